This is an optimization exercise on Yosys and OpenROAD, whose aim is small area, a short achievable clock period and few clock cycles per item, not a production implementation. At most, simulation tests tie the RTL to the original design; equivalence was not proved. Order is by start time. A run may have started before the one above it ended, and the first run may already hold edits. Some runs may be left out. An edit can pass the tests and still lose a function that they never use. Function not checked in runs 2, 3, 5, 7 to 10, 12, 14 and 23: the RTL went through the layout flow alone. No activity file was given, so power comes from the tool's default toggle rates.

### flow/config.mk
export PLATFORM = sky130hd
export DESIGN_NAME = ysyx_23060203_MDU
export DESIGN_NICKNAME = ysyx_23060203_MDU
export VERILOG_FILES = /design/flow/design.v
export SDC_FILE = /design/flow/constraint.sdc
export NUM_CORES = 4
export LEC_CHECK = 0
export CAP_MARGIN = 20
export CORE_MARGIN = 2
export CORE_UTILIZATION = 40
export SLEW_MARGIN = 20
### flow/constraint.sdc
create_clock -name core_clock -period 7.0 [get_ports {clock}]
set_input_delay 1.4000 -clock core_clock [delete_from_list [all_inputs] [get_ports {clock}]]
set_output_delay 1.4000 -clock core_clock [all_outputs]
set_load 0.01 [all_outputs]
### flow/design.v
module ysyx_23060203_MUL_radix_4 (
  input clock, reset,
  input flush,
  output in_ready,
  input in_valid,
  input [1:0] in_sign,
  input [31:0] in_a, in_b,
  input out_ready,
  output out_valid,
  output [63:0] out_prod
);
  reg [5:0] state, state_next;
  wire st_idle = state == 0;
  wire st_hold = state == 6'd34;
  reg [33:0] a, a_next;
  reg [33:0] b, b_next;
  wire [67:0] s = {a, 34'b0};
  wire [67:0] ds = {s[66:0], 1'b0};
  wire [67:0] ms = {~a + 1, 34'b0};
  wire [67:0] mds = {ms[66:0], 1'b0};
  reg [67:0] prod, prod_next;
  reg [67:0] prod_next_add;
  always_comb begin
    case ({b[state+1], b[state], b[state-1]})
      3'b001, 3'b010 : prod_next_add = s;
      3'b011         : prod_next_add = ds;
      3'b100         : prod_next_add = mds;
      3'b101, 3'b110 : prod_next_add = ms;
      default        : prod_next_add = 0;
    endcase
  end
  wire [67:0] prod_next_uns = prod + prod_next_add;
  always @(posedge clock) begin
    if (reset) begin
      state <= 0;
    end else begin
      state <= state_next;
      prod <= prod_next;
      a <= a_next;
      b <= b_next;
    end
  end
  wire [33:0] in_sa = {{2{in_sign[1] & in_a[31]}}, in_a};
  wire [67:0] in_s = {in_sa, 34'b0};
  wire [67:0] in_ms = {~in_sa + 1, 34'b0};
  always_comb begin
    state_next = state;
    prod_next = prod;
    a_next = a;
    b_next = b;
    if (in_ready & in_valid) begin
      state_next = 6'd2;
      case (in_b[1:0])
        2'b01: prod_next = {{2{in_s[67]}}, in_s[67:2]};
        2'b10: prod_next = {in_ms[67], in_ms[67:1]};
        2'b11: prod_next = {{2{in_ms[67]}}, in_ms[67:2]};
        default: prod_next = 0;
      endcase
      a_next = in_sa;
      b_next = {{2{in_sign[0] & in_b[31]}}, in_b};
    end
    if (st_idle) begin
      if (in_valid) ;
    end else if (st_hold) begin
      if (flush | out_ready) begin
        if (in_valid) begin
          ;  
        end else begin
          state_next = 0;
        end
      end
    end else begin
      if (flush) begin
        if (in_valid) begin
          ;  
        end else begin
          state_next = 0;
        end
      end else begin
        state_next = state + 6'd2;
        prod_next = {{2{prod_next_uns[67]}}, prod_next_uns[67:2]};
      end
    end
  end
  assign in_ready = st_idle | flush | (out_ready & st_hold);
  assign out_valid = st_hold & ~flush;
  assign out_prod = prod[63:0];
endmodule
module ysyx_23060203_DIV (
  input clock, reset,
  input flush,
  output in_ready,
  input in_valid,
  input in_sign,
  input [31:0] in_a, in_b,
  input out_ready,
  output out_valid,
  output [31:0] out_quot,
  output [31:0] out_rem
);
  parameter ST_HOLD = 6'b111111;
  parameter ST_IDLE = 6'd32;
  reg [5:0] state, state_next;
  wire st_hold = state == ST_HOLD;
  wire st_idle = state == ST_IDLE;
  reg [63:0] a, a_next;
  reg [31:0] b, b_next;
  reg qs, qs_next;
  reg rs, rs_next;
  reg [31:0] q, q_next;
  wire [32:0] rem = a[63:31] - {1'b0, b};
  always @(posedge clock) begin
    if (reset) begin
      state <= ST_IDLE;
    end else begin
      state <= state_next;
      a <= a_next;
      b <= b_next;
      qs <= qs_next;
      rs <= rs_next;
      q <= q_next;
    end
  end
  wire in_as = in_a[31] & in_sign;
  wire in_bs = in_b[31] & in_sign;
  always_comb begin
    state_next = state;
    a_next = a;
    b_next = b;
    qs_next = qs;
    rs_next = rs;
    q_next = q;
    if (in_ready & in_valid) begin
      state_next = 6'd31;
      a_next = {32'b0, ({32{in_as}} ^ in_a) + {31'b0, in_as}};
      b_next = ({32{in_bs}} ^ in_b) + {31'b0, in_bs};
      qs_next = (in_a[31] ^ in_b[31]) & in_sign & (|in_b);
      rs_next = in_a[31] & in_sign;
    end
    if (st_idle) begin
      if (in_valid) ;
    end else if (st_hold) begin
      if (flush | out_ready) begin
        if (in_valid) begin
          ;
        end else begin
          state_next = ST_IDLE;
        end
      end
    end else begin
      if (flush) begin
        if (in_valid) begin
          ;
        end else begin
          state_next = ST_IDLE;
        end
      end else begin
        state_next = state - 1;
        a_next = rem[32] ? {a[62:0], 1'b0} : {rem[31:0], a[30:0], 1'b0};
        q_next = {q[30:0], ~rem[32]};
      end
    end
  end
  assign in_ready = st_idle | flush | (out_ready & st_hold);
  assign out_valid = st_hold & ~flush;
  assign out_quot = ({32{qs}} ^ q) + {31'b0, qs};
  assign out_rem  = ({32{rs}} ^ a[63:32]) + {31'b0, rs};
endmodule
module ysyx_23060203_MDU (
  input clock, reset,
  input flush,
  output in_ready,
  input in_valid,
  input [2:0] in_op,  
  input [31:0] in_a, in_b,
  input out_ready,
  output out_valid,
  output [31:0] out_data
);
  wire in_div = in_op[2];
  wire fire = in_valid & in_ready;
  reg [2:0] op;
  always @(posedge clock) begin
    if (fire) op <= in_op;
  end
  wire [1:0] mul_sign = {^in_op[1:0], ~in_op[1] & in_op[0]};
  wire mul_in_ready, mul_out_valid;
  wire [63:0] mul_prod;
  wire [31:0] mul_val = (|op[1:0]) ? mul_prod[63:32] : mul_prod[31:0];
  ysyx_23060203_MUL_radix_4 MUL (
    .clock(clock), .reset(reset), .flush(flush),
    .in_ready(mul_in_ready), .in_valid(fire & ~in_div),
    .in_sign(mul_sign), .in_a(in_a), .in_b(in_b),
    .out_ready(out_ready), .out_valid(mul_out_valid),
    .out_prod(mul_prod)
  );
  wire div_sign = ~in_op[0];
  wire div_in_ready, div_out_valid;
  wire [31:0] div_quot, div_rem;
  wire [31:0] div_val = op[1] ? div_rem : div_quot;
  ysyx_23060203_DIV DIV (
    .clock(clock), .reset(reset), .flush(flush),
    .in_ready(div_in_ready), .in_valid(fire & in_div),
    .in_sign(div_sign), .in_a(in_a), .in_b(in_b),
    .out_ready(out_ready), .out_valid(div_out_valid),
    .out_quot(div_quot), .out_rem(div_rem)
  );
  assign in_ready = mul_in_ready & div_in_ready;
  assign out_valid = mul_out_valid | div_out_valid;
  assign out_data = op[2] ? div_val : mul_val;
endmodule
### flow/run.sh
#!/bin/bash
# synth_recipe.tcl (not shown) runs the flow's synth.tcl, then flattens the netlist and writes it again
# the make line also repeats each setting of config.mk as NAME=value (left out here)
make -C /OpenROAD-flow-scripts/flow DESIGN_CONFIG=/design/flow/config.mk WORK_HOME=/design/flow/orfs CLKGATE_MAP_FILE= SYNTH_SCRIPT=/design/flow/synth_recipe.tcl finish
==> results.json, run 1 <==
{
  "outcome": "complete, no violations",
  "avgRoutedWirePerCell_um": 21.0,
  "dieArea_mm2": 0.0628,
  "cts_made_buffers": 35,
  "netlist_instances": 2847,
  "worst_hold_path_type": "flip-flop to flip-flop",
  "p_comb_share_pct": 43.1,
  "ys_seq_area_share_pct": 34.0,
  "syn_avg_cell_area_um2": 8.54,
  "cts_root_buf": "clkbuf_16",
  "placed_cells": 3574,
  "cts.sinks": 279,
  "relSlewSlack_pct": 7.49,
  "yosysUniqueCellTypes": 99,
  "final_util_pct": 45.0,
  "crit_type": "flip-flop to primary output",
  "dp_slack_ps": 375,
  "core_area_mm2": 0.0602,
  "synth_common_cells": "nand2_1 (292), edfxtp_1 (267), nor2_1 (225)",
  "finClkSkew_ps": 23.4,
  "power_switching_mw": 3.17,
  "totalWireLength_um": 76300,
  "cts_tree": "built",
  "vdd_drop_max_v": 0.000224,
  "internal_power_mw": 4.81,
  "timing.rr.end": "MUL.prod[65]",
  "path_clk_slew_ps": 60,
  "fin_setup_tns_ps": 0,
  "portBuffers": 105,
  "dr.first_iter.drc_count": 2093,
  "p_seq_share_pct": 32.8,
  "cp-startpoint": "DIV.qs",
  "areaGrowthSynthToFinish_pct": 11.5,
  "synthArstFlopShare_pct": 0,
  "setup_viol_count_final": 0,
  "synth-edff-count": 267,
  "htree_num_levels": 2,
  "ys.warnings.count": 3,
  "drive_above_1_share_pct": 5.99,
  "vias": 22000,
  "worstPathArrival_ps": 5100,
  "crit_end": "out_data[29]",
  "start_util_pct": 40.4,
  "yosys-top-cells-area": "edfxtp_1 (33%), xnor2_1 (6.9%), nand2_1 (4.5%)",
  "start_kind": "flip-flop",
  "r2r_setup_slack_ps": 540,
  "dp_hpwl_um": 56600,
  "row_count": 90,
  "syn-num-nets": 3005,
  "r2r_start": "MUL.state[1]",
  "overflow": 0,
  "synth_top_area_share_pct": 33.0,
  "power_density_mw_per_mm2": 294,
  "ant_nets": 0,
  "post-route-period-util_pct": 92.8,
  "hold_violations": 0,
  "cts_max_path_buffers": 3,
  "ff2ff_path_depth": 24,
  "ios": 106,
  "antenna_found_initial": 2,
  "fin_area_mm2": 0.0271,
  "finalNetCount": 2987,
  "tightest_slew_ps": 1370,
  "leakagePower_nw": 9.71,
  "max_freq_mhz": 154,
  "synthFlopType": "edfxtp_1",
  "clkPwrFrac_pct": 24.1,
  "postPlaceCellArea_mm2": 0.0259,
  "stdcell_count": 3636,
  "grt_max_degree": 81,
  "crit_path_end_kind": "primary output",
  "min_from": "DIV.q[0]",
  "post-route-min-period_ps": 6500,
  "postCtsSetupBuffers": 0,
  "grt.total_usage_pct": 23.7,
  "synth_area_leader_cell": "edfxtp_1",
  "die_y_um": 251,
  "grt_pass1_vias": 20000,
  "drc": 0,
  "rsz0062_at_grt": "no",
  "die_x_um": 251,
  "fin_ws_ps": 503,
  "synthesis.area_mm2": 0.0243,
  "via_per_inst": 6.06,
  "routabilityCongestion": 0.954,
  "ys_ff_latch": 279,
  "grt_pass1_wl_um": 119000,
  "synth_most_common_cell": "nand2_1",
  "cap_viol_max_count": 0,
  "dr.pass1.iters": 6,
  "clock_latency_ps": 560,
  "p_sw_share_pct": 39.8,
  "finalMaxSlewViolations": 0,
  "crit_fanout": 24,
  "required_ps": 5600
}
==> per-layer routing <==
metal	vias up	part of all wire, %	GRT usage [%]
li1	10500	-	-
met1	10600	48	36.3
met2	824	43	35.3
met3	89	7.0	2.82
met4	0	2.0	5.90
met5	-	0	0
==> area by class of cell <==
class	instances	area [µm²]
diodes	1	2.50
multi-input cells	2258	14900
repair buffers	143	1330
flip-flops and latches	279	8260
fillers	5713	33100
well taps	782	978
clock buffers	42	945
clock inverters	19	241
inverters	112	423
==> power by group through the flow <==
stage	combinational (mW)	clock, mW	sequential (mW)
6_report	3.44	1.92	2.62
5_1_grt	3.79	2.01	2.67
4_1_cts	3.39	1.96	2.61
3_5_place_dp	3.38	0	2.64
3_3_place_gp	3.31	0	2.63
2_1_floorplan	2.55	0	2.44
==> cell usage in the layout, fill, tap and decap left out, types with 11 or more instances in the layout <==
master           synthesis  routed
a211oi_1                29      29
a21o_1                  42      42
a21oi_1                192     191
a22oi_1                 13      13
a31oi_1                 29      29
a32oi_1                 17      17
and3_1                  32      31
buf_4                    3      38
clkbuf_16                0      37
clkdlybuf4s50_1          0     103
dfxtp_1                 12      11
edfxtp_1               267     267
ha_1                    84      84
inv_1                  109     108
mux2i_1                 52      51
mux4_2                  24      24
nand2_1                292     290
nand2b_1                43      43
nand3_1                 96      95
nand3b_1                17      17
nand4_1                 36      36
nor2_1                 225     217
nor2b_1                 30      30
nor3_1                  79      77
nor3b_1                 15      15
nor4_1                  15      15
o211ai_1                63      63
o21a_1                  19      19
o21ai_0                203     203
o21ai_1                 24      24
o221ai_1                26      26
o22ai_1                 30      30
o311ai_1                13      13
o31ai_1                 20      20
or3_1                   28      28
xnor2_1                193     193
xor2_1                  94      93
==> sequential cells by signal, summed over array words and instances (netlist names) <==
name,cells
MUL.b,33
MUL.state,6
DIV.state,6
MUL.prod,68
DIV.a,64
MUL.a,33
DIV.b,32
DIV.q,32
op,3
DIV.rs,1
DIV.qs,1
==> cell families after synthesis <==
| group | after synthesis | share of synthesized area (%) |
|---|---|---|
| adders and majority gates | 86 | 4.49 |
| and+or+nand+nor | 985 | 20.1 |
| muxes | 79 | 4.50 |
| DFF | 279 | 34.0 |
| AOI/OAI and AO/OA | 821 | 21.7 |
| xor gates and xnor gates | 287 | 10.3 |
| buffers and inverters | 310 | 4.95 |
==> how the worst min path moves through the flow <==
stage / to / slack [ps] / cells after the start
final: DIV.q[1] / 470 / 0
after global routing: DIV.q[1] / 480 / 0
after CTS: DIV.q[1] / 470 / 0
after detailed placement: DIV.q[1] / 460 / 0
after global placement: DIV.q[1] / 450 / 0
after floorplan: DIV.q[24] / 420 / 0
==> through the flow <==
| step | hold WS [ps] | total power, mW |
|---|---|---|
| CTS | 468 | 7.96 |
| finish | 467 | 7.98 |
| floorplan | 421 | 4.99 |
| detailed placement | 458 | 6.02 |
| global route | 484 | 8.46 |
| global placement | 448 | 5.94 |
==> critical path, stage by stage, from the launching register on <==
cell and delay (ps):
edfxtp_1 930, or3b_2 520, a21oi_1 360, o2111a_1 360, and3_1 310, and3b_1 400, nand2_1 140, o21ai_0 200
a21oi_1 100, xnor2_1 130, a221oi_1 440, clkdlybuf4s50_1 630
==> repair_timing <==
action / CTS / global route
resized for setup: 0 / 5
hold buffers: 0 / 0
setup endpoints to repair: 0 / 4
Testbench counts, summed over its fixed seeds: cycles 80,184, ops 3,200.
==> inputs of run 2 (changes only) <==
==> flow/design.v (replaced) <==
module ysyx_23060203_LZC (
  input [31:0] x,
  output [5:0] z
);
  wire [15:0] v0;
  wire [15:0] z0;
  wire [7:0] v1;
  wire [15:0] z1;
  wire [3:0] v2;
  wire [11:0] z2;
  wire [1:0] v3;
  wire [7:0] z3;
  genvar i;
  generate
    for (i = 0; i < 16; i = i + 1) begin : g0
      assign v0[i] = x[2*i+1] | x[2*i];
      assign z0[i] = ~x[2*i+1];
    end
    for (i = 0; i < 8; i = i + 1) begin : g1
      assign v1[i] = v0[2*i+1] | v0[2*i];
      assign z1[2*i+1:2*i] = v0[2*i+1] ? {1'b0, z0[2*i+1]} : {1'b1, z0[2*i]};
    end
    for (i = 0; i < 4; i = i + 1) begin : g2
      assign v2[i] = v1[2*i+1] | v1[2*i];
      assign z2[3*i+2:3*i] = v1[2*i+1] ? {1'b0, z1[4*i+3:4*i+2]} : {1'b1, z1[4*i+1:4*i]};
    end
    for (i = 0; i < 2; i = i + 1) begin : g3
      assign v3[i] = v2[2*i+1] | v2[2*i];
      assign z3[4*i+3:4*i] = v2[2*i+1] ? {1'b0, z2[6*i+5:6*i+3]} : {1'b1, z2[6*i+2:6*i]};
    end
  endgenerate
  assign z = v3[1] ? {2'b00, z3[7:4]} : (v3[0] ? {2'b01, z3[3:0]} : 6'd32);
endmodule
module ysyx_23060203_MDU (
  input clock, reset,
  input flush,
  output in_ready,
  input in_valid,
  input [2:0] in_op,  
  input [31:0] in_a, in_b,
  input out_ready,
  output out_valid,
  output [31:0] out_data
);
  localparam S_IDLE = 2'd0, S_PREP = 2'd1, S_RUN = 2'd2, S_DONE = 2'd3;
  reg [1:0] st;
  reg [2:0] op;
  reg [4:0] cnt;
  reg neg;
  reg [31:0] H, L, B;
  reg [32:0] A;
  wire fire = in_valid & in_ready;
  assign in_ready = (st == S_IDLE) | ((st == S_DONE) & out_ready);
  assign out_valid = st == S_DONE;
  wire is_div = op[2];
  wire in_div = in_op[2];
  wire a_signed = in_div ? ~in_op[0] : (in_op[1:0] != 2'd3);
  wire b_signed = in_div ? ~in_op[0] : ~in_op[1];
  wire sa = a_signed & in_a[31];
  wire sb = b_signed & in_b[31];
  wire [31:0] ua = sa ? -in_a : in_a;
  wire [31:0] ub = sb ? -in_b : in_b;
  wire [5:0] za_in, zb_in;
  ysyx_23060203_LZC lza (.x(ua), .z(za_in));
  ysyx_23060203_LZC lzb (.x(ub), .z(zb_in));
  wire bz_in = zb_in[5];
  wire neg_in = in_div ? (in_op[1] ? sa : (sa ^ sb) & ~bz_in) : (sa ^ sb);
  wire [5:0] za = H[5:0];
  wire [5:0] zb = H[11:6];
  wire swap = za > zb;  
  wire [31:0] mcand = swap ? A[31:0] : L;
  wire [31:0] mplier = swap ? L : A[31:0];
  wire [5:0] zm = swap ? za : zb;
  wire bz = zb[5];
  wire [6:0] k = {1'b0, zb} - {1'b0, za};
  wire kneg = k[6];
  wire [4:0] sh_amt = is_div ? {k[4:1], 1'b1} : {zm[4:1], 1'b0};
  wire [31:0] sh_in = is_div ? A[31:0] : mplier;
  wire [32:0] sh_out = {1'b0, sh_in} << sh_amt;
  wire [4:0] steps = is_div ? ((bz | kneg) ? 5'd0 : {1'b0, k[4:1]} + 5'd1)
                            : (zm[5] ? 5'd0 : 5'd16 - {1'b0, zm[4:1]});
  wire [32:0] x1 = is_div ? {1'b0, L} : {1'b0, L[30:0], 1'b0};
  wire [32:0] y1 = is_div ? ~A : {1'b0, B[31] ? A[31:0] : 32'd0};
  wire [33:0] s1 = {1'b0, x1} + {1'b0, y1} + {33'd0, is_div};
  wire c1 = is_div ? s1[33] : s1[32];
  wire [31:0] r1 = (is_div & ~c1) ? L : s1[31:0];
  wire [32:0] x2 = is_div ? {1'b0, r1} : {1'b0, r1[30:0], 1'b0};
  wire [32:0] y2 = is_div ? {1'b1, ~A[32:1]} : {1'b0, B[30] ? A[31:0] : 32'd0};
  wire [33:0] s2 = {1'b0, x2} + {1'b0, y2} + {33'd0, is_div};
  wire c2 = is_div ? s2[33] : s2[32];
  wire [31:0] r2 = (is_div & ~c2) ? r1 : s2[31:0];
  wire [31:0] hsh = {H[29:0], L[31], r1[31]};
  always @(posedge clock) begin
    if (reset) begin
      st <= S_IDLE;
    end else if (fire) begin
      st <= S_PREP;
    end else if (flush) begin
      st <= S_IDLE;
    end else begin
      case (st)
        S_PREP: st <= (steps == 5'd0) ? S_DONE : S_RUN;
        S_RUN: if (cnt == 5'd1) st <= S_DONE;
        S_DONE: if (out_ready) st <= S_IDLE;
        default: ;
      endcase
    end
  end
  always @(posedge clock) begin
    if (fire) begin
      op <= in_op;
      neg <= neg_in;
      L <= ua;
      A <= {1'b0, ub};
      H[11:0] <= {zb_in, za_in};
    end else if (st == S_PREP) begin
      cnt <= steps;
      H <= 32'd0;
      if (is_div) begin
        A <= sh_out;
        B <= {32{bz}};
      end else begin
        L <= 32'd0;
        A <= {1'b0, mcand};
        B <= sh_out[31:0];
      end
    end else if (st == S_RUN) begin
      cnt <= cnt - 5'd1;
      L <= r2;
      if (is_div) begin
        A <= {2'b0, A[32:2]};
        B <= {B[29:0], c1, c2};
      end else begin
        H <= hsh + {30'd0, c1, c2};
        B <= {B[29:0], 2'b0};
      end
    end
  end
  wire hi = ~is_div & (op[1:0] != 2'd0);
  wire [31:0] x = hi ? H : ((is_div & ~op[1]) ? B : L);
  wire cin = hi ? (L == 32'd0) : 1'b1;
  assign out_data = neg ? (~x + {31'd0, cin}) : x;
endmodule
==> results.json, run 2 <==
{
  "crit_family": "compound AO/OA/AOI/OAI gates",
  "outcome": "failed layout checks",
  "die_x_um": 225,
  "finClkSkew_ps": 14.4,
  "crit_fanout": 7,
  "worst_hold_path_type": "flip-flop to flip-flop",
  "grt_pass1_wl_um": 137000,
  "worstPathArrival_ps": 7870,
  "final_common_cell": "buf_4",
  "largest_reg_flops": 33,
  "setup_viol_count_final": 28,
  "row_count": 80,
  "finalMaxSlewViolations": 0,
  "relSlewSlack_pct": 13.4,
  "synth_common_cells": "nand2_1 (320), nor2_1 (255), o21ai_0 (230)",
  "grt_pass1_vias": 21900,
  "cap_viol_max_count": 0,
  "grt.total_usage_pct": 36.6,
  "yosys-top-cells-area": "edfxtp_1 (21%), mux2i_1 (6.2%), nand2_1 (6.2%)",
  "portBuffers": 105,
  "path_clk_slew_ps": 70,
  "synth_area_leader_cell": "edfxtp_1",
  "antenna_found_initial": 6,
  "violations": "negative setup slack",
  "ys_ff_latch": 140,
  "avgRoutedWirePerCell_um": 25.6,
  "cts.sinks": 140,
  "ys_seq_area_share_pct": 21.4,
  "hold_violations": 0,
  "drive_above_1_share_pct": 26.5,
  "htree_num_levels": 4,
  "max_freq_mhz": 131,
  "final_cell_mix": "buf_4 (488), nand2_1 (298), nor2_1 (243)",
  "cts_tree": "built",
  "cts_root_buf": "clkbuf_16",
  "areaGrowthSynthToFinish_pct": 36.7,
  "synth-edff-count": 137,
  "synth_top_area_share_pct": 21.1,
  "rsz0062_at_grt": "yes",
  "post-route-min-period_ps": 7660,
  "ys.warnings.count": 1,
  "dr.first_iter.drc_count": 2672,
  "crit_type": "flip-flop to flip-flop",
  "post-route-period-util_pct": 109,
  "ios": 106,
  "totalWireLength_um": 94600,
  "ff2ff_path_depth": 40,
  "syn_avg_cell_area_um2": 7.55,
  "die_y_um": 225,
  "dp_hpwl_um": 74300,
  "yosysUniqueCellTypes": 87,
  "crit_path_end_kind": "flip-flop",
  "ant_nets": 0,
  "via_per_inst": 6.24,
  "slowest_delay_ps": 440,
  "syn-num-nets": 2748,
  "grt_max_degree": 79,
  "routabilityCongestion": 1.04,
  "required_ps": 7200,
  "vias": 23000,
  "tightest_slew_ps": 1290,
  "cts_made_buffers": 17,
  "synthArstFlopShare_pct": 0,
  "fin_hold_ws_ps": 570,
  "netlist_instances": 2585,
  "crit_path_top_delay_cell": "edfxtp_1",
  "r2r_setup_slack_ps": -660,
  "clock_latency_ps": 480,
  "cts_max_path_buffers": 2,
  "synth_most_common_cell": "nand2_1",
  "start_util_pct": 40.7,
  "start_kind": "flip-flop",
  "critPathBufInv": 6,
  "ctsHoldBuffers": 0,
  "crit_cells": 40,
  "core_area_mm2": 0.0479,
  "finalNetCount": 3227,
  "dr.pass1.iters": 5,
  "dieArea_mm2": 0.0506,
  "drc": 0,
  "fin_ws_ps": -662,
  "whs_path_depth": 1,
  "overflow": 0,
  "synthFlopType": "edfxtp_1",
  "synthesis.area_mm2": 0.0195,
  "largest_register": "A"
}
## run 2: changes by cell type in the layout (fill, tap and decap cells not counted), sizes merged, moves of 27 or more
cell,before,now
edfxtp,267,137
a21oi,192,154
nand2,293,320
nand3,96,60
mux2,3,52
nor2,228,256
mux2i,52,120
xnor2,193,100
buf,40,525
inv,112,82
a21o,42,75
## run 2: timing repair
item / in CTS / in global routing
resized for setup: 138 / 78
pin swaps: 76 / 56
setup buffers: 51 / 23
setup endpoints to repair: 31 / 60
cloned: 5 / 0
## run 2: final cells by class
cell class	count	area, µm²
Fill cell	4528	21300
Multi-Input combinational cell	2194	15500
Timing Repair Buffer	632	5330
Sequential cell	140	4170
Tap cell	615	769
Clock buffer	19	443
Inverter	79	302
Clock inverter	13	131
Antenna cell	1	2.50
## run 2: worst paths after layout
| path | from | end |
|---|---|---|
| worst min register to register | B[1] | B[3] |
| worst max register to register | op[2] | H[29] |
| worst min-delay path | B[1] | B[3] |
| worst max-delay path | op[2] | H[29] |
## run 2: metal layers
metal / vias to the layer above / GRT usage (%) / share of wire [%] / wire [µm]
li1: 10600 / - / - / -
met1: 11000 / 47.8 / 42 / 39300
met2: 1170 / 56.0 / 43 / 40800
met3: 247 / 9.29 / 9.9 / 9360
met4: 6 / 17.9 / 5.4 / 5140
met5: - / 0 / 0.068 / 64
## run 2: logic make-up (layout without fill, tap and decap cells)
family	after synthesis	in the layout	share of synthesized area [%]
xor gates and xnor gates	182	182	8.17
muxes	174	174	9.39
AOI/OAI and AO/OA	838	838	28.2
adders and majority gates	91	91	6.07
DFF	140	140	21.4
buffers and inverters	251	743	4.92
other	0	1	0
and+or+nand+nor	909	909	21.9
## run 2: through the flow
step	instances	cell area, µm²	setup TNS (ps)	setup WS, ps	utilization, %
after floorplan	2585	19900	-18490	-1040	-
after global placement	3589	24400	-13750	-817	50.9
after detailed placement	3590	24400	-20510	-1050	51.0
after CTS	3674	26100	-11800	-702	54.5
after global routing	3692	26700	-18840	-968	55.6
final	3693	26700	-10710	-662	55.6
## run 2: worst reg2reg max path, delay by kind of cell (launching register included)
family	cells	cell delay, ps
simple gates	14	2060
xor+xnor	1	140
mux	2	550
fa+ha+maj	4	1250
buf+inv	6	890
flops	1	440
compound gates	13	2050
Power of run 2 is not shown: the default activity estimate is doubtful for this run.
==> inputs of run 3 (changes only) <==
--- a/flow/config.mk
+++ b/flow/config.mk
@@ -8,4 +8,5 @@
 export CAP_MARGIN = 20
 export CORE_MARGIN = 2
 export CORE_UTILIZATION = 40
+export SETUP_SLACK_MARGIN = 3.0
 export SLEW_MARGIN = 20
==> results.json, run 3 <==
{
  "outcome": "failed layout checks",
  "violations": "negative setup slack",
  "antenna_cells": 0,
  "routabilityCongestion": 1.03,
  "ff2ff_path_depth": 40,
  "drive_above_1_share_pct": 33.8,
  "ctsHoldBuffers": 0,
  "dr.first_iter.drc_count": 2757,
  "crit_path_frequent_cell": "buf_12",
  "seq_area_mm2": 0.00417,
  "finClkSkew_ps": 14.5,
  "grt_pass1_vias": 22200,
  "max_freq_mhz": 131,
  "yosys-top-cells-area": "edfxtp_1 (21%), mux2i_1 (6.2%), nand2_1 (6.2%)",
  "synth_top_family_by_area": "compound AO/OA/AOI/OAI gates",
  "slowest_delay_ps": 420,
  "fin_hold_ws_ps": 578,
  "cts_made_buffers": 17,
  "path_clk_slew_ps": 70,
  "setup_viol_count_final": 32,
  "vias": 23900,
  "rsz0062_at_grt": "yes",
  "placed_cells": 3590,
  "crit_path_end_kind": "flip-flop",
  "final_common_cell": "buf_4",
  "min_from": "B[12]",
  "cts_tree": "built",
  "synthFlopType": "edfxtp_1",
  "synth_common_cells": "nand2_1 (320), nor2_1 (255), o21ai_0 (230)",
  "tightest_slew_ps": 1130,
  "ys_ff_latch": 140,
  "finalMaxSlewViolations": 0,
  "largest_register": "A",
  "muxShareOfSynthArea_pct": 9.39,
  "stdcell_count": 3764,
  "dp_slack_ps": -994,
  "ys_seq_area_share_pct": 21.4,
  "fin_area_mm2": 0.0286,
  "areaGrowthSynthToFinish_pct": 46.6,
  "timing.rr.end": "H[28]",
  "cts.sinks": 140,
  "r2r_setup_slack_ps": -620,
  "start_kind": "flip-flop",
  "netlist_instances": 2585,
  "post-route-min-period_ps": 7620,
  "largest_reg_flops": 33,
  "syn-num-nets": 2748,
  "postPlaceCellArea_mm2": 0.0247,
  "cts_root_buf": "clkbuf_16",
  "synth_area_leader_cell": "edfxtp_1",
  "synthesis.area_mm2": 0.0195,
  "ant_nets": 0,
  "synth_most_common_cell": "nand2_1",
  "post-route-period-util_pct": 109,
  "cts_max_path_buffers": 2,
  "antenna_found_initial": 1,
  "synth_compound_area_share_pct": 28.2,
  "multi_input_area_mm2": 0.0166,
  "dieArea_mm2": 0.0506,
  "synth-edff-count": 137,
  "synthArstFlopShare_pct": 0,
  "yosysUniqueCellTypes": 87,
  "die_y_um": 225,
  "ys.warnings.count": 1,
  "crit_fanout": 7,
  "clock_latency_ps": 480,
  "htree_num_levels": 4,
  "overflow": 0,
  "row_count": 80,
  "worstPathArrival_ps": 7820,
  "crit_path_top_delay_cell": "edfxtp_1",
  "drc": 0,
  "worst_hold_path_type": "flip-flop to flip-flop",
  "synthAdderAreaFrac_pct": 6.07,
  "syn_avg_cell_area_um2": 7.55,
  "relSlewSlack_pct": 24.2,
  "core_area_mm2": 0.0479,
  "grt_pass1_wl_um": 141000,
  "portBuffers": 105,
  "dp_hpwl_um": 74000,
  "whs_endpoint": "B[14]",
  "avgRoutedWirePerCell_um": 26.2,
  "start_util_pct": 40.7,
  "yosys.area_share.simple_pct": 21.9,
  "finalNetCount": 3299,
  "cap_viol_max_count": 0,
  "whs_path_depth": 1,
  "hold_violations": 0,
  "ios": 106,
  "grt_max_degree": 83,
  "r2r_start": "op[2]",
  "synth_xor_area_share_pct": 8.17,
  "totalWireLength_um": 98600,
  "required_ps": 7200,
  "final_cell_mix": "buf_4 (509), nand2_1 (288), nor2_1 (234)",
  "dr.pass1.iters": 6,
  "synth_top_area_share_pct": 21.1,
  "crit_type": "flip-flop to flip-flop",
  "fill_cells": 4249,
  "fin_ws_ps": -620,
  "via_per_inst": 6.36,
  "grt.total_usage_pct": 37.3,
  "die_x_um": 225
}
[run 3: repair_timing]
action,CTS,global route
setup buffers,45,84
pin swaps,81,115
resized for setup,278,261
hold endpoints to repair,0,0
endpoints found under the setup margin,161,163
gates cloned,6,5
[run 3: final cells by class]
type	instances	area share, %
clock inverters	15	0.647
inverters	79	1.08
repair buffers	703	21.5
multi-input cells	2195	58.0
well taps	615	2.69
flip-flops and latches	140	14.6
clock buffers	17	1.49
[run 3: worst max path at each step]
| stage | startpoint | endpoint | slack, ps | depth (start not counted) |
|---|---|---|---|---|
| 3_3_place_gp | op[2] | H[31] | -900 | 38 |
| 3_5_place_dp | op[2] | H[31] | -990 | 38 |
| 2_1_floorplan | op[2] | H[26] | -1040 | 40 |
| 6_report | op[2] | H[28] | -620 | 40 |
| 4_1_cts | B[31] | H[28] | -420 | 38 |
| 5_1_grt | op[2] | H[29] | -890 | 41 |
[run 3: cell families (layout without fill, tap and decap cells)]
group | Yosys count | after routing
compound gates | 838 | 838
simple gates | 909 | 910
buf+inv | 251 | 814
fa+ha+maj | 91 | 91
flops | 140 | 140
xor+xnor | 182 | 182
mux | 174 | 174
[run 3: metal layers]
metal	GRT usage (%)	vias to the layer above	wire, µm
li1	-	10800	-
met1	47.9	11600	39600
met2	59.0	1285	44100
met3	8.41	287	9570
met4	18.5	0	5220
met5	0	-	0
[run 3: stage by stage]
step | utilization [%] | setup TNS [ps]
after global routing | 59.7 | -18940
after global placement | 51.6 | -15280
after detailed placement | 51.6 | -20480
after floorplan | - | -18490
final | 59.7 | -10120
after CTS | 56.2 | -4930
[run 3: critical path, delay by kind of cell (launching register included)]
family | cells | cell delay (ps)
compound gates | 12 | 2140
xor+xnor | 1 | 160
fa+ha+maj | 4 | 1150
buf+inv | 6 | 740
flops | 1 | 420
mux | 2 | 340
simple gates | 15 | 2380
Power of run 3 is not shown: the default activity estimate is doubtful for this run.
==> inputs of run 4 (changes only) <==
--- a/flow/design.v
+++ b/flow/design.v
@@ -45,10 +45,9 @@
   localparam S_IDLE = 2'd0, S_PREP = 2'd1, S_RUN = 2'd2, S_DONE = 2'd3;
   reg [1:0] st;
   reg [2:0] op;
-  reg [4:0] cnt;
+  reg [5:0] cnt;
   reg neg;
-  reg [31:0] H, L, B;
-  reg [32:0] A;
+  reg [31:0] H, L, A, B;
   wire fire = in_valid & in_ready;
   assign in_ready = (st == S_IDLE) | ((st == S_DONE) & out_ready);
   assign out_valid = st == S_DONE;
@@ -68,28 +67,23 @@
   wire [5:0] za = H[5:0];
   wire [5:0] zb = H[11:6];
   wire swap = za > zb;  
-  wire [31:0] mcand = swap ? A[31:0] : L;
-  wire [31:0] mplier = swap ? L : A[31:0];
+  wire [31:0] mcand = swap ? A : L;
+  wire [31:0] mplier = swap ? L : A;
   wire [5:0] zm = swap ? za : zb;
   wire bz = zb[5];
   wire [6:0] k = {1'b0, zb} - {1'b0, za};
   wire kneg = k[6];
-  wire [4:0] sh_amt = is_div ? {k[4:1], 1'b1} : {zm[4:1], 1'b0};
-  wire [31:0] sh_in = is_div ? A[31:0] : mplier;
-  wire [32:0] sh_out = {1'b0, sh_in} << sh_amt;
-  wire [4:0] steps = is_div ? ((bz | kneg) ? 5'd0 : {1'b0, k[4:1]} + 5'd1)
-                            : (zm[5] ? 5'd0 : 5'd16 - {1'b0, zm[4:1]});
-  wire [32:0] x1 = is_div ? {1'b0, L} : {1'b0, L[30:0], 1'b0};
-  wire [32:0] y1 = is_div ? ~A : {1'b0, B[31] ? A[31:0] : 32'd0};
-  wire [33:0] s1 = {1'b0, x1} + {1'b0, y1} + {33'd0, is_div};
-  wire c1 = is_div ? s1[33] : s1[32];
-  wire [31:0] r1 = (is_div & ~c1) ? L : s1[31:0];
-  wire [32:0] x2 = is_div ? {1'b0, r1} : {1'b0, r1[30:0], 1'b0};
-  wire [32:0] y2 = is_div ? {1'b1, ~A[32:1]} : {1'b0, B[30] ? A[31:0] : 32'd0};
-  wire [33:0] s2 = {1'b0, x2} + {1'b0, y2} + {33'd0, is_div};
-  wire c2 = is_div ? s2[33] : s2[32];
-  wire [31:0] r2 = (is_div & ~c2) ? r1 : s2[31:0];
-  wire [31:0] hsh = {H[29:0], L[31], r1[31]};
+  wire [4:0] sh_amt = is_div ? k[4:0] : zm[4:0];
+  wire [31:0] sh_in = is_div ? A : mplier;
+  wire [31:0] sh_out = sh_in << sh_amt;
+  wire [5:0] steps = is_div ? ((bz | kneg) ? 6'd0 : {1'b0, k[4:0]} + 6'd1)
+                            : 6'd32 - zm;
+  wire [31:0] opx = is_div ? L : {L[30:0], 1'b0};
+  wire [31:0] opy = is_div ? ~A : (B[31] ? A : 32'd0);
+  wire [32:0] sum = {1'b0, opx} + {1'b0, opy} + {32'd0, is_div};
+  wire cout = sum[32];
+  wire [31:0] hsh = {H[30:0], L[31]};
+  wire [31:0] hinc = hsh + 32'd1;
   always @(posedge clock) begin
     if (reset) begin
       st <= S_IDLE;
@@ -99,8 +93,8 @@
       st <= S_IDLE;
     end else begin
       case (st)
-        S_PREP: st <= (steps == 5'd0) ? S_DONE : S_RUN;
-        S_RUN: if (cnt == 5'd1) st <= S_DONE;
+        S_PREP: st <= (steps == 6'd0) ? S_DONE : S_RUN;
+        S_RUN: if (cnt == 6'd1) st <= S_DONE;
         S_DONE: if (out_ready) st <= S_IDLE;
         default: ;
       endcase
@@ -111,7 +105,7 @@
       op <= in_op;
       neg <= neg_in;
       L <= ua;
-      A <= {1'b0, ub};
+      A <= ub;
       H[11:0] <= {zb_in, za_in};
     end else if (st == S_PREP) begin
       cnt <= steps;
@@ -121,18 +115,19 @@
         B <= {32{bz}};
       end else begin
         L <= 32'd0;
-        A <= {1'b0, mcand};
-        B <= sh_out[31:0];
+        A <= mcand;
+        B <= sh_out;
       end
     end else if (st == S_RUN) begin
-      cnt <= cnt - 5'd1;
-      L <= r2;
+      cnt <= cnt - 6'd1;
       if (is_div) begin
-        A <= {2'b0, A[32:2]};
-        B <= {B[29:0], c1, c2};
+        if (cout) L <= sum[31:0];
+        A <= {1'b0, A[31:1]};
+        B <= {B[30:0], cout};
       end else begin
-        H <= hsh + {30'd0, c1, c2};
-        B <= {B[29:0], 2'b0};
+        L <= sum[31:0];
+        H <= cout ? hinc : hsh;
+        B <= {B[30:0], 1'b0};
       end
     end
   end
--- a/flow/config.mk
+++ b/flow/config.mk
@@ -8,5 +8,5 @@
 export CAP_MARGIN = 20
 export CORE_MARGIN = 2
 export CORE_UTILIZATION = 40
-export SETUP_SLACK_MARGIN = 3.0
+export SETUP_SLACK_MARGIN = 4.0
 export SLEW_MARGIN = 20
==> results.json, run 4 <==
{
  "synthesis.area_mm2": 0.0166,
  "outcome": "complete, no violations",
  "yosys-top-cells-area": "edfxtp_1 (25%), mux2i_1 (6.0%), o21ai_0 (5.6%)",
  "grt_pass1_wl_um": 118000,
  "synth_common_cells": "nand2_1 (235), o21ai_0 (185), nor2_1 (178)",
  "cts_tree": "built",
  "power_density_mw_per_mm2": 427,
  "ys.warnings.count": 1,
  "max_freq_mhz": 184,
  "cts_root_buf": "clkbuf_16",
  "die_x_um": 208,
  "drive_above_1_share_pct": 41.6,
  "grt_max_degree": 69,
  "post-route-min-period_ps": 5430,
  "min_from": "st[1]",
  "hold_violations": 0,
  "routabilityCongestion": 1.01,
  "clock_latency_ps": 470,
  "start_kind": "flip-flop",
  "syn-num-nets": 2255,
  "row_count": 74,
  "synth_top_area_share_pct": 25.0,
  "cts_max_path_buffers": 2,
  "overflow": 0,
  "fin_ws_ps": 1570,
  "worstPathArrival_ps": 4030,
  "synth_area_leader_cell": "edfxtp_1",
  "placed_cells": 2677,
  "avgRoutedWirePerCell_um": 27.2,
  "r2r_start": "op[2]",
  "antenna_found_initial": 1,
  "final_cell_mix": "buf_4 (242), nand2_1 (189), nor2_1 (143)",
  "portBuffers": 105,
  "dieArea_mm2": 0.0431,
  "crit_type": "flip-flop to primary output",
  "cp-startpoint": "L[10]",
  "die_y_um": 208,
  "cts.sinks": 140,
  "finClkSkew_ps": 13.4,
  "crit_fanout": 5,
  "final_common_cell": "buf_4",
  "dr.first_iter.drc_count": 2476,
  "cts_made_buffers": 17,
  "synth-edff-count": 138,
  "dr.pass1.iters": 5,
  "vias": 20100,
  "areaGrowthSynthToFinish_pct": 57.0,
  "dp_slack_ps": 1150,
  "crit_path_end_kind": "primary output",
  "tightest_slew_ps": 1200,
  "ios": 106,
  "synth_most_common_cell": "nand2_1",
  "vdd_drop_max_v": 0.000211,
  "dp_hpwl_um": 54300,
  "leakagePower_nw": 10.0,
  "post-route-period-util_pct": 77.6,
  "rsz0062_at_grt": "yes",
  "worst_hold_path_type": "flip-flop to flip-flop",
  "netlist_instances": 2127,
  "fin_setup_tns_ps": 0,
  "ys_ff_latch": 140,
  "fill_cells": 3338,
  "grt.total_usage_pct": 36.1,
  "required_ps": 5600,
  "totalWireLength_um": 83400,
  "cap_viol_max_count": 0,
  "drc": 0,
  "path_clk_slew_ps": 70,
  "ant_nets": 0,
  "via_per_inst": 6.58,
  "grt_pass1_vias": 18500,
  "finalMaxSlewViolations": 0,
  "htree_num_levels": 4,
  "synthArstFlopShare_pct": 0,
  "setup_viol_count_final": 0,
  "relSlewSlack_pct": 19.6,
  "ys_seq_area_share_pct": 25.2,
  "finalNetCount": 2643,
  "core_area_mm2": 0.0409,
  "start_util_pct": 40.5,
  "syn_avg_cell_area_um2": 7.80,
  "yosysUniqueCellTypes": 87,
  "stdcell_count": 3061,
  "synthFlopType": "edfxtp_1"
}
-- run 4: cells by family after synthesis --
logic type                 count (synthesis)  share of synthesized area (%)
xor gates and xnor gates                 159                           8.39
and+or+nand+nor                          771                           22.5
DFF                                      140                           25.2
adders and majority gates                 56                           4.36
AOI/OAI and AO/OA                        671                           26.4
muxes                                    138                           8.63
buffers and inverters                    192                           4.49
-- run 4: repair_timing --
action	4_1_cts	5_1_grt
buffers inserted	219	115
setup endpoints to repair	270	229
cloned	15	2
resized for setup	727	320
hold endpoints to repair	0	0
hold buffers	0	0
pin swaps	235	201
-- run 4: worst paths after layout --
| path | cells after the start | end | slack, ps |
|---|---|---|---|
| worst max register to register | 21 | H[4] | 2440 |
| worst max-delay path | 15 | out_data[31] | 1570 |
| worst min-delay path | 2 | st[1] | 550 |
| worst min register to register | 2 | st[1] | 550 |
-- run 4: metal layers --
layer  vias up  GRT usage [%]  share of wire [%]
met5         -              0                  0
met4         0           19.9                7.2
met3       310           8.96                 11
met2      1333           55.7                 44
met1      9663           46.3                 38
li1       8824              -                  -
-- run 4: power breakdown --
group / leakage [nW] / internal [mW] / total, mW / switching, mW
Clock: 0.294 / 0.589 / 0.983 / 0.393
Combinational: 8.37 / 3.83 / 8.65 / 4.82
Sequential: 1.34 / 1.20 / 1.50 / 0.298
-- run 4: cell type report --
| cell class | instances | area (µm²) | share of cell area, % |
|---|---|---|---|
| clock buffer | 18 | 429 | 1.65 |
| sequential | 140 | 4190 | 16.1 |
| timing repair inverter | 1 | 8.76 | 0.0336 |
| antenna | 1 | 2.50 | 0.00961 |
| timing repair buffer | 504 | 4940 | 18.9 |
| multi-input combinational | 1799 | 15400 | 59.2 |
| clock inverter | 14 | 176 | 0.677 |
| tap | 532 | 666 | 2.56 |
| inverter | 52 | 225 | 0.865 |
-- run 4: critical path, cell delays in order (launching register included) --
cell      delay, ps
edfxtp_1        550
nor4_4          340
nand4_1         250
o21ai_2         250
ha_4            200
buf_6           110
inv_4            30
or4_4           420
nand4b_1        240
nor2_2          200
nand2_2          90
or2_4           310
buf_6           130
o31ai_4         170
xnor2_1         130
buf_2           140
-- run 4: through the flow --
| step | utilization [%] | total power, mW | cell area [µm²] | hold WS, ps |
|---|---|---|---|---|
| 2_1_floorplan | - | 4.62 | 17400 | 531 |
| 3_3_place_gp | 45.9 | 6.38 | 18800 | 559 |
| 3_5_place_dp | 45.9 | 6.39 | 18800 | 561 |
| 4_1_cts | 58.1 | 9.57 | 23800 | 552 |
| 5_1_grt | 63.6 | 11.4 | 26000 | 572 |
| 6_report | 63.7 | 11.1 | 26100 | 552 |
Testbench counts for the RTL of run 4, summed over its fixed seeds: cycles 36,279, ops 3,200.
==> inputs of run 5 (changes only) <==
--- a/flow/design.v
+++ b/flow/design.v
@@ -42,12 +42,14 @@
   output out_valid,
   output [31:0] out_data
 );
-  localparam S_IDLE = 2'd0, S_PREP = 2'd1, S_RUN = 2'd2, S_DONE = 2'd3;
-  reg [1:0] st;
+  localparam S_IDLE = 3'd0, S_PREP = 3'd1, S_RUN = 3'd2, S_FIX = 3'd3,
+             S_DONE = 3'd4;
+  reg [2:0] st;
   reg [2:0] op;
   reg [5:0] cnt;
   reg neg;
-  reg [31:0] H, L, A, B;
+  reg [32:0] H;
+  reg [31:0] L, A, B;
   wire fire = in_valid & in_ready;
   assign in_ready = (st == S_IDLE) | ((st == S_DONE) & out_ready);
   assign out_valid = st == S_DONE;
@@ -62,7 +64,7 @@
   wire [5:0] za_in, zb_in;
   ysyx_23060203_LZC lza (.x(ua), .z(za_in));
   ysyx_23060203_LZC lzb (.x(ub), .z(zb_in));
-  wire bz_in = zb_in[5];
+  wire bz_in = in_b == 32'd0;
   wire neg_in = in_div ? (in_op[1] ? sa : (sa ^ sb) & ~bz_in) : (sa ^ sb);
   wire [5:0] za = H[5:0];
   wire [5:0] zb = H[11:6];
@@ -76,14 +78,18 @@
   wire [4:0] sh_amt = is_div ? k[4:0] : zm[4:0];
   wire [31:0] sh_in = is_div ? A : mplier;
   wire [31:0] sh_out = sh_in << sh_amt;
+  wire top = sh_out[31];  
   wire [5:0] steps = is_div ? ((bz | kneg) ? 6'd0 : {1'b0, k[4:0]} + 6'd1)
-                            : 6'd32 - zm;
-  wire [31:0] opx = is_div ? L : {L[30:0], 1'b0};
-  wire [31:0] opy = is_div ? ~A : (B[31] ? A : 32'd0);
-  wire [32:0] sum = {1'b0, opx} + {1'b0, opy} + {32'd0, is_div};
-  wire cout = sum[32];
-  wire [31:0] hsh = {H[30:0], L[31]};
-  wire [31:0] hinc = hsh + 32'd1;
+                            : (zm[5] ? 6'd0 : 6'd31 - zm);
+  wire en = is_div | B[31];
+  wire [32:0] sum = {1'b0, L} + {1'b0, A & {32{en}}} + {32'd0, is_div};
+  wire c = sum[32];
+  wire [32:0] hinc = H + 33'd1;
+  wire hi = ~is_div & (op[1:0] != 2'd0);
+  wire [31:0] plo = {H[0], L[31:1]};
+  wire [31:0] x = hi ? H[32:1] : (is_div ? (op[1] ? L : B) : plo);
+  wire xc = hi ? (plo == 32'd0) : 1'b1;
+  wire [31:0] nx = ~x + {31'd0, xc};
   always @(posedge clock) begin
     if (reset) begin
       st <= S_IDLE;
@@ -93,10 +99,11 @@
       st <= S_IDLE;
     end else begin
       case (st)
-        S_PREP: st <= (steps == 6'd0) ? S_DONE : S_RUN;
-        S_RUN: if (cnt == 6'd1) st <= S_DONE;
+        S_PREP: st <= (steps != 6'd0) ? S_RUN : (neg ? S_FIX : S_DONE);
+        S_RUN: if (cnt == 6'd1) st <= neg ? S_FIX : S_DONE;
+        S_FIX: st <= S_DONE;
         S_DONE: if (out_ready) st <= S_IDLE;
-        default: ;
+        default: st <= S_IDLE;
       endcase
     end
   end
@@ -109,30 +116,30 @@
       H[11:0] <= {zb_in, za_in};
     end else if (st == S_PREP) begin
       cnt <= steps;
-      H <= 32'd0;
       if (is_div) begin
-        A <= sh_out;
+        A <= ~sh_out;
         B <= {32{bz}};
       end else begin
-        L <= 32'd0;
+        H <= {32'd0, top & mcand[31]};
+        L <= {mcand[30:0] & {31{top}}, 1'b0};
         A <= mcand;
-        B <= sh_out;
+        B <= {sh_out[30:0], 1'b0};
       end
     end else if (st == S_RUN) begin
       cnt <= cnt - 6'd1;
       if (is_div) begin
-        if (cout) L <= sum[31:0];
-        A <= {1'b0, A[31:1]};
-        B <= {B[30:0], cout};
+        if (c) L <= sum[31:0];
+        A <= {1'b1, A[31:1]};
+        B <= {B[30:0], c};
       end else begin
-        L <= sum[31:0];
-        H <= cout ? hinc : hsh;
+        L <= {sum[30:0], 1'b0};
+        H <= {c ? hinc[31:0] : H[31:0], sum[31]};
         B <= {B[30:0], 1'b0};
       end
+    end else if (st == S_FIX) begin
+      L <= nx;
     end
   end
-  wire hi = ~is_div & (op[1:0] != 2'd0);
-  wire [31:0] x = hi ? H : ((is_div & ~op[1]) ? B : L);
-  wire cin = hi ? (L == 32'd0) : 1'b1;
-  assign out_data = neg ? (~x + {31'd0, cin}) : x;
+  wire sel_l = neg | (is_div & op[1]);
+  assign out_data = sel_l ? L : x;
 endmodule
--- a/flow/config.mk
+++ b/flow/config.mk
@@ -8,5 +8,4 @@
 export CAP_MARGIN = 20
 export CORE_MARGIN = 2
 export CORE_UTILIZATION = 40
-export SETUP_SLACK_MARGIN = 4.0
 export SLEW_MARGIN = 20
==> results.json, run 5 <==
{
  "synth_most_common_cell": "nand2_1",
  "grt.total_usage_pct": 41.9,
  "r2r_setup_slack_ps": 1610,
  "ios": 106,
  "htree_num_levels": 4,
  "ant_nets": 0,
  "dr.pass1.iters": 8,
  "largest_register": "H",
  "yosysUniqueCellTypes": 108,
  "hold_violations": 0,
  "dp_slack_ps": 1400,
  "postCtsSetupBuffers": 0,
  "areaGrowthSynthToFinish_pct": 12.9,
  "ctsHoldBuffers": 0,
  "final_util_pct": 45.8,
  "setup_viol_count_final": 0,
  "crit_path_end_kind": "flip-flop",
  "max_freq_mhz": 186,
  "r2r_start": "H[2]",
  "whs_endpoint": "B[6]",
  "fin_setup_tns_ps": 0,
  "ys_seq_area_share_pct": 23.0,
  "syn-num-nets": 2563,
  "post-route-period-util_pct": 77.0,
  "totalWireLength_um": 102000,
  "drive_above_1_share_pct": 8.07,
  "path_clk_slew_ps": 70,
  "synth_common_cells": "nand2_1 (293), o21ai_0 (202), nor2_1 (193)",
  "synth-edff-count": 139,
  "synthArstFlopShare_pct": 0,
  "dr.first_iter.drc_count": 3293,
  "via_per_inst": 7.13,
  "finalNetCount": 2587,
  "crit_type": "flip-flop to flip-flop",
  "tightest_slew_ps": 1200,
  "outcome": "complete, no violations",
  "required_ps": 7200,
  "die_y_um": 218,
  "start_util_pct": 40.5,
  "whs_path_depth": 2,
  "largest_reg_flops": 33,
  "postPlaceCellArea_mm2": 0.0202,
  "dieArea_mm2": 0.0477,
  "finClkSkew_ps": 12.6,
  "syn_avg_cell_area_um2": 7.54,
  "post_cts_resized": 0,
  "yosys-top-cells-area": "edfxtp_1 (23%), nand2_1 (6.0%), o21ai_0 (5.5%)",
  "start_kind": "flip-flop",
  "rsz0062_at_grt": "no",
  "crit_fanout": 17,
  "row_count": 78,
  "clock_latency_ps": 490,
  "worst_hold_path_type": "flip-flop to flip-flop",
  "grt_pass1_vias": 19700,
  "synthFlopType": "edfxtp_1",
  "avgRoutedWirePerCell_um": 33.2,
  "overflow": 0,
  "cts_made_buffers": 17,
  "synth_top_area_share_pct": 22.7,
  "antenna_found_initial": 6,
  "fin_ws_ps": 1610,
  "portBuffers": 105,
  "drc": 0,
  "core_area_mm2": 0.0454,
  "cts.sinks": 142,
  "dp_hpwl_um": 77500,
  "ys.warnings.count": 1,
  "grt_pass1_wl_um": 143000,
  "cts_root_buf": "clkbuf_16",
  "netlist_instances": 2440,
  "synth_area_leader_cell": "edfxtp_1",
  "fin_area_mm2": 0.0208,
  "cts_max_path_buffers": 2,
  "post-route-min-period_ps": 5390,
  "min_from": "B[5]",
  "cap_viol_max_count": 0,
  "worstPathArrival_ps": 5590,
  "final_cell_mix": "nand2_1 (293), o21ai_0 (202), nor2_1 (192)",
  "finalMaxSlewViolations": 0,
  "vias": 22000,
  "synthesis.area_mm2": 0.0184,
  "ff2ff_path_depth": 14,
  "relSlewSlack_pct": 19.1,
  "cts_tree": "built",
  "die_x_um": 218,
  "final_common_cell": "nand2_1",
  "ys_ff_latch": 142,
  "routabilityCongestion": 1.08,
  "timing.rr.end": "A[18]",
  "grt_max_degree": 137
}
-- run 5: worst max path at each step --
| stage | start | end | slack, ps | cells past startpoint |
|---|---|---|---|---|
| finish | H[2] | A[18] | 1610 | 14 |
| global route | H[2] | L[22] | 1530 | 15 |
| CTS | op[1] | out_data[22] | 1680 | 6 |
| detailed placement | in_a[1] | H[0] | 1400 | 13 |
| global placement | in_a[1] | H[0] | 1590 | 13 |
| floorplan | op[2] | L[0] | 490 | 23 |
-- run 5: worst max-delay path: stages, from the launching register on --
cell	delay (ps)
edfxtp_1	320
buf_4	260
clkinv_1	180
buf_4	200
ha_1	360
o21a_1	220
o31a_1	200
o2111ai_2	840
o211ai_2	480
o211ai_1	350
a32oi_1	270
nand2_1	130
a31oi_1	110
o21ai_0	980
nand2_1	160
-- run 5: cells by family after synthesis --
| family | share of synthesized area (%) |
|---|---|
| and+or+nand+nor | 24.3 |
| AOI/OAI and AO/OA | 30.4 |
| buffers and inverters | 5.44 |
| xor gates and xnor gates | 7.52 |
| DFF | 23.0 |
| muxes | 5.84 |
| adders and majority gates | 3.55 |
-- run 5: area by class of cell --
type,instances,area [µm²]
Multi-Input combinational cell,2049,13300
Clock inverter,15,160
Sequential cell,142,4230
Fill cell,4650,24600
Tap cell,600,751
Clock buffer,17,425
Timing Repair Buffer,190,1700
Antenna cell,1,2.50
Inverter,64,240
-- run 5: per-stage QoR --
| step | cells | hold WS, ps |
|---|---|---|
| after floorplan | 2440 | 536 |
| after global placement | 3045 | 549 |
| after detailed placement | 3045 | 562 |
| after CTS | 3077 | 577 |
| after global routing | 3077 | 603 |
| final | 3078 | 577 |
-- run 5: metal layers --
metal / track usage, % / part of all wire (%)
met1: 54.2 / 39
met2: 59.8 / 40
met5: 0 / 0.037
met3: 14.6 / 14
met4: 24.9 / 7.0
Power of run 5 is not shown: the default activity estimate is doubtful for this run.
==> inputs of run 6 (changes only) <==
==> flow/design.v: back to that of run 4 <==
==> results.json, run 6 <==
{
  "outcome": "complete, no violations",
  "stdcell_count": 2715,
  "power_density_mw_per_mm2": 394,
  "setup_viol_count_final": 0,
  "post-route-period-util_pct": 91.8,
  "portBuffers": 105,
  "ys.warnings.count": 1,
  "synth-edff-count": 138,
  "avgRoutedWirePerCell_um": 25.7,
  "synth_xor_area_share_pct": 8.39,
  "vias": 17700,
  "synth_compound_area_share_pct": 26.4,
  "postCtsSetupBuffers": 0,
  "critPathBufInv": 2,
  "drive_above_1_share_pct": 8.11,
  "synth_top_family_by_area": "compound AO/OA/AOI/OAI gates",
  "dp_hpwl_um": 54700,
  "cts.sinks": 140,
  "vdd_drop_max_v": 0.000244,
  "start_util_pct": 40.5,
  "grt_pass1_wl_um": 104000,
  "dp_slack_ps": 1100,
  "finClkSkew_ps": 17.7,
  "rsz0062_at_grt": "no",
  "post_cts_resized": 0,
  "totalWireLength_um": 69800,
  "yosys.area_share.simple_pct": 22.5,
  "cts_made_buffers": 17,
  "final_cell_mix": "nand2_1 (234), o21ai_0 (182), nor2_1 (177)",
  "ant_nets": 0,
  "leakagePower_nw": 6.94,
  "grt_max_degree": 76,
  "ys_ff_latch": 140,
  "fin_setup_tns_ps": 0,
  "placed_cells": 2683,
  "ios": 106,
  "dr.pass1.iters": 7,
  "crit_path_top_delay_cell": "or4_1",
  "routabilityCongestion": 1.07,
  "row_count": 74,
  "die_y_um": 208,
  "ys_seq_area_share_pct": 25.2,
  "synth_top_area_share_pct": 25.0,
  "synth_most_common_cell": "nand2_1",
  "start_kind": "flip-flop",
  "clock_latency_ps": 480,
  "hold_violations": 0,
  "synth_area_leader_cell": "edfxtp_1",
  "slowest_delay_ps": 600,
  "yosys-top-cells-area": "edfxtp_1 (25%), mux2i_1 (6.0%), o21ai_0 (5.6%)",
  "synthAdderAreaFrac_pct": 4.36,
  "areaGrowthSynthToFinish_pct": 13.7,
  "muxShareOfSynthArea_pct": 8.63,
  "via_per_inst": 6.53,
  "worst_hold_path_type": "flip-flop to flip-flop",
  "cts_root_buf": "clkbuf_16",
  "yosysUniqueCellTypes": 87,
  "required_ps": 5600,
  "tightest_slew_ps": 994,
  "synthFlopType": "edfxtp_1",
  "antenna_cells": 0,
  "synthesis.area_mm2": 0.0166,
  "max_freq_mhz": 156,
  "drc": 0,
  "ctsHoldBuffers": 0,
  "antenna_found_initial": 1,
  "final_common_cell": "nand2_1",
  "post-route-min-period_ps": 6430,
  "die_x_um": 208,
  "syn-num-nets": 2255,
  "cts_tree": "built",
  "synth_common_cells": "nand2_1 (235), o21ai_0 (185), nor2_1 (178)",
  "netlist_instances": 2127,
  "fill_cells": 4143,
  "finalMaxSlewViolations": 0,
  "worstPathCellList": "o21ba_2, nor2_1, a21oi_1, ha_1, inv_1, or4_1, nand4b_1, nor2_1, nand2_1, or2_2, o41ai_1, xor2_1, clkdlybuf4s50_1",
  "crit_type": "flip-flop to primary output",
  "cts_max_path_buffers": 2,
  "relSlewSlack_pct": 33.7,
  "crit_path_end_kind": "primary output",
  "crit_fanout": 19,
  "overflow": 0,
  "grt_pass1_vias": 16100,
  "core_area_mm2": 0.0409,
  "worstPathArrival_ps": 5030,
  "cap_viol_max_count": 0,
  "crit_family": "simple AND/OR/NAND/NOR gates",
  "path_clk_slew_ps": 60,
  "grt.total_usage_pct": 31.5,
  "syn_avg_cell_area_um2": 7.80,
  "crit_path_frequent_cell": "nor2_1",
  "dr.first_iter.drc_count": 2335,
  "dieArea_mm2": 0.0431,
  "htree_num_levels": 4,
  "synthArstFlopShare_pct": 0,
  "fin_ws_ps": 573,
  "finalNetCount": 2298
}
[run 6: cell count changes after synthesis, sizes merged, moves of 17 or more]
cell / before / now
nor3: 75 / 45
nand4: 53 / 32
nand2: 295 / 235
o221ai: 23 / 6
nor2b: 50 / 29
clkbuf: 128 / 107
a21o: 22 / 43
a21oi: 166 / 117
buf: 57 / 33
nor2: 195 / 178
a221o: 25 / 5
mux2i: 77 / 100
o21ai: 208 / 190
[run 6: layout make-up]
| type | instances | area, µm² | share of cell area, % |
|---|---|---|---|
| Clock buffer | 18 | 429 | 2.27 |
| Clock inverter | 14 | 184 | 0.975 |
| Inverter | 52 | 195 | 1.03 |
| Multi-Input combinational cell | 1795 | 11700 | 62.1 |
| Sequential cell | 140 | 4180 | 22.2 |
| Tap cell | 532 | 666 | 3.53 |
| Timing Repair Buffer | 164 | 1490 | 7.92 |
[run 6: worst paths after layout]
| kind | startpoint | cells past startpoint | slack [ps] | to |
|---|---|---|---|---|
| max | op[2] | 13 | 570 | out_data[27] |
| min | B[12] | 1 | 570 | B[13] |
| max reg2reg | H[1] | 13 | 1450 | A[28] |
| min reg2reg | B[12] | 1 | 570 | B[13] |
[run 6: per-layer routing]
metal,global-route usage (%),vias to the layer above,part of all wire [%]
li1,-,8111,-
met2,47.8,987,43
met4,14.6,0,4.7
met1,43.2,8462,42
met3,5.90,158,9.6
met5,0,-,0
[run 6: metrics by stage]
stage	hold WS, ps	power, mW	instance area (µm²)	util, %
final	574	7.42	18900	46.1
after CTS	573	7.22	18900	46.1
after global placement	562	6.22	18200	44.6
after floorplan	531	4.46	16600	-
after detailed placement	562	6.23	18200	44.6
after global routing	594	7.74	18900	46.1
[run 6: cells by family after synthesis]
group | after synthesis
XOR/XNOR | 159
AND/OR/NAND/NOR | 771
AO/OA/AOI/OAI | 671
flip-flops | 140
adder cells (fa/ha/maj) | 56
multiplexers | 138
buffers and inverters | 192
[run 6: power by group]
| part | switching, mW | internal [mW] | leakage [nW] |
|---|---|---|---|
| clock | 0.418 | 0.568 | 0.293 |
| sequential | 0.321 | 1.21 | 1.34 |
| combinational | 3.17 | 1.74 | 5.30 |
Testbench counts for the RTL of run 6, summed over its fixed seeds: cycles 36,279, ops 3,200.
==> inputs of run 7 (changes only) <==
==> flow/design.v: back to that of run 5 <==
--- a/flow/config.mk
+++ b/flow/config.mk
@@ -8,4 +8,5 @@
 export CAP_MARGIN = 20
 export CORE_MARGIN = 2
 export CORE_UTILIZATION = 40
+export SETUP_SLACK_MARGIN = 3.0
 export SLEW_MARGIN = 20
==> results.json, run 7 <==
{
  "rsz0062_at_grt": "yes",
  "ys_seq_area_share_pct": 23.0,
  "ant_nets": 0,
  "worstPathArrival_ps": 4400,
  "via_per_inst": 7.13,
  "worst_hold_path_type": "flip-flop to flip-flop",
  "start_util_pct": 40.5,
  "largest_register": "H",
  "cts_tree": "built",
  "tightest_slew_ps": 1150,
  "netlist_instances": 2440,
  "ys.warnings.count": 1,
  "row_count": 78,
  "finalNetCount": 2812,
  "timing.rr.end": "H[9]",
  "areaGrowthSynthToFinish_pct": 38.1,
  "grt_pass1_vias": 21500,
  "avgRoutedWirePerCell_um": 32.9,
  "syn_avg_cell_area_um2": 7.54,
  "relSlewSlack_pct": 23.2,
  "cts.sinks": 142,
  "clock_latency_ps": 500,
  "cts_max_path_buffers": 2,
  "portBuffers": 105,
  "outcome": "complete, no violations",
  "cts_root_buf": "clkbuf_16",
  "finalMaxSlewViolations": 0,
  "crit_fanout": 15,
  "synth_top_area_share_pct": 22.7,
  "max_freq_mhz": 240,
  "ios": 106,
  "synth_common_cells": "nand2_1 (293), o21ai_0 (202), nor2_1 (193)",
  "cap_viol_max_count": 0,
  "setup_viol_count_final": 0,
  "ff2ff_path_depth": 14,
  "ctsHoldBuffers": 0,
  "r2r_setup_slack_ps": 2840,
  "fin_setup_tns_ps": 0,
  "routabilityCongestion": 1.06,
  "synth-edff-count": 139,
  "cp-startpoint": "B[31]",
  "multi_input_area_mm2": 0.0156,
  "synthFlopType": "edfxtp_1",
  "die_x_um": 218,
  "crit_type": "flip-flop to flip-flop",
  "grt_max_degree": 52,
  "required_ps": 7240,
  "dieArea_mm2": 0.0477,
  "dp_hpwl_um": 74400,
  "htree_num_levels": 4,
  "post-route-period-util_pct": 59.4,
  "antenna_found_initial": 8,
  "drive_above_1_share_pct": 27.4,
  "vias": 23600,
  "grt.total_usage_pct": 43.1,
  "fill_cells": 4310,
  "synth_area_leader_cell": "edfxtp_1",
  "grt_pass1_wl_um": 149000,
  "finClkSkew_ps": 11.7,
  "crit_end": "H[9]",
  "yosysUniqueCellTypes": 108,
  "path_clk_slew_ps": 70,
  "drc": 0,
  "final_cell_mix": "nand2_1 (285), buf_4 (224), nor2_1 (174)",
  "r2r_start": "B[31]",
  "cts_made_buffers": 17,
  "die_y_um": 218,
  "seq_area_mm2": 0.00423,
  "synth_most_common_cell": "nand2_1",
  "yosys-top-cells-area": "edfxtp_1 (23%), nand2_1 (6.0%), o21ai_0 (5.5%)",
  "hold_violations": 0,
  "dr.pass1.iters": 8,
  "crit_path_end_kind": "flip-flop",
  "largest_reg_flops": 33,
  "post-route-min-period_ps": 4160,
  "syn-num-nets": 2563,
  "overflow": 0,
  "start_kind": "flip-flop",
  "synthArstFlopShare_pct": 0,
  "final_common_cell": "nand2_1",
  "totalWireLength_um": 109000,
  "core_area_mm2": 0.0454,
  "ys_ff_latch": 142,
  "synthesis.area_mm2": 0.0184,
  "dr.first_iter.drc_count": 4045
}
## run 7: through the flow
stage          instance area [µm²]  instances  hold WS, ps  utilization (%)  setup slack, ps
2_1_floorplan                18600       2440          536                -             1990
3_3_place_gp                 20100       3024          556             44.3             1740
3_5_place_dp                 20100       3024          561             44.4             1690
4_1_cts                      23300       3196          577             51.3             2790
5_1_grt                      25400       3301          617             56.0             2800
6_report                     25400       3304          581             56.0             2840
## run 7: area by class of cell
class | count | area share (%)
multi-input cells | 2059 | 61.2
flip-flops and latches | 142 | 16.7
repair buffers | 405 | 15.8
well taps | 600 | 2.96
clock buffers | 19 | 1.70
inverters | 64 | 1.04
clock inverters | 12 | 0.571
diodes | 3 | 0.0296
## run 7: worst min path at each step
stage,startpoint,to,slack [ps],cells past startpoint
4_1_cts,B[8],B[9],580,2
3_3_place_gp,B[8],B[9],560,2
6_report,B[8],B[9],580,2
5_1_grt,B[11],B[12],620,1
2_1_floorplan,B[15],B[16],540,2
3_5_place_dp,B[8],B[9],560,2
## run 7: worst max-delay path, stage by stage (launching register included)
cell       delay [ps]
edfxtp_1          570
nor2_4            220
buf_8             170
clkbuf_16         210
nor2b_1           110
ha_2              420
nand4_1           130
or3_4             410
o211a_4           280
buf_6             120
buf_6             110
o31a_4            440
or3_4             420
xor2_1            180
o22ai_1            90
## run 7: per-layer routing
layer / track usage (%) / up-vias / wire length (µm)
met5: 0 / - / 48
met2: 63.4 / 1980 / 45200
met1: 52.0 / 11200 / 39200
met4: 31.7 / 8 / 9170
met3: 14.8 / 542 / 15200
li1: - / 9812 / -
## run 7: cell families (layout without fill, tap and decap cells)
kind of cell | count (synthesis) | in the layout | synth area share, %
buffers and inverters | 249 | 500 | 5.44
DFF | 142 | 142 | 23.0
and+or+nand+nor | 914 | 918 | 24.3
other | 0 | 3 | 0
AOI/OAI and AO/OA | 823 | 828 | 30.4
adders and majority gates | 51 | 51 | 3.55
xor gates and xnor gates | 158 | 158 | 7.52
muxes | 103 | 104 | 5.84
## run 7: repair_timing
item,in CTS,in global routing
buffers inserted,123,95
pin swaps,70,114
gates resized for setup,392,270
cloned,18,9
endpoints found under the setup margin,189,150
Power of run 7 is not shown: the default activity estimate is doubtful for this run.
==> inputs of run 8 (changes only) <==
--- a/flow/config.mk
+++ b/flow/config.mk
@@ -8,5 +8,5 @@
 export CAP_MARGIN = 20
 export CORE_MARGIN = 2
 export CORE_UTILIZATION = 40
-export SETUP_SLACK_MARGIN = 3.0
+export SETUP_SLACK_MARGIN = 1.5
 export SLEW_MARGIN = 20
==> results.json, run 8 <==
{
  "vias": 21700,
  "final_common_cell": "nand2_1",
  "max_freq_mhz": 186,
  "finClkSkew_ps": 17.9,
  "crit_type": "flip-flop to primary output",
  "syn_avg_cell_area_um2": 7.54,
  "synthFlopType": "edfxtp_1",
  "fin_hold_ws_ps": 618,
  "grt_pass1_vias": 20100,
  "via_per_inst": 7.04,
  "fin_setup_tns_ps": 0,
  "synthArstFlopShare_pct": 0,
  "synth-edff-count": 139,
  "overflow": 0,
  "timing.rr.end": "L[9]",
  "htree_num_levels": 4,
  "die_y_um": 218,
  "final_cell_mix": "nand2_1 (293), o21ai_0 (202), nor2_1 (191)",
  "cts_root_buf": "clkbuf_16",
  "antenna_found_initial": 3,
  "r2r_start": "H[1]",
  "clock_latency_ps": 490,
  "grt_pass1_wl_um": 143000,
  "cts_max_path_buffers": 2,
  "cts_made_buffers": 17,
  "ff2ff_path_depth": 17,
  "ys_ff_latch": 142,
  "required_ps": 5600,
  "dr.first_iter.drc_count": 3412,
  "cap_viol_max_count": 0,
  "start_kind": "flip-flop",
  "ios": 106,
  "dp_hpwl_um": 77100,
  "ant_nets": 0,
  "largest_register": "H",
  "rsz0062_at_grt": "no",
  "start_util_pct": 40.5,
  "finalNetCount": 2592,
  "totalWireLength_um": 100000,
  "outcome": "complete, no violations",
  "drc": 0,
  "path_clk_slew_ps": 70,
  "cts.sinks": 142,
  "r2r_setup_slack_ps": 1700,
  "grt.total_usage_pct": 41.2,
  "setup_viol_count_final": 0,
  "yosys-top-cells-area": "edfxtp_1 (23%), nand2_1 (6.0%), o21ai_0 (5.5%)",
  "dr.pass1.iters": 6,
  "postCtsSetupBuffers": 0,
  "post-route-min-period_ps": 5380,
  "yosysUniqueCellTypes": 108,
  "syn-num-nets": 2563,
  "routabilityCongestion": 1.04,
  "crit_path_end_kind": "primary output",
  "drive_above_1_share_pct": 8.46,
  "whs_path_depth": 2,
  "ys.warnings.count": 1,
  "synth_most_common_cell": "nand2_1",
  "core_area_mm2": 0.0454,
  "hold_violations": 0,
  "relSlewSlack_pct": 21.4,
  "grt_max_degree": 138,
  "whs_endpoint": "B[6]",
  "ctsHoldBuffers": 0,
  "die_x_um": 218,
  "min_from": "B[5]",
  "finalMaxSlewViolations": 0,
  "synth_common_cells": "nand2_1 (293), o21ai_0 (202), nor2_1 (193)",
  "portBuffers": 105,
  "dieArea_mm2": 0.0477,
  "tightest_slew_ps": 1170,
  "worst_hold_path_type": "flip-flop to flip-flop",
  "cts_tree": "built",
  "post_cts_resized": 0,
  "ys_seq_area_share_pct": 23.0,
  "synthesis.area_mm2": 0.0184,
  "row_count": 78,
  "netlist_instances": 2440,
  "fill_cells": 4702,
  "post-route-period-util_pct": 76.9,
  "worstPathArrival_ps": 3980,
  "avgRoutedWirePerCell_um": 32.4,
  "areaGrowthSynthToFinish_pct": 13.4,
  "crit_fanout": 21,
  "synth_area_leader_cell": "edfxtp_1",
  "synth_top_area_share_pct": 22.7,
  "largest_reg_flops": 33
}
[run 8: final cells by class]
cell class | count | area [µm²] | area share [%]
diodes | 4 | 10.0 | 0.0480
clock buffers | 22 | 474 | 2.27
clock inverters | 10 | 125 | 0.599
inverters | 64 | 240 | 1.15
multi-input cells | 2049 | 13300 | 63.6
flip-flops and latches | 142 | 4230 | 20.3
well taps | 600 | 751 | 3.60
repair buffers | 195 | 1760 | 8.43
[run 8: through the flow]
step | setup WS [ps] | instance area (µm²) | utilization [%] | std cells
6_report | 1620 | 20900 | 46.0 | 3086
2_1_floorplan | 1500 | 18400 | - | 2440
3_5_place_dp | 1420 | 20200 | 44.6 | 3049
4_1_cts | 1550 | 20800 | 45.9 | 3081
3_3_place_gp | 1590 | 20200 | 44.6 | 3049
5_1_grt | 1530 | 20900 | 46.0 | 3082
[run 8: how the worst max path moves through the flow]
stage / from / end / cells past startpoint
2_1_floorplan: op[2] / L[0] / 23
3_3_place_gp: in_a[1] / H[0] / 13
3_5_place_dp: in_a[0] / H[0] / 13
4_1_cts: op[1] / out_data[2] / 6
5_1_grt: in_a[16] / H[0] / 11
6_report: op[1] / out_data[23] / 6
[run 8: per-layer routing]
layer | vias to the layer above | track usage, % | part of all wire (%)
met4 | 2 | 25.3 | 7.0
met1 | 10400 | 54.0 | 39
li1 | 9358 | - | -
met3 | 353 | 10.6 | 13
met2 | 1636 | 60.1 | 41
met5 | - | 0.938 | 0.065
[run 8: kinds of logic (layout without fill, tap and decap cells)]
kind of cell / after synthesis / count (layout) / share of synthesized area [%]
flops: 142 / 142 / 23.0
compound gates: 823 / 823 / 30.4
other cells: 0 / 4 / 0
simple gates: 914 / 914 / 24.3
mux: 103 / 103 / 5.84
buf+inv: 249 / 291 / 5.44
xor+xnor: 158 / 158 / 7.52
fa+ha+maj: 51 / 51 / 3.55
[run 8: critical path, cell delays in order (launching register included)]
cell and delay (ps):
edfxtp_1 760, or2_1 820, buf_4 350, nand2_1 150, o21ai_0 670, o21ai_0 200
clkdlybuf4s50_1 520
Power of run 8 is not shown: the default activity estimate is doubtful for this run.
==> inputs of run 9 (changes only) <==
--- a/flow/design.v
+++ b/flow/design.v
@@ -42,13 +42,13 @@
   output out_valid,
   output [31:0] out_data
 );
-  localparam S_IDLE = 3'd0, S_PREP = 3'd1, S_RUN = 3'd2, S_FIX = 3'd3,
-             S_DONE = 3'd4;
+  localparam S_IDLE = 3'd0, S_PREP = 3'd1, S_TRIP = 3'd2, S_RUN = 3'd3,
+             S_FIX = 3'd4, S_DONE = 3'd5;
   reg [2:0] st;
   reg [2:0] op;
   reg [5:0] cnt;
   reg neg;
-  reg [32:0] H;
+  reg [33:0] H, T;
   reg [31:0] L, A, B;
   wire fire = in_valid & in_ready;
   assign in_ready = (st == S_IDLE) | ((st == S_DONE) & out_ready);
@@ -68,26 +68,46 @@
   wire neg_in = in_div ? (in_op[1] ? sa : (sa ^ sb) & ~bz_in) : (sa ^ sb);
   wire [5:0] za = H[5:0];
   wire [5:0] zb = H[11:6];
-  wire swap = za > zb;  
+  wire [6:0] k = {1'b0, zb} - {1'b0, za};
+  wire kneg = k[6];
+  wire swap = kneg;  
   wire [31:0] mcand = swap ? A : L;
   wire [31:0] mplier = swap ? L : A;
   wire [5:0] zm = swap ? za : zb;
   wire bz = zb[5];
-  wire [6:0] k = {1'b0, zb} - {1'b0, za};
-  wire kneg = k[6];
-  wire [4:0] sh_amt = is_div ? k[4:0] : zm[4:0];
+  wire [4:0] sh_amt = is_div ? k[4:0] : {zm[4:1], 1'b0};
   wire [31:0] sh_in = is_div ? A : mplier;
   wire [31:0] sh_out = sh_in << sh_amt;
-  wire top = sh_out[31];  
   wire [5:0] steps = is_div ? ((bz | kneg) ? 6'd0 : {1'b0, k[4:0]} + 6'd1)
-                            : (zm[5] ? 6'd0 : 6'd31 - zm);
-  wire en = is_div | B[31];
-  wire [32:0] sum = {1'b0, L} + {1'b0, A & {32{en}}} + {32'd0, is_div};
-  wire c = sum[32];
-  wire [32:0] hinc = H + 33'd1;
+                            : (zm[5] ? 6'd0 : 6'd15 - {2'b0, zm[4:1]});
+  wire [1:0] d = (is_div | (st == S_TRIP)) ? 2'b01 : B[31:30];
+  reg [33:0] m;
+  always @* begin
+    case (d)
+      2'd0: m = 34'd0;
+      2'd1: m = {2'b00, A};
+      2'd2: m = {1'b0, A, 1'b0};
+      default: m = T;
+    endcase
+  end
+  wire [34:0] sum = {3'b000, L} + {1'b0, m} + {34'd0, is_div};
+  wire [2:0] cy = sum[34:32];
+  wire ge = sum[32];
+  wire [33:0] tri_a = {sum[33:32] + {1'b0, A[31]}, sum[31:0]};
+  reg [33:0] x0;
+  always @* begin
+    case (B[31:30])
+      2'd0: x0 = 34'd0;
+      2'd1: x0 = {2'b00, A};
+      2'd2: x0 = {1'b0, A, 1'b0};
+      default: x0 = tri_a;
+    endcase
+  end
+  wire [2:0] hlo = {1'b0, H[1:0]} + cy;
+  wire [29:0] hhi = hlo[2] ? H[31:2] + 30'd1 : H[31:2];
   wire hi = ~is_div & (op[1:0] != 2'd0);
-  wire [31:0] plo = {H[0], L[31:1]};
-  wire [31:0] x = hi ? H[32:1] : (is_div ? (op[1] ? L : B) : plo);
+  wire [31:0] plo = {H[1:0], L[31:2]};
+  wire [31:0] x = hi ? H[33:2] : (is_div ? (op[1] ? L : B) : plo);
   wire xc = hi ? (plo == 32'd0) : 1'b1;
   wire [31:0] nx = ~x + {31'd0, xc};
   always @(posedge clock) begin
@@ -99,7 +119,9 @@
       st <= S_IDLE;
     end else begin
       case (st)
-        S_PREP: st <= (steps != 6'd0) ? S_RUN : (neg ? S_FIX : S_DONE);
+        S_PREP: st <= is_div ? ((steps != 6'd0) ? S_RUN : (neg ? S_FIX : S_DONE))
+                             : S_TRIP;
+        S_TRIP: st <= (cnt != 6'd0) ? S_RUN : (neg ? S_FIX : S_DONE);
         S_RUN: if (cnt == 6'd1) st <= neg ? S_FIX : S_DONE;
         S_FIX: st <= S_DONE;
         S_DONE: if (out_ready) st <= S_IDLE;
@@ -120,21 +142,25 @@
         A <= ~sh_out;
         B <= {32{bz}};
       end else begin
-        H <= {32'd0, top & mcand[31]};
-        L <= {mcand[30:0] & {31{top}}, 1'b0};
+        L <= {mcand[30:0], 1'b0};
         A <= mcand;
-        B <= {sh_out[30:0], 1'b0};
+        B <= sh_out;
       end
+    end else if (st == S_TRIP) begin
+      T <= tri_a;
+      H <= {30'd0, x0[33:30]};
+      L <= {x0[29:0], 2'b00};
+      B <= {B[29:0], 2'b00};
     end else if (st == S_RUN) begin
       cnt <= cnt - 6'd1;
       if (is_div) begin
-        if (c) L <= sum[31:0];
+        if (ge) L <= sum[31:0];
         A <= {1'b1, A[31:1]};
-        B <= {B[30:0], c};
+        B <= {B[30:0], ge};
       end else begin
-        L <= {sum[30:0], 1'b0};
-        H <= {c ? hinc[31:0] : H[31:0], sum[31]};
-        B <= {B[30:0], 1'b0};
+        L <= {sum[29:0], 2'b00};
+        H <= {hhi, hlo[1:0], sum[31:30]};
+        B <= {B[29:0], 2'b00};
       end
     end else if (st == S_FIX) begin
       L <= nx;
--- a/flow/config.mk
+++ b/flow/config.mk
@@ -8,5 +8,5 @@
 export CAP_MARGIN = 20
 export CORE_MARGIN = 2
 export CORE_UTILIZATION = 40
-export SETUP_SLACK_MARGIN = 1.5
+export SETUP_SLACK_MARGIN = 3.0
 export SLEW_MARGIN = 20
==> results.json, run 9 <==
{
  "power_density_mw_per_mm2": 313,
  "final_common_cell": "nand2_1",
  "crit_path_top_delay_cell": "or3b_4",
  "ctsHoldBuffers": 0,
  "portBuffers": 105,
  "totalWireLength_um": 110000,
  "drive_above_1_share_pct": 27.9,
  "crit_type": "flip-flop to flip-flop",
  "grt_pass1_vias": 23000,
  "fin_setup_tns_ps": 0,
  "cts_tree": "built",
  "areaGrowthSynthToFinish_pct": 31.8,
  "synth_area_leader_cell": "edfxtp_1",
  "vdd_drop_max_v": 0.000257,
  "finalNetCount": 2972,
  "ios": 106,
  "cts_made_buffers": 17,
  "synth-edff-count": 174,
  "required_ps": 7250,
  "internal_power_mw": 4.18,
  "slowest_delay_ps": 450,
  "syn_avg_cell_area_um2": 7.90,
  "grt_max_degree": 71,
  "final_util_pct": 53.5,
  "dr.pass1.iters": 8,
  "leakagePower_nw": 10.2,
  "overflow": 0,
  "rsz0062_at_grt": "yes",
  "antenna_found_initial": 8,
  "dp_hpwl_um": 76000,
  "clock_latency_ps": 530,
  "via_per_inst": 7.06,
  "synth_top_area_share_pct": 25.0,
  "start_util_pct": 40.6,
  "post-route-period-util_pct": 84.3,
  "worstPathArrival_ps": 6150,
  "post-route-min-period_ps": 5900,
  "cts_root_buf": "clkbuf_16",
  "setup_viol_count_final": 0,
  "p_seq_share_pct": 20.3,
  "grt_pass1_wl_um": 155000,
  "hold_violations": 0,
  "finalMaxSlewViolations": 0,
  "drc": 0,
  "finClkSkew_ps": 19.1,
  "syn-num-nets": 2776,
  "crit_path_end_kind": "flip-flop",
  "start_kind": "flip-flop",
  "wl_met2_um": 45700,
  "outcome": "complete, no violations",
  "route.top_layer_used": "met5",
  "ys_ff_latch": 177,
  "vias": 25000,
  "synth_most_common_cell": "nand2_1",
  "worst_hold_path_type": "flip-flop to flip-flop",
  "path_clk_slew_ps": 80,
  "tightest_slew_ps": 1210,
  "dr.first_iter.drc_count": 3890,
  "dieArea_mm2": 0.0542,
  "netlist_instances": 2649,
  "grt.total_usage_pct": 39.1,
  "relSlewSlack_pct": 18.8,
  "avgRoutedWirePerCell_um": 31.1,
  "die_y_um": 233,
  "ys.warnings.count": 1,
  "wl_met3_um": 15100,
  "yosysUniqueCellTypes": 96,
  "cts.sinks": 177,
  "final_cell_mix": "nand2_1 (337), buf_4 (210), edfxtp_1 (174)",
  "max_freq_mhz": 170,
  "synthesis.area_mm2": 0.0209,
  "row_count": 83,
  "p_sw_share_pct": 51.5,
  "synthArstFlopShare_pct": 0,
  "power_switching_mw": 4.44,
  "cap_viol_max_count": 0,
  "reg.largest.list": "H (34), T (34)",
  "crit_path_frequent_cell": "fa_2",
  "core_area_mm2": 0.0515,
  "ys_seq_area_share_pct": 25.3,
  "synth_common_cells": "nand2_1 (354), o21ai_0 (188), nor2_1 (178)",
  "synthFlopType": "edfxtp_1",
  "crit_fanout": 6,
  "yosys-top-cells-area": "edfxtp_1 (25%), mux2i_1 (7.2%), nand2_1 (6.4%)",
  "routabilityCongestion": 1.09,
  "die_x_um": 233,
  "cts_max_path_buffers": 2,
  "worstPathCellList": "nand2b_4, or2_4, inv_2, or3_4, a32o_2, fa_2, fa_2, a21o_1, a221oi_4, or3_4, a211oi_4, o211ai_1, a21oi_1, xor2_1, ha_2, fa_2, or3b_4, buf_12, mux2_4, a211oi_2, xnor2_1, nor2_1",
  "htree_num_levels": 4,
  "fin_hold_ws_ps": 654,
  "clkPwrFrac_pct": 11.8,
  "route.layer.met1.wl_um": 40100,
  "p_comb_share_pct": 67.9,
  "ant_nets": 0
}
==> run 9: cell count changes after synthesis, moves of 23 or more <==
cell	previous run	this run
a22oi_1	17	42
buf_2	34	10
clkbuf_1	124	175
edfxtp_1	139	174
mux2_2	25	64
mux2i_1	77	151
nand2_1	293	354
nand4_1	53	30
nor2b_1	50	19
xor2_1	75	43
==> run 9: cell type report <==
type | instances | area, µm²
fillers | 4754 | 23900
well taps | 680 | 851
repair buffers | 370 | 3450
clock inverters | 13 | 136
diodes | 2 | 5.00
clock buffers | 18 | 429
flip-flops and latches | 177 | 5290
inverters | 59 | 225
multi-input cells | 2220 | 17200
==> run 9: final timing paths <==
kind                              from      to  slack (ps)  depth (start not counted)
worst max-delay path             st[2]   H[13]        1100                         22
worst max register to register   st[2]   H[13]        1100                         22
worst min register to register  cnt[0]  cnt[0]         650                          1
worst min-delay path            cnt[0]  cnt[0]         650                          1
==> run 9: routing by layer <==
| metal | up-vias | global-route usage, % |
|---|---|---|
| met5 | - | 0 |
| met4 | 10 | 25.1 |
| met3 | 574 | 13.5 |
| met2 | 2074 | 57.8 |
| met1 | 11800 | 48.3 |
| li1 | 10500 | - |
==> run 9: kinds of logic (layout without fill, tap and decap cells) <==
kind of cell               count (synthesis)  in the layout  share of synthesized area (%)
xor gates and xnor gates                 147            147                           6.29
other                                      0              2                              0
AOI/OAI and AO/OA                        888            895                           28.7
and+or+nand+nor                          898            900                           20.3
muxes                                    220            223                           11.2
DFF                                      177            177                           25.3
adders and majority gates                 55             55                           3.43
buffers and inverters                    264            460                           4.90
==> run 9: per-stage QoR <==
stage	area, µm²	setup slack [ps]	total power, mW	std cells
finish	27600	1100	8.62	3539
global route	27600	990	8.80	3537
CTS	25800	1230	7.66	3435
detailed placement	22800	34.1	5.96	3297
global placement	22800	356	5.94	3297
floorplan	21200	719	4.31	2649
==> run 9: worst max-delay path, delay by kind of cell, from the launching register on <==
family                   cells  cell delay, ps
buffers and inverters        2             210
multiplexers                 1             370
adder cells (fa/ha/maj)      4            1400
AND/OR/NAND/NOR              6            1420
flip-flops                   1             350
AO/OA/AOI/OAI                7            1530
XOR/XNOR                     2             350
==> run 9: power groups by stage <==
stage	Clock, mW	Combinational, mW	Sequential, mW
finish	1.02	5.85	1.75
global route	1.05	6.01	1.74
CTS	1.02	4.92	1.72
detailed placement	0	4.21	1.75
global placement	0	4.19	1.75
floorplan	0	2.79	1.53
==> run 9: repair_timing <==
item	in CTS	in global routing
endpoints found under the setup margin	223	182
gates resized for setup	433	250
pin swaps	120	98
gates cloned	15	6
setup buffers	92	96
==> inputs of run 10 (changes only) <==
--- a/flow/design.v
+++ b/flow/design.v
@@ -43,13 +43,13 @@
   output [31:0] out_data
 );
   localparam S_IDLE = 3'd0, S_PREP = 3'd1, S_TRIP = 3'd2, S_RUN = 3'd3,
-             S_FIX = 3'd4, S_DONE = 3'd5;
+             S_DONE = 3'd4;
   reg [2:0] st;
   reg [2:0] op;
   reg [5:0] cnt;
   reg neg;
   reg [33:0] H, T;
-  reg [31:0] L, A, B;
+  reg [31:0] L, A;
   wire fire = in_valid & in_ready;
   assign in_ready = (st == S_IDLE) | ((st == S_DONE) & out_ready);
   assign out_valid = st == S_DONE;
@@ -80,7 +80,7 @@
   wire [31:0] sh_out = sh_in << sh_amt;
   wire [5:0] steps = is_div ? ((bz | kneg) ? 6'd0 : {1'b0, k[4:0]} + 6'd1)
                             : (zm[5] ? 6'd0 : 6'd15 - {2'b0, zm[4:1]});
-  wire [1:0] d = (is_div | (st == S_TRIP)) ? 2'b01 : B[31:30];
+  wire [1:0] d = (is_div | (st == S_TRIP)) ? 2'b01 : H[33:32];
   reg [33:0] m;
   always @* begin
     case (d)
@@ -96,7 +96,7 @@
   wire [33:0] tri_a = {sum[33:32] + {1'b0, A[31]}, sum[31:0]};
   reg [33:0] x0;
   always @* begin
-    case (B[31:30])
+    case (H[33:32])
       2'd0: x0 = 34'd0;
       2'd1: x0 = {2'b00, A};
       2'd2: x0 = {1'b0, A, 1'b0};
@@ -107,7 +107,7 @@
   wire [29:0] hhi = hlo[2] ? H[31:2] + 30'd1 : H[31:2];
   wire hi = ~is_div & (op[1:0] != 2'd0);
   wire [31:0] plo = {H[1:0], L[31:2]};
-  wire [31:0] x = hi ? H[33:2] : (is_div ? (op[1] ? L : B) : plo);
+  wire [31:0] x = hi ? H[33:2] : (is_div ? (op[1] ? L : H[31:0]) : plo);
   wire xc = hi ? (plo == 32'd0) : 1'b1;
   wire [31:0] nx = ~x + {31'd0, xc};
   always @(posedge clock) begin
@@ -119,11 +119,10 @@
       st <= S_IDLE;
     end else begin
       case (st)
-        S_PREP: st <= is_div ? ((steps != 6'd0) ? S_RUN : (neg ? S_FIX : S_DONE))
+        S_PREP: st <= is_div ? ((steps != 6'd0) ? S_RUN : S_DONE)
                              : S_TRIP;
-        S_TRIP: st <= (cnt != 6'd0) ? S_RUN : (neg ? S_FIX : S_DONE);
-        S_RUN: if (cnt == 6'd1) st <= neg ? S_FIX : S_DONE;
-        S_FIX: st <= S_DONE;
+        S_TRIP: st <= (cnt != 6'd0) ? S_RUN : S_DONE;
+        S_RUN: if (cnt == 6'd1) st <= S_DONE;
         S_DONE: if (out_ready) st <= S_IDLE;
         default: st <= S_IDLE;
       endcase
@@ -140,32 +139,27 @@
       cnt <= steps;
       if (is_div) begin
         A <= ~sh_out;
-        B <= {32{bz}};
+        H <= {34{bz}};
       end else begin
         L <= {mcand[30:0], 1'b0};
         A <= mcand;
-        B <= sh_out;
+        H <= {sh_out, 2'b00};
       end
     end else if (st == S_TRIP) begin
       T <= tri_a;
-      H <= {30'd0, x0[33:30]};
+      H <= {H[31:2], x0[33:30]};
       L <= {x0[29:0], 2'b00};
-      B <= {B[29:0], 2'b00};
     end else if (st == S_RUN) begin
       cnt <= cnt - 6'd1;
       if (is_div) begin
         if (ge) L <= sum[31:0];
         A <= {1'b1, A[31:1]};
-        B <= {B[30:0], ge};
+        H <= {H[32:0], ge};
       end else begin
         L <= {sum[29:0], 2'b00};
         H <= {hhi, hlo[1:0], sum[31:30]};
-        B <= {B[29:0], 2'b00};
       end
-    end else if (st == S_FIX) begin
-      L <= nx;
     end
   end
-  wire sel_l = neg | (is_div & op[1]);
-  assign out_data = sel_l ? L : x;
+  assign out_data = neg ? nx : x;
 endmodule
==> results.json, run 10 <==
{
  "clock_latency_ps": 480,
  "cts_made_buffers": 17,
  "hold_violations": 0,
  "max_freq_mhz": 173,
  "use_met3_pct": 13.4,
  "fin_setup_tns_ps": 0,
  "worstPathArrival_ps": 6000,
  "use_met2_pct": 59.5,
  "areaGrowthSynthToFinish_pct": 40.5,
  "ios": 106,
  "synthFlopType": "edfxtp_1",
  "die_y_um": 225,
  "avgRoutedWirePerCell_um": 30.2,
  "synth_top_area_share_pct": 21.8,
  "synth_most_common_cell": "nand2_1",
  "worst_hold_path_type": "flip-flop to flip-flop",
  "htree_num_levels": 4,
  "p_sw_share_pct": 52.9,
  "p_seq_share_pct": 13.7,
  "drc": 0,
  "ys_seq_area_share_pct": 22.1,
  "antenna_found_initial": 8,
  "p_comb_share_pct": 78.5,
  "finalNetCount": 2984,
  "outcome": "complete, no violations",
  "row_count": 80,
  "required_ps": 7200,
  "synth_area_leader_cell": "edfxtp_1",
  "grt_pass1_vias": 22400,
  "busiest_layer": "met2",
  "dr.pass1.iters": 8,
  "yosys-top-cells-area": "edfxtp_1 (22%), mux2i_1 (9.1%), a21oi_1 (5.8%)",
  "start_util_pct": 40.7,
  "post-route-period-util_pct": 82.8,
  "cap_viol_max_count": 0,
  "finalMaxSlewViolations": 0,
  "post-route-min-period_ps": 5790,
  "die_x_um": 225,
  "synthesis.area_mm2": 0.0195,
  "ys.warnings.count": 1,
  "reg.largest.list": "H (34), T (34)",
  "grt_max_degree": 66,
  "final_cell_mix": "buf_4 (304), nand2_1 (238), a21oi_1 (200)",
  "cts_tree": "built",
  "drive_above_1_share_pct": 32.4,
  "synth_common_cells": "nand2_1 (258), a21oi_1 (225), o21ai_0 (220)",
  "crit_type": "flip-flop to flip-flop",
  "syn-num-nets": 2650,
  "final_common_cell": "buf_4",
  "fin_hold_ws_ps": 674,
  "via_per_inst": 6.97,
  "grt.total_usage_pct": 39.5,
  "cts_root_buf": "clkbuf_16",
  "netlist_instances": 2523,
  "tightest_slew_ps": 1270,
  "clkPwrFrac_pct": 7.8,
  "syn_avg_cell_area_um2": 7.74,
  "leakagePower_nw": 10.5,
  "cts.sinks": 145,
  "yosysUniqueCellTypes": 102,
  "fill_cells": 4233,
  "crit_fanout": 5,
  "vdd_drop_max_v": 0.000266,
  "internal_power_mw": 6.43,
  "grtUsageMet1_pct": 48.0,
  "synth-edff-count": 142,
  "ys_ff_latch": 145,
  "path_clk_slew_ps": 80,
  "routabilityCongestion": 1.03,
  "power_switching_mw": 7.22,
  "overflow": 0,
  "grt_pass1_wl_um": 148000,
  "dp_hpwl_um": 69700,
  "cts_max_path_buffers": 2,
  "core_area_mm2": 0.0479,
  "totalWireLength_um": 105000,
  "rsz0062_at_grt": "yes",
  "ant_nets": 0,
  "finClkSkew_ps": 19.5,
  "synthArstFlopShare_pct": 0,
  "ctsHoldBuffers": 0,
  "vias": 24300,
  "portBuffers": 105,
  "dieArea_mm2": 0.0506,
  "dr.first_iter.drc_count": 3406,
  "relSlewSlack_pct": 14.1,
  "crit_path_end_kind": "flip-flop",
  "start_kind": "flip-flop",
  "setup_viol_count_final": 0,
  "power_density_mw_per_mm2": 497
}
run 10: changes by cell type in the layout (fill, tap and decap cells not counted), moves of 33 or more:
cell	change
nand2_1	-99
buf_4	+94
buf_6	+58
a21oi_1	+53
nand3_1	-37
mux2_2	-33
run 10: critical path, cell delays in order (launching register included):
cell and delay, ps:
dfxtp_2 320, nand2b_4 120, or2_4 150, inv_4 50, or3_4 440, nand2_4 100
o21ai_4 80, fa_2 370, fa_2 430, a211oi_4 280, o21ai_2 110, a22oi_2 180
buf_6 140, o22ai_4 90, nor3_4 160, o31ai_2 80, buf_4 190, xor2_4 190
ha_4 200, fa_2 390, nor4_4 230, buf_4 190, o31ai_4 110, a31oi_4 280
buf_6 200, and3_4 210, xnor2_2 110, o221ai_2 100
run 10: path summary, 6_finish.rpt:
path	cells after the start	from	slack [ps]	to
max	27	st[2]	1210	H[14]
max reg2reg	27	st[2]	1210	H[14]
min	2	H[18]	670	H[20]
min reg2reg	2	H[18]	670	H[20]
run 10: metrics by stage:
step           util, %  setup slack (ps)  cells  total power [mW]  instance area, µm²
2_1_floorplan        -               993   2523              6.39               19900
3_3_place_gp      44.6               484   3103              8.98               21400
3_5_place_dp      44.6               434   3103              9.03               21400
4_1_cts           53.0              1370   3366              11.6               25400
5_1_grt           57.2              1150   3485              13.9               27400
6_report          57.2              1210   3489              13.6               27400
run 10: power by group through the flow:
stage | Clock [mW] | Combinational [mW] | Sequential (mW)
after floorplan | 0 | 4.83 | 1.55
after global placement | 0 | 6.99 | 1.99
after detailed placement | 0 | 7.04 | 1.99
after CTS | 1.06 | 8.76 | 1.83
after global routing | 1.08 | 11.0 | 1.86
final | 1.06 | 10.7 | 1.87
run 10: cell type report:
class / instances / area [µm²] / area share [%]
timing repair buffer: 526 / 4850 / 17.7
clock buffer: 18 / 429 / 1.56
multi-input combinational: 2110 / 16600 / 60.6
antenna: 4 / 10.0 / 0.0365
sequential: 145 / 4330 / 15.8
clock inverter: 14 / 201 / 0.734
inverter: 57 / 238 / 0.866
tap: 615 / 769 / 2.80
run 10: what timing repair did:
action | 4_1_cts | 5_1_grt
pin swaps | 152 | 132
gates resized for setup | 572 | 230
setup endpoints to repair | 169 | 162
gates cloned | 9 | 5
buffers inserted | 222 | 114
run 10: layer usage:
metal / part of all wire (%) / wire length, µm
met1: 36 / 38100
met2: 42 / 44600
met3: 13 / 14000
met4: 7.9 / 8320
met5: 0.18 / 189
run 10: kinds of logic after synthesis:
family / share of synthesized area, %
fa+ha+maj: 3.68
mux: 11.8
buf+inv: 5.54
simple gates: 19.6
xor+xnor: 6.66
flops: 22.1
compound gates: 30.6
==> inputs of run 11 (changes only) <==
--- a/flow/design.v
+++ b/flow/design.v
@@ -48,6 +48,7 @@
   reg [2:0] op;
   reg [5:0] cnt;
   reg neg;
+  reg [3:1] dig;  
   reg [33:0] H, T;
   reg [31:0] L, A;
   wire fire = in_valid & in_ready;
@@ -80,16 +81,8 @@
   wire [31:0] sh_out = sh_in << sh_amt;
   wire [5:0] steps = is_div ? ((bz | kneg) ? 6'd0 : {1'b0, k[4:0]} + 6'd1)
                             : (zm[5] ? 6'd0 : 6'd15 - {2'b0, zm[4:1]});
-  wire [1:0] d = (is_div | (st == S_TRIP)) ? 2'b01 : H[33:32];
-  reg [33:0] m;
-  always @* begin
-    case (d)
-      2'd0: m = 34'd0;
-      2'd1: m = {2'b00, A};
-      2'd2: m = {1'b0, A, 1'b0};
-      default: m = T;
-    endcase
-  end
+  wire [33:0] m = ({34{dig[1]}} & {2'b00, A}) | ({34{dig[2]}} & {1'b0, A, 1'b0})
+                 | ({34{dig[3]}} & T);
   wire [34:0] sum = {3'b000, L} + {1'b0, m} + {34'd0, is_div};
   wire [2:0] cy = sum[34:32];
   wire ge = sum[32];
@@ -103,8 +96,18 @@
       default: x0 = tri_a;
     endcase
   end
-  wire [2:0] hlo = {1'b0, H[1:0]} + cy;
-  wire [29:0] hhi = hlo[2] ? H[31:2] + 30'd1 : H[31:2];
+  wire [29:0] hinc = H[31:2] + 30'd1;
+  reg hc;
+  always @* begin
+    case (cy[1:0])
+      2'd0: hc = 1'b0;
+      2'd1: hc = H[1] & H[0];
+      2'd2: hc = H[1];
+      default: hc = H[1] | H[0];
+    endcase
+  end
+  wire [1:0] hlo = H[1:0] + cy[1:0];
+  wire [29:0] hhi = hc ? hinc : H[31:2];
   wire hi = ~is_div & (op[1:0] != 2'd0);
   wire [31:0] plo = {H[1:0], L[31:2]};
   wire [31:0] x = hi ? H[33:2] : (is_div ? (op[1] ? L : H[31:0]) : plo);
@@ -157,9 +160,13 @@
         H <= {H[32:0], ge};
       end else begin
         L <= {sum[29:0], 2'b00};
-        H <= {hhi, hlo[1:0], sum[31:30]};
+        H <= {hhi, hlo, sum[31:30]};
       end
     end
   end
+  wire [1:0] dn = (is_div | (st == S_PREP)) ? 2'b01 : H[31:30];
+  always @(posedge clock) begin
+    dig <= {dn == 2'd3, dn == 2'd2, dn == 2'd1};
+  end
   assign out_data = neg ? nx : x;
 endmodule
--- a/flow/config.mk
+++ b/flow/config.mk
@@ -8,5 +8,5 @@
 export CAP_MARGIN = 20
 export CORE_MARGIN = 2
 export CORE_UTILIZATION = 40
-export SETUP_SLACK_MARGIN = 3.0
+export SETUP_SLACK_MARGIN = 3.5
 export SLEW_MARGIN = 20
==> results.json, run 11 <==
{
  "portBuffers": 105,
  "finalMaxSlewViolations": 0,
  "synth_common_cells": "nand2_1 (269), o21ai_0 (173), nor2_1 (166)",
  "clock_latency_ps": 510,
  "power_density_mw_per_mm2": 487,
  "drive_above_1_share_pct": 38.8,
  "final_common_cell": "buf_4",
  "ant_nets": 0,
  "synthesis.area_mm2": 0.0187,
  "netlist_instances": 2381,
  "die_x_um": 220,
  "synth_area_leader_cell": "edfxtp_1",
  "final_cell_mix": "buf_4 (293), nand2_1 (236), edfxtp_1 (142)",
  "dieArea_mm2": 0.0484,
  "worstPathCellList": "buf_6, or4_1, o31a_1, o22ai_2, nand4_1, nor2b_2, buf_4, nand2b_4, nor2_4, nand3_4, o21ai_4, xor2_2, buf_2",
  "synthFlopType": "edfxtp_1",
  "dr.pass1.iters": 9,
  "worstPathArrival_ps": 3550,
  "areaGrowthSynthToFinish_pct": 50.2,
  "cts_max_path_buffers": 2,
  "cts_root_buf": "clkbuf_16",
  "core_area_mm2": 0.0463,
  "rsz0062_at_grt": "yes",
  "cts_made_buffers": 17,
  "ys_ff_latch": 148,
  "fin_setup_tns_ps": 0,
  "dp_hpwl_um": 66800,
  "drc": 0,
  "crit_fanout": 4,
  "ys.warnings.count": 1,
  "r2r_setup_slack_ps": 2280,
  "grt_max_degree": 54,
  "ff2ff_path_depth": 15,
  "postPlaceCellArea_mm2": 0.0207,
  "synth-edff-count": 142,
  "row_count": 79,
  "finalNetCount": 2893,
  "grt_pass1_wl_um": 143000,
  "worst_hold_path_type": "flip-flop to flip-flop",
  "via_per_inst": 6.95,
  "syn_avg_cell_area_um2": 7.84,
  "start_util_pct": 40.3,
  "tightest_slew_ps": 1180,
  "htree_num_levels": 4,
  "syn-num-nets": 2507,
  "yosys-top-cells-area": "edfxtp_1 (23%), mux2i_1 (6.1%), nand2_1 (5.4%)",
  "die_y_um": 220,
  "timing.rr.end": "H[5]",
  "totalWireLength_um": 103000,
  "cts.sinks": 148,
  "relSlewSlack_pct": 20.6,
  "start_kind": "flip-flop",
  "yosysUniqueCellTypes": 87,
  "post-route-min-period_ps": 4950,
  "synth_most_common_cell": "nand2_1",
  "crit_end": "out_data[26]",
  "synth_top_area_share_pct": 22.9,
  "setup_viol_count_final": 0,
  "hold_violations": 0,
  "required_ps": 5600,
  "routabilityCongestion": 1.02,
  "ctsHoldBuffers": 0,
  "slowest_delay_ps": 570,
  "crit_path_end_kind": "primary output",
  "grt.total_usage_pct": 40.5,
  "r2r_start": "A[19]",
  "grt_pass1_vias": 21600,
  "overflow": 0,
  "vias": 23600,
  "leakagePower_nw": 10.7,
  "finClkSkew_ps": 19.0,
  "ys_seq_area_share_pct": 23.5,
  "fin_area_mm2": 0.0280,
  "cp-startpoint": "L[13]",
  "outcome": "complete, no violations",
  "post-route-period-util_pct": 70.8,
  "crit_type": "flip-flop to primary output",
  "synthArstFlopShare_pct": 0,
  "ios": 106,
  "total_power_mw": 13.6,
  "cts_tree": "built",
  "cap_viol_max_count": 0,
  "avgRoutedWirePerCell_um": 30.5,
  "dr.first_iter.drc_count": 3665,
  "crit_path_top_delay_cell": "edfxtp_1",
  "reg.largest.list": "H (34), T (34)",
  "max_freq_mhz": 202,
  "vdd_drop_max_v": 0.000351,
  "antenna_found_initial": 2,
  "path_clk_slew_ps": 60
}
==> run 11: what timing repair did <==
action                     in CTS  in global routing
gates cloned                   18                  7
resized for setup             623                354
setup endpoints to repair     198                182
buffers inserted              218                142
pin swaps                     139                206
==> run 11: cell families after synthesis <==
logic type / share of synthesized area (%)
adders and majority gates: 3.74
muxes: 11.4
xor gates and xnor gates: 6.61
DFF: 23.5
and+or+nand+nor: 19.6
buffers and inverters: 5.63
AOI/OAI and AO/OA: 29.5
==> run 11: worst min path at each step <==
stage | endpoint | cells past startpoint | startpoint
after floorplan | dig[3] | 1 | H[30]
after global placement | cnt[4] | 2 | cnt[4]
after detailed placement | cnt[4] | 2 | cnt[4]
after CTS | cnt[4] | 2 | cnt[4]
after global routing | dig[3] | 1 | H[30]
final | cnt[4] | 2 | cnt[4]
==> run 11: routing by layer <==
| metal | track usage (%) | vias up | wire [µm] |
|---|---|---|---|
| met1 | 49.3 | 11300 | 37300 |
| met4 | 26.4 | 2 | 8680 |
| met2 | 60.5 | 1793 | 43100 |
| met5 | 0 | - | 15 |
| met3 | 14.3 | 519 | 14100 |
| li1 | - | 9953 | - |
==> run 11: critical path, delay by kind of cell, from the launching register on <==
kind                   cells  cell delay, ps
AND/OR/NAND/NOR            6            1290
XOR/XNOR                   1             140
flip-flops                 1             570
AO/OA/AOI/OAI              3             560
buffers and inverters      3             490
==> run 11: stage by stage <==
step	worst slack, ps	hold WS [ps]	utilization, %	instances
3_5_place_dp	1420	661	44.7	2970
2_1_floorplan	2510	544	-	2381
5_1_grt	1970	710	60.6	3386
3_3_place_gp	1490	651	44.7	2970
6_report	2050	673	60.6	3389
4_1_cts	2080	680	54.4	3237
==> run 11: layout make-up <==
type | count | area, µm²
clock buffers | 18 | 429
fillers | 3968 | 18200
multi-input cells | 1968 | 16600
clock inverters | 13 | 159
inverters | 87 | 347
well taps | 607 | 759
flip-flops and latches | 148 | 4390
repair buffers | 545 | 5290
diodes | 3 | 7.51
==> run 11: power by group <==
part / internal (mW) / leakage, nW / total (mW) / switching, mW
Clock: 0.557 / 0.286 / 1.00 / 0.448
Combinational: 4.67 / 8.99 / 10.8 / 6.14
Sequential: 1.36 / 1.40 / 1.82 / 0.455
Testbench counts for the RTL of run 11, summed over its fixed seeds: cycles 26,601, ops 3,200.
==> inputs of run 12 (changes only) <==
--- a/flow/design.v
+++ b/flow/design.v
@@ -112,7 +112,7 @@
   wire [31:0] plo = {H[1:0], L[31:2]};
   wire [31:0] x = hi ? H[33:2] : (is_div ? (op[1] ? L : H[31:0]) : plo);
   wire xc = hi ? (plo == 32'd0) : 1'b1;
-  wire [31:0] nx = ~x + {31'd0, xc};
+  wire [31:0] nx = xc ? -x : ~x;  
   always @(posedge clock) begin
     if (reset) begin
       st <= S_IDLE;
--- a/flow/config.mk
+++ b/flow/config.mk
@@ -8,5 +8,5 @@
 export CAP_MARGIN = 20
 export CORE_MARGIN = 2
 export CORE_UTILIZATION = 40
-export SETUP_SLACK_MARGIN = 3.5
+export SETUP_SLACK_MARGIN = 3.0
 export SLEW_MARGIN = 20
==> results.json, run 12 <==
{
  "post-route-period-util_pct": 71.7,
  "placed_cells": 3041,
  "synthArstFlopShare_pct": 0,
  "vias": 23700,
  "totalWireLength_um": 101000,
  "r2r_setup_slack_ps": 2510,
  "portBuffers": 105,
  "p_sw_share_pct": 52.3,
  "synthesis.area_mm2": 0.0191,
  "core_area_mm2": 0.0474,
  "tightest_slew_ps": 913,
  "htree_num_levels": 4,
  "ctsHoldBuffers": 0,
  "power_density_mw_per_mm2": 503,
  "finalNetCount": 2941,
  "final_cell_mix": "buf_4 (329), nand2_1 (253), edfxtp_1 (142), a21oi_1 (142), o21ai_0 (140)",
  "cp-startpoint": "op[1]",
  "rsz0062_at_grt": "yes",
  "hold_violations": 0,
  "final_common_cell": "buf_4",
  "r2r_start": "H[1]",
  "row_count": 80,
  "synth_common_cells": "nand2_1 (274), o21ai_0 (212), clkbuf_1 (177)",
  "ios": 106,
  "fin_hold_ws_ps": 585,
  "p_seq_share_pct": 13.2,
  "post-route-min-period_ps": 5020,
  "required_ps": 5600,
  "start_kind": "flip-flop",
  "via_per_inst": 6.89,
  "routabilityCongestion": 1.01,
  "internal_power_mw": 6.58,
  "syn_avg_cell_area_um2": 7.76,
  "ys_ff_latch": 148,
  "path_clk_slew_ps": 70,
  "setup_viol_count_final": 0,
  "synth_most_common_cell": "nand2_1",
  "overflow": 0,
  "yosysUniqueCellTypes": 97,
  "dr.first_iter.drc_count": 3260,
  "netlist_instances": 2460,
  "dp_hpwl_um": 65900,
  "worstPathArrival_ps": 3620,
  "ff2ff_path_depth": 20,
  "ys.warnings.count": 1,
  "drive_above_1_share_pct": 34.7,
  "vdd_drop_max_v": 0.000292,
  "die_x_um": 223,
  "crit_fanout": 5,
  "cts_root_buf": "clkbuf_16",
  "cap_viol_max_count": 0,
  "cts_made_buffers": 17,
  "max_freq_mhz": 199,
  "dr.pass1.iters": 9,
  "p_comb_share_pct": 79.3,
  "timing.rr.end": "A[29]",
  "finClkSkew_ps": 15.5,
  "synth_area_leader_cell": "edfxtp_1",
  "reg.largest.list": "H (34), T (34)",
  "crit_path_end_kind": "primary output",
  "worst_hold_path_type": "flip-flop to flip-flop",
  "drc": 0,
  "synth-edff-count": 142,
  "avgRoutedWirePerCell_um": 29.3,
  "crit_end": "out_data[29]",
  "fin_setup_tns_ps": 0,
  "syn-num-nets": 2585,
  "ys_seq_area_share_pct": 23.0,
  "grt_pass1_vias": 21800,
  "synthFlopType": "edfxtp_1",
  "finalMaxSlewViolations": 0,
  "grt.total_usage_pct": 38.0,
  "dieArea_mm2": 0.0495,
  "clkPwrFrac_pct": 7.4,
  "cts_tree": "built",
  "fill_cells": 4273,
  "leakagePower_nw": 10.3,
  "clock_latency_ps": 480,
  "antenna_found_initial": 5,
  "synth_top_area_share_pct": 22.3,
  "relSlewSlack_pct": 37.6,
  "grt_pass1_wl_um": 142000,
  "crit_type": "flip-flop to primary output",
  "cts_max_path_buffers": 2,
  "start_util_pct": 40.3,
  "stdcell_count": 3447,
  "die_y_um": 223,
  "yosys-top-cells-area": "edfxtp_1 (22%), mux2i_1 (7.3%), o21ai_0 (5.6%)",
  "power_switching_mw": 7.20,
  "cts.sinks": 148,
  "outcome": "complete, no violations",
  "grt_max_degree": 91,
  "ant_nets": 0,
  "areaGrowthSynthToFinish_pct": 43.5
}
==> run 12: cell types whose count changed after synthesis, sizes merged, moves of 12 or more <==
cell    delta
mux2      -40
o21ai     +31
mux2i     +26
clkbuf    +22
a21o      +20
nand3     +20
inv       -19
nor2      -19
buf       +15
or3       -14
nand2b    +12
o211ai    +12
==> run 12: metal layers <==
layer / track usage [%] / up-vias / wire (µm) / part of all wire (%)
met5: 0.880 / - / 85 / 0.084
met4: 24.5 / 6 / 7070 / 7.0
met3: 10.9 / 375 / 11900 / 12
met2: 58.0 / 1678 / 44200 / 44
met1: 46.9 / 11500 / 37800 / 37
li1: - / 10200 / - / -
==> run 12: final cells by class <==
cell class	instances	area, µm²	share of cell area (%)
Clock buffer	19	443	1.62
Timing Repair Buffer	550	4950	18.1
Multi-Input combinational cell	2028	16400	59.7
Tap cell	615	769	2.81
Sequential cell	148	4390	16.0
Clock inverter	13	170	0.621
Antenna cell	3	7.51	0.0274
Inverter	71	310	1.13
==> run 12: repair_timing <==
item                                    in CTS  in global routing
gates resized for setup                    575                282
setup buffers                              223                131
gates cloned                                10                  7
pin swaps                                  163                144
endpoints found under the setup margin     188                 99
==> run 12: power groups by stage <==
stage / Sequential, mW / Clock, mW / Combinational, mW
floorplan: 1.56 / 0 / 4.67
detailed placement: 2.03 / 0 / 6.93
global route: 1.83 / 1.04 / 11.3
CTS: 1.90 / 1.01 / 8.50
global placement: 2.03 / 0 / 6.90
finish: 1.82 / 1.03 / 10.9
==> run 12: worst min-delay path by stage <==
stage | startpoint | to | slack (ps) | depth (start not counted)
CTS | H[30] | dig[2] | 580 | 1
global route | H[30] | dig[2] | 600 | 1
detailed placement | H[30] | dig[2] | 570 | 1
floorplan | H[30] | dig[2] | 510 | 1
global placement | H[30] | dig[2] | 560 | 1
finish | H[30] | dig[2] | 590 | 1
==> run 12: per-stage QoR <==
step | setup WS (ps) | utilization [%] | instance area (µm²) | power, mW
after floorplan | 2540 | - | 19500 | 6.24
after global placement | 1260 | 44.4 | 21100 | 8.93
after detailed placement | 1180 | 44.4 | 21100 | 8.96
after CTS | 2040 | 52.8 | 25100 | 11.4
after global routing | 1820 | 57.7 | 27400 | 14.1
final | 1980 | 57.8 | 27400 | 13.8
==> run 12: kinds of logic (layout without fill, tap and decap cells) <==
family | Yosys count | after routing | share of synthesized area, %
AOI/OAI and AO/OA | 888 | 889 | 31.8
and+or+nand+nor | 754 | 760 | 19.2
buffers and inverters | 291 | 653 | 5.99
muxes | 186 | 186 | 10.1
DFF | 148 | 148 | 23.0
xor gates and xnor gates | 140 | 140 | 6.42
adders and majority gates | 53 | 53 | 3.59
other | 0 | 3 | 0
==> run 12: critical path, stage by stage, from the launching register on <==
cell	delay (ps)
edfxtp_1	380
buf_6	160
buf_12	120
o21a_1	160
a211o_1	290
a222oi_1	430
nand4_1	230
buf_4	190
buf_6	110
nor2_4	70
nand2_2	80
inv_2	80
nand4_1	170
buf_4	200
o31ai_4	170
xnor2_1	140
buf_2	150
==> inputs of run 13 (changes only) <==
--- a/flow/design.v
+++ b/flow/design.v
@@ -112,7 +112,7 @@
   wire [31:0] plo = {H[1:0], L[31:2]};
   wire [31:0] x = hi ? H[33:2] : (is_div ? (op[1] ? L : H[31:0]) : plo);
   wire xc = hi ? (plo == 32'd0) : 1'b1;
-  wire [31:0] nx = xc ? -x : ~x;  
+  wire [31:0] nx = ~x + {31'd0, xc};
   always @(posedge clock) begin
     if (reset) begin
       st <= S_IDLE;
==> results.json, run 13 <==
{
  "outcome": "complete, no violations",
  "final_common_cell": "buf_4",
  "p_seq_share_pct": 15.2,
  "worstPathArrival_ps": 3430,
  "vias": 23200,
  "die_y_um": 220,
  "ys_ff_latch": 148,
  "routabilityCongestion": 1.02,
  "p_comb_share_pct": 76.7,
  "areaGrowthSynthToFinish_pct": 39.8,
  "synthArstFlopShare_pct": 0,
  "ant_nets": 0,
  "internal_power_mw": 5.57,
  "muxShareOfSynthArea_pct": 11.4,
  "portBuffers": 105,
  "required_ps": 5600,
  "dr.first_iter.drc_count": 3494,
  "power_density_mw_per_mm2": 455,
  "post-route-min-period_ps": 4830,
  "r2r_setup_slack_ps": 2350,
  "rsz0062_at_grt": "yes",
  "synth_top_family_by_area": "compound AO/OA/AOI/OAI gates",
  "synthFlopType": "edfxtp_1",
  "max_freq_mhz": 207,
  "finalMaxSlewViolations": 0,
  "final_util_pct": 56.4,
  "yosys.area_share.simple_pct": 19.6,
  "finClkSkew_ps": 13.4,
  "core_area_mm2": 0.0463,
  "dp_hpwl_um": 66400,
  "synthAdderAreaFrac_pct": 3.74,
  "finalNetCount": 2830,
  "p_sw_share_pct": 53.0,
  "whs_path_depth": 2,
  "yosysUniqueCellTypes": 87,
  "ys_seq_area_share_pct": 23.5,
  "grt_pass1_vias": 20900,
  "grt_max_degree": 61,
  "netlist_instances": 2381,
  "worst_hold_path_type": "flip-flop to flip-flop",
  "post-route-period-util_pct": 69.0,
  "vdd_drop_max_v": 0.000326,
  "yosys-top-cells-area": "edfxtp_1 (23%), mux2i_1 (6.1%), nand2_1 (5.4%)",
  "dieArea_mm2": 0.0484,
  "syn_avg_cell_area_um2": 7.84,
  "syn-num-nets": 2507,
  "cts_made_buffers": 17,
  "crit_path_end_kind": "primary output",
  "drc": 0,
  "power_switching_mw": 6.28,
  "grt_pass1_wl_um": 141000,
  "start_util_pct": 40.3,
  "ys.warnings.count": 1,
  "crit_fanout": 4,
  "crit_type": "flip-flop to primary output",
  "cts_max_path_buffers": 2,
  "totalWireLength_um": 102000,
  "cap_viol_max_count": 0,
  "synth-edff-count": 142,
  "cts_root_buf": "clkbuf_16",
  "grt.total_usage_pct": 39.9,
  "synth_area_leader_cell": "edfxtp_1",
  "cts.sinks": 148,
  "fill_cells": 4179,
  "row_count": 79,
  "path_clk_slew_ps": 70,
  "cts_tree": "built",
  "clock_latency_ps": 480,
  "avgRoutedWirePerCell_um": 30.5,
  "start_kind": "flip-flop",
  "synth_common_cells": "nand2_1 (269), o21ai_0 (173), nor2_1 (166)",
  "via_per_inst": 6.96,
  "reg.largest.list": "H (34), T (34)",
  "ios": 106,
  "synth_compound_area_share_pct": 29.5,
  "fin_setup_tns_ps": 0,
  "drive_above_1_share_pct": 32.8,
  "synthesis.area_mm2": 0.0187,
  "stdcell_count": 3331,
  "dr.pass1.iters": 7,
  "ff2ff_path_depth": 19,
  "final_cell_mix": "buf_4 (300), nand2_1 (250), nor2_1 (151)",
  "relSlewSlack_pct": 22.3,
  "clkPwrFrac_pct": 8.1,
  "synth_top_area_share_pct": 22.9,
  "tightest_slew_ps": 1150,
  "die_x_um": 220,
  "hold_violations": 0,
  "htree_num_levels": 4,
  "overflow": 0,
  "synth_most_common_cell": "nand2_1",
  "placed_cells": 2976,
  "leakagePower_nw": 9.96,
  "antenna_found_initial": 9,
  "setup_viol_count_final": 0,
  "synth_xor_area_share_pct": 6.61
}
==> run 13: path summary, 6_finish.rpt <==
| check | startpoint | to |
|---|---|---|
| setup / recovery | L[17] | out_data[28] |
| setup reg to reg | dig[1] | H[26] |
| hold / removal | cnt[4] | cnt[4] |
| hold reg to reg | cnt[4] | cnt[4] |
==> run 13: through the flow <==
| step | cell area (µm²) | setup WS [ps] | power (mW) | hold slack, ps |
|---|---|---|---|---|
| CTS | 23900 | 2290 | 10.2 | 670 |
| global route | 26100 | 2100 | 12.1 | 720 |
| floorplan | 19000 | 2500 | 5.64 | 544 |
| global placement | 20600 | 1450 | 7.96 | 651 |
| detailed placement | 20600 | 1420 | 7.97 | 652 |
| finish | 26100 | 2170 | 11.9 | 664 |
==> run 13: power groups by stage <==
stage / combinational [mW] / clock [mW] / sequential, mW
finish: 9.09 / 0.959 / 1.80
floorplan: 4.07 / 0 / 1.57
CTS: 7.46 / 0.942 / 1.78
global route: 9.35 / 0.981 / 1.79
global placement: 5.98 / 0 / 1.98
detailed placement: 5.99 / 0 / 1.98
==> run 13: metal layers <==
layer | global-route usage (%) | part of all wire (%) | up-vias
li1 | - | - | 9787
met1 | 50.6 | 37 | 11100
met2 | 58.6 | 42 | 1787
met3 | 12.9 | 14 | 508
met4 | 23.9 | 7.5 | 6
met5 | 2.40 | 0.18 | -
==> run 13: final cells by class <==
| class | count | area (µm²) | area share (%) |
|---|---|---|---|
| Multi-Input combinational cell | 1964 | 15600 | 59.8 |
| Timing Repair Buffer | 486 | 4420 | 16.9 |
| Sequential cell | 148 | 4400 | 16.9 |
| Tap cell | 607 | 759 | 2.91 |
| Clock buffer | 19 | 433 | 1.66 |
| Inverter | 87 | 337 | 1.29 |
| Clock inverter | 13 | 134 | 0.513 |
| Antenna cell | 7 | 17.5 | 0.0672 |
==> run 13: cells by family after synthesis <==
kind of cell | count (synthesis)
adder cells (fa/ha/maj) | 54
flip-flops | 148
buffers and inverters | 270
AO/OA/AOI/OAI | 804
AND/OR/NAND/NOR | 764
multiplexers | 201
XOR/XNOR | 140
==> run 13: worst max-delay path, stage by stage, from the launching register on <==
cell	delay, ps
edfxtp_1	560
nor4_2	320
nand4_1	150
o21ai_1	180
ha_2	230
ha_4	150
nand4_1	160
or2_4	310
nand2b_4	160
nor2_4	120
nand3_4	140
o21ai_4	200
xor2_2	140
buf_2	140
==> run 13: repair_timing <==
action,CTS,global route
endpoints found under the hold margin,0,0
setup endpoints to repair,146,140
gates resized for setup,482,235
hold buffers,0,0
cloned,6,6
pin swaps,122,131
setup buffers,184,120
Testbench counts for the RTL of run 13, summed over its fixed seeds: cycles 26,601, ops 3,200.
==> inputs of run 14 (changes only) <==
--- a/flow/design.v
+++ b/flow/design.v
@@ -48,7 +48,8 @@
   reg [2:0] op;
   reg [5:0] cnt;
   reg neg;
-  reg [3:1] dig;  
+  reg [33:0] M;  
+  reg sub;       
   reg [33:0] H, T;
   reg [31:0] L, A;
   wire fire = in_valid & in_ready;
@@ -81,9 +82,7 @@
   wire [31:0] sh_out = sh_in << sh_amt;
   wire [5:0] steps = is_div ? ((bz | kneg) ? 6'd0 : {1'b0, k[4:0]} + 6'd1)
                             : (zm[5] ? 6'd0 : 6'd15 - {2'b0, zm[4:1]});
-  wire [33:0] m = ({34{dig[1]}} & {2'b00, A}) | ({34{dig[2]}} & {1'b0, A, 1'b0})
-                 | ({34{dig[3]}} & T);
-  wire [34:0] sum = {3'b000, L} + {1'b0, m} + {34'd0, is_div};
+  wire [34:0] sum = {3'b000, L} + {1'b0, M} + {34'd0, sub};
   wire [2:0] cy = sum[34:32];
   wire ge = sum[32];
   wire [33:0] tri_a = {sum[33:32] + {1'b0, A[31]}, sum[31:0]};
@@ -112,7 +111,7 @@
   wire [31:0] plo = {H[1:0], L[31:2]};
   wire [31:0] x = hi ? H[33:2] : (is_div ? (op[1] ? L : H[31:0]) : plo);
   wire xc = hi ? (plo == 32'd0) : 1'b1;
-  wire [31:0] nx = ~x + {31'd0, xc};
+  wire [31:0] nx = xc ? -x : ~x;  
   always @(posedge clock) begin
     if (reset) begin
       st <= S_IDLE;
@@ -140,8 +139,8 @@
       H[11:0] <= {zb_in, za_in};
     end else if (st == S_PREP) begin
       cnt <= steps;
+      sub <= is_div;
       if (is_div) begin
-        A <= ~sh_out;
         H <= {34{bz}};
       end else begin
         L <= {mcand[30:0], 1'b0};
@@ -156,7 +155,6 @@
       cnt <= cnt - 6'd1;
       if (is_div) begin
         if (ge) L <= sum[31:0];
-        A <= {1'b1, A[31:1]};
         H <= {H[32:0], ge};
       end else begin
         L <= {sum[29:0], 2'b00};
@@ -164,9 +162,20 @@
       end
     end
   end
-  wire [1:0] dn = (is_div | (st == S_PREP)) ? 2'b01 : H[31:30];
+  wire [33:0] t3 = (st == S_TRIP) ? tri_a : T;
+  reg [33:0] mn;
+  always @* begin
+    case (H[31:30])
+      2'd0: mn = 34'd0;
+      2'd1: mn = {2'b00, A};
+      2'd2: mn = {1'b0, A, 1'b0};
+      default: mn = t3;
+    endcase
+    if (st == S_PREP) mn = is_div ? {2'b00, ~sh_out} : {2'b00, mcand};
+    else if (is_div) mn = {3'b001, M[31:1]};
+  end
   always @(posedge clock) begin
-    dig <= {dn == 2'd3, dn == 2'd2, dn == 2'd1};
+    M <= mn;
   end
   assign out_data = neg ? nx : x;
 endmodule
==> results.json, run 14 <==
{
  "cts.sinks": 180,
  "start_util_pct": 40.4,
  "ant_nets": 0,
  "start_kind": "flip-flop",
  "drc": 0,
  "synth_most_common_cell": "nand2_1",
  "dp_hpwl_um": 80700,
  "cts_tree": "built",
  "yosys.area_share.simple_pct": 22.3,
  "synth_top_family_by_area": "compound AO/OA/AOI/OAI gates",
  "grt.total_usage_pct": 42.1,
  "ios": 106,
  "postPlaceCellArea_mm2": 0.0232,
  "syn_avg_cell_area_um2": 7.59,
  "dieArea_mm2": 0.0550,
  "post-route-period-util_pct": 71.5,
  "portBuffers": 105,
  "clock_latency_ps": 530,
  "finalMaxSlewViolations": 0,
  "synth_area_leader_cell": "edfxtp_1",
  "r2r_setup_slack_ps": 2390,
  "synthFlopType": "edfxtp_1",
  "multi_input_area_mm2": 0.0179,
  "path_clk_slew_ps": 80,
  "outcome": "complete, no violations",
  "yosys-top-cells-area": "edfxtp_1 (20%), nand2_1 (6.3%), o21ai_0 (5.9%)",
  "grt_max_degree": 54,
  "antenna_found_initial": 3,
  "seq_area_mm2": 0.00503,
  "cap_viol_max_count": 0,
  "relSlewSlack_pct": 22.0,
  "finalNetCount": 3177,
  "rsz0062_at_grt": "yes",
  "synth-edff-count": 143,
  "crit_path_end_kind": "primary output",
  "cts_max_path_buffers": 2,
  "grt_pass1_vias": 24200,
  "htree_num_levels": 4,
  "finClkSkew_ps": 15.4,
  "final_cell_mix": "nand2_1 (342), buf_4 (272), nor2_1 (202)",
  "ys_ff_latch": 180,
  "worstPathArrival_ps": 3610,
  "totalWireLength_um": 119000,
  "tightest_slew_ps": 1160,
  "post-route-min-period_ps": 5010,
  "final_common_cell": "nand2_1",
  "required_ps": 5600,
  "via_per_inst": 7.07,
  "synth_compound_area_share_pct": 29.8,
  "synth_top_area_share_pct": 20.2,
  "fin_area_mm2": 0.0289,
  "dr.first_iter.drc_count": 3507,
  "overflow": 0,
  "syn-num-nets": 2920,
  "routabilityCongestion": 1.05,
  "synth_common_cells": "nand2_1 (359), o21ai_0 (250), nor2_1 (230)",
  "die_y_um": 234,
  "dr.pass1.iters": 9,
  "avgRoutedWirePerCell_um": 31.7,
  "core_area_mm2": 0.0526,
  "row_count": 84,
  "synthArstFlopShare_pct": 0,
  "setup_viol_count_final": 0,
  "ys_seq_area_share_pct": 23.7,
  "synthesis.area_mm2": 0.0212,
  "cts_root_buf": "clkbuf_16",
  "fin_setup_tns_ps": 0,
  "max_freq_mhz": 200,
  "synth_xor_area_share_pct": 5.48,
  "areaGrowthSynthToFinish_pct": 36.0,
  "die_x_um": 234,
  "vias": 26500,
  "hold_violations": 0,
  "fill_cells": 4992,
  "crit_type": "flip-flop to primary output",
  "synthAdderAreaFrac_pct": 3.11,
  "cts_made_buffers": 17,
  "stdcell_count": 3756,
  "drive_above_1_share_pct": 29.6,
  "muxShareOfSynthArea_pct": 10.1,
  "yosysUniqueCellTypes": 91,
  "reg.largest.list": "H (34), M (34), T (34)",
  "grt_pass1_wl_um": 168000,
  "crit_fanout": 4,
  "worst_hold_path_type": "flip-flop to flip-flop",
  "ys.warnings.count": 1,
  "netlist_instances": 2797,
  "placed_cells": 3444
}
run 14: per-layer routing:
layer	wire length, µm	vias up	GRT usage (%)
li1	-	11200	-
met1	43700	12700	52.6
met2	49200	2056	60.6
met3	15800	526	14.4
met4	10400	4	29.5
met5	26	-	0
run 14: worst paths after layout:
path	end	cells past startpoint	startpoint
worst max-delay path	out_data[15]	9	L[29]
worst min-delay path	M[22]	2	M[23]
worst max register to register	H[10]	21	L[0]
worst min register to register	M[22]	2	M[23]
run 14: what timing repair did:
item | 4_1_cts | 5_1_grt
hold buffers | 0 | 0
pin swaps | 127 | 114
gates cloned | 12 | 3
endpoints found under the setup margin | 191 | 167
buffers inserted | 203 | 61
gates resized for setup | 568 | 253
run 14: logic make-up after synthesis:
| logic type | Yosys count |
|---|---|
| xor+xnor | 133 |
| fa+ha+maj | 51 |
| buf+inv | 301 |
| mux | 185 |
| compound gates | 943 |
| simple gates | 1004 |
| flops | 180 |
run 14: critical path, cell delays in order (launching register included):
cell	delay, ps
edfxtp_1	540
nor4_4	390
nand4_1	250
o21ai_4	240
and2_4	190
nand2_4	60
or3_4	370
o21ai_0	230
xor2_1	220
clkdlybuf4s50_1	590
run 14: per-stage QoR:
stage          setup WS, ps  hold slack, ps  utilization (%)
2_1_floorplan          2150             453                -
3_3_place_gp            923             487             44.2
3_5_place_dp            973             471             44.2
4_1_cts                2080             497             51.7
5_1_grt                1940             527             55.0
6_report               1990             491             55.0
run 14: final cells by class:
cell class	instances	area share, %
clock buffers	18	1.49
diodes	1	0.00866
inverters	74	1.01
flip-flops and latches	180	17.4
clock inverters	14	0.468
repair buffers	458	14.7
multi-input cells	2323	62.0
well taps	688	2.98
Power of run 14 is not shown: the default activity estimate is doubtful for this run.
==> inputs of run 15 (changes only) <==
--- a/flow/design.v
+++ b/flow/design.v
@@ -48,8 +48,8 @@
   reg [2:0] op;
   reg [5:0] cnt;
   reg neg;
-  reg [33:0] M;  
-  reg sub;       
+  reg o_hi, o_lo, o_q, o_r;  
+  reg [3:1] dig;  
   reg [33:0] H, T;
   reg [31:0] L, A;
   wire fire = in_valid & in_ready;
@@ -67,10 +67,11 @@
   ysyx_23060203_LZC lza (.x(ua), .z(za_in));
   ysyx_23060203_LZC lzb (.x(ub), .z(zb_in));
   wire bz_in = in_b == 32'd0;
+  wire [6:0] k_in = {1'b0, zb_in} - {1'b0, za_in};
   wire neg_in = in_div ? (in_op[1] ? sa : (sa ^ sb) & ~bz_in) : (sa ^ sb);
   wire [5:0] za = H[5:0];
   wire [5:0] zb = H[11:6];
-  wire [6:0] k = {1'b0, zb} - {1'b0, za};
+  wire [6:0] k = H[18:12];  
   wire kneg = k[6];
   wire swap = kneg;  
   wire [31:0] mcand = swap ? A : L;
@@ -82,7 +83,9 @@
   wire [31:0] sh_out = sh_in << sh_amt;
   wire [5:0] steps = is_div ? ((bz | kneg) ? 6'd0 : {1'b0, k[4:0]} + 6'd1)
                             : (zm[5] ? 6'd0 : 6'd15 - {2'b0, zm[4:1]});
-  wire [34:0] sum = {3'b000, L} + {1'b0, M} + {34'd0, sub};
+  wire [33:0] m = ({34{dig[1]}} & {2'b00, A}) | ({34{dig[2]}} & {1'b0, A, 1'b0})
+                 | ({34{dig[3]}} & T);
+  wire [34:0] sum = {3'b000, L} + {1'b0, m} + {34'd0, is_div};
   wire [2:0] cy = sum[34:32];
   wire ge = sum[32];
   wire [33:0] tri_a = {sum[33:32] + {1'b0, A[31]}, sum[31:0]};
@@ -107,10 +110,10 @@
   end
   wire [1:0] hlo = H[1:0] + cy[1:0];
   wire [29:0] hhi = hc ? hinc : H[31:2];
-  wire hi = ~is_div & (op[1:0] != 2'd0);
   wire [31:0] plo = {H[1:0], L[31:2]};
-  wire [31:0] x = hi ? H[33:2] : (is_div ? (op[1] ? L : H[31:0]) : plo);
-  wire xc = hi ? (plo == 32'd0) : 1'b1;
+  wire [31:0] x = ({32{o_hi}} & H[33:2]) | ({32{o_lo}} & plo)
+                | ({32{o_q}} & H[31:0]) | ({32{o_r}} & L);
+  wire xc = ~o_hi | (plo == 32'd0);
   wire [31:0] nx = xc ? -x : ~x;  
   always @(posedge clock) begin
     if (reset) begin
@@ -136,11 +139,15 @@
       neg <= neg_in;
       L <= ua;
       A <= ub;
-      H[11:0] <= {zb_in, za_in};
+      H[18:0] <= {k_in, zb_in, za_in};
+      o_hi <= ~in_op[2] & (in_op[1:0] != 2'd0);
+      o_lo <= ~in_op[2] & (in_op[1:0] == 2'd0);
+      o_q <= in_op[2] & ~in_op[1];
+      o_r <= in_op[2] & in_op[1];
     end else if (st == S_PREP) begin
       cnt <= steps;
-      sub <= is_div;
       if (is_div) begin
+        A <= ~sh_out;
         H <= {34{bz}};
       end else begin
         L <= {mcand[30:0], 1'b0};
@@ -155,6 +162,7 @@
       cnt <= cnt - 6'd1;
       if (is_div) begin
         if (ge) L <= sum[31:0];
+        A <= {1'b1, A[31:1]};
         H <= {H[32:0], ge};
       end else begin
         L <= {sum[29:0], 2'b00};
@@ -162,20 +170,9 @@
       end
     end
   end
-  wire [33:0] t3 = (st == S_TRIP) ? tri_a : T;
-  reg [33:0] mn;
-  always @* begin
-    case (H[31:30])
-      2'd0: mn = 34'd0;
-      2'd1: mn = {2'b00, A};
-      2'd2: mn = {1'b0, A, 1'b0};
-      default: mn = t3;
-    endcase
-    if (st == S_PREP) mn = is_div ? {2'b00, ~sh_out} : {2'b00, mcand};
-    else if (is_div) mn = {3'b001, M[31:1]};
-  end
+  wire [1:0] dn = (is_div | (st == S_PREP)) ? 2'b01 : H[31:30];
   always @(posedge clock) begin
-    M <= mn;
+    dig <= {dn == 2'd3, dn == 2'd2, dn == 2'd1};
   end
   assign out_data = neg ? nx : x;
 endmodule
==> results.json, run 15 <==
{
  "synth_top_family_by_area": "compound AO/OA/AOI/OAI gates",
  "synthesis.area_mm2": 0.0186,
  "row_count": 79,
  "ant_nets": 0,
  "ios": 106,
  "yosys.area_share.simple_pct": 21.0,
  "worst_hold_path_type": "flip-flop to flip-flop",
  "synth_most_common_cell": "nand2_1",
  "antenna_found_initial": 2,
  "crit_type": "primary input to flip-flop",
  "synth_top_area_share_pct": 23.2,
  "crit_fanout": 4,
  "cap_viol_max_count": 0,
  "post-route-period-util_pct": 77.1,
  "syn_avg_cell_area_um2": 7.75,
  "finalNetCount": 2720,
  "synth_xor_area_share_pct": 6.91,
  "cts_tree": "built",
  "vdd_drop_max_v": 0.000216,
  "cts_max_path_buffers": 2,
  "areaGrowthSynthToFinish_pct": 32.9,
  "p_seq_share_pct": 22.1,
  "drive_above_1_share_pct": 28.4,
  "htree_num_levels": 4,
  "stdcell_count": 3216,
  "cts_root_buf": "clkbuf_16",
  "dr.pass1.iters": 9,
  "routabilityCongestion": 1.04,
  "p_sw_share_pct": 50.7,
  "worstPathArrival_ps": 5640,
  "outcome": "complete, no violations",
  "grt_pass1_vias": 20300,
  "die_y_um": 220,
  "synthAdderAreaFrac_pct": 3.79,
  "yosys-top-cells-area": "edfxtp_1 (23%), a21oi_1 (4.4%), nand2_1 (4.3%)",
  "finalMaxSlewViolations": 0,
  "placed_cells": 2960,
  "core_area_mm2": 0.0463,
  "grt_max_degree": 65,
  "muxShareOfSynthArea_pct": 5.65,
  "dieArea_mm2": 0.0483,
  "ys_seq_area_share_pct": 23.8,
  "drc": 0,
  "ys.warnings.count": 1,
  "synth_area_leader_cell": "edfxtp_1",
  "path_clk_slew_ps": 70,
  "power_switching_mw": 4.13,
  "yosysUniqueCellTypes": 98,
  "dr.first_iter.drc_count": 3211,
  "synth-edff-count": 144,
  "vias": 22100,
  "ff2ff_path_depth": 17,
  "hold_violations": 0,
  "internal_power_mw": 4.02,
  "overflow": 0,
  "cts_made_buffers": 17,
  "fin_setup_tns_ps": 0,
  "postPlaceCellArea_mm2": 0.0205,
  "portBuffers": 105,
  "power_density_mw_per_mm2": 329,
  "setup_viol_count_final": 0,
  "p_comb_share_pct": 65.7,
  "syn-num-nets": 2531,
  "synth_common_cells": "nand2_1 (216), nor2_1 (205), clkbuf_1 (185)",
  "final_common_cell": "buf_4",
  "netlist_instances": 2406,
  "clock_latency_ps": 480,
  "leakagePower_nw": 9.28,
  "required_ps": 7240,
  "relSlewSlack_pct": 20.4,
  "whs_path_depth": 1,
  "max_freq_mhz": 185,
  "synthArstFlopShare_pct": 0,
  "reg.largest.list": "H (34), T (34)",
  "fin_area_mm2": 0.0248,
  "start_kind": "primary input",
  "final_cell_mix": "buf_4 (212), nand2_1 (200), nor2_1 (193)",
  "totalWireLength_um": 93100,
  "ctsHoldBuffers": 0,
  "cts.sinks": 150,
  "fill_cells": 4323,
  "grt_pass1_wl_um": 133000,
  "synth_compound_area_share_pct": 32.6,
  "via_per_inst": 6.88,
  "avgRoutedWirePerCell_um": 28.9,
  "finClkSkew_ps": 10.3,
  "start_util_pct": 40.3,
  "die_x_um": 220,
  "ys_ff_latch": 150,
  "crit_path_end_kind": "flip-flop",
  "post-route-min-period_ps": 5400,
  "rsz0062_at_grt": "yes",
  "synthFlopType": "edfxtp_1",
  "clkPwrFrac_pct": 12.3,
  "tightest_slew_ps": 1190,
  "grt.total_usage_pct": 37.3,
  "dp_hpwl_um": 64700
}
-- run 15: cell types whose count changed in the layout (fill, tap and decap cells not counted), moves of 23 or more --
cell      delta
a222oi_1    +23
a22oi_1     +52
buf_4       -60
dfxtp_1     -32
mux2i_1     -33
nand2_1    -142
nand3_1     -23
o21ai_0     -84
-- run 15: timing repair --
action / in CTS / in global routing
hold endpoints to repair: 0 / 0
setup buffers: 136 / 82
setup endpoints to repair: 129 / 122
resized for setup: 464 / 227
pin swaps: 107 / 124
cloned: 5 / 0
-- run 15: area by class of cell --
class	count	area [µm²]	share of cell area, %
clock buffers	17	425	1.72
diodes	1	2.50	0.0101
inverters	81	329	1.33
clock inverters	15	166	0.672
repair buffers	392	3400	13.7
flip-flops and latches	150	4450	18.0
well taps	607	759	3.07
multi-input cells	1953	15200	61.5
-- run 15: logic make-up (layout without fill, tap and decap cells) --
kind of cell | after synthesis | count (layout)
flip-flops | 150 | 150
multiplexers | 102 | 102
AND/OR/NAND/NOR | 791 | 791
buffers and inverters | 304 | 505
other | 0 | 1
XOR/XNOR | 147 | 147
adder cells (fa/ha/maj) | 55 | 56
AO/OA/AOI/OAI | 857 | 857
-- run 15: critical path, stage by stage --
cell and delay (ps):
clkdlybuf4s50_1 420, or3_4 400, or3_4 400, o41ai_2 280, mux2i_1 170, a21oi_2 180
nand3b_1 150, buf_4 180, nor3_4 210, inv_2 70, o31a_1 350, fa_2 420
nor2b_1 130, o21ai_1 80, nand2b_1 100, a21o_1 120, a21oi_1 60, nor2_1 170
o32ai_2 120, a31o_2 230
-- run 15: power groups by stage --
stage | clock (mW) | combinational [mW] | sequential, mW
floorplan | 0 | 2.81 | 1.46
global placement | 0 | 3.91 | 1.84
detailed placement | 0 | 3.94 | 1.84
CTS | 0.987 | 4.60 | 1.78
global route | 1.02 | 5.60 | 1.78
finish | 0.998 | 5.35 | 1.80
-- run 15: layer usage --
metal,part of all wire [%],up-vias,GRT usage (%)
li1,-,9642,-
met1,37,10600,45.1
met2,44,1522,57.7
met3,12,366,11.5
met4,7.5,2,22.8
met5,0.012,-,0
-- run 15: worst paths after layout --
| kind | start | end | slack, ps |
|---|---|---|---|
| setup / recovery | in_b[23] | H[18] | 1600 |
| hold / removal | H[30] | dig[2] | 610 |
| setup reg to reg | A[0] | H[3] | 2200 |
| hold reg to reg | H[30] | dig[2] | 610 |
-- run 15: metrics by stage --
step	power [mW]	util (%)	hold WS [ps]	setup slack [ps]
global placement	5.75	44.3	609	342
CTS	7.37	50.2	614	1630
detailed placement	5.78	44.3	610	287
finish	8.15	53.6	611	1600
floorplan	4.28	-	558	1470
global route	8.40	53.5	640	1480
Testbench counts for the RTL of run 15, summed over its fixed seeds: cycles 26,601, ops 3,200.
==> inputs of run 16 (changes only) <==
--- a/flow/config.mk
+++ b/flow/config.mk
@@ -8,5 +8,5 @@
 export CAP_MARGIN = 20
 export CORE_MARGIN = 2
 export CORE_UTILIZATION = 40
-export SETUP_SLACK_MARGIN = 3.0
+export SETUP_SLACK_MARGIN = 2.0
 export SLEW_MARGIN = 20
==> results.json, run 16 <==
{
  "antenna_cells": 0,
  "ys_seq_area_share_pct": 23.8,
  "synth_xor_area_share_pct": 6.91,
  "dieArea_mm2": 0.0483,
  "vias": 21800,
  "synth_most_common_cell": "nand2_1",
  "grt_pass1_vias": 19900,
  "final_cell_mix": "nand2_1 (209), buf_4 (206), nor2_1 (195)",
  "vdd_drop_max_v": 0.000205,
  "grt.total_usage_pct": 34.7,
  "ant_nets": 0,
  "crit_type": "primary input to flip-flop",
  "muxShareOfSynthArea_pct": 5.65,
  "yosysUniqueCellTypes": 98,
  "drc": 0,
  "r2r_start": "dig[1]",
  "post-route-min-period_ps": 5400,
  "finClkSkew_ps": 15.5,
  "finalNetCount": 2663,
  "leakagePower_nw": 8.65,
  "crit_end": "H[18]",
  "rsz0062_at_grt": "yes",
  "via_per_inst": 6.90,
  "stdcell_count": 3158,
  "required_ps": 7270,
  "areaGrowthSynthToFinish_pct": 23.7,
  "crit_path_end_kind": "flip-flop",
  "dr.first_iter.drc_count": 2931,
  "synthesis.area_mm2": 0.0186,
  "synth-edff-count": 144,
  "netlist_instances": 2406,
  "cts_root_buf": "clkbuf_16",
  "grt_pass1_wl_um": 126000,
  "worstPathArrival_ps": 5660,
  "finalMaxSlewViolations": 0,
  "yosys.area_share.simple_pct": 21.0,
  "routabilityCongestion": 1.04,
  "final_util_pct": 49.8,
  "tightest_slew_ps": 1270,
  "cp-startpoint": "in_a[0]",
  "synth_top_family_by_area": "compound AO/OA/AOI/OAI gates",
  "synthFlopType": "edfxtp_1",
  "syn-num-nets": 2531,
  "crit_fanout": 4,
  "synthArstFlopShare_pct": 0,
  "htree_num_levels": 4,
  "max_freq_mhz": 185,
  "overflow": 0,
  "core_area_mm2": 0.0463,
  "syn_avg_cell_area_um2": 7.75,
  "cts_made_buffers": 17,
  "path_clk_slew_ps": 70,
  "die_x_um": 220,
  "total_power_mw": 7.16,
  "hold_violations": 0,
  "post-route-period-util_pct": 77.1,
  "cts_tree": "built",
  "totalWireLength_um": 87100,
  "cts_max_path_buffers": 2,
  "final_common_cell": "nand2_1",
  "ff2ff_path_depth": 15,
  "antenna_found_initial": 3,
  "yosys-top-cells-area": "edfxtp_1 (23%), a21oi_1 (4.4%), nand2_1 (4.3%)",
  "dp_hpwl_um": 62000,
  "synth_area_leader_cell": "edfxtp_1",
  "r2r_setup_slack_ps": 2040,
  "portBuffers": 105,
  "placed_cells": 2971,
  "row_count": 79,
  "avgRoutedWirePerCell_um": 27.6,
  "cap_viol_max_count": 0,
  "start_util_pct": 40.3,
  "relSlewSlack_pct": 14.1,
  "power_density_mw_per_mm2": 311,
  "grt_max_degree": 74,
  "synthAdderAreaFrac_pct": 3.79,
  "ys_ff_latch": 150,
  "fin_setup_tns_ps": 0,
  "setup_viol_count_final": 0,
  "dr.pass1.iters": 9,
  "timing.rr.end": "H[10]",
  "outcome": "complete, no violations",
  "clock_latency_ps": 500,
  "synth_top_area_share_pct": 23.2,
  "cts.sinks": 150,
  "drive_above_1_share_pct": 20.6,
  "synth_compound_area_share_pct": 32.6,
  "die_y_um": 220,
  "ios": 106,
  "ys.warnings.count": 1,
  "ctsHoldBuffers": 0,
  "synth_common_cells": "nand2_1 (216), nor2_1 (205), clkbuf_1 (185)",
  "worst_hold_path_type": "flip-flop to flip-flop",
  "start_kind": "primary input",
  "reg.largest.list": "H (34), T (34)"
}
[run 16: power breakdown]
group          internal (mW)  switching (mW)  leakage [nW]
logic                   1.70            2.72          6.94
clock network          0.540           0.425         0.277
registers               1.31           0.463          1.43
[run 16: worst min-delay path by stage]
stage	start	endpoint	slack (ps)	depth (start not counted)
floorplan	st[1]	st[2]	560	2
global placement	st[1]	st[2]	620	2
detailed placement	H[30]	dig[2]	620	1
CTS	H[30]	dig[2]	640	1
global route	H[30]	dig[2]	680	1
finish	st[1]	st[2]	650	2
[run 16: critical path, cell delays in order]
cell and delay [ps]:
buf_12 110, inv_12 50, ha_4 140, or3b_4 400, or3_4 400, buf_6 130, or4_4 520, nor4_4 140
a211o_1 180, nand3_2 120, nor3_4 200, o221a_2 200, a211oi_2 40, buf_4 170, ha_4 160, fa_2 340
nor2b_1 130, o21ai_1 70, nand2b_1 110, a21o_1 140, a21oi_2 50, nor2_1 130, o32ai_2 110, a31o_2 230
[run 16: logic make-up (layout without fill, tap and decap cells)]
family,after synthesis,count (layout)
compound gates,857,857
simple gates,791,791
buf+inv,304,447
flops,150,150
xor+xnor,147,147
mux,102,102
fa+ha+maj,55,57
[run 16: metal layers]
metal	vias up	global-route usage, %	part of all wire [%]
met5	-	0	0.013
met4	2	21.8	7.0
met3	324	9.12	11
met2	1411	52.2	43
met1	10500	44.1	39
li1	9533	-	-
[run 16: layout make-up]
class                   count  area (µm²)
inverters                  81         324
well taps                 607         759
flip-flops and latches    150        4450
clock inverters             9         104
clock buffers              23         468
multi-input cells        1954       14100
fillers                  4551       23200
repair buffers            334        2850
[run 16: repair_timing]
action | 4_1_cts | 5_1_grt
endpoints found under the setup margin | 95 | 52
pin swaps | 48 | 69
resized for setup | 241 | 181
buffers inserted | 86 | 60
cloned | 4 | 3
[run 16: metrics by stage]
stage	setup slack, ps	instance area [µm²]	hold WS (ps)
CTS	1600	22100	638
floorplan	1470	18700	558
global placement	344	20300	623
finish	1600	23100	653
detailed placement	328	20300	625
global route	1500	23100	681
==> inputs of run 17 (changes only) <==
--- a/flow/design.v
+++ b/flow/design.v
@@ -67,11 +67,10 @@
   ysyx_23060203_LZC lza (.x(ua), .z(za_in));
   ysyx_23060203_LZC lzb (.x(ub), .z(zb_in));
   wire bz_in = in_b == 32'd0;
-  wire [6:0] k_in = {1'b0, zb_in} - {1'b0, za_in};
   wire neg_in = in_div ? (in_op[1] ? sa : (sa ^ sb) & ~bz_in) : (sa ^ sb);
   wire [5:0] za = H[5:0];
   wire [5:0] zb = H[11:6];
-  wire [6:0] k = H[18:12];  
+  wire [6:0] k = {1'b0, zb} - {1'b0, za};
   wire kneg = k[6];
   wire swap = kneg;  
   wire [31:0] mcand = swap ? A : L;
@@ -139,7 +138,7 @@
       neg <= neg_in;
       L <= ua;
       A <= ub;
-      H[18:0] <= {k_in, zb_in, za_in};
+      H[11:0] <= {zb_in, za_in};
       o_hi <= ~in_op[2] & (in_op[1:0] != 2'd0);
       o_lo <= ~in_op[2] & (in_op[1:0] == 2'd0);
       o_q <= in_op[2] & ~in_op[1];
==> results.json, run 17 <==
{
  "cts_tree": "built",
  "dr.first_iter.drc_count": 3406,
  "finClkSkew_ps": 27.1,
  "relSlewSlack_pct": 18.4,
  "rsz0062_at_grt": "yes",
  "fin_hold_ws_ps": 588,
  "leakagePower_nw": 8.00,
  "synthArstFlopShare_pct": 0,
  "final_common_cell": "nand2_1",
  "synth_compound_area_share_pct": 31.5,
  "drc": 0,
  "synthesis.area_mm2": 0.0188,
  "grt_max_degree": 48,
  "fill_cells": 4623,
  "cts_root_buf": "clkbuf_16",
  "netlist_instances": 2382,
  "avgRoutedWirePerCell_um": 30.8,
  "dr.pass1.iters": 9,
  "grt_pass1_vias": 19800,
  "grt.total_usage_pct": 37.8,
  "synth_area_leader_cell": "edfxtp_1",
  "die_x_um": 221,
  "postPlaceCellArea_mm2": 0.0203,
  "ant_nets": 0,
  "power_switching_mw": 5.39,
  "vias": 21700,
  "post-route-period-util_pct": 74.8,
  "synthAdderAreaFrac_pct": 3.65,
  "synth-edff-count": 144,
  "syn_avg_cell_area_um2": 7.88,
  "internal_power_mw": 4.25,
  "die_y_um": 221,
  "totalWireLength_um": 94300,
  "cts_made_buffers": 17,
  "synth_common_cells": "nand2_1 (233), a21oi_1 (185), clkbuf_1 (173)",
  "power_density_mw_per_mm2": 442,
  "required_ps": 7270,
  "ys_ff_latch": 150,
  "p_seq_share_pct": 18.1,
  "row_count": 79,
  "synth_most_common_cell": "nand2_1",
  "finalMaxSlewViolations": 0,
  "clock_latency_ps": 490,
  "worst_hold_path_type": "flip-flop to flip-flop",
  "fin_setup_tns_ps": 0,
  "fin_area_mm2": 0.0218,
  "overflow": 0,
  "worstPathArrival_ps": 5500,
  "routabilityCongestion": 1.07,
  "synth_top_area_share_pct": 23.0,
  "clkPwrFrac_pct": 9.7,
  "grt_pass1_wl_um": 135000,
  "vdd_drop_max_v": 0.000208,
  "crit_type": "flip-flop to flip-flop",
  "p_sw_share_pct": 55.9,
  "areaGrowthSynthToFinish_pct": 16.2,
  "start_kind": "flip-flop",
  "yosys.area_share.simple_pct": 18.5,
  "p_comb_share_pct": 72.3,
  "outcome": "complete, no violations",
  "final_cell_mix": "nand2_1 (230), a21oi_1 (182), o21ai_0 (158)",
  "crit_path_end_kind": "flip-flop",
  "ios": 106,
  "path_clk_slew_ps": 70,
  "cap_viol_max_count": 0,
  "muxShareOfSynthArea_pct": 9.75,
  "post-route-min-period_ps": 5230,
  "via_per_inst": 7.10,
  "synthFlopType": "edfxtp_1",
  "total_power_mw": 9.64,
  "ys.warnings.count": 1,
  "hold_violations": 0,
  "synth_top_family_by_area": "compound AO/OA/AOI/OAI gates",
  "crit_fanout": 38,
  "core_area_mm2": 0.0465,
  "yosysUniqueCellTypes": 101,
  "antenna_found_initial": 3,
  "syn-num-nets": 2507,
  "max_freq_mhz": 191,
  "synth_xor_area_share_pct": 6.52,
  "drive_above_1_share_pct": 13.3,
  "dieArea_mm2": 0.0487,
  "htree_num_levels": 4,
  "cts_max_path_buffers": 2,
  "setup_viol_count_final": 0,
  "finalNetCount": 2562,
  "ys_seq_area_share_pct": 23.7,
  "portBuffers": 105,
  "ctsHoldBuffers": 0,
  "reg.largest.list": "H (34), T (34)",
  "tightest_slew_ps": 1210,
  "cts.sinks": 150,
  "dp_hpwl_um": 67800,
  "final_util_pct": 46.9,
  "start_util_pct": 40.4,
  "yosys-top-cells-area": "edfxtp_1 (23%), mux2i_1 (7.5%), a21oi_1 (4.9%)"
}
run 17: final timing paths:
kind	to	slack, ps	depth (start not counted)	startpoint
setup / recovery	H[5]	1770	13	H[2]
hold / removal	dig[2]	590	1	H[30]
setup reg to reg	H[5]	1770	13	H[2]
hold reg to reg	dig[2]	590	1	H[30]
run 17: worst max-delay path, stage by stage (launching register included):
cell and delay, ps:
edfxtp_1 390, buf_4 310, inv_1 230, ha_1 410
a211o_1 230, a21o_1 180, a21o_1 120, buf_4 510
mux2_2 480, o21ai_1 740, nand2_1 470, o221ai_1 600
a31oi_1 180, o41ai_1 130
run 17: stage by stage:
step | instances | setup WS, ps
2_1_floorplan | 2382 | 2740
3_3_place_gp | 2946 | 1420
3_5_place_dp | 2946 | 1300
4_1_cts | 3039 | 1850
5_1_grt | 3057 | 1860
6_report | 3063 | 1770
run 17: repair_timing:
item | 4_1_cts | 5_1_grt
buffers inserted | 61 | 18
pin swaps | 4 | 12
resized for setup | 48 | 46
endpoints found under the setup margin | 51 | 58
run 17: layer usage:
metal | wire length (µm) | vias up | part of all wire, % | track usage (%)
met5 | 117 | - | 0.12 | 0.606
met4 | 5680 | 2 | 6.0 | 20.0
met3 | 12700 | 368 | 13 | 13.0
met2 | 39900 | 1682 | 42 | 56.4
met1 | 36000 | 10400 | 38 | 48.0
li1 | - | 9274 | - | -
run 17: area by class of cell:
type	instances	area (µm²)	area share (%)
antenna	6	15.0	0.0688
clock buffer	18	429	1.97
clock inverter	14	113	0.516
inverter	95	357	1.63
multi-input combinational	1922	13500	62.0
sequential	150	4450	20.4
tap	607	759	3.48
timing repair buffer	251	2170	9.94
run 17: power groups by stage:
stage / combinational (mW) / sequential, mW / clock [mW]
global route: 7.20 / 1.73 / 0.947
floorplan: 4.02 / 1.48 / 0
finish: 6.97 / 1.74 / 0.932
global placement: 6.03 / 1.88 / 0
detailed placement: 6.02 / 1.89 / 0
CTS: 6.46 / 1.71 / 0.918
run 17: logic make-up (layout without fill, tap and decap cells):
| family | count (synthesis) | count (layout) |
|---|---|---|
| buf+inv | 310 | 378 |
| compound gates | 848 | 848 |
| flops | 150 | 150 |
| fa+ha+maj | 53 | 53 |
| other cells | 0 | 6 |
| mux | 178 | 178 |
| simple gates | 705 | 705 |
| xor+xnor | 138 | 138 |
Testbench counts for the RTL of run 17, summed over its fixed seeds: cycles 26,601, ops 3,200.
==> inputs of run 18 (changes only) <==
--- a/flow/design.v
+++ b/flow/design.v
@@ -67,10 +67,11 @@
   ysyx_23060203_LZC lza (.x(ua), .z(za_in));
   ysyx_23060203_LZC lzb (.x(ub), .z(zb_in));
   wire bz_in = in_b == 32'd0;
+  wire [6:0] k_in = {1'b0, zb_in} - {1'b0, za_in};
   wire neg_in = in_div ? (in_op[1] ? sa : (sa ^ sb) & ~bz_in) : (sa ^ sb);
   wire [5:0] za = H[5:0];
   wire [5:0] zb = H[11:6];
-  wire [6:0] k = {1'b0, zb} - {1'b0, za};
+  wire [6:0] k = H[18:12];  
   wire kneg = k[6];
   wire swap = kneg;  
   wire [31:0] mcand = swap ? A : L;
@@ -138,7 +139,7 @@
       neg <= neg_in;
       L <= ua;
       A <= ub;
-      H[11:0] <= {zb_in, za_in};
+      H[18:0] <= {k_in, zb_in, za_in};
       o_hi <= ~in_op[2] & (in_op[1:0] != 2'd0);
       o_lo <= ~in_op[2] & (in_op[1:0] == 2'd0);
       o_q <= in_op[2] & ~in_op[1];
--- a/flow/config.mk
+++ b/flow/config.mk
@@ -5,6 +5,7 @@
 export SDC_FILE = /design/flow/constraint.sdc
 export NUM_CORES = 4
 export LEC_CHECK = 0
+export ABC_AREA = 1
 export CAP_MARGIN = 20
 export CORE_MARGIN = 2
 export CORE_UTILIZATION = 40
==> results.json, run 18 <==
{
  "relSlewSlack_pct": 27.7,
  "synth_area_leader_cell": "edfxtp_1",
  "post-route-period-util_pct": 70.5,
  "ctsHoldBuffers": 0,
  "netlist_instances": 3149,
  "slowest_delay_ps": 550,
  "htree_num_levels": 4,
  "worstPathArrival_ps": 3540,
  "rsz0062_at_grt": "yes",
  "synth_common_cells": "nand2_1 (905), inv_1 (357), nor2_1 (284)",
  "crit_path_end_kind": "primary output",
  "setup_viol_count_final": 0,
  "dp_slack_ps": 1220,
  "start_kind": "flip-flop",
  "path_clk_slew_ps": 70,
  "dr.first_iter.drc_count": 3307,
  "dieArea_mm2": 0.0505,
  "tightest_slew_ps": 1080,
  "finalMaxSlewViolations": 0,
  "antenna_found_initial": 2,
  "leakagePower_nw": 9.59,
  "worstPathCellList": "inv_1, nand4_1, nor2_1, nand4_1, nand2_4, nand3_1, nor2_2, nand4_1, nand2_1, o21a_2, xor2_1, clkdlybuf4s50_1",
  "dp_hpwl_um": 72800,
  "yosysUniqueCellTypes": 70,
  "ant_nets": 0,
  "worst_hold_path_type": "flip-flop to flip-flop",
  "overflow": 0,
  "crit_path_frequent_cell": "nand4_1",
  "outcome": "complete, no violations",
  "total_power_mw": 7.21,
  "cts_root_buf": "clkbuf_16",
  "grt_pass1_wl_um": 136000,
  "cts_max_path_buffers": 2,
  "synthesis.area_mm2": 0.0195,
  "cts_tree": "built",
  "syn-num-nets": 3274,
  "critPathBufInv": 2,
  "synth_most_common_cell": "nand2_1",
  "core_area_mm2": 0.0479,
  "portBuffers": 105,
  "ys.warnings.count": 1,
  "routabilityCongestion": 1.05,
  "power_density_mw_per_mm2": 328,
  "hold_violations": 0,
  "crit_path_top_delay_cell": "clkdlybuf4s50_1",
  "reg.largest.list": "H (34), T (34)",
  "yosys-top-cells-area": "edfxtp_1 (22%), nand2_1 (17%), inv_1 (6.9%)",
  "fin_setup_tns_ps": 0,
  "synthFlopType": "edfxtp_1",
  "die_x_um": 225,
  "fin_hold_ws_ps": 501,
  "clock_latency_ps": 510,
  "areaGrowthSynthToFinish_pct": 12.6,
  "required_ps": 5600,
  "vias": 23200,
  "drc": 0,
  "avgRoutedWirePerCell_um": 24.5,
  "drive_above_1_share_pct": 7.93,
  "final_cell_mix": "nand2_1 (900), inv_1 (337), nor2_1 (274)",
  "crit_family": "simple AND/OR/NAND/NOR gates",
  "finClkSkew_ps": 12.8,
  "die_y_um": 225,
  "finalNetCount": 3316,
  "synth-edff-count": 144,
  "ios": 106,
  "grt_max_degree": 68,
  "grt.total_usage_pct": 36.4,
  "grt_pass1_vias": 21400,
  "synth_top_area_share_pct": 22.2,
  "crit_fanout": 9,
  "syn_avg_cell_area_um2": 6.19,
  "dr.pass1.iters": 7,
  "synthArstFlopShare_pct": 0,
  "fin_ws_ps": 2060,
  "final_common_cell": "nand2_1",
  "post-route-min-period_ps": 4940,
  "max_freq_mhz": 203,
  "ys_seq_area_share_pct": 22.8,
  "cts.sinks": 150,
  "cap_viol_max_count": 0,
  "row_count": 80,
  "start_util_pct": 40.7,
  "crit_type": "flip-flop to primary output",
  "vdd_drop_max_v": 0.000225,
  "totalWireLength_um": 93400,
  "ys_ff_latch": 150,
  "cts_made_buffers": 17,
  "via_per_inst": 6.07
}
==> run 18: changes by cell type in the layout (fill, tap and decap cells not counted), moves of 38 or more <==
cell / before / now
nor3_1: 72 / 30
mux2_2: 38 / 0
inv_1: 92 / 337
nand2_1: 230 / 900
a22oi_1: 76 / 9
o22ai_1: 21 / 83
o211ai_1: 22 / 78
mux2i_1: 136 / 2
o21ai_0: 158 / 209
nor2_1: 146 / 274
buf_4: 139 / 54
nand3_1: 53 / 202
xnor2_1: 80 / 37
==> run 18: power breakdown <==
group	switching [mW]	leakage [nW]	total, mW	internal, mW
logic	3.21	7.88	4.61	1.40
registers	0.268	1.42	1.57	1.30
clock network	0.461	0.286	1.02	0.563
==> run 18: cell families (layout without fill, tap and decap cells) <==
logic type,count (synthesis),after routing,synth area share (%)
xor+xnor,136,136,6.22
buf+inv,527,582,11.0
fa+ha+maj,53,53,3.52
other cells,0,1,0
flops,150,150,22.8
compound gates,686,686,21.2
mux,3,3,0.218
simple gates,1594,1594,35.1
==> run 18: routing by layer <==
layer  track usage (%)  share of wire, %  vias to the layer above
li1                  -                 -                    10700
met1              47.1                39                    10700
met2              54.0                42                     1496
met3              9.48                12                      291
met4              22.8               7.2                        2
met5                 0             0.019                        -
==> run 18: worst paths after layout <==
path / depth (start not counted) / endpoint / slack (ps) / startpoint
worst max-delay path: 12 / out_data[18] / 2060 / H[0]
worst min-delay path: 1 / dig[2] / 500 / H[30]
worst max register to register: 22 / H[2] / 2150 / dig[1]
worst min register to register: 1 / dig[2] / 500 / H[30]
==> run 18: timing repair <==
item                       in CTS  in global routing
pin swaps                       3                  8
gates resized for setup        32                 49
setup endpoints to repair      29                 22
setup buffers                  10                 14
cloned                          0                  2
==> run 18: layout make-up <==
cell class              instances  area (µm²)
multi-input cells            2472       13100
diodes                          1        2.50
inverters                     387        1490
fillers                      5041       26000
repair buffers                162        1540
well taps                     615         769
clock buffers                  18         429
repair inverters                1        5.00
flip-flops and latches        150        4440
clock inverters                14         176
==> run 18: through the flow <==
stage                     instances  instance area, µm²  util, %
after detailed placement       3761               20900     43.6
after global placement         3761               20900     43.6
after global routing           3819               22000     45.8
final                          3820               22000     45.8
after CTS                      3803               21700     45.2
after floorplan                3149               19500        -
==> run 18: worst register-to-register path, delay by kind of cell (launching register included) <==
family                     cells  cell delay (ps)
and+or+nand+nor               14             1560
adders and majority gates      3             1230
buffers and inverters          2              810
AOI/OAI and AO/OA              3              710
DFF                            1              300
Testbench counts for the RTL of run 18, summed over its fixed seeds: cycles 26,601, ops 3,200.
==> inputs of run 19 (changes only) <==
--- a/flow/design.v
+++ b/flow/design.v
@@ -67,11 +67,10 @@
   ysyx_23060203_LZC lza (.x(ua), .z(za_in));
   ysyx_23060203_LZC lzb (.x(ub), .z(zb_in));
   wire bz_in = in_b == 32'd0;
-  wire [6:0] k_in = {1'b0, zb_in} - {1'b0, za_in};
   wire neg_in = in_div ? (in_op[1] ? sa : (sa ^ sb) & ~bz_in) : (sa ^ sb);
   wire [5:0] za = H[5:0];
   wire [5:0] zb = H[11:6];
-  wire [6:0] k = H[18:12];  
+  wire [6:0] k = {1'b0, zb} - {1'b0, za};
   wire kneg = k[6];
   wire swap = kneg;  
   wire [31:0] mcand = swap ? A : L;
@@ -139,7 +138,7 @@
       neg <= neg_in;
       L <= ua;
       A <= ub;
-      H[18:0] <= {k_in, zb_in, za_in};
+      H[11:0] <= {zb_in, za_in};
       o_hi <= ~in_op[2] & (in_op[1:0] != 2'd0);
       o_lo <= ~in_op[2] & (in_op[1:0] == 2'd0);
       o_q <= in_op[2] & ~in_op[1];
==> results.json, run 19 <==
{
  "via_per_inst": 6.14,
  "crit_type": "flip-flop to primary output",
  "antenna_found_initial": 2,
  "grt.total_usage_pct": 36.9,
  "core_area_mm2": 0.0490,
  "cts_root_buf": "clkbuf_16",
  "yosysUniqueCellTypes": 71,
  "ys.warnings.count": 1,
  "internal_power_mw": 4.30,
  "synthArstFlopShare_pct": 0,
  "post-route-min-period_ps": 4920,
  "ctsHoldBuffers": 0,
  "clock_latency_ps": 480,
  "row_count": 81,
  "required_ps": 5600,
  "path_clk_slew_ps": 70,
  "whs_endpoint": "cnt[0]",
  "syn-num-nets": 3297,
  "p_sw_share_pct": 59.7,
  "syn_avg_cell_area_um2": 6.25,
  "ios": 106,
  "ff2ff_path_depth": 15,
  "areaGrowthSynthToFinish_pct": 11.5,
  "dp_slack_ps": 2190,
  "synth_most_common_cell": "nand2_1",
  "fin_ws_ps": 2080,
  "power_switching_mw": 6.36,
  "slowest_delay_ps": 580,
  "r2r_setup_slack_ps": 2210,
  "worstPathCellList": "inv_1, o22ai_1, nor2_2, nand2_1, nor2_2, nand2_1, nor4_1, nand2_1, xor2_1, nand2_1, o21ai_1, nand2_1, o21ai_1, clkdlybuf4s50_1",
  "clkPwrFrac_pct": 10.1,
  "seq_area_mm2": 0.00444,
  "synthFlopType": "edfxtp_1",
  "post-route-period-util_pct": 70.3,
  "synthesis.area_mm2": 0.0198,
  "hold_violations": 0,
  "dp_hpwl_um": 75100,
  "ant_nets": 0,
  "crit_fanout": 6,
  "crit_cells": 14,
  "reg.largest.list": "H (34), T (34)",
  "dr.pass1.iters": 8,
  "die_y_um": 227,
  "outcome": "complete, no violations",
  "fin_setup_tns_ps": 0,
  "crit_path_top_delay_cell": "clkdlybuf4s50_1",
  "grt_max_degree": 73,
  "worstPathArrival_ps": 3520,
  "drive_above_1_share_pct": 9.11,
  "synth-edff-count": 144,
  "grt_pass1_wl_um": 139000,
  "synth_area_leader_cell": "edfxtp_1",
  "yosys-top-cells-area": "edfxtp_1 (22%), nand2_1 (17%), nand3_1 (7.0%)",
  "max_freq_mhz": 203,
  "dieArea_mm2": 0.0513,
  "tightest_slew_ps": 1030,
  "timing.rr.end": "A[4]",
  "p_seq_share_pct": 17.3,
  "synth_top_area_share_pct": 21.8,
  "vias": 23800,
  "portBuffers": 105,
  "relSlewSlack_pct": 31.2,
  "start_util_pct": 40.5,
  "crit_path_frequent_cell": "nand2_1",
  "rsz0062_at_grt": "yes",
  "crit_family": "simple AND/OR/NAND/NOR gates",
  "power_density_mw_per_mm2": 482,
  "cts_tree": "built",
  "final_common_cell": "nand2_1",
  "finalNetCount": 3328,
  "finClkSkew_ps": 17.9,
  "dr.first_iter.drc_count": 3393,
  "cts_made_buffers": 17,
  "overflow": 0,
  "netlist_instances": 3172,
  "vdd_drop_max_v": 0.000269,
  "r2r_start": "H[3]",
  "die_x_um": 227,
  "cap_viol_max_count": 0,
  "whs_path_depth": 1,
  "drc": 0,
  "totalWireLength_um": 96500,
  "worst_hold_path_type": "flip-flop to flip-flop",
  "grt_pass1_vias": 21800,
  "leakagePower_nw": 9.47,
  "min_from": "cnt[0]",
  "critPathBufInv": 2,
  "htree_num_levels": 4,
  "setup_viol_count_final": 0,
  "ys_ff_latch": 150,
  "synth_common_cells": "nand2_1 (882), inv_1 (361), nand3_1 (278)",
  "fill_cells": 5280,
  "ys_seq_area_share_pct": 22.4,
  "avgRoutedWirePerCell_um": 24.9,
  "cts.sinks": 150,
  "final_cell_mix": "nand2_1 (880), inv_1 (332), nand3_1 (278)",
  "finalMaxSlewViolations": 0,
  "crit_path_end_kind": "primary output",
  "multi_input_area_mm2": 0.0132,
  "antenna_cells": 0,
  "routabilityCongestion": 1.06,
  "start_kind": "flip-flop",
  "cts_max_path_buffers": 2,
  "p_comb_share_pct": 72.6
}
==> run 19: power groups by stage <==
stage,Clock (mW),Combinational [mW],Sequential (mW)
after global placement,0,7.24,1.84
after floorplan,0,5.06,1.61
after CTS,1.06,7.36,1.82
final,1.08,7.73,1.84
after detailed placement,0,7.28,1.84
after global routing,1.10,8.28,1.84
==> run 19: kinds of logic after synthesis <==
| group | Yosys count | synth area share [%] |
|---|---|---|
| flops | 150 | 22.4 |
| buf+inv | 538 | 11.4 |
| fa+ha+maj | 53 | 3.46 |
| xor+xnor | 122 | 5.43 |
| compound gates | 659 | 20.3 |
| simple gates | 1650 | 37.0 |
==> run 19: layout make-up <==
cell class              count  area share, %
well taps                 664           3.76
repair inverters            2         0.0453
inverters                 398           7.07
multi-input cells        2484           59.8
repair buffers            150           6.35
clock buffers              18           1.94
flip-flops and latches    150           20.1
clock inverters            13          0.934
==> run 19: stage by stage <==
stage / area, µm² / power (mW) / utilization, % / hold slack [ps] / std cells
2_1_floorplan: 19800 / 6.67 / - / 475 / 3172
3_3_place_gp: 21200 / 9.08 / 43.3 / 622 / 3829
3_5_place_dp: 21200 / 9.12 / 43.3 / 627 / 3829
4_1_cts: 21900 / 10.2 / 44.7 / 641 / 3864
5_1_grt: 22100 / 11.2 / 45.1 / 675 / 3879
6_report: 22100 / 10.7 / 45.1 / 637 / 3879
==> run 19: metal layers <==
metal | vias up | global-route usage, % | part of all wire [%]
li1 | 10800 | - | -
met1 | 11000 | 46.3 | 38
met2 | 1626 | 58.1 | 44
met3 | 375 | 7.87 | 11
met4 | 2 | 22.5 | 7.0
met5 | - | 0 | 0.013
==> run 19: how the worst max path moves through the flow <==
stage	from	to
after detailed placement	L[20]	out_data[21]
after CTS	L[4]	out_data[21]
after global routing	L[29]	out_data[15]
after global placement	L[20]	out_data[29]
final	H[11]	out_data[24]
after floorplan	out_ready	L[0]
==> run 19: repair_timing <==
action / 4_1_cts / 5_1_grt
setup endpoints to repair: 22 / 21
hold endpoints to repair: 0 / 0
cloned: 0 / 2
gates resized for setup: 27 / 31
pin swaps: 0 / 5
setup buffers: 4 / 12
Testbench counts for the RTL of run 19, summed over its fixed seeds: cycles 26,601, ops 3,200.
==> inputs of run 20 (changes only) <==
--- a/flow/design.v
+++ b/flow/design.v
@@ -67,10 +67,11 @@
   ysyx_23060203_LZC lza (.x(ua), .z(za_in));
   ysyx_23060203_LZC lzb (.x(ub), .z(zb_in));
   wire bz_in = in_b == 32'd0;
+  wire [6:0] k_in = {1'b0, zb_in} - {1'b0, za_in};
   wire neg_in = in_div ? (in_op[1] ? sa : (sa ^ sb) & ~bz_in) : (sa ^ sb);
   wire [5:0] za = H[5:0];
   wire [5:0] zb = H[11:6];
-  wire [6:0] k = {1'b0, zb} - {1'b0, za};
+  wire [6:0] k = H[18:12];  
   wire kneg = k[6];
   wire swap = kneg;  
   wire [31:0] mcand = swap ? A : L;
@@ -138,7 +139,7 @@
       neg <= neg_in;
       L <= ua;
       A <= ub;
-      H[11:0] <= {zb_in, za_in};
+      H[18:0] <= {k_in, zb_in, za_in};
       o_hi <= ~in_op[2] & (in_op[1:0] != 2'd0);
       o_lo <= ~in_op[2] & (in_op[1:0] == 2'd0);
       o_q <= in_op[2] & ~in_op[1];
--- a/flow/config.mk
+++ b/flow/config.mk
@@ -9,5 +9,5 @@
 export CAP_MARGIN = 20
 export CORE_MARGIN = 2
 export CORE_UTILIZATION = 40
-export SETUP_SLACK_MARGIN = 2.0
+export SETUP_SLACK_MARGIN = 3.0
 export SLEW_MARGIN = 20
==> results.json, run 20 <==
{
  "avgRoutedWirePerCell_um": 25.5,
  "clkPwrFrac_pct": 12.5,
  "final_cell_mix": "nand2_1 (829), inv_1 (286), buf_4 (244)",
  "finalMaxSlewViolations": 0,
  "internal_power_mw": 3.46,
  "worstPathCellList": "buf_6, clkinv_8, buf_12, buf_6, o22ai_4, nor2_2, inv_2, nor2_4, nand2_4, buf_4, nor2_4, nand4_1, buf_4, o21ai_2, xnor2_1, inv_1, buf_2",
  "crit_fanout": 7,
  "start_kind": "flip-flop",
  "tightest_slew_ps": 980,
  "wl_met2_um": 44000,
  "route.top_layer_used": "met4",
  "routabilityCongestion": 1.01,
  "cts_made_buffers": 17,
  "ios": 106,
  "outcome": "complete, no violations",
  "rsz0062_at_grt": "yes",
  "synth_common_cells": "nand2_1 (905), inv_1 (357), nor2_1 (284)",
  "fin_setup_tns_ps": 0,
  "worstPathArrival_ps": 3030,
  "power_density_mw_per_mm2": 299,
  "syn_avg_cell_area_um2": 6.19,
  "synthArstFlopShare_pct": 0,
  "htree_num_levels": 4,
  "dr.first_iter.drc_count": 3748,
  "cts.sinks": 150,
  "antenna_found_initial": 4,
  "vias": 25000,
  "via_per_inst": 6.14,
  "path_clk_slew_ps": 70,
  "drc": 0,
  "crit_path_end_kind": "primary output",
  "cap_viol_max_count": 0,
  "yosys-top-cells-area": "edfxtp_1 (22%), nand2_1 (17%), inv_1 (6.9%)",
  "required_ps": 5600,
  "p_seq_share_pct": 20.2,
  "leakagePower_nw": 11.3,
  "core_area_mm2": 0.0479,
  "finalNetCount": 3567,
  "synth_area_leader_cell": "edfxtp_1",
  "synth_top_area_share_pct": 22.2,
  "portBuffers": 105,
  "wl_met3_um": 12700,
  "row_count": 80,
  "setup_viol_count_final": 0,
  "post-route-min-period_ps": 4430,
  "post-route-period-util_pct": 63.2,
  "crit_path_top_delay_cell": "edfxtp_1",
  "syn-num-nets": 3274,
  "totalWireLength_um": 104000,
  "clock_latency_ps": 500,
  "route.layer.met1.wl_um": 39400,
  "placed_cells": 3765,
  "stdcell_count": 4074,
  "die_x_um": 225,
  "ys_ff_latch": 150,
  "grt_pass1_wl_um": 147000,
  "finClkSkew_ps": 9.95,
  "relSlewSlack_pct": 34.2,
  "final_common_cell": "nand2_1",
  "vdd_drop_max_v": 0.000194,
  "crit_type": "flip-flop to primary output",
  "synthesis.area_mm2": 0.0195,
  "max_freq_mhz": 226,
  "p_sw_share_pct": 54.8,
  "hold_violations": 0,
  "netlist_instances": 3149,
  "dp_hpwl_um": 73600,
  "grt_max_degree": 68,
  "yosysUniqueCellTypes": 70,
  "ys.warnings.count": 1,
  "synth-edff-count": 144,
  "areaGrowthSynthToFinish_pct": 31.6,
  "dr.pass1.iters": 6,
  "grt_pass1_vias": 23000,
  "synthFlopType": "edfxtp_1",
  "cts_max_path_buffers": 2,
  "synth_most_common_cell": "nand2_1",
  "dieArea_mm2": 0.0505,
  "grt.total_usage_pct": 39.5,
  "overflow": 0,
  "cts_tree": "built",
  "cts_root_buf": "clkbuf_16",
  "worst_hold_path_type": "flip-flop to flip-flop",
  "ys_seq_area_share_pct": 22.8,
  "reg.largest.list": "H (34), T (34)",
  "die_y_um": 225,
  "p_comb_share_pct": 67.2,
  "power_switching_mw": 4.21,
  "ant_nets": 0,
  "slowest_delay_ps": 380,
  "start_util_pct": 40.7,
  "drive_above_1_share_pct": 25.6
}
-- run 20: cells by family after synthesis --
kind of cell	share of synthesized area, %
DFF	22.8
AOI/OAI and AO/OA	21.2
xor gates and xnor gates	6.22
muxes	0.218
adders and majority gates	3.52
and+or+nand+nor	35.1
buffers and inverters	11.0
-- run 20: area by class of cell --
type	count	area, µm²
Tap cell	615	769
Inverter	387	1570
Timing Repair inverter	3	23.8
Multi-Input combinational cell	2475	14700
Antenna cell	4	10.0
Timing Repair Buffer	408	3550
Sequential cell	150	4450
Fill cell	4767	22300
Clock buffer	18	429
Clock inverter	14	126
-- run 20: path summary, 6_finish.rpt --
kind,start,end,slack (ps),cells after the start
setup / recovery,o_q,out_data[31],2570,17
hold / removal,H[30],dig[2],490,1
setup reg to reg,op[2],H[10],3080,12
hold reg to reg,H[30],dig[2],490,1
-- run 20: per-layer routing --
layer / track usage [%] / up-vias
met5: 0 / -
met4: 24.5 / 0
met3: 10.3 / 407
met2: 59.4 / 1796
met1: 50.5 / 11600
li1: - / 11200
-- run 20: worst max-delay path, delay by kind of cell, from the launching register on --
kind	cells	cell delay (ps)
flops	1	380
buf+inv	9	1110
compound gates	2	190
simple gates	5	700
xor+xnor	1	150
-- run 20: power by group through the flow --
stage,clock (mW),combinational [mW],sequential [mW]
5_1_grt,0.989,5.48,1.55
6_report,0.960,5.16,1.55
3_3_place_gp,0,4.28,1.61
2_1_floorplan,0,2.92,1.41
4_1_cts,0.959,4.78,1.53
3_5_place_dp,0,4.28,1.60
-- run 20: per-stage QoR --
| step | power (mW) | worst slack [ps] | instance area (µm²) | util, % | hold WS, ps |
|---|---|---|---|---|---|
| 2_1_floorplan | 4.34 | 2860 | 19600 | - | 417 |
| 3_3_place_gp | 5.88 | 1560 | 21100 | 43.9 | 500 |
| 3_5_place_dp | 5.88 | 1420 | 21100 | 43.9 | 522 |
| 4_1_cts | 7.27 | 2580 | 24500 | 51.2 | 519 |
| 5_1_grt | 8.02 | 2510 | 25700 | 53.5 | 533 |
| 6_report | 7.67 | 2570 | 25700 | 53.5 | 494 |
-- run 20: repair_timing --
action	in CTS	in global routing
pin swaps	190	149
setup endpoints to repair	118	71
gates resized for setup	686	209
cloned	10	2
hold buffers	0	0
buffers inserted	205	55
Testbench counts for the RTL of run 20, summed over its fixed seeds: cycles 26,601, ops 3,200.
==> inputs of run 21 (changes only) <==
--- a/flow/design.v
+++ b/flow/design.v
@@ -67,11 +67,10 @@
   ysyx_23060203_LZC lza (.x(ua), .z(za_in));
   ysyx_23060203_LZC lzb (.x(ub), .z(zb_in));
   wire bz_in = in_b == 32'd0;
-  wire [6:0] k_in = {1'b0, zb_in} - {1'b0, za_in};
   wire neg_in = in_div ? (in_op[1] ? sa : (sa ^ sb) & ~bz_in) : (sa ^ sb);
   wire [5:0] za = H[5:0];
   wire [5:0] zb = H[11:6];
-  wire [6:0] k = H[18:12];  
+  wire [6:0] k = {1'b0, zb} - {1'b0, za};
   wire kneg = k[6];
   wire swap = kneg;  
   wire [31:0] mcand = swap ? A : L;
@@ -139,7 +138,7 @@
       neg <= neg_in;
       L <= ua;
       A <= ub;
-      H[18:0] <= {k_in, zb_in, za_in};
+      H[11:0] <= {zb_in, za_in};
       o_hi <= ~in_op[2] & (in_op[1:0] != 2'd0);
       o_lo <= ~in_op[2] & (in_op[1:0] == 2'd0);
       o_q <= in_op[2] & ~in_op[1];
==> results.json, run 21 <==
{
  "outcome": "complete, no violations",
  "synth-edff-count": 144,
  "netlist_instances": 3172,
  "core_area_mm2": 0.0490,
  "hold_violations": 0,
  "reg.largest.list": "H (34), T (34)",
  "relSlewSlack_pct": 31.6,
  "synth_compound_area_share_pct": 20.3,
  "synth_top_area_share_pct": 21.8,
  "drc": 0,
  "via_per_inst": 6.18,
  "grt_pass1_vias": 23000,
  "ant_nets": 0,
  "grt_pass1_wl_um": 147000,
  "worstPathArrival_ps": 3170,
  "finalNetCount": 3506,
  "crit_path_end_kind": "primary output",
  "antenna_found_initial": 4,
  "dr.pass1.iters": 9,
  "cap_viol_max_count": 0,
  "worst_hold_path_type": "flip-flop to flip-flop",
  "synth_top_family_by_area": "simple AND/OR/NAND/NOR gates",
  "ctsHoldBuffers": 0,
  "finalMaxSlewViolations": 0,
  "dieArea_mm2": 0.0513,
  "cts_tree": "built",
  "synthArstFlopShare_pct": 0,
  "syn-num-nets": 3297,
  "yosys.area_share.simple_pct": 37.0,
  "yosys-top-cells-area": "edfxtp_1 (22%), nand2_1 (17%), nand3_1 (7.0%)",
  "htree_num_levels": 4,
  "vias": 25100,
  "clock_latency_ps": 480,
  "setup_viol_count_final": 0,
  "avgRoutedWirePerCell_um": 25.4,
  "power_density_mw_per_mm2": 477,
  "yosysUniqueCellTypes": 71,
  "post-route-period-util_pct": 65.3,
  "die_x_um": 227,
  "post-route-min-period_ps": 4570,
  "fill_cells": 5110,
  "areaGrowthSynthToFinish_pct": 22.4,
  "ios": 106,
  "syn_avg_cell_area_um2": 6.25,
  "max_freq_mhz": 219,
  "required_ps": 5600,
  "row_count": 81,
  "ys_seq_area_share_pct": 22.4,
  "final_common_cell": "nand2_1",
  "fin_hold_ws_ps": 637,
  "synthesis.area_mm2": 0.0198,
  "tightest_slew_ps": 1020,
  "synth_area_leader_cell": "edfxtp_1",
  "fin_setup_tns_ps": 0,
  "routabilityCongestion": 1.06,
  "cts_made_buffers": 17,
  "leakagePower_nw": 10.5,
  "muxShareOfSynthArea_pct": 0,
  "synth_common_cells": "nand2_1 (882), inv_1 (361), nand3_1 (278)",
  "cts.sinks": 150,
  "totalWireLength_um": 103000,
  "synthFlopType": "edfxtp_1",
  "final_cell_mix": "nand2_1 (855), inv_1 (311), nand3_1 (265)",
  "cts_root_buf": "clkbuf_16",
  "crit_type": "flip-flop to primary output",
  "dp_hpwl_um": 75100,
  "synth_xor_area_share_pct": 5.43,
  "drive_above_1_share_pct": 19.0,
  "cts_max_path_buffers": 2,
  "portBuffers": 105,
  "r2r_setup_slack_ps": 2970,
  "path_clk_slew_ps": 70,
  "start_util_pct": 40.5,
  "finClkSkew_ps": 15.3,
  "grt.total_usage_pct": 39.3,
  "crit_fanout": 4,
  "overflow": 0,
  "synthAdderAreaFrac_pct": 3.46,
  "dr.first_iter.drc_count": 3519,
  "ys.warnings.count": 1,
  "grt_max_degree": 64,
  "die_y_um": 227,
  "ys_ff_latch": 150,
  "start_kind": "flip-flop",
  "vdd_drop_max_v": 0.000265,
  "synth_most_common_cell": "nand2_1",
  "rsz0062_at_grt": "yes"
}
[run 21: changes by cell type in the layout (fill, tap and decap cells not counted), sizes merged, moves of 25 or more]
cell	before	now
nor2	317	289
buf	349	235
nand3	207	294
clkdlybuf4s50	8	70
a21oi	153	128
[run 21: path summary, 6_finish.rpt]
kind / from / depth (start not counted) / end
max: H[0] / 12 / out_data[21]
min: cnt[0] / 1 / cnt[0]
max reg2reg: H[9] / 16 / A[4]
min reg2reg: cnt[0] / 1 / cnt[0]
[run 21: kinds of logic after synthesis]
family / count (synthesis)
AND/OR/NAND/NOR: 1650
AO/OA/AOI/OAI: 659
buffers and inverters: 538
flip-flops: 150
XOR/XNOR: 122
adder cells (fa/ha/maj): 53
[run 21: critical path, cell delays in order, from the launching register on]
cell and delay (ps):
edfxtp_1 540, nor4_2 310, nand2_1 130, nor3_4 310
a21oi_2 110, buf_6 150, nor3_4 270, nand2_2 140
nand2_4 110, o21ai_4 80, nor2_2 130, xor2_1 220
buf_2 170
[run 21: what timing repair did]
action / 4_1_cts / 5_1_grt
resized for setup: 328 / 123
gates cloned: 17 / 2
pin swaps: 60 / 63
buffers inserted: 120 / 58
endpoints found under the setup margin: 148 / 145
[run 21: layer usage]
layer	share of wire, %	global-route usage (%)	up-vias
met3	12	10.6	497
met4	8.0	25.2	6
met1	37	48.2	11600
met2	43	60.8	1821
li1	-	-	11200
met5	0.039	0	-
[run 21: metrics by stage]
step / area, µm² / total power, mW / utilization (%) / setup WS [ps] / instances
after global placement: 21200 / 9.08 / 43.3 / 2200 / 3829
after CTS: 23400 / 10.7 / 47.7 / 2580 / 3997
after global routing: 24200 / 12.1 / 49.5 / 2400 / 4057
after detailed placement: 21200 / 9.12 / 43.3 / 2190 / 3829
after floorplan: 19800 / 6.67 / - / 3380 / 3172
final: 24300 / 11.6 / 49.5 / 2430 / 4058
[run 21: report_power, final]
| group | switching, mW | leakage, nW | internal (mW) | total, mW |
|---|---|---|---|---|
| Combinational | 6.07 | 8.79 | 2.63 | 8.70 |
| Clock | 0.443 | 0.296 | 0.629 | 1.07 |
| Sequential | 0.360 | 1.42 | 1.44 | 1.80 |
| Total | 6.87 | 10.5 | 4.70 | 11.6 |
[run 21: layout make-up]
class | count | area [µm²] | share of cell area, %
antenna | 1 | 2.50 | 0.0103
clock inverter | 13 | 206 | 0.851
sequential | 150 | 4450 | 18.4
timing repair inverter | 10 | 80.1 | 0.330
timing repair buffer | 312 | 2650 | 10.9
inverter | 398 | 1640 | 6.77
clock buffer | 18 | 429 | 1.77
multi-input combinational | 2492 | 14000 | 57.6
tap | 664 | 831 | 3.43
Testbench counts for the RTL of run 21, summed over its fixed seeds: cycles 26,601, ops 3,200.
==> inputs of run 22 (changes only) <==
--- a/flow/config.mk
+++ b/flow/config.mk
@@ -9,5 +9,5 @@
 export CAP_MARGIN = 20
 export CORE_MARGIN = 2
 export CORE_UTILIZATION = 40
-export SETUP_SLACK_MARGIN = 3.0
+export SETUP_SLACK_MARGIN = 2.5
 export SLEW_MARGIN = 20
==> results.json, run 22 <==
{
  "areaGrowthSynthToFinish_pct": 16.0,
  "whs_endpoint": "cnt[0]",
  "cts_max_path_buffers": 2,
  "syn_avg_cell_area_um2": 6.25,
  "syn-num-nets": 3297,
  "reg.largest.list": "H (34), T (34)",
  "ant_nets": 0,
  "post-route-period-util_pct": 67.8,
  "clock_latency_ps": 480,
  "slowest_delay_ps": 480,
  "cts_made_buffers": 17,
  "core_area_mm2": 0.0490,
  "power_density_mw_per_mm2": 480,
  "outcome": "complete, no violations",
  "fin_ws_ps": 2250,
  "dieArea_mm2": 0.0513,
  "totalWireLength_um": 99900,
  "dr.pass1.iters": 7,
  "die_x_um": 227,
  "synth-edff-count": 144,
  "finClkSkew_ps": 16.2,
  "crit_path_top_delay_cell": "clkdlybuf4s50_1",
  "die_y_um": 227,
  "relSlewSlack_pct": 27.9,
  "ios": 106,
  "path_clk_slew_ps": 70,
  "synth_common_cells": "nand2_1 (882), inv_1 (361), nand3_1 (278)",
  "total_power_mw": 11.0,
  "crit_fanout": 9,
  "worstPathCellList": "clkinvlp_4, nand4_1, nor3_4, a21oi_2, buf_6, nor3_4, nand2_2, o21ai_1, xor2_1, inv_1, clkdlybuf4s50_1",
  "worstPathArrival_ps": 3350,
  "yosys-top-cells-area": "edfxtp_1 (22%), nand2_1 (17%), nand3_1 (7.0%)",
  "required_ps": 5600,
  "crit_path_end_kind": "primary output",
  "drc": 0,
  "grt_pass1_vias": 22100,
  "post-route-min-period_ps": 4750,
  "drive_above_1_share_pct": 13.2,
  "vdd_drop_max_v": 0.000275,
  "synth_most_common_cell": "nand2_1",
  "synth_area_leader_cell": "edfxtp_1",
  "avgRoutedWirePerCell_um": 25.2,
  "final_cell_mix": "nand2_1 (875), inv_1 (320), nand3_1 (275)",
  "row_count": 81,
  "routabilityCongestion": 1.06,
  "hold_violations": 0,
  "setup_viol_count_final": 0,
  "seq_area_mm2": 0.00445,
  "synthArstFlopShare_pct": 0,
  "cts_root_buf": "clkbuf_16",
  "dr.first_iter.drc_count": 3736,
  "crit_type": "flip-flop to primary output",
  "rsz0062_at_grt": "yes",
  "timing.rr.end": "A[4]",
  "fill_cells": 5227,
  "antenna_found_initial": 4,
  "portBuffers": 105,
  "crit_path_frequent_cell": "nor3_4",
  "ff2ff_path_depth": 15,
  "cp-startpoint": "L[25]",
  "ys_seq_area_share_pct": 22.4,
  "fin_setup_tns_ps": 0,
  "multi_input_area_mm2": 0.0134,
  "via_per_inst": 6.18,
  "synthesis.area_mm2": 0.0198,
  "leakagePower_nw": 9.97,
  "max_freq_mhz": 211,
  "whs_path_depth": 1,
  "start_util_pct": 40.5,
  "finalMaxSlewViolations": 0,
  "ys.warnings.count": 1,
  "synth_top_area_share_pct": 21.8,
  "critPathBufInv": 4,
  "netlist_instances": 3172,
  "ctsHoldBuffers": 0,
  "dp_slack_ps": 2190,
  "htree_num_levels": 4,
  "grt.total_usage_pct": 37.7,
  "dp_hpwl_um": 75100,
  "ys_ff_latch": 150,
  "r2r_start": "H[0]",
  "final_common_cell": "nand2_1",
  "start_kind": "flip-flop",
  "overflow": 0,
  "cts.sinks": 150,
  "synthFlopType": "edfxtp_1",
  "crit_family": "buffers and inverters",
  "yosysUniqueCellTypes": 71,
  "finalNetCount": 3406,
  "grt_pass1_wl_um": 142000,
  "cap_viol_max_count": 0,
  "grt_max_degree": 73,
  "worst_hold_path_type": "flip-flop to flip-flop",
  "min_from": "cnt[0]",
  "cts_tree": "built",
  "r2r_setup_slack_ps": 2470,
  "tightest_slew_ps": 1080,
  "vias": 24500
}
## run 22: cell counts after synthesis
No cell type changed its count.
## run 22: final cells by class
class / instances / area share (%)
clock inverter: 13 / 0.898
sequential: 150 / 19.3
clock buffer: 18 / 1.87
antenna: 3 / 0.0327
timing repair buffer: 219 / 8.58
multi-input combinational: 2487 / 58.5
inverter: 398 / 6.94
tap: 664 / 3.61
timing repair inverter: 8 / 0.239
## run 22: cells by family after synthesis
kind of cell             Yosys count  share of synthesized area, %
AND/OR/NAND/NOR                 1650                          37.0
XOR/XNOR                         122                          5.43
AO/OA/AOI/OAI                    659                          20.3
buffers and inverters            538                          11.4
adder cells (fa/ha/maj)           53                          3.46
flip-flops                       150                          22.4
## run 22: how the worst max path moves through the flow
| stage | to | slack (ps) | cells past startpoint |
|---|---|---|---|
| floorplan | L[0] | 3380 | 8 |
| global placement | out_data[29] | 2200 | 12 |
| detailed placement | out_data[21] | 2190 | 12 |
| CTS | out_data[24] | 2310 | 13 |
| global route | out_data[28] | 2180 | 16 |
| finish | out_data[15] | 2250 | 11 |
## run 22: through the flow
| step | area, µm² | utilization, % | cells | hold slack, ps |
|---|---|---|---|---|
| 2_1_floorplan | 19800 | - | 3172 | 475 |
| 4_1_cts | 22400 | 45.8 | 3917 | 641 |
| 3_5_place_dp | 21200 | 43.3 | 3829 | 627 |
| 5_1_grt | 23000 | 46.9 | 3957 | 675 |
| 3_3_place_gp | 21200 | 43.3 | 3829 | 622 |
| 6_report | 23000 | 47.0 | 3960 | 637 |
## run 22: where the power goes
part | leakage, nW | internal [mW] | switching, mW | total [mW]
combinational | 8.25 | 2.40 | 5.76 | 8.16
clock | 0.296 | 0.629 | 0.447 | 1.08
sequential | 1.42 | 1.44 | 0.369 | 1.81
## run 22: what timing repair did
action | CTS | global route
endpoints found under the setup margin | 38 | 72
setup buffers | 51 | 35
gates cloned | 6 | 5
resized for setup | 105 | 81
pin swaps | 9 | 21
## run 22: routing by layer
metal	track usage, %	vias to the layer above	wire length [µm]
met3	8.18	420	11400
met2	58.5	1741	43300
met1	47.6	11300	37800
met4	23.2	2	7340
li1	-	11000	-
met5	0	-	18
==> inputs of run 23 (changes only) <==
--- a/flow/design.v
+++ b/flow/design.v
@@ -43,7 +43,7 @@
   output [31:0] out_data
 );
   localparam S_IDLE = 3'd0, S_PREP = 3'd1, S_TRIP = 3'd2, S_RUN = 3'd3,
-             S_DONE = 3'd4;
+             S_FIX = 3'd4, S_DONE = 3'd5;
   reg [2:0] st;
   reg [2:0] op;
   reg [5:0] cnt;
@@ -123,10 +123,11 @@
       st <= S_IDLE;
     end else begin
       case (st)
-        S_PREP: st <= is_div ? ((steps != 6'd0) ? S_RUN : S_DONE)
+        S_PREP: st <= is_div ? ((steps != 6'd0) ? S_RUN : (neg ? S_FIX : S_DONE))
                              : S_TRIP;
-        S_TRIP: st <= (cnt != 6'd0) ? S_RUN : S_DONE;
-        S_RUN: if (cnt == 6'd1) st <= S_DONE;
+        S_TRIP: st <= (cnt != 6'd0) ? S_RUN : (neg ? S_FIX : S_DONE);
+        S_RUN: if (cnt == 6'd1) st <= neg ? S_FIX : S_DONE;
+        S_FIX: st <= S_DONE;
         S_DONE: if (out_ready) st <= S_IDLE;
         default: st <= S_IDLE;
       endcase
@@ -157,6 +158,8 @@
       T <= tri_a;
       H <= {H[31:2], x0[33:30]};
       L <= {x0[29:0], 2'b00};
+    end else if (st == S_FIX) begin
+      L <= nx;
     end else if (st == S_RUN) begin
       cnt <= cnt - 6'd1;
       if (is_div) begin
@@ -173,5 +176,5 @@
   always @(posedge clock) begin
     dig <= {dn == 2'd3, dn == 2'd2, dn == 2'd1};
   end
-  assign out_data = neg ? nx : x;
+  assign out_data = (neg | o_r) ? L : x;
 endmodule
==> results.json, run 23 <==
{
  "whs_endpoint": "cnt[0]",
  "r2r_start": "H[1]",
  "whs_path_depth": 1,
  "synth_top_area_share_pct": 21.0,
  "syn-num-nets": 3580,
  "crit_path_frequent_cell": "nand2_1",
  "synth_most_common_cell": "nand2_1",
  "synthesis.area_mm2": 0.0206,
  "synth_area_leader_cell": "edfxtp_1",
  "final_common_cell": "nand2_1",
  "netlist_instances": 3455,
  "die_x_um": 231,
  "fin_setup_tns_ps": 0,
  "post-route-period-util_pct": 64.9,
  "synth_common_cells": "nand2_1 (1065), nand3_1 (371), inv_1 (322)",
  "cts.sinks": 150,
  "cts_root_buf": "clkbuf_16",
  "cts_max_path_buffers": 2,
  "portBuffers": 105,
  "tightest_slew_ps": 1010,
  "reg.largest.list": "H (34), T (34)",
  "worstPathCellList": "inv_1, fa_1, nand4_1, nand3_2, o21ai_0, o21ai_0, nand2_1, nand3_1, nand2_1, nand2_1, nand2_1, nand2_1, nand3_1, nand3b_1",
  "crit_fanout": 15,
  "via_per_inst": 6.08,
  "vias": 25200,
  "ant_nets": 0,
  "drive_above_1_share_pct": 6.08,
  "overflow": 0,
  "crit_type": "flip-flop to flip-flop",
  "ios": 106,
  "areaGrowthSynthToFinish_pct": 10.0,
  "ys_seq_area_share_pct": 21.6,
  "ys.warnings.count": 1,
  "r2r_setup_slack_ps": 2460,
  "min_from": "cnt[0]",
  "crit_path_end_kind": "flip-flop",
  "cap_viol_max_count": 0,
  "dieArea_mm2": 0.0534,
  "finClkSkew_ps": 22.0,
  "antenna_found_initial": 2,
  "finalMaxSlewViolations": 0,
  "antenna_cells": 0,
  "dr.first_iter.drc_count": 3852,
  "finalNetCount": 3580,
  "post-route-min-period_ps": 4540,
  "grt.total_usage_pct": 40.0,
  "dp_hpwl_um": 84600,
  "path_clk_slew_ps": 90,
  "relSlewSlack_pct": 32.2,
  "fill_cells": 5707,
  "start_util_pct": 40.4,
  "core_area_mm2": 0.0511,
  "final_cell_mix": "nand2_1 (1062), nand3_1 (371), inv_1 (318)",
  "timing.rr.end": "H[31]",
  "multi_input_area_mm2": 0.0141,
  "required_ps": 7260,
  "start_kind": "flip-flop",
  "yosys-top-cells-area": "edfxtp_1 (21%), nand2_1 (19%), nand3_1 (9.0%)",
  "die_y_um": 231,
  "crit_path_top_delay_cell": "o21ai_0",
  "max_freq_mhz": 220,
  "final_util_pct": 44.4,
  "worst_hold_path_type": "flip-flop to flip-flop",
  "grt_max_degree": 89,
  "dr.pass1.iters": 8,
  "totalWireLength_um": 109000,
  "setup_viol_count_final": 0,
  "synthArstFlopShare_pct": 0,
  "outcome": "complete, no violations",
  "worstPathArrival_ps": 4800,
  "hold_violations": 0,
  "routabilityCongestion": 1.03,
  "ys_ff_latch": 150,
  "syn_avg_cell_area_um2": 5.97,
  "synth-edff-count": 144,
  "cts_made_buffers": 17,
  "synthFlopType": "edfxtp_1",
  "grt_pass1_vias": 23000,
  "seq_area_mm2": 0.00445,
  "drc": 0,
  "clock_latency_ps": 530,
  "rsz0062_at_grt": "no",
  "ff2ff_path_depth": 14,
  "ctsHoldBuffers": 0,
  "yosysUniqueCellTypes": 70,
  "avgRoutedWirePerCell_um": 26.2,
  "row_count": 83,
  "cts_tree": "built",
  "htree_num_levels": 4,
  "slowest_delay_ps": 720,
  "grt_pass1_wl_um": 156000
}
run 23: routing by layer:
| layer | share of wire (%) | global-route usage, % | vias up |
|---|---|---|---|
| met5 | 0.012 | 0 | - |
| met4 | 6.3 | 21.2 | 2 |
| met3 | 13 | 13.8 | 363 |
| met2 | 41 | 59.1 | 1756 |
| met1 | 39 | 51.3 | 11500 |
| li1 | - | - | 11600 |
run 23: area by class of cell:
cell class,instances,share of cell area [%]
multi-input combinational,2781,62.0
clock buffer,17,1.88
inverter,357,6.06
timing repair inverter,1,0.0221
timing repair buffer,147,6.11
tap,680,3.75
clock inverter,15,0.596
sequential,150,19.6
run 23: worst max path at each step:
| stage | start | endpoint | depth (start not counted) |
|---|---|---|---|
| after floorplan | st[0] | L[0] | 9 |
| after global placement | in_b[0] | H[9] | 15 |
| after detailed placement | in_b[0] | H[9] | 15 |
| after CTS | dig[1] | H[5] | 23 |
| after global routing | H[1] | H[27] | 14 |
| final | H[1] | H[31] | 14 |
run 23: repair_timing:
item,in CTS,in global routing
cloned,0,1
setup endpoints to repair,23,87
pin swaps,0,0
setup buffers,0,2
resized for setup,1,16
run 23: logic make-up after synthesis:
| logic type | count (synthesis) | synth area share (%) |
|---|---|---|
| fa+ha+maj | 53 | 3.33 |
| xor+xnor | 104 | 4.49 |
| compound gates | 653 | 18.9 |
| buf+inv | 524 | 10.4 |
| simple gates | 1971 | 41.3 |
| flops | 150 | 21.6 |
run 23: worst max-delay path: cells and delay by family (launching register included):
kind	cells	cell delay (ps)
adders and majority gates	1	570
buffers and inverters	1	370
DFF	1	680
AOI/OAI and AO/OA	2	1070
and+or+nand+nor	10	1560
run 23: through the flow:
stage,std cells,hold WS [ps],worst slack [ps],area [µm²]
floorplan,3455,593,3270,20600
global placement,4112,666,2430,22100
detailed placement,4112,669,2380,22100
CTS,4144,687,2510,22600
global route,4148,761,2500,22700
finish,4148,679,2460,22700
Power of run 23 is not shown: the default activity estimate is doubtful for this run.
==> inputs of run 24 (changes only) <==
--- a/flow/design.v
+++ b/flow/design.v
@@ -43,7 +43,7 @@
   output [31:0] out_data
 );
   localparam S_IDLE = 3'd0, S_PREP = 3'd1, S_TRIP = 3'd2, S_RUN = 3'd3,
-             S_FIX = 3'd4, S_DONE = 3'd5;
+             S_DONE = 3'd4;
   reg [2:0] st;
   reg [2:0] op;
   reg [5:0] cnt;
@@ -123,11 +123,10 @@
       st <= S_IDLE;
     end else begin
       case (st)
-        S_PREP: st <= is_div ? ((steps != 6'd0) ? S_RUN : (neg ? S_FIX : S_DONE))
+        S_PREP: st <= is_div ? ((steps != 6'd0) ? S_RUN : S_DONE)
                              : S_TRIP;
-        S_TRIP: st <= (cnt != 6'd0) ? S_RUN : (neg ? S_FIX : S_DONE);
-        S_RUN: if (cnt == 6'd1) st <= neg ? S_FIX : S_DONE;
-        S_FIX: st <= S_DONE;
+        S_TRIP: st <= (cnt != 6'd0) ? S_RUN : S_DONE;
+        S_RUN: if (cnt == 6'd1) st <= S_DONE;
         S_DONE: if (out_ready) st <= S_IDLE;
         default: st <= S_IDLE;
       endcase
@@ -158,8 +157,6 @@
       T <= tri_a;
       H <= {H[31:2], x0[33:30]};
       L <= {x0[29:0], 2'b00};
-    end else if (st == S_FIX) begin
-      L <= nx;
     end else if (st == S_RUN) begin
       cnt <= cnt - 6'd1;
       if (is_div) begin
@@ -176,5 +173,5 @@
   always @(posedge clock) begin
     dig <= {dn == 2'd3, dn == 2'd2, dn == 2'd1};
   end
-  assign out_data = (neg | o_r) ? L : x;
+  assign out_data = neg ? nx : x;
 endmodule
--- a/flow/config.mk
+++ b/flow/config.mk
@@ -8,6 +8,6 @@
 export ABC_AREA = 1
 export CAP_MARGIN = 20
 export CORE_MARGIN = 2
-export CORE_UTILIZATION = 40
+export CORE_UTILIZATION = 50
 export SETUP_SLACK_MARGIN = 2.5
 export SLEW_MARGIN = 20
==> results.json, run 24 <==
{
  "routabilityCongestion": 1.08,
  "slowest_delay_ps": 490,
  "synth_area_leader_cell": "edfxtp_1",
  "grt_pass1_vias": 22600,
  "portBuffers": 105,
  "overflow": 0,
  "leakagePower_nw": 9.88,
  "worstPathCellList": "buf_6, clkinvlp_4, o22ai_4, nor2_4, and3_4, nand3_2, nor3_4, nand3_4, o21ai_2, xor2_1, inv_1, clkdlybuf4s50_1",
  "synthArstFlopShare_pct": 0,
  "die_x_um": 203,
  "synthFlopType": "edfxtp_1",
  "clock_latency_ps": 490,
  "ys_seq_area_share_pct": 22.4,
  "synth_most_common_cell": "nand2_1",
  "tightest_slew_ps": 1140,
  "grt_pass1_wl_um": 137000,
  "ios": 106,
  "cts_root_buf": "clkbuf_16",
  "totalWireLength_um": 92700,
  "final_cell_mix": "nand2_1 (877), inv_1 (326), nand3_1 (276)",
  "fin_setup_tns_ps": 0,
  "dr.first_iter.drc_count": 3613,
  "relSlewSlack_pct": 24.1,
  "vdd_drop_max_v": 0.000243,
  "row_count": 72,
  "crit_type": "flip-flop to primary output",
  "max_freq_mhz": 217,
  "worst_hold_path_type": "flip-flop to flip-flop",
  "ys.warnings.count": 1,
  "power_density_mw_per_mm2": 478,
  "synth-edff-count": 144,
  "ctsHoldBuffers": 0,
  "drive_above_1_share_pct": 12.5,
  "finalMaxSlewViolations": 0,
  "grt_max_degree": 73,
  "crit_path_end_kind": "primary output",
  "path_clk_slew_ps": 70,
  "finalNetCount": 3383,
  "synth_common_cells": "nand2_1 (882), inv_1 (361), nand3_1 (278)",
  "cts_made_buffers": 17,
  "ant_nets": 0,
  "drc": 0,
  "areaGrowthSynthToFinish_pct": 13.9,
  "synthesis.area_mm2": 0.0198,
  "crit_family": "simple AND/OR/NAND/NOR gates",
  "via_per_inst": 6.42,
  "post-route-period-util_pct": 65.9,
  "post-route-min-period_ps": 4610,
  "syn_avg_cell_area_um2": 6.25,
  "dr.pass1.iters": 10,
  "antenna_found_initial": 12,
  "core_area_mm2": 0.0389,
  "dp_hpwl_um": 69900,
  "cap_viol_max_count": 0,
  "grt.total_usage_pct": 43.8,
  "start_kind": "flip-flop",
  "crit_fanout": 4,
  "finClkSkew_ps": 23.1,
  "cts_max_path_buffers": 2,
  "total_power_mw": 10.8,
  "worstPathArrival_ps": 3210,
  "required_ps": 5600,
  "synth_top_area_share_pct": 21.8,
  "htree_num_levels": 4,
  "final_common_cell": "nand2_1",
  "syn-num-nets": 3297,
  "rsz0062_at_grt": "yes",
  "critPathBufInv": 4,
  "final_util_pct": 58.0,
  "netlist_instances": 3172,
  "start_util_pct": 50.9,
  "die_y_um": 203,
  "vias": 24400,
  "reg.largest.list": "H (34), T (34)",
  "crit_path_top_delay_cell": "edfxtp_1",
  "avgRoutedWirePerCell_um": 24.4,
  "cts.sinks": 150,
  "setup_viol_count_final": 0,
  "cts_tree": "built",
  "yosysUniqueCellTypes": 71,
  "outcome": "complete, no violations",
  "dieArea_mm2": 0.0412,
  "yosys-top-cells-area": "edfxtp_1 (22%), nand2_1 (17%), nand3_1 (7.0%)",
  "ys_ff_latch": 150,
  "hold_violations": 0
}
-- run 24: cell types whose count changed after synthesis, moves of 11 or more --
cell      change
nand2_1     -183
nand3_1      -93
nor2_1       -50
inv_1        +39
o22ai_1      +39
a21oi_1      -36
o21ai_1      +36
o21ai_0      -31
clkbuf_1     -30
xor2_1       +16
o211ai_1     -15
buf_6        +13
a221oi_1     +11
nand3b_1     -11
-- run 24: area by class of cell --
| cell class | instances | area [µm²] |
|---|---|---|
| Timing Repair Buffer | 201 | 1750 |
| Antenna cell | 5 | 12.5 |
| Multi-Input combinational cell | 2485 | 13500 |
| Clock buffer | 19 | 433 |
| Clock inverter | 13 | 149 |
| Tap cell | 518 | 648 |
| Fill cell | 3895 | 16300 |
| Inverter | 398 | 1600 |
| Timing Repair inverter | 5 | 43.8 |
| Sequential cell | 150 | 4440 |
-- run 24: where the power goes --
part           internal, mW  switching, mW  leakage, nW  total (mW)
sequential             1.44          0.308         1.42        1.75
combinational          2.36           5.70         8.19        8.06
clock                 0.529          0.458        0.270       0.987
-- run 24: cell families (layout without fill, tap and decap cells) --
logic type | count (synthesis) | after routing | share of synthesized area (%)
simple gates | 1650 | 1651 | 37.0
xor+xnor | 122 | 122 | 5.43
flops | 150 | 150 | 22.4
fa+ha+maj | 53 | 53 | 3.46
buf+inv | 538 | 636 | 11.4
other cells | 0 | 5 | 0
compound gates | 659 | 659 | 20.3
-- run 24: layer usage --
layer	vias to the layer above	GRT usage (%)	share of wire, %
li1	10900	-	-
met1	11100	55.2	37
met2	1922	63.2	41
met3	442	16.3	15
met4	6	27.0	7.3
met5	-	0	0.038
-- run 24: metrics by stage --
stage	cell area [µm²]	hold WS, ps	instances	worst slack [ps]
after global routing	22600	556	3790	2290
after floorplan	19800	475	3172	3380
after detailed placement	21000	515	3683	2110
final	22600	548	3794	2390
after CTS	22200	534	3774	2310
after global placement	21000	528	3683	2120
-- run 24: final timing paths --
check,to,from,cells past startpoint,slack (ps)
setup / recovery,out_data[25],H[1],12,2390
hold / removal,dig[2],H[30],1,550
setup reg to reg,A[7],H[1],15,2520
hold reg to reg,dig[2],H[30],1,550
-- run 24: what timing repair did --
item | in CTS | in global routing
cloned | 5 | 1
setup endpoints to repair | 31 | 119
buffers inserted | 54 | 14
pin swaps | 13 | 17
gates resized for setup | 111 | 89
Testbench counts for the RTL of run 24, summed over its fixed seeds: cycles 26,601, ops 3,200.

## port drivers added, routing unchanged
How much do the figures lean on ideal ports? The routed layouts below were timed once more, with nothing changed but the port constraints.
Step 1: set_driving_cell puts a clkbuf_16 on clock and a buf_2 on each other input, an assumption about the parent block.
Step 2 adds t to the input delays and takes it off the output delays; t is the mean of the earliest and latest rising clock arrival at the registers after step 1. Input paths then give back, and output paths get back, about the clock's delay inside the block.
a / b / c = no drivers / after step 1 / after step 2; a / b = the first two.
run	shift t [ns]	setup WS [ns]	clock arrival spread, ns
run 1	0.609	0.503 / 0.441 / 0.537	0.024 / 0.024
run 2	0.530	-0.662 / -0.662 / -0.662	0.015 / 0.014
run 3	0.536	-0.620 / -0.620 / -0.620	0.015 / 0.014
run 4	0.518	1.566 / 1.511 / 2.029	0.013 / 0.013
run 5	0.544	1.613 / 1.585 / 1.272	0.012 / 0.013
run 6	0.521	0.573 / 0.520 / 1.041	0.018 / 0.018
run 7	0.548	2.839 / 2.839 / 2.360	0.012 / 0.012
run 8	0.541	1.619 / 1.562 / 1.335	0.018 / 0.018
run 9	0.571	1.102 / 1.102 / 1.102	0.019 / 0.019
run 10	0.536	1.207 / 1.207 / 1.207	0.020 / 0.019
run 11	0.562	2.046 / 1.983 / 2.278	0.019 / 0.019
run 12	0.526	1.983 / 1.926 / 2.252	0.015 / 0.015
run 13	0.538	2.168 / 2.105 / 2.204	0.014 / 0.014
run 14	0.589	1.994 / 1.927 / 1.966	0.016 / 0.016
run 15	0.536	1.602 / 1.631 / 1.094	0.010 / 0.011
run 16	0.550	1.601 / 1.608 / 1.057	0.016 / 0.015
run 17	0.536	1.767 / 1.767 / 1.657	0.027 / 0.027
run 18	0.562	2.064 / 2.006 / 1.568	0.013 / 0.013
run 19	0.533	2.077 / 2.015 / 2.141	0.018 / 0.018
run 20	0.559	2.573 / 2.508 / 2.216	0.010 / 0.010
run 21	0.542	2.426 / 2.361 / 2.547	0.016 / 0.015
run 22	0.544	2.255 / 2.187 / 2.095	0.016 / 0.017
run 23	0.583	2.456 / 2.396 / 2.292	0.022 / 0.022
run 24	0.540	2.387 / 2.324 / 2.128	0.023 / 0.023
The setup slack of run 16, which loses most, moves by +0.007 ns with the drivers and by -0.544 ns with both steps.
